Background: an optimization exercise with open tools, aiming at small area and few clock cycles per item. Do not read the settings as production practice. Where RTL was checked, it was by simulation tests only, not by an equivalence proof against the original. Runs are listed by start time; runs that overlapped did not see each other's results, and the first one shown may already differ from the original design. Not every run is shown, and edits may drop behaviour that the tests do not exercise. No functional check of the RTL was part of runs 1 to 3. In runs 12 to 14 the design's own scripts or RTL, not TritonCTS, make the clock network. The clock port is modelled as an ideal driver, which makes a skipped or thinned clock tree look cheaper than it is; a real chip needs a root buffer or a tree. No activity file was given, so power comes from the tool's default toggle rates.

==> flow/run.sh <==
#!/bin/bash
# synth_recipe.tcl (not shown) runs the flow's synth.tcl, then flattens the netlist and writes it again
# the make line also repeats each setting of config.mk as NAME=value (left out here)
make -C /OpenROAD-flow-scripts/flow DESIGN_CONFIG=/design/flow/config.mk WORK_HOME=/design/flow/orfs CLKGATE_MAP_FILE= SYNTH_SCRIPT=/design/flow/synth_recipe.tcl finish
==> flow/config.mk <==
export PLATFORM = sky130hd
export DESIGN_NAME = system
export DESIGN_NICKNAME = system
export VERILOG_FILES = /design/flow/design.v
export SDC_FILE = /design/flow/constraint.sdc
export NUM_CORES = 4
export LEC_CHECK = 0
export CAP_MARGIN = 20
export CORE_MARGIN = 2
export CORE_UTILIZATION = 40
export SLEW_MARGIN = 20
==> flow/constraint.sdc <==
create_clock -name core_clock -period 4.0 [get_ports {aclk}]
set_input_delay 0.8000 -clock core_clock [delete_from_list [all_inputs] [get_ports {aclk}]]
set_output_delay 0.8000 -clock core_clock [all_outputs]
set_load 0.01 [all_outputs]
==> flow/design.v <==
`timescale 1ns / 1ps
module scrambler
 #(parameter WIDTH = 32,
   parameter SEED = 7'b1111111)
  (input aclk,
   input aresetn,
   input [WIDTH-1:0] s_axis_tdata,
   input [3:0] s_axis_tuser,
   input s_axis_tvalid,
   output s_axis_tready,
   input s_axis_tlast,
   output reg [WIDTH-1:0] m_axis_tdata,
   output reg [3:0] m_axis_tuser,
   output reg m_axis_tvalid,
   input m_axis_tready,
   output reg m_axis_tlast);
  localparam TAIL_MASK = {{7{1'b0}}, {(WIDTH-7){1'b1}}};
  wire axis_tready_int = m_axis_tready;
  assign s_axis_tready = axis_tready_int;
  wire m_handshake = m_axis_tvalid && axis_tready_int;
  wire s_handshake = s_axis_tvalid && axis_tready_int;
  reg [6:0] lfsr;
  wire [WIDTH-1:0] fb;
  genvar i;
  generate
    for (i = 0; i < WIDTH; i = i + 1) begin : gen_feedback
      if (i < 4)
        assign fb[i] = lfsr[i+3] ^ lfsr[i];
      else if (i < 7)
        assign fb[i] = lfsr[i] ^ fb[i-4];
      else
        assign fb[i] = fb[i-7] ^ fb[i-4];
    end
  endgenerate
  always @(posedge aclk)
    if (~aresetn) begin
      m_axis_tdata <= {WIDTH{1'b0}};
      m_axis_tuser <= 4'h0;
      m_axis_tlast <= 1'b0;
      m_axis_tvalid <= 1'b0;
    end
    else if (s_handshake) begin
      if (s_axis_tlast)
        m_axis_tdata <= (s_axis_tdata ^ fb) & TAIL_MASK;
      else
        m_axis_tdata <= s_axis_tdata ^ fb;
      m_axis_tuser <= s_axis_tuser;
      m_axis_tlast <= s_axis_tlast;
      m_axis_tvalid <= 1'b1;
    end
    else if (m_handshake)
      m_axis_tvalid <= 1'b0;
  always @(posedge aclk)
    if (~aresetn)
      lfsr <= SEED;
    else if (s_handshake)
      lfsr <= fb[WIDTH-1:WIDTH-7];
endmodule
`timescale 1ns / 1ps
module encoder
 #(parameter WIDTH = 24)
  (input aclk,
   input aresetn,
   input [WIDTH-1:0] s_axis_tdata,
   input [3:0] s_axis_tuser,
   input s_axis_tvalid,
   output s_axis_tready,
   input s_axis_tlast,
   output reg [2*WIDTH-1:0] m_axis_tdata,
   output reg [3:0] m_axis_tuser,
   output reg m_axis_tvalid,
   input m_axis_tready,
   output reg m_axis_tlast);
  localparam HISTSIZE = 6;
  wire axis_tready_int = m_axis_tready;
  assign s_axis_tready = axis_tready_int;
  wire m_handshake = m_axis_tvalid && axis_tready_int;
  wire s_handshake = s_axis_tvalid && axis_tready_int;
  reg [2*WIDTH-1:0] m_axis_tdata_int;
  wire [WIDTH-1:0] g0;
  wire [WIDTH-1:0] g1;
  wire [2*WIDTH-1:0] hr;
  wire [2*WIDTH-1:0] tfr;
  wire [2*WIDTH-1:0] ttr;
  reg [HISTSIZE-1:0] history;
  wire [WIDTH+HISTSIZE-1:0] operand = {s_axis_tdata, history};
  genvar i;
  generate
    for (i = 0; i < WIDTH; i = i + 1) begin : gen_poly
      assign g0[i] = operand[i+6] ^ operand[i+4] ^ operand[i+3] ^ operand[i+1] ^ operand[i];
      assign g1[i] = g0[i] ^ operand[i+5] ^ operand[i+1];
    end
    for (i = 0; i < 2*WIDTH-1; i = i + 2) begin : gen_half_rate
      assign hr[i]   = g0[i/2];
      assign hr[i+1] = g1[i/2];
    end
    for (i = 0; i < 3*WIDTH/2-2; i = i + 3) begin : gen_two_thirds
      assign ttr[i]   = g0[2*(i/3)];
      assign ttr[i+1] = g1[2*(i/3)];
      assign ttr[i+2] = g0[2*(i/3)+1];
    end
    for (i = 0; i < 4*WIDTH/3-3; i = i + 4) begin : gen_three_fourths
      assign tfr[i]   = g0[i-i/4];
      assign tfr[i+1] = g1[i-i/4];
      assign tfr[i+2] = g0[i-i/4+1];
      assign tfr[i+3] = g1[i-i/4+2];
    end
  endgenerate
  assign ttr[2*WIDTH-1:3*WIDTH/2] = 0;
  assign tfr[2*WIDTH-1:4*WIDTH/3] = 0;
  always @*
    case (s_axis_tuser)
      4'b1111, 4'b0111, 4'b1011, 4'b0011:
        m_axis_tdata_int = tfr;
      4'b0001:
        m_axis_tdata_int = ttr;
      default:
        m_axis_tdata_int = hr;
    endcase
  always @(posedge aclk)
    if (~aresetn) begin
      m_axis_tdata <= {2*WIDTH{1'b0}};
      m_axis_tuser <= 4'h0;
      m_axis_tlast <= 1'b0;
      m_axis_tvalid <= 1'b0;
    end
    else if (s_handshake) begin
      m_axis_tdata <= m_axis_tdata_int;
      m_axis_tuser <= s_axis_tuser;
      m_axis_tlast <= s_axis_tlast;
      m_axis_tvalid <= 1'b1;
    end
    else if (m_handshake)
      m_axis_tvalid <= 1'b0;
  always @(posedge aclk)
    if (~aresetn)
      history <= {HISTSIZE{1'b0}};
    else if (s_handshake)
      history <= s_axis_tdata[WIDTH-1:WIDTH-HISTSIZE];
endmodule
`timescale 1ns / 1ps
module system
  #(parameter WIDTH = 24)
   (input aclk,
    input aresetn,
    input [WIDTH-1:0] s_axis_tdata,
    input s_axis_tvalid,
    output s_axis_tready,
    input s_axis_tlast,
    input [3:0] s_axis_tuser,
    output [2*WIDTH-1:0] m_axis_tdata,
    output m_axis_tvalid,
    input m_axis_tready,
    output m_axis_tlast,
    output [3:0] m_axis_tuser);
    localparam SEED = 7'b1011101;
    wire [WIDTH-1:0] s2e_tdata;
    wire s2e_tvalid;
    wire s2e_tready;
    wire s2e_tlast;
    wire [3:0] s2e_tuser;
    scrambler #(.WIDTH(WIDTH), .SEED(SEED)) scrambler_i(
        .aclk(aclk),
        .aresetn(aresetn),
        .s_axis_tdata(s_axis_tdata),
        .s_axis_tvalid(s_axis_tvalid),
        .s_axis_tready(s_axis_tready),
        .s_axis_tuser(s_axis_tuser),
        .s_axis_tlast(s_axis_tlast),
        .m_axis_tdata(s2e_tdata),
        .m_axis_tvalid(s2e_tvalid),
        .m_axis_tready(s2e_tready),
        .m_axis_tuser(s2e_tuser),
        .m_axis_tlast(s2e_tlast)
    );
    encoder #(.WIDTH(WIDTH)) encoder_i(
        .aclk(aclk),
        .aresetn(aresetn),
        .s_axis_tdata(s2e_tdata),
        .s_axis_tvalid(s2e_tvalid),
        .s_axis_tready(s2e_tready),
        .s_axis_tuser(s2e_tuser),
        .s_axis_tlast(s2e_tlast),
        .m_axis_tdata(m_axis_tdata),
        .m_axis_tvalid(m_axis_tvalid),
        .m_axis_tready(m_axis_tready),
        .m_axis_tuser(m_axis_tuser),
        .m_axis_tlast(m_axis_tlast)
    );
endmodule
==> results_dict.tcl, run 1 <==
set metrics [dict create \
    synth_ff_type "dfxtp_1" \
    cp-end-kind "primary output" \
    synth_area_leaders "dfxtp_1, xnor3_1, xnor2_1" \
    grt_usage_pct 20.5 \
    drt_iter0_drc 384 \
    slew_viol_final 0 \
    synth_seq_cells 97 \
    die-area_sq_um 16200 \
    rsz0062_at_grt "false" \
    r2r_cells 4 \
    min_to "encoder_i.m_axis_tdata[0]" \
    die_h_microns 127 \
    cts_resized 0 \
    drc 0 \
    fp.coreArea_sq_um 14600 \
    synth_edf_count 0 \
    dpl_cell_area_sq_um 6920 \
    hold_depth 2 \
    min_from "encoder_i.m_axis_tdata[0]" \
    synth-warning-count 2 \
    reg2reg_setup_slack_ns 1.89 \
    use_met3_pct 3.06 \
    outcome "no timing/DRC/antenna violations" \
    p_leak_nw 2.84 \
    hold_buffers 0 \
    clk_pin_slew_worst_paths_ns 0.07 \
    fin_area_sq_um 7210 \
    cpMostUsedCell "clkdlybuf4s50_1" \
    cp_num_buf_inv 2 \
    syn_inst 613 \
    grt_util_met2_pct 31.3 \
    critPathMaxFanout 8 \
    slowest_stage "clkdlybuf4s50_1" \
    hold_violations 0 \
    diodes 0 \
    drive_gt1_share_pct 6.26 \
    max_freq_mhz 361 \
    synth_nets 646 \
    grt_pass1_wl_microns 25800 \
    ios 88 \
    ys_types 50 \
    relSlewSlack_pct 39.9 \
    setup_tns_ns 0 \
    hp-class "reg2reg" \
    critPathKind "in2out" \
    gp_congestion 0.841 \
    synth_largest_area_cell "dfxtp_1" \
    io_buffer_count 87 \
    rr_startpoint "scrambler_i.m_axis_tuser[1]" \
    maxCapViolations 0 \
    final_cell_mix "dfxtp_1, clkdlybuf4s50_1, nand2_1, a21oi_1, xnor2_1" \
    htree_levels 3 \
    drt_first_pass_iters 5 \
    drt-total-wl_microns 16300 \
    grt-ovfl-total 0 \
    top_usage_layer "met2" \
    seq_area_frac_synth_pct 32.0 \
    cts.sinks 97 \
    insertion_delay_ns 0.35 \
    grt_max_degree 63 \
    r2r_end "encoder_i.m_axis_tdata[29]" \
    final_antenna_net_count 0 \
    ir_drop_v 0.000236 \
    nets 683 \
    finalSetupViolations 0 \
    start_util_pct 41.4 \
    power_mw 3.00 \
    skew_ns 0.00886 \
    postCtsSetupBuffers 0 \
    viasPerCell 5.64 \
    layoutNonFillerInstCount 839 \
    place_hpwl_microns 11600 \
    period_share_pct 69.2 \
    critPathArrivalTime_ns 1.97 \
    layout.cells.most_common "dfxtp_1" \
    dieWidth_microns 127 \
    worstPathRequired_ns 3.20 \
    via_count 4732 \
    cp-start-kind "input port" \
    max_stage_delay_ns 0.59 \
    powerDensity_nw_per_um2 416 \
    finalCriticalPeriod_ns 2.77 \
    wire_per_inst_microns 19.4 \
    cts_buffers 9 \
    grt_use_met1_pct 29.6 \
    tightest_slew_ns 0.902 \
    clk_root_buffer_cell "clkbuf_16" \
    placed_cells 823 \
    antenna_found_initial 0 \
    synth.avg_cell_area_sq_um 9.89 \
    timing.hold.ws_ns 0.457 \
    async_flop_share_pct 0 \
    grt_pass1_vias 4683 \
    synth_top_area_share_pct 32.0 \
    rows 44 \
    cpLargestDelayFamily "buffers and inverters" \
    clk_path_buf_depth 2 \
    cts_tree "built" \
    crit_path_cell_trace "clkdlybuf4s50_1 > clkdlybuf4s50_1" \
    synth_area_sq_um 6060 \
    area_delta_synth_final_pct 19.0 \
]
==> cell families after synthesis <==
group           Yosys count  synth area share, %
compound gates          167                 17.8
simple gates            139                 10.2
flops                    97                 32.0
xor+xnor                138                 34.3
mux                       1                0.165
buf+inv                  71                 5.53
==> layer usage <==
| metal | vias to the layer above | wire length, microns |
|---|---|---|
| li1 | 2240 | - |
| met1 | 2284 | 7790 |
| met2 | 190 | 7270 |
| met3 | 18 | 952 |
| met4 | 0 | 257 |
| met5 | - | 0 |
==> sequential cells by signal (all words and copies together), names as in the netlist <==
register and flops:
scrambler_i.m_axis_tdata 24, encoder_i.m_axis_tlast 1, scrambler_i.m_axis_tuser 4, scrambler_i.m_axis_tvalid 1, encoder_i.m_axis_tuser 4, scrambler_i.m_axis_tlast 1
encoder_i.m_axis_tdata 48, scrambler_i.lfsr 7, encoder_i.history 6, encoder_i.m_axis_tvalid 1
==> per-stage QoR <==
step,utilization (%),worst slack [ns]
after floorplan,-,2.15
after global placement,47.2,1.23
after detailed placement,47.2,1.20
after CTS,49.3,1.22
after global routing,49.3,1.18
final,49.3,1.23
==> tightest hold or removal path: cells and delay by family, from the launching register on <==
kind	cells	cell delay [ns]
AO/OA/AOI/OAI	1	0.05
flip-flops	1	0.31
AND/OR/NAND/NOR	1	0.05
==> synth_stat cells (4+ instances only) <==
cell type   n
a222oi_1    8
or3_1       9
xnor2_2     6
a32oi_1     8
a21oi_1    56
dfxtp_1    97
buf_2      21
buf_4       8
xor3_1     11
xnor2_1    48
xor2_1     25
o22ai_1     6
nor2_1     23
nand3_1    11
and2_1      8
a22oi_1    25
nand2_1    76
o21ai_0    31
a2bb2oi_1   4
clkbuf_1   36
a211oi_1   10
xnor3_1    41
==> how the worst max path moves through the flow <==
stage,cells after the start,to,slack (ns),start
floorplan,4,scrambler_i.m_axis_tdata[13],2.15,aresetn
global route,2,s_axis_tready,1.18,m_axis_tready
CTS,2,s_axis_tready,1.22,m_axis_tready
detailed placement,4,scrambler_i.m_axis_tdata[13],1.20,m_axis_tready
global placement,2,s_axis_tready,1.23,m_axis_tready
finish,2,s_axis_tready,1.23,m_axis_tready
==> power by group <==
part           switching, mW  internal [mW]
clock                  0.380          0.500
combinational          0.477          0.529
sequential            0.0985           1.02
==> final cells by class <==
class / count / area [sq um]
well taps: 184 / 230
fillers: 1362 / 7430
inverters: 1 / 3.75
clock inverters: 5 / 55.1
clock buffers: 11 / 243
flip-flops and latches: 97 / 1940
multi-input cells: 445 / 3790
repair buffers: 96 / 951
==> run 2: changes to the inputs <==
==> flow/design.v (replaced) <==
`timescale 1ns / 1ps
module scrambler
 #(parameter WIDTH = 24)
  (input  [6:0]       lfsr,
   output [WIDTH-1:0] fb);
  genvar i;
  generate
    for (i = 0; i < WIDTH; i = i + 1) begin : gen_feedback
      if (i < 4)
        assign fb[i] = lfsr[i+3] ^ lfsr[i];
      else if (i < 7)
        assign fb[i] = lfsr[i] ^ fb[i-4];
      else
        assign fb[i] = fb[i-7] ^ fb[i-4];
    end
  endgenerate
endmodule
`timescale 1ns / 1ps
module encoder
 #(parameter WIDTH = 24)
  (input  [WIDTH-1:0]   data,
   input  [5:0]         history,
   input  [3:0]         tuser,
   output reg [2*WIDTH-1:0] coded);
  wire [WIDTH-1:0] g0;
  wire [WIDTH-1:0] g1;
  wire [2*WIDTH-1:0] hr;
  wire [2*WIDTH-1:0] tfr;
  wire [2*WIDTH-1:0] ttr;
  wire [WIDTH+5:0] operand = {data, history};
  genvar i;
  generate
    for (i = 0; i < WIDTH; i = i + 1) begin : gen_poly
      assign g0[i] = operand[i+6] ^ operand[i+4] ^ operand[i+3] ^ operand[i+1] ^ operand[i];
      assign g1[i] = g0[i] ^ operand[i+5] ^ operand[i+1];
    end
    for (i = 0; i < 2*WIDTH-1; i = i + 2) begin : gen_half_rate
      assign hr[i]   = g0[i/2];
      assign hr[i+1] = g1[i/2];
    end
    for (i = 0; i < 3*WIDTH/2-2; i = i + 3) begin : gen_two_thirds
      assign ttr[i]   = g0[2*(i/3)];
      assign ttr[i+1] = g1[2*(i/3)];
      assign ttr[i+2] = g0[2*(i/3)+1];
    end
    for (i = 0; i < 4*WIDTH/3-3; i = i + 4) begin : gen_three_fourths
      assign tfr[i]   = g0[i-i/4];
      assign tfr[i+1] = g1[i-i/4];
      assign tfr[i+2] = g0[i-i/4+1];
      assign tfr[i+3] = g1[i-i/4+2];
    end
  endgenerate
  assign ttr[2*WIDTH-1:3*WIDTH/2] = 0;
  assign tfr[2*WIDTH-1:4*WIDTH/3] = 0;
  always @*
    case (tuser)
      4'b1111, 4'b0111, 4'b1011, 4'b0011:
        coded = tfr;
      4'b0001:
        coded = ttr;
      default:
        coded = hr;
    endcase
endmodule
`timescale 1ns / 1ps
module system
  #(parameter WIDTH = 24)
   (input aclk,
    input aresetn,
    input [WIDTH-1:0] s_axis_tdata,
    input s_axis_tvalid,
    output s_axis_tready,
    input s_axis_tlast,
    input [3:0] s_axis_tuser,
    output [2*WIDTH-1:0] m_axis_tdata,
    output m_axis_tvalid,
    input m_axis_tready,
    output m_axis_tlast,
    output [3:0] m_axis_tuser);
    localparam SEED = 7'b1011101;
    reg [6:0]       lfsr;      
    reg [WIDTH-1:0] sdata;     
    reg [3:0]       tuser;
    reg             tlast;
    reg             tvalid;
    reg [5:0]       history;   
    wire [WIDTH-1:0] fb;
    scrambler #(.WIDTH(WIDTH)) scrambler_i(.lfsr(lfsr), .fb(fb));
    wire [WIDTH-1:0] smask = {sdata[WIDTH-1:WIDTH-7] & {7{~tlast}}, sdata[WIDTH-8:0]};
    assign s_axis_tready = ~tvalid | m_axis_tready;
    wire accept = s_axis_tvalid & s_axis_tready;
    always @(posedge aclk)
      if (~aresetn) begin
        lfsr   <= SEED;
        tlast  <= 1'b1;
        tvalid <= 1'b0;
      end
      else begin
        if (accept) begin
          lfsr  <= fb[WIDTH-1:WIDTH-7];
          tlast <= s_axis_tlast;
        end
        tvalid <= accept | (tvalid & ~m_axis_tready);
      end
    always @(posedge aclk)
      if (accept) begin
        sdata   <= s_axis_tdata ^ fb;
        tuser   <= s_axis_tuser;
        history <= smask[WIDTH-1:WIDTH-6];
      end
    encoder #(.WIDTH(WIDTH)) encoder_i(
        .data(smask),
        .history(history),
        .tuser(tuser),
        .coded(m_axis_tdata)
    );
    assign m_axis_tvalid = tvalid;
    assign m_axis_tlast  = tlast;
    assign m_axis_tuser  = tuser;
endmodule
==> run 2 against run 1 <==
Still clean on timing, DRC and antenna. Non-clock buffer count fell by 4. Register-to-register slack improved by 0.10 ns. Sequential share of layout area fell by 1.8 points. Via count fell by 40%. Area after synthesis fell by 38%. Cell area fell by 34%. Critical path depth rose by 4.
==> results_dict.tcl, run 2 <==
set metrics [dict create \
    cts_tree "built" \
    fin_area_sq_um 4780 \
    slew_viol_final 0 \
    skew_ns 0.00754 \
    grt_pass1_wl_microns 14700 \
    synth_largest_area_cell "xnor2_1" \
    synth_area_leaders "xnor2_1, edfxtp_1, xor2_1" \
    synth.avg_cell_area_sq_um 9.80 \
    cp-start-kind "register" \
    synth_nets 419 \
    start_util_pct 41.1 \
    hold_buffers 0 \
    die-area_sq_um 10300 \
    hold_violations 0 \
    dieWidth_microns 101 \
    cts_buffers 5 \
    synth_seq_cells 43 \
    synth_ff_type "edfxtp_1" \
    dpl_cell_area_sq_um 4690 \
    io_buffer_count 87 \
    cts.sinks 43 \
    cpMostUsedCell "xnor2_1" \
    largest_reg_flops 24 \
    clk_pin_slew_worst_paths_ns 0.09 \
    grt_max_degree 24 \
    grt_usage_pct 18.4 \
    antenna_found_initial 0 \
    drt_first_pass_iters 5 \
    worstPathRequired_ns 3.20 \
    rsz0062_at_grt "false" \
    postCtsSetupBuffers 0 \
    grt_pass1_vias 2804 \
    regMostFlops "sdata" \
    relSlewSlack_pct 47.7 \
    synth_area_sq_um 3780 \
    max_stage_delay_ns 0.58 \
    finalSetupViolations 0 \
    drt_iter0_drc 145 \
    fp.coreArea_sq_um 9200 \
    rows 35 \
    seq_area_frac_synth_pct 31.7 \
    crit_path_cell_trace "xnor2_1 > xor3_1 > xnor2_1 > or2_0 > o221ai_1 > clkdlybuf4s50_1" \
    cts_resized 0 \
    ys_types 43 \
    layout.cells.most_common "xnor2_1" \
    async_flop_share_pct 0 \
    period_share_pct 87.9 \
    clk_root_buffer_cell "clkbuf_8" \
    maxCapViolations 0 \
    drt-total-wl_microns 9180 \
    critPathMaxFanout 6 \
    ios 88 \
    nets 485 \
    syn_inst 386 \
    outcome "no timing/DRC/antenna violations" \
    setup_tns_ns 0 \
    yosysMostFrequentCell "xnor2_1" \
    die_h_microns 101 \
    clk_path_buf_depth 2 \
    drc 0 \
    drive_gt1_share_pct 5.96 \
    htree_levels 2 \
    reg_top3 "sdata: 24 flops, lfsr: 7 flops, history: 6 flops" \
    wire_per_inst_microns 16.3 \
    area_delta_synth_final_pct 26.4 \
    timing.hold.ws_ns 0.551 \
    tightest_slew_ns 0.785 \
    critPathKind "reg2out" \
    finalCriticalPeriod_ns 3.52 \
    slowest_stage "clkdlybuf4s50_1" \
    hp-class "reg2reg" \
    final_cell_mix "xnor2_1, clkdlybuf4s50_1, xor2_1, edfxtp_1, nand2_1" \
    gp_congestion 0.833 \
    synth_top_area_share_pct 28.7 \
    max_freq_mhz 284 \
    cp-end-kind "primary output" \
    place_hpwl_microns 7510 \
    viasPerCell 5.01 \
    via_count 2826 \
    synth-warning-count 2 \
    final_antenna_net_count 0 \
    yosys-top-cells-count "xnor2_1, xor2_1, edfxtp_1, nand2_1, nor2_1" \
    critPathArrivalTime_ns 2.72 \
    diodes 0 \
    grt-ovfl-total 0 \
    synth_edf_count 34 \
    insertion_delay_ns 0.30 \
]
[run 2: worst paths after layout]
check	slack, ns	end	depth (start not counted)	startpoint
setup / recovery	0.48	m_axis_tdata[31]	6	sdata[15]
hold reg to reg	0.55	tvalid	2	tvalid
setup reg to reg	1.99	sdata[19]	4	lfsr[3]
hold / removal	0.55	tvalid	2	tvalid
[run 2: cell type report]
| cell class | count | area (sq um) |
|---|---|---|
| Timing Repair Buffer | 92 | 908 |
| Sequential cell | 43 | 1200 |
| Fill cell | 879 | 4410 |
| Clock inverter | 3 | 26.3 |
| Clock buffer | 5 | 68.8 |
| Tap cell | 111 | 139 |
| Inverter | 9 | 33.8 |
| Multi-Input combinational cell | 301 | 2400 |
[run 2: kinds of logic after synthesis]
kind of cell           after synthesis  share of synthesized area [%]
AO/OA/AOI/OAI                       50                           10.1
XOR/XNOR                           174                           44.3
buffers and inverters               42                           4.86
flip-flops                          43                           31.7
AND/OR/NAND/NOR                     77                           9.06
[run 2: worst max-delay path, delay by kind of cell (launching register included)]
kind,cells,cell delay (ns)
xor gates and xnor gates,3,1.03
DFF,1,0.53
AOI/OAI and AO/OA,1,0.07
and+or+nand+nor,1,0.20
buffers and inverters,1,0.58
[run 2: metrics by stage]
stage	std cells	worst slack [ns]	utilization, %
2_1_floorplan	386	1.36	-
3_3_place_gp	556	0.818	51.0
3_5_place_dp	556	0.808	51.0
4_1_cts	564	0.463	52.0
5_1_grt	564	0.287	52.0
6_report	564	0.482	52.0
[run 2: per-layer routing]
layer  global-route usage, %  wire length, microns  vias up
met2                    32.0                  4470       94
met3                    2.48                   565        7
met1                    24.5                  4060     1323
li1                        -                     -     1402
met5                       0                     0        -
met4                    3.95                    85        0
Power of run 2 is left out: the tool's default activity adds up to more than one toggle a clock period on the data nets, which glitch-free logic cannot reach.
==> run 3: changes to the inputs <==
--- a/flow/design.v
+++ b/flow/design.v
@@ -28,11 +28,21 @@
   wire [2*WIDTH-1:0] tfr;
   wire [2*WIDTH-1:0] ttr;
   wire [WIDTH+5:0] operand = {data, history};
+  wire [WIDTH+5:0] a;
+  wire [WIDTH+5:0] b;
   genvar i;
   generate
+    for (i = 3; i < WIDTH + 6; i = i + 1) begin : gen_a
+      assign a[i] = operand[i] ^ operand[i-2];
+    end
+    assign a[2:0] = 3'b000;
+    for (i = 6; i < WIDTH + 6; i = i + 1) begin : gen_b
+      assign b[i] = a[i] ^ operand[i-6];
+    end
+    assign b[5:0] = 6'b000000;
     for (i = 0; i < WIDTH; i = i + 1) begin : gen_poly
-      assign g0[i] = operand[i+6] ^ operand[i+4] ^ operand[i+3] ^ operand[i+1] ^ operand[i];
-      assign g1[i] = g0[i] ^ operand[i+5] ^ operand[i+1];
+      assign g0[i] = b[i+6] ^ a[i+3];
+      assign g1[i] = b[i+6] ^ a[i+5];
     end
     for (i = 0; i < 2*WIDTH-1; i = i + 2) begin : gen_half_rate
       assign hr[i]   = g0[i/2];
==> run 3 against run 2 <==
Sequential share of layout area shrank 0.14 points. Setup slack improved by 0.16 ns. Critical path depth stayed put. Clock skew shrank 0.0025 ns. Fmax rose by 4.9%. Hold slack got worse by 0.0058 ns. Synthesized cell count increased by 2.1%. Global-route usage decreased by 1.1 points. Non-clock buffer count down 1. Cell count rose by 2.0%. Area after synthesis is 0.17% lower. Critical path type unchanged.
==> results_dict.tcl, run 3 <==
set metrics [dict create \
    outcome "no timing/DRC/antenna violations" \
    seq_area_frac_synth_pct 31.8 \
    seq_area_sq_um 1200 \
    yosysMostFrequentCell "xnor2_1" \
    cts.sinks 43 \
    clk_root_buffer_cell "clkbuf_8" \
    via_count 2818 \
    synth_top_area_share_pct 30.6 \
    grt_usage_pct 17.3 \
    cts_resized 0 \
    layoutNonFillerInstCount 575 \
    synth-warning-count 2 \
    drt-total-wl_microns 8660 \
    clk_path_buf_depth 2 \
    cts_buffers 5 \
    dieWidth_microns 101 \
    nets 496 \
    hold_buffers 0 \
    grt-ovfl-total 0 \
    finalCriticalPeriod_ns 3.35 \
    final_antenna_net_count 0 \
    finalSetupViolations 0 \
    start_util_pct 41.1 \
    final_cell_mix "xnor2_1, clkdlybuf4s50_1, xor2_1, edfxtp_1, nand2_1" \
    wire_per_inst_microns 15.1 \
    worstPathRequired_ns 3.20 \
    cts_tree "built" \
    skew_ns 0.00504 \
    postCtsSetupBuffers 0 \
    crit_path_start "sdata[14]" \
    critPathKind "reg2out" \
    hold_violations 0 \
    tightest_slew_ns 0.679 \
    fillers 882 \
    grt_pass1_wl_microns 14000 \
    drt_iter0_drc 152 \
    synth_largest_area_cell "xnor2_1" \
    grt_pass1_vias 2771 \
    yosys-top-cells-count "xnor2_1, xor2_1, edfxtp_1, nand2_1, nor2_1" \
    synth.avg_cell_area_sq_um 9.59 \
    drive_gt1_share_pct 4.31 \
    viasPerCell 4.90 \
    setup_tns_ns 0 \
    async_flop_share_pct 0 \
    insertion_delay_ns 0.29 \
    rr_startpoint "lfsr[2]" \
    cp-end-kind "primary output" \
    synth_ff_type "edfxtp_1" \
    grt_max_degree 32 \
    timing.hold.ws_ns 0.545 \
    die_h_microns 101 \
    drc 0 \
    cp-start-kind "register" \
    critPathMaxFanout 7 \
    clk_pin_slew_worst_paths_ns 0.08 \
    io_buffer_count 87 \
    min_from "tvalid" \
    period_share_pct 83.9 \
    multi_input_area_sq_um 2410 \
    synth_area_sq_um 3780 \
    synth_area_leaders "xnor2_1, edfxtp_1, xor2_1" \
    regMostFlops "sdata" \
    rows 35 \
    relSlewSlack_pct 54.7 \
    largest_reg_flops 24 \
    reg_top3 "sdata: 24 flops, lfsr: 7 flops, history: 6 flops" \
    maxCapViolations 0 \
    synth_edf_count 34 \
    syn_inst 394 \
    synth_seq_cells 43 \
    htree_levels 2 \
    fp.coreArea_sq_um 9200 \
    gp_congestion 0.889 \
    slew_viol_final 0 \
    die-area_sq_um 10200 \
    max_freq_mhz 298 \
    ios 88 \
    diodes 0 \
    area_delta_synth_final_pct 27.3 \
    critPathArrivalTime_ns 2.55 \
    ys_types 38 \
    antenna_found_initial 0 \
    synth_nets 427 \
    drt_first_pass_iters 7 \
    placed_cells 567 \
    rsz0062_at_grt "false" \
    layout.cells.most_common "xnor2_1" \
    place_hpwl_microns 7240 \
    hp-class "reg2reg" \
]
-- run 3: cell families (layout without fill, tap and decap cells) --
family                    Yosys count  in the layout  share of synthesized area, %
xor gates and xnor gates          183            183                          43.8
and+or+nand+nor                    76             76                          9.31
AOI/OAI and AO/OA                  49             49                          9.87
DFF                                43             43                          31.8
buffers and inverters              41            111                          4.67
muxes                               2              2                         0.530
-- run 3: worst paths after layout --
kind	end	slack, ns	depth (start not counted)
setup / recovery	m_axis_tdata[19]	0.65	6
hold / removal	tvalid	0.54	2
setup reg to reg	sdata[17]	2.36	4
hold reg to reg	tvalid	0.54	2
-- run 3: layer usage --
metal	vias to the layer above	global-route usage (%)	wire, microns
li1	1443	-	-
met1	1276	24.5	4170
met2	90	28.6	4020
met3	9	2.48	386
met4	0	3.12	82
met5	-	0	0
-- run 3: stage by stage --
step / worst slack (ns) / instance area (sq um) / util (%)
global route: 0.441 / 4810 / 52.3
finish: 0.646 / 4810 / 52.3
detailed placement: 0.973 / 4700 / 51.1
global placement: 0.962 / 4700 / 51.1
CTS: 0.634 / 4810 / 52.3
floorplan: 1.36 / 3780 / -
-- run 3: critical path: stages, from the launching register on --
cell and delay [ns]:
edfxtp_1 0.56, xnor2_1 0.36, xor2_1 0.27, xor2_1 0.15
a222oi_1 0.38, inv_1 0.07, clkdlybuf4s50_1 0.48
-- run 3: final cells by class --
class	instances	share of cell area (%)
Clock buffer	5	1.43
Timing Repair Buffer	91	18.7
Inverter	12	0.937
Sequential cell	43	25.0
Clock inverter	3	0.884
Tap cell	111	2.89
Multi-Input combinational cell	310	50.2
Power of run 3 is left out for the same reason.
==> run 4: changes to the inputs <==
--- a/flow/design.v
+++ b/flow/design.v
@@ -7,11 +7,11 @@
   generate
     for (i = 0; i < WIDTH; i = i + 1) begin : gen_feedback
       if (i < 4)
-        assign fb[i] = lfsr[i+3] ^ lfsr[i];
+        xor2 u_fb(.a(lfsr[i+3]), .b(lfsr[i]), .y(fb[i]));
       else if (i < 7)
-        assign fb[i] = lfsr[i] ^ fb[i-4];
+        xor2 u_fb(.a(lfsr[i]), .b(fb[i-4]), .y(fb[i]));
       else
-        assign fb[i] = fb[i-7] ^ fb[i-4];
+        xor2 u_fb(.a(fb[i-7]), .b(fb[i-4]), .y(fb[i]));
     end
   endgenerate
 endmodule
@@ -33,16 +33,16 @@
   genvar i;
   generate
     for (i = 3; i < WIDTH + 6; i = i + 1) begin : gen_a
-      assign a[i] = operand[i] ^ operand[i-2];
+      xor2 u_a(.a(operand[i]), .b(operand[i-2]), .y(a[i]));
     end
     assign a[2:0] = 3'b000;
     for (i = 6; i < WIDTH + 6; i = i + 1) begin : gen_b
-      assign b[i] = a[i] ^ operand[i-6];
+      xor2 u_b(.a(a[i]), .b(operand[i-6]), .y(b[i]));
     end
     assign b[5:0] = 6'b000000;
     for (i = 0; i < WIDTH; i = i + 1) begin : gen_poly
-      assign g0[i] = b[i+6] ^ a[i+3];
-      assign g1[i] = b[i+6] ^ a[i+5];
+      xor2 u_g0(.a(b[i+6]), .b(a[i+3]), .y(g0[i]));
+      xor2 u_g1(.a(b[i+6]), .b(a[i+5]), .y(g1[i]));
     end
     for (i = 0; i < 2*WIDTH-1; i = i + 2) begin : gen_half_rate
       assign hr[i]   = g0[i/2];
@@ -71,6 +71,12 @@
       default:
         coded = hr;
     endcase
+endmodule
+module xor2
+  (input a,
+   input b,
+   output y);
+  assign y = a ^ b;
 endmodule
 `timescale 1ns / 1ps
 module system
--- a/flow/config.mk
+++ b/flow/config.mk
@@ -9,3 +9,5 @@
 export CORE_MARGIN = 2
 export CORE_UTILIZATION = 40
 export SLEW_MARGIN = 20
+export SYNTH_HIERARCHICAL = 1
+export SYNTH_MINIMUM_KEEP_SIZE = 0
==> run 4 against run 3 <==
Die area down 7.7%. Cell count down 12%. Area after synthesis down 8.0%. Critical path type unchanged. Critical endpoint is now m_axis_tdata[27].
==> results_dict.tcl, run 4 <==
set metrics [dict create \
    die_h_microns 97.2 \
    grt_pass1_vias 2580 \
    dieWidth_microns 97.2 \
    finalCriticalPeriod_ns 3.65 \
    hold_depth 2 \
    cpMostUsedCell "xor2_1" \
    syn_inst 321 \
    relSlewSlack_pct 42.3 \
    drt-total-wl_microns 7940 \
    ys_types 25 \
    final_antenna_net_count 0 \
    nets 431 \
    grt_usage_pct 16.8 \
    synth_largest_area_cell "xor2_1" \
    outcome "no timing/DRC/antenna violations" \
    period_share_pct 91.3 \
    async_flop_share_pct 0 \
    place_hpwl_microns 6470 \
    synth_nets 354 \
    drt_iter0_drc 74 \
    hp-class "reg2reg" \
    gp_congestion 0.835 \
    maxCapViolations 0 \
    grt_pass1_wl_microns 12900 \
    min_from "lfsr[1]" \
    clk_pin_slew_worst_paths_ns 0.09 \
    start_util_pct 40.6 \
    min_to "lfsr[1]" \
    antenna_found_initial 0 \
    rows 34 \
    clk_path_buf_depth 2 \
    reg2reg_setup_slack_ns 0.92 \
    synth_seq_cells 43 \
    yosysMostFrequentCell "xor2_1" \
    crit_path_cell_trace "nor2b_1 > xor2_1 > xor2_1 > xor2_1 > and3_1 > a221o_1 > clkdlybuf4s50_1" \
    synth_edf_count 34 \
    fp.coreArea_sq_um 8550 \
    viasPerCell 5.03 \
    rr_startpoint "lfsr[3]" \
    cts_buffers 5 \
    synth_area_sq_um 3470 \
    synth_top_area_share_pct 37.1 \
    drt_first_pass_iters 4 \
    cp-start-kind "register" \
    final_cell_mix "xor2_1, clkdlybuf4s50_1, edfxtp_1, and3_1, a221o_1" \
    max_freq_mhz 274 \
    skew_ns 0.0126 \
    synth.avg_cell_area_sq_um 10.8 \
    area_delta_synth_final_pct 27.7 \
    grt_max_degree 46 \
    drc 0 \
    via_count 2552 \
    io_buffer_count 87 \
    setup_tns_ns 0 \
    diodes 0 \
    htree_levels 2 \
    cp-end-kind "primary output" \
    r2r_cells 7 \
    yosys-top-cells-count "xor2_1, edfxtp_1, a221o_1, and3_1, and2_1" \
    cts_tree "built" \
    synth_area_leaders "xor2_1, edfxtp_1, a221o_1" \
    cts.sinks 43 \
    die-area_sq_um 9450 \
    r2r_end "sdata[20]" \
    drive_gt1_share_pct 3.76 \
    largest_reg_flops 24 \
    rsz0062_at_grt "false" \
    crit_path_start "tlast" \
    layout.cells.most_common "xor2_1" \
    seq_area_frac_synth_pct 34.6 \
    reg_top3 "sdata: 24 flops, lfsr: 7 flops, history: 6 flops" \
    max_stage_delay_ns 0.54 \
    cts_resized 0 \
    slew_viol_final 0 \
    ios 88 \
    regMostFlops "sdata" \
    worstPathRequired_ns 3.20 \
    grt-ovfl-total 0 \
    hold_buffers 0 \
    slowest_stage "clkdlybuf4s50_1" \
    synth-warning-count 8 \
    critPathArrivalTime_ns 2.85 \
    tightest_slew_ns 0.866 \
    wire_per_inst_microns 15.7 \
    clk_root_buffer_cell "clkbuf_8" \
    hold_violations 0 \
    insertion_delay_ns 0.29 \
    postCtsSetupBuffers 0 \
    synth_ff_type "edfxtp_1" \
    critPathKind "reg2out" \
    critPathMaxFanout 9 \
    finalSetupViolations 0 \
]
## run 4: area by class of cell
class / count / area (sq um)
fillers: 781 / 4110
clock buffers: 6 / 82.6
flip-flops and latches: 43 / 1200
repair buffers: 90 / 893
inverters: 7 / 26.3
multi-input cells: 251 / 2080
clock inverters: 2 / 13.8
well taps: 108 / 135
## run 4: worst max-delay path: cells and delay by family, from the launching register on
family	cells	cell delay, ns
XOR/XNOR	3	0.96
AND/OR/NAND/NOR	2	0.55
AO/OA/AOI/OAI	1	0.11
buffers and inverters	1	0.54
flip-flops	1	0.40
## run 4: worst max-delay path by stage
stage,end,slack [ns]
3_3_place_gp,m_axis_tdata[30],0.70
6_report,m_axis_tdata[27],0.35
5_1_grt,m_axis_tdata[30],0.18
2_1_floorplan,m_axis_tdata[26],1.38
3_5_place_dp,m_axis_tdata[30],0.68
4_1_cts,m_axis_tdata[30],0.33
## run 4: cells by family after synthesis
group	share of synthesized area [%]
DFF	34.6
muxes	0.900
and+or+nand+nor	11.2
AOI/OAI and AO/OA	10.8
buffers and inverters	5.44
xor gates and xnor gates	37.1
## run 4: through the flow
stage	util [%]	area [sq um]	std cells	worst slack (ns)	hold slack (ns)
2_1_floorplan	-	3470	321	1.38	0.446
3_3_place_gp	50.8	4340	499	0.705	0.461
3_5_place_dp	50.8	4340	499	0.681	0.468
4_1_cts	51.9	4440	507	0.335	0.480
5_1_grt	51.9	4440	507	0.177	0.523
6_report	51.9	4440	507	0.350	0.474
## run 4: Yosys stat by module, one instance, submodules excluded, a selection
| module | flip-flops and latches | area (sq um) | copies in the design |
|---|---|---|---|
| xor2 | 0 | 8.76 | 123 |
| system | 43 | 1650 | 1 |
## run 4: per-layer routing
layer,global-route usage (%),vias to the layer above,part of all wire (%)
met2,29.2,86,49
met4,4.55,0,1.2
met5,0,-,0
met1,21.4,1189,45
li1,-,1271,-
met3,2.95,6,5.6
Testbench counts for the RTL of run 4, summed over its fixed seeds: cycles 12,472, items 12,464.
Power of run 4 is left out for the same reason.
==> run 5: changes to the inputs <==
==> flow/design.v (replaced) <==
`timescale 1ns / 1ps
module scrambler
 #(parameter WIDTH = 24)
  (input  [6:0]       lfsr,
   output [WIDTH-1:0] fb);
  genvar i;
  generate
    for (i = 0; i < WIDTH; i = i + 1) begin : gen_feedback
      if (i < 4)
        xor2 u_fb(.a(lfsr[i+3]), .b(lfsr[i]), .y(fb[i]));
      else if (i < 7)
        xor2 u_fb(.a(lfsr[i]), .b(fb[i-4]), .y(fb[i]));
      else
        xor2 u_fb(.a(fb[i-7]), .b(fb[i-4]), .y(fb[i]));
    end
  endgenerate
endmodule
`timescale 1ns / 1ps
module encoder
  (input  [23:0] data,
   input  [5:0]  history,
   input         sh,
   input         st,
   input         sf,
   input         shn,
   input         stn,
   output [47:0] coded);
  wire [29:0] op = {data, history};
  wire [29:0] a;
  wire [29:0] b;
  wire [23:0] g0;
  wire [23:0] g1;
  xor2 u_a3 (.a(op[3]), .b(op[1]), .y(a[3]));
  xor2 u_a4 (.a(op[4]), .b(op[2]), .y(a[4]));
  xor2 u_a5 (.a(op[5]), .b(op[3]), .y(a[5]));
  xor2 u_a6 (.a(op[6]), .b(op[4]), .y(a[6]));
  xor2 u_a7 (.a(op[7]), .b(op[5]), .y(a[7]));
  xor2 u_a8 (.a(op[8]), .b(op[6]), .y(a[8]));
  xor2 u_a9 (.a(op[9]), .b(op[7]), .y(a[9]));
  xor2 u_a10 (.a(op[10]), .b(op[8]), .y(a[10]));
  xor2 u_a11 (.a(op[11]), .b(op[9]), .y(a[11]));
  xor2 u_a12 (.a(op[12]), .b(op[10]), .y(a[12]));
  xor2 u_a13 (.a(op[13]), .b(op[11]), .y(a[13]));
  xor2 u_a14 (.a(op[14]), .b(op[12]), .y(a[14]));
  xor2 u_a15 (.a(op[15]), .b(op[13]), .y(a[15]));
  xor2 u_a16 (.a(op[16]), .b(op[14]), .y(a[16]));
  xor2 u_a17 (.a(op[17]), .b(op[15]), .y(a[17]));
  xor2 u_a18 (.a(op[18]), .b(op[16]), .y(a[18]));
  xor2 u_a19 (.a(op[19]), .b(op[17]), .y(a[19]));
  xor2 u_a20 (.a(op[20]), .b(op[18]), .y(a[20]));
  xor2 u_a21 (.a(op[21]), .b(op[19]), .y(a[21]));
  xor2 u_a22 (.a(op[22]), .b(op[20]), .y(a[22]));
  xor2 u_a23 (.a(op[23]), .b(op[21]), .y(a[23]));
  xor2 u_a24 (.a(op[24]), .b(op[22]), .y(a[24]));
  xor2 u_a25 (.a(op[25]), .b(op[23]), .y(a[25]));
  xor2 u_a26 (.a(op[26]), .b(op[24]), .y(a[26]));
  xor2 u_a27 (.a(op[27]), .b(op[25]), .y(a[27]));
  xor2 u_a28 (.a(op[28]), .b(op[26]), .y(a[28]));
  xor2 u_a29 (.a(op[29]), .b(op[27]), .y(a[29]));
  assign a[2:0] = 3'b000;
  xor2 u_b6 (.a(a[6]), .b(op[0]), .y(b[6]));
  xor2 u_b7 (.a(a[7]), .b(op[1]), .y(b[7]));
  xor2 u_b8 (.a(a[8]), .b(op[2]), .y(b[8]));
  xor2 u_b9 (.a(a[9]), .b(op[3]), .y(b[9]));
  xor2 u_b10 (.a(a[10]), .b(op[4]), .y(b[10]));
  xor2 u_b11 (.a(a[11]), .b(op[5]), .y(b[11]));
  xor2 u_b12 (.a(a[12]), .b(op[6]), .y(b[12]));
  xor2 u_b13 (.a(a[13]), .b(op[7]), .y(b[13]));
  xor2 u_b14 (.a(a[14]), .b(op[8]), .y(b[14]));
  xor2 u_b15 (.a(a[15]), .b(op[9]), .y(b[15]));
  xor2 u_b16 (.a(a[16]), .b(op[10]), .y(b[16]));
  xor2 u_b17 (.a(a[17]), .b(op[11]), .y(b[17]));
  xor2 u_b18 (.a(a[18]), .b(op[12]), .y(b[18]));
  xor2 u_b19 (.a(a[19]), .b(op[13]), .y(b[19]));
  xor2 u_b20 (.a(a[20]), .b(op[14]), .y(b[20]));
  xor2 u_b21 (.a(a[21]), .b(op[15]), .y(b[21]));
  xor2 u_b22 (.a(a[22]), .b(op[16]), .y(b[22]));
  xor2 u_b23 (.a(a[23]), .b(op[17]), .y(b[23]));
  xor2 u_b24 (.a(a[24]), .b(op[18]), .y(b[24]));
  xor2 u_b25 (.a(a[25]), .b(op[19]), .y(b[25]));
  xor2 u_b26 (.a(a[26]), .b(op[20]), .y(b[26]));
  xor2 u_b27 (.a(a[27]), .b(op[21]), .y(b[27]));
  xor2 u_b28 (.a(a[28]), .b(op[22]), .y(b[28]));
  xor2 u_b29 (.a(a[29]), .b(op[23]), .y(b[29]));
  assign b[5:0] = 6'b000000;
  xor2 u_g0_0 (.a(b[6]), .b(a[3]), .y(g0[0]));
  xor2 u_g1_0 (.a(b[6]), .b(a[5]), .y(g1[0]));
  xor2 u_g0_1 (.a(b[7]), .b(a[4]), .y(g0[1]));
  xnor2 u_g1_1 (.a(b[7]), .b(a[6]), .y(g1[1]));
  xnor2 u_g0_2 (.a(b[8]), .b(a[5]), .y(g0[2]));
  xnor2 u_g1_2 (.a(b[8]), .b(a[7]), .y(g1[2]));
  xnor2 u_g0_3 (.a(b[9]), .b(a[6]), .y(g0[3]));
  xnor2 u_g1_3 (.a(b[9]), .b(a[8]), .y(g1[3]));
  xnor2 u_g0_4 (.a(b[10]), .b(a[7]), .y(g0[4]));
  xnor2 u_g1_4 (.a(b[10]), .b(a[9]), .y(g1[4]));
  xnor2 u_g0_5 (.a(b[11]), .b(a[8]), .y(g0[5]));
  xnor2 u_g1_5 (.a(b[11]), .b(a[10]), .y(g1[5]));
  xnor2 u_g0_6 (.a(b[12]), .b(a[9]), .y(g0[6]));
  xnor2 u_g1_6 (.a(b[12]), .b(a[11]), .y(g1[6]));
  xnor2 u_g0_7 (.a(b[13]), .b(a[10]), .y(g0[7]));
  xnor2 u_g1_7 (.a(b[13]), .b(a[12]), .y(g1[7]));
  xnor2 u_g0_8 (.a(b[14]), .b(a[11]), .y(g0[8]));
  xnor2 u_g1_8 (.a(b[14]), .b(a[13]), .y(g1[8]));
  xnor2 u_g0_9 (.a(b[15]), .b(a[12]), .y(g0[9]));
  xnor2 u_g1_9 (.a(b[15]), .b(a[14]), .y(g1[9]));
  xnor2 u_g0_10 (.a(b[16]), .b(a[13]), .y(g0[10]));
  xnor2 u_g1_10 (.a(b[16]), .b(a[15]), .y(g1[10]));
  xnor2 u_g0_11 (.a(b[17]), .b(a[14]), .y(g0[11]));
  xnor2 u_g1_11 (.a(b[17]), .b(a[16]), .y(g1[11]));
  xnor2 u_g0_12 (.a(b[18]), .b(a[15]), .y(g0[12]));
  xnor2 u_g1_12 (.a(b[18]), .b(a[17]), .y(g1[12]));
  xnor2 u_g0_13 (.a(b[19]), .b(a[16]), .y(g0[13]));
  xnor2 u_g1_13 (.a(b[19]), .b(a[18]), .y(g1[13]));
  xnor2 u_g0_14 (.a(b[20]), .b(a[17]), .y(g0[14]));
  xnor2 u_g1_14 (.a(b[20]), .b(a[19]), .y(g1[14]));
  xnor2 u_g0_15 (.a(b[21]), .b(a[18]), .y(g0[15]));
  xnor2 u_g1_15 (.a(b[21]), .b(a[20]), .y(g1[15]));
  xnor2 u_g0_16 (.a(b[22]), .b(a[19]), .y(g0[16]));
  xnor2 u_g1_16 (.a(b[22]), .b(a[21]), .y(g1[16]));
  xnor2 u_g0_17 (.a(b[23]), .b(a[20]), .y(g0[17]));
  xnor2 u_g1_17 (.a(b[23]), .b(a[22]), .y(g1[17]));
  xnor2 u_g0_18 (.a(b[24]), .b(a[21]), .y(g0[18]));
  xnor2 u_g1_18 (.a(b[24]), .b(a[23]), .y(g1[18]));
  xnor2 u_g0_19 (.a(b[25]), .b(a[22]), .y(g0[19]));
  xnor2 u_g1_19 (.a(b[25]), .b(a[24]), .y(g1[19]));
  xnor2 u_g0_20 (.a(b[26]), .b(a[23]), .y(g0[20]));
  xnor2 u_g1_20 (.a(b[26]), .b(a[25]), .y(g1[20]));
  xnor2 u_g0_21 (.a(b[27]), .b(a[24]), .y(g0[21]));
  xnor2 u_g1_21 (.a(b[27]), .b(a[26]), .y(g1[21]));
  xnor2 u_g0_22 (.a(b[28]), .b(a[25]), .y(g0[22]));
  xnor2 u_g1_22 (.a(b[28]), .b(a[27]), .y(g1[22]));
  xnor2 u_g0_23 (.a(b[29]), .b(a[26]), .y(g0[23]));
  xnor2 u_g1_23 (.a(b[29]), .b(a[28]), .y(g1[23]));
  assign coded[0] = g0[0];
  assign coded[1] = g1[0];
  assign coded[2] = g0[1];
  aoi222 u_o3 (.a0(g1[1]), .b0(sh), .a1(g0[2]), .b1(st), .a2(g1[2]), .b2(sf), .y(coded[3]));
  aoi222 u_o4 (.a0(g0[2]), .b0(sh), .a1(g1[2]), .b1(st), .a2(g0[3]), .b2(sf), .y(coded[4]));
  aoi222 u_o5 (.a0(g1[2]), .b0(sh), .a1(g0[3]), .b1(st), .a2(g1[3]), .b2(sf), .y(coded[5]));
  mux2i u_o6 (.a0(g0[4]), .a1(g0[3]), .s(sh), .y(coded[6]));
  aoi222 u_o7 (.a0(g1[3]), .b0(sh), .a1(g1[4]), .b1(st), .a2(g1[5]), .b2(sf), .y(coded[7]));
  aoi222 u_o8 (.a0(g0[4]), .b0(sh), .a1(g0[5]), .b1(st), .a2(g0[6]), .b2(sf), .y(coded[8]));
  aoi222 u_o9 (.a0(g1[4]), .b0(sh), .a1(g0[6]), .b1(st), .a2(g1[6]), .b2(sf), .y(coded[9]));
  aoi222 u_o10 (.a0(g0[5]), .b0(sh), .a1(g1[6]), .b1(st), .a2(g0[7]), .b2(sf), .y(coded[10]));
  aoi222 u_o11 (.a0(g1[5]), .b0(sh), .a1(g0[7]), .b1(st), .a2(g1[8]), .b2(sf), .y(coded[11]));
  aoi222 u_o12 (.a0(g0[6]), .b0(sh), .a1(g0[8]), .b1(st), .a2(g0[9]), .b2(sf), .y(coded[12]));
  aoi222 u_o13 (.a0(g1[6]), .b0(sh), .a1(g1[8]), .b1(st), .a2(g1[9]), .b2(sf), .y(coded[13]));
  aoi222 u_o14 (.a0(g0[7]), .b0(sh), .a1(g0[9]), .b1(st), .a2(g0[10]), .b2(sf), .y(coded[14]));
  aoi222 u_o15 (.a0(g1[7]), .b0(sh), .a1(g0[10]), .b1(st), .a2(g1[11]), .b2(sf), .y(coded[15]));
  aoi222 u_o16 (.a0(g0[8]), .b0(sh), .a1(g1[10]), .b1(st), .a2(g0[12]), .b2(sf), .y(coded[16]));
  aoi222 u_o17 (.a0(g1[8]), .b0(sh), .a1(g0[11]), .b1(st), .a2(g1[12]), .b2(sf), .y(coded[17]));
  aoi222 u_o18 (.a0(g0[9]), .b0(sh), .a1(g0[12]), .b1(st), .a2(g0[13]), .b2(sf), .y(coded[18]));
  aoi222 u_o19 (.a0(g1[9]), .b0(sh), .a1(g1[12]), .b1(st), .a2(g1[14]), .b2(sf), .y(coded[19]));
  aoi222 u_o20 (.a0(g0[10]), .b0(sh), .a1(g0[13]), .b1(st), .a2(g0[15]), .b2(sf), .y(coded[20]));
  aoi222 u_o21 (.a0(g1[10]), .b0(sh), .a1(g0[14]), .b1(st), .a2(g1[15]), .b2(sf), .y(coded[21]));
  aoi222 u_o22 (.a0(g0[11]), .b0(sh), .a1(g1[14]), .b1(st), .a2(g0[16]), .b2(sf), .y(coded[22]));
  aoi222 u_o23 (.a0(g1[11]), .b0(sh), .a1(g0[15]), .b1(st), .a2(g1[17]), .b2(sf), .y(coded[23]));
  aoi222 u_o24 (.a0(g0[12]), .b0(sh), .a1(g0[16]), .b1(st), .a2(g0[18]), .b2(sf), .y(coded[24]));
  aoi222 u_o25 (.a0(g1[12]), .b0(sh), .a1(g1[16]), .b1(st), .a2(g1[18]), .b2(sf), .y(coded[25]));
  aoi222 u_o26 (.a0(g0[13]), .b0(sh), .a1(g0[17]), .b1(st), .a2(g0[19]), .b2(sf), .y(coded[26]));
  aoi222 u_o27 (.a0(g1[13]), .b0(sh), .a1(g0[18]), .b1(st), .a2(g1[20]), .b2(sf), .y(coded[27]));
  aoi222 u_o28 (.a0(g0[14]), .b0(sh), .a1(g1[18]), .b1(st), .a2(g0[21]), .b2(sf), .y(coded[28]));
  aoi222 u_o29 (.a0(g1[14]), .b0(sh), .a1(g0[19]), .b1(st), .a2(g1[21]), .b2(sf), .y(coded[29]));
  aoi222 u_o30 (.a0(g0[15]), .b0(sh), .a1(g0[20]), .b1(st), .a2(g0[22]), .b2(sf), .y(coded[30]));
  aoi222 u_o31 (.a0(g1[15]), .b0(sh), .a1(g1[20]), .b1(st), .a2(g1[23]), .b2(sf), .y(coded[31]));
  oai22 u_o32 (.a0(g0[16]), .b0(shn), .a1(g0[21]), .b1(stn), .y(coded[32]));
  oai22 u_o33 (.a0(g1[16]), .b0(shn), .a1(g0[22]), .b1(stn), .y(coded[33]));
  oai22 u_o34 (.a0(g0[17]), .b0(shn), .a1(g1[22]), .b1(stn), .y(coded[34]));
  oai22 u_o35 (.a0(g1[17]), .b0(shn), .a1(g0[23]), .b1(stn), .y(coded[35]));
  nor2 u_o36 (.a(g0[18]), .b(shn), .y(coded[36]));
  nor2 u_o37 (.a(g1[18]), .b(shn), .y(coded[37]));
  nor2 u_o38 (.a(g0[19]), .b(shn), .y(coded[38]));
  nor2 u_o39 (.a(g1[19]), .b(shn), .y(coded[39]));
  nor2 u_o40 (.a(g0[20]), .b(shn), .y(coded[40]));
  nor2 u_o41 (.a(g1[20]), .b(shn), .y(coded[41]));
  nor2 u_o42 (.a(g0[21]), .b(shn), .y(coded[42]));
  nor2 u_o43 (.a(g1[21]), .b(shn), .y(coded[43]));
  nor2 u_o44 (.a(g0[22]), .b(shn), .y(coded[44]));
  nor2 u_o45 (.a(g1[22]), .b(shn), .y(coded[45]));
  nor2 u_o46 (.a(g0[23]), .b(shn), .y(coded[46]));
  nor2 u_o47 (.a(g1[23]), .b(shn), .y(coded[47]));
endmodule
module xor2 (input a, input b, output y);
  assign y = a ^ b;
endmodule
module xnor2 (input a, input b, output y);
  assign y = ~(a ^ b);
endmodule
module nor2 (input a, input b, output y);
  assign y = ~(a | b);
endmodule
module oai22 (input a0, input b0, input a1, input b1, output y);
  assign y = ~((a0 | b0) & (a1 | b1));
endmodule
module aoi222 (input a0, input b0, input a1, input b1, input a2, input b2, output y);
  assign y = ~((a0 & b0) | (a1 & b1) | (a2 & b2));
endmodule
module mux2i (input a0, input a1, input s, output y);
  assign y = ~(s ? a1 : a0);
endmodule
`timescale 1ns / 1ps
module system
  #(parameter WIDTH = 24)
   (input aclk,
    input aresetn,
    input [WIDTH-1:0] s_axis_tdata,
    input s_axis_tvalid,
    output s_axis_tready,
    input s_axis_tlast,
    input [3:0] s_axis_tuser,
    output [2*WIDTH-1:0] m_axis_tdata,
    output m_axis_tvalid,
    input m_axis_tready,
    output m_axis_tlast,
    output [3:0] m_axis_tuser);
    localparam SEED = 7'b1011101;
    localparam [WIDTH-1:0] INV = {{7{1'b1}}, {(WIDTH-7){1'b0}}};
    reg [6:0]       lfsr;      
    reg [WIDTH-1:0] sdata;     
    reg [3:0]       tuser;
    reg             tlast;
    reg             tvalid;
    reg [5:0]       history;   
    wire [WIDTH-1:0] fb;
    scrambler #(.WIDTH(WIDTH)) scrambler_i(.lfsr(lfsr), .fb(fb));
    wire [WIDTH-1:0] smask;
    assign smask[WIDTH-8:0] = sdata[WIDTH-8:0];
    genvar i;
    generate
      for (i = WIDTH-7; i < WIDTH; i = i + 1) begin : gen_mask
        nor2 u_mask(.a(sdata[i]), .b(tlast), .y(smask[i]));
      end
    endgenerate
    assign s_axis_tready = ~tvalid | m_axis_tready;
    wire accept = s_axis_tvalid & s_axis_tready;
    always @(posedge aclk)
      if (~aresetn) begin
        lfsr   <= SEED;
        tlast  <= 1'b1;
        tvalid <= 1'b0;
      end
      else begin
        if (accept) begin
          lfsr  <= fb[WIDTH-1:WIDTH-7];
          tlast <= s_axis_tlast;
        end
        tvalid <= accept | (tvalid & ~m_axis_tready);
      end
    always @(posedge aclk)
      if (accept) begin
        sdata   <= s_axis_tdata ^ fb ^ INV;
        tuser   <= s_axis_tuser;
        history <= smask[WIDTH-1:WIDTH-6];
      end
    reg r34, r23;
    always @*
      case (tuser)
        4'b1111, 4'b0111, 4'b1011, 4'b0011: {r34, r23} = 2'b10;
        4'b0001:                                 {r34, r23} = 2'b01;
        default:                                   {r34, r23} = 2'b00;
      endcase
    wire r12 = ~(r34 | r23);
    encoder encoder_i(
        .data(smask),
        .history(history),
        .sh(r12),
        .st(r23),
        .sf(r34),
        .shn(~r12),
        .stn(~r23),
        .coded(m_axis_tdata)
    );
    assign m_axis_tvalid = tvalid;
    assign m_axis_tlast  = tlast;
    assign m_axis_tuser  = tuser;
endmodule
==> flow/flow/run.sh (new file) <==
#!/bin/bash
# The standard layout, except that the port buffers buffer_ports inserts are
# the smallest buffer, sky130_fd_sc_hd__buf_1, instead of the cell it picks
# by default. Everything else (synthesis, floorplan, power grid, tap cells,
# CTS, routing) is standard.sh unchanged.
set -euo pipefail
export BUFFER_PORTS_ARGS="-buffer_cell sky130_fd_sc_hd__buf_1"
bash standard.sh > standard.log 2>&1
==> flow/standard.sh (new file) <==
#!/bin/bash
# synth_recipe.tcl (not shown) runs the flow's synth.tcl, then flattens the netlist and writes it again
# the make line also repeats each setting of config.mk as NAME=value (left out here)
make -C /OpenROAD-flow-scripts/flow DESIGN_CONFIG=/design/flow/config.mk WORK_HOME=/design/flow/orfs CLKGATE_MAP_FILE= SYNTH_SCRIPT=/design/flow/synth_recipe.tcl "${@:-finish}"
removed: flow/run.sh
==> run 5 against run 4 <==
Cell area decreased by 17%. Area after synthesis is 10% lower. Largest cell class unchanged. Still clean on timing, DRC and antenna. Die area fell by 9.6%. Sequential cell count is the same. Hold slack better by 0.0022 ns. First-iteration DRC count increased to 2.7 times the previous value. Sequential share of layout area increased by 5.6 points. Critical endpoint unchanged. Clock skew decreased by 0.0062 ns. Via count decreased by 3.5%. Global-route usage up 0.87 points.
==> results_dict.tcl, run 5 <==
set metrics [dict create \
    dieWidth_microns 92.4 \
    final_antenna_net_count 0 \
    finalSetupViolations 0 \
    synth_nets 316 \
    seq_area_frac_synth_pct 38.4 \
    start_util_pct 40.9 \
    clk_path_buf_depth 2 \
    dp_slack_ns 0.984 \
    slew_viol_final 0 \
    ys_types 22 \
    grt_usage_pct 17.7 \
    hold_violations 0 \
    synth_seq_cells 43 \
    place_hpwl_microns 6100 \
    maxCapViolations 0 \
    relSlewSlack_pct 36.5 \
    synth_area_leaders "edfxtp_1, xor2_1, xnor2_1" \
    cts_buffers 5 \
    setup_tns_ns 0 \
    cp-start-kind "register" \
    diodes 0 \
    worstPathRequired_ns 3.20 \
    clk_root_buffer_cell "clkbuf_8" \
    die-area_sq_um 8540 \
    largest_reg_flops 24 \
    timing.hold.ws_ns 0.476 \
    max_stage_delay_ns 0.48 \
    synth_ff_type "edfxtp_1" \
    synth.avg_cell_area_sq_um 11.0 \
    clk_pin_slew_worst_paths_ns 0.08 \
    yosys-top-cells-count "xor2_1, xnor2_1, edfxtp_1, a222oi_1, nor2_1" \
    drc 0 \
    layout.cells.most_common "xor2_1" \
    synth_largest_area_cell "edfxtp_1" \
    synth-warning-count 7 \
    io_buffer_count 87 \
    async_flop_share_pct 0 \
    synth_area_sq_um 3130 \
    gp_congestion 0.856 \
    synth_top_area_share_pct 32.7 \
    htree_levels 2 \
    grt_pass1_wl_microns 11700 \
    hold_buffers 0 \
    die_h_microns 92.4 \
    drt_first_pass_iters 14 \
    syn_inst 283 \
    reg_top3 "sdata: 24 flops, lfsr: 7 flops, history: 6 flops" \
    grt_max_degree 43 \
    synth_edf_count 34 \
    drt-total-wl_microns 7620 \
    worst_slack_ns 0.713 \
    antenna_found_initial 0 \
    fp.coreArea_sq_um 7650 \
    cts_tree "built" \
    insertion_delay_ns 0.30 \
    postCtsSetupBuffers 0 \
    max_freq_mhz 304 \
    finalCriticalPeriod_ns 3.29 \
    final_util_pct 48.0 \
    area_delta_synth_final_pct 17.5 \
    via_count 2463 \
    regMostFlops "sdata" \
    cpMostUsedCell "xor2_1" \
    rsz0062_at_grt "false" \
    critPathMaxFanout 9 \
    nets 404 \
    cp-end-kind "primary output" \
    ios 88 \
    drive_gt1_share_pct 3.23 \
    outcome "no timing/DRC/antenna violations" \
    critPathArrivalTime_ns 2.49 \
    cp_num_buf_inv 1 \
    viasPerCell 5.20 \
    cpLargestDelayFamily "XOR/XNOR gates" \
    crit_path_cell_trace "nor2_1 > xor2_1 > xor2_1 > xnor2_1 > a222oi_1 > buf_1" \
    hp-class "reg2reg" \
    cts.sinks 43 \
    cts_resized 0 \
    slowest_stage "a222oi_1" \
    tightest_slew_ns 0.953 \
    rows 32 \
    wire_per_inst_microns 16.1 \
    final_cell_mix "xor2_1, buf_1, xnor2_1, edfxtp_1, a222oi_1" \
    critPathKind "reg2out" \
    period_share_pct 82.2 \
    skew_ns 0.00641 \
    grt-ovfl-total 0 \
    drt_iter0_drc 199 \
    grt_pass1_vias 2330 \
    yosysMostFrequentCell "xor2_1" \
]
-- run 5: cell count changes in the layout (fill, tap and decap cells not counted), moves of 7 or more --
cell and delta:
nor2b_1 -7, a221o_1 -28, and2_1 -11, buf_1 +87
a222oi_1 +28, clkdlybuf4s50_1 -87, xnor2_1 +52, nor2_1 +19
xor2_1 -52, and3_1 -28
-- run 5: final timing paths --
path           start          endpoint  slack, ns  cells after the start
max reg2reg  lfsr[4]         sdata[21]       0.97                      7
min reg2reg  lfsr[1]           lfsr[1]       0.48                      2
min          lfsr[1]           lfsr[1]       0.48                      2
max            tlast  m_axis_tdata[27]       0.71                      6
-- run 5: area by class of cell --
type	count	area, sq um
Multi-Input combinational cell	224	1840
Fill cell	768	3970
Inverter	9	33.8
Tap cell	102	128
Timing Repair Buffer	88	334
Sequential cell	43	1200
Clock buffer	5	68.8
Clock inverter	3	67.6
-- run 5: layer usage --
layer	vias to the layer above	wire [microns]	GRT usage (%)
met4	0	68	4.85
met5	-	0	0
met3	5	589	3.25
met1	1154	3270	23.1
li1	1194	-	-
met2	110	3690	29.9
-- run 5: worst reg2reg max path, cell delays in order (launching register included) --
cell and delay [ns]:
dfxtp_1 0.41, xor2_1 0.35, xor2_1 0.44, xor2_1 0.44
xor2_1 0.36, xor2_1 0.35, xor2_1 0.32, xnor2_1 0.11
-- run 5: per-module statistics from Yosys (local to each module, per instance), excerpt --
module,cells inside,cell area [sq um],copies in the design,flip-flops and latches
xor2,1,8.76,78,0
nor2,1,3.75,19,0
system,105,1640,1,43
aoi222,1,10.0,28,0
mux2i,1,10.0,1,0
oai22,1,6.26,4,0
xnor2,1,8.76,45,0
-- run 5: cells by family after synthesis --
group,synth area share [%]
xor gates and xnor gates,41.2
DFF,38.4
AOI/OAI and AO/OA,11.6
and+or+nand+nor,5.00
buffers and inverters,2.80
muxes,0.961
-- run 5: per-stage QoR --
| stage | cells | cell area, sq um |
|---|---|---|
| finish | 474 | 3670 |
| global route | 474 | 3670 |
| CTS | 474 | 3670 |
| detailed placement | 466 | 3540 |
| global placement | 466 | 3540 |
| floorplan | 283 | 3130 |
Testbench counts for the RTL of run 5, summed over its fixed seeds: cycles 12,472, items 12,464.
Power of run 5 is left out for the same reason.
==> run 6: changes to the inputs <==
==> flow/run.sh (new file) <==
#!/bin/bash
# synth_recipe.tcl (not shown) runs the flow's synth.tcl, then flattens the netlist and writes it again
# the make line also repeats each setting of config.mk as NAME=value (left out here)
make -C /OpenROAD-flow-scripts/flow DESIGN_CONFIG=/design/flow/config.mk WORK_HOME=/design/flow/orfs CLKGATE_MAP_FILE= SYNTH_SCRIPT=/design/flow/synth_recipe.tcl finish
removed: flow/flow/run.sh
removed: flow/standard.sh
==> run 6 against run 5 <==
Sequential cell count did not move. Non-clock buffer count rose by 1. Clock skew fell by 0.0029 ns. Fmax fell by 8.5%. Setup slack got worse by 0.31 ns. Critical path type unchanged. Register-to-register slack got worse by 0.02 ns. Die area did not move. Global-route usage rose by 0.66 points. Cell count rose by 0.21%. First-iteration DRC count fell by 27%. Highest routed layer unchanged.
==> results_dict.tcl, run 6 <==
set metrics [dict create \
    outcome "no timing/DRC/antenna violations" \
    tightest_slew_ns 0.961 \
    drc 0 \
    via_count 2435 \
    clk_root_buffer_cell "clkbuf_8" \
    synth.avg_cell_area_sq_um 11.0 \
    final_antenna_net_count 0 \
    htree_levels 2 \
    wire_per_inst_microns 16.3 \
    cts_tree "built" \
    grt_max_degree 43 \
    reg2reg_setup_slack_ns 0.95 \
    hold_buffers 0 \
    drive_gt1_share_pct 2.95 \
    drt_first_pass_iters 10 \
    async_flop_share_pct 0 \
    synth_ff_type "edfxtp_1" \
    grt_pass1_vias 2414 \
    layout.cells.most_common "xor2_1" \
    cp-end-kind "primary output" \
    cts_resized 0 \
    rsz0062_at_grt "false" \
    worstPathRequired_ns 3.20 \
    finalCriticalPeriod_ns 3.59 \
    yosysMostFrequentCell "xor2_1" \
    fp.coreArea_sq_um 7650 \
    rows 32 \
    skew_ns 0.00347 \
    antenna_found_initial 0 \
    synth_top_area_share_pct 32.7 \
    start_util_pct 40.9 \
    area_delta_synth_final_pct 34.2 \
    synth_seq_cells 43 \
    synth_largest_area_cell "edfxtp_1" \
    critPathArrivalTime_ns 2.79 \
    cts_buffers 5 \
    gp_congestion 0.889 \
    critPathKind "reg2out" \
    cts.sinks 43 \
    critPathMaxFanout 9 \
    ys_types 22 \
    ios 88 \
    synth_area_sq_um 3130 \
    reg_top3 "sdata: 24 flops, lfsr: 7 flops, history: 6 flops" \
    clk_path_buf_depth 2 \
    finalSetupViolations 0 \
    period_share_pct 89.8 \
    die_h_microns 92.4 \
    maxCapViolations 0 \
    place_hpwl_microns 6390 \
    seq_area_frac_synth_pct 38.4 \
    hp-class "reg2reg" \
    hold_violations 0 \
    synth_nets 316 \
    final_cell_mix "xor2_1, clkdlybuf4s50_1, xnor2_1, edfxtp_1, a222oi_1" \
    synth-warning-count 7 \
    grt_usage_pct 18.3 \
    io_buffer_count 87 \
    setup_tns_ns 0 \
    fillers 681 \
    viasPerCell 5.13 \
    max_freq_mhz 278 \
    insertion_delay_ns 0.29 \
    largest_reg_flops 24 \
    cp-start-kind "register" \
    postCtsSetupBuffers 0 \
    nets 405 \
    grt-ovfl-total 0 \
    diodes 0 \
    regMostFlops "sdata" \
    relSlewSlack_pct 35.9 \
    grt_pass1_wl_microns 12200 \
    syn_inst 283 \
    slew_viol_final 0 \
    drt-total-wl_microns 7740 \
    synth_area_leaders "edfxtp_1, xor2_1, xnor2_1" \
    clk_pin_slew_worst_paths_ns 0.08 \
    yosys-top-cells-count "xor2_1, xnor2_1, edfxtp_1, a222oi_1, nor2_1" \
    drt_iter0_drc 145 \
    die-area_sq_um 8540 \
    dieWidth_microns 92.4 \
    synth_edf_count 34 \
]
run 6: changes by cell type in the layout (fill, tap and decap cells not counted), sizes merged:
cell,change
buf,-86
clkinvlp,-1
clkbuf,+2
bufinv,-1
clkdlybuf4s50,+87
run 6: kinds of logic (layout without fill, tap and decap cells):
kind of cell              count (synthesis)  in the layout  synth area share (%)
AOI/OAI and AO/OA                        40             40                  11.6
muxes                                     3              3                 0.961
and+or+nand+nor                          34             34                  5.00
xor gates and xnor gates                147            147                  41.2
DFF                                      43             43                  38.4
buffers and inverters                    16            106                  2.80
run 6: worst paths after layout:
check | startpoint | to | depth (start not counted)
worst min register to register | lfsr[1] | lfsr[1] | 2
worst max-delay path | tlast | m_axis_tdata[26] | 6
worst max register to register | lfsr[3] | sdata[23] | 7
worst min-delay path | lfsr[1] | lfsr[1] | 2
run 6: per-module statistics from Yosys, one instance, submodules excluded, a selection:
module,times used,flops+latches
nor2,19,0
mux2i,1,0
aoi222,28,0
oai22,4,0
system,1,43
encoder,1,0
xnor2,45,0
xor2,78,0
run 6: critical path, stage by stage (launching register included):
cell and delay [ns]:
dfxtp_1 0.39, nor2_1 0.30, xor2_1 0.36, xor2_1 0.29, xnor2_1 0.14, a222oi_1 0.42, clkdlybuf4s50_1 0.61
run 6: per-layer routing:
metal / vias up / global-route usage [%] / part of all wire (%)
li1: 1198 / - / -
met1: 1132 / 22.2 / 42
met2: 95 / 33.2 / 50
met3: 10 / 2.85 / 5.5
met4: 0 / 5.85 / 2.1
met5: - / 0 / 0
run 6: metrics by stage:
stage          std cells  setup WS, ns  util [%]  cell area, sq um  hold WS [ns]
2_1_floorplan        283         0.203         -              3130         0.446
3_3_place_gp         467         0.778      53.5              4090         0.460
3_5_place_dp         467         0.718      53.5              4090         0.469
4_1_cts              475         0.365      54.9              4200         0.480
5_1_grt              475         0.168      54.9              4200         0.490
6_report             475         0.407      54.9              4200         0.480
run 6: area by class of cell:
| type | instances | area [sq um] | area share, % |
|---|---|---|---|
| Sequential cell | 43 | 1200 | 28.6 |
| Inverter | 9 | 33.8 | 0.805 |
| Timing Repair Buffer | 89 | 886 | 21.1 |
| Tap cell | 102 | 128 | 3.04 |
| Clock inverter | 1 | 30.0 | 0.716 |
| Clock buffer | 7 | 76.3 | 1.82 |
| Multi-Input combinational cell | 224 | 1840 | 43.9 |
Power of run 6 is left out for the same reason.
==> run 7: changes to the inputs <==
--- a/flow/design.v
+++ b/flow/design.v
@@ -231,7 +231,7 @@
         nor2 u_mask(.a(sdata[i]), .b(tlast), .y(smask[i]));
       end
     endgenerate
-    assign s_axis_tready = ~tvalid | m_axis_tready;
+    assign s_axis_tready = m_axis_tready;
     wire accept = s_axis_tvalid & s_axis_tready;
     always @(posedge aclk)
       if (~aresetn) begin
==> flow/flow/run.sh (new file) <==
#!/bin/bash
# The standard layout (standard.sh, unchanged) with two settings:
# - the port buffers that buffer_ports inserts are the smallest buffer,
#   sky130_fd_sc_hd__buf_1, instead of the cell it picks by default;
# - clock tree synthesis uses sky130_fd_sc_hd__clkbuf_8 and inserts no dummy
#   loads. The tree is otherwise TritonCTS's own (H-tree, balanced).
set -euo pipefail
export BUFFER_PORTS_ARGS="-buffer_cell sky130_fd_sc_hd__buf_1"
export CTS_ARGS="-sink_clustering_enable -repair_clock_nets -dont_use_dummy_load -buf_list sky130_fd_sc_hd__clkbuf_8"
bash standard.sh > standard.log 2>&1
==> flow/standard.sh (new file) <==
#!/bin/bash
# synth_recipe.tcl (not shown) runs the flow's synth.tcl, then flattens the netlist and writes it again
# the make line also repeats each setting of config.mk as NAME=value (left out here)
make -C /OpenROAD-flow-scripts/flow DESIGN_CONFIG=/design/flow/config.mk WORK_HOME=/design/flow/orfs CLKGATE_MAP_FILE= SYNTH_SCRIPT=/design/flow/synth_recipe.tcl "${@:-finish}"
removed: flow/run.sh
==> run 7 against run 6 <==
Area after synthesis shrank 0.12%. Register-to-register slack better by 0.13 ns. Clock-buffer cell count shrank 2. Synthesized cell count is the same. Sequential cell count stayed put. Cell area is 14% lower. Clock skew rose by 0.022 ns. Fmax increased by 9.8%. Critical path depth stayed put. Non-clock buffer count did not move. Via count rose by 0.16%. Cell count fell by 0.84%.
==> results_dict.tcl, run 7 <==
set metrics [dict create \
    drt_iter0_drc 261 \
    drc 0 \
    final_antenna_net_count 0 \
    seq_area_frac_synth_pct 38.5 \
    setup_tns_ns 0 \
    slowest_stage "dfxtp_1" \
    relSlewSlack_pct 38.9 \
    diodes 0 \
    place_hpwl_microns 6040 \
    critPathKind "reg2out" \
    fin_area_sq_um 3610 \
    fp.coreArea_sq_um 7650 \
    layoutNonFillerInstCount 471 \
    grt_max_degree 44 \
    synth_ff_type "edfxtp_1" \
    drt-total-wl_microns 7430 \
    die_h_microns 92.3 \
    finalCriticalPeriod_ns 3.27 \
    ios 88 \
    r2r_end "sdata[22]" \
    final_cell_mix "xor2_1, buf_1, xnor2_1, edfxtp_1, a222oi_1" \
    cts_buffers 5 \
    outcome "no timing/DRC/antenna violations" \
    worstPathRequired_ns 3.20 \
    synth_top_area_share_pct 32.7 \
    nets 404 \
    synth_edf_count 34 \
    clk_root_buffer_cell "clkbuf_8" \
    viasPerCell 5.18 \
    cp_num_buf_inv 1 \
    cp-start-kind "register" \
    ys_types 24 \
    reg_top3 "sdata: 24 flops, lfsr: 7 flops, history: 6 flops" \
    min_from "lfsr[1]" \
    slew_viol_final 0 \
    min_to "lfsr[1]" \
    grt-ovfl-total 0 \
    drt_first_pass_iters 8 \
    synth_seq_cells 43 \
    synth_nets 316 \
    max_stage_delay_ns 0.40 \
    antenna_found_initial 0 \
    critPathArrivalTime_ns 2.47 \
    synth_area_sq_um 3120 \
    clk_path_buf_depth 2 \
    max_freq_mhz 306 \
    insertion_delay_ns 0.30 \
    wire_per_inst_microns 15.8 \
    cpLargestDelayFamily "XOR/XNOR gates" \
    layout.cells.most_common "xor2_1" \
    htree_levels 2 \
    crit_path_cell_trace "nor2_1 > xor2_1 > xor2_1 > xnor2_1 > a222oi_1 > buf_1" \
    yosys-top-cells-count "xor2_1, xnor2_1, edfxtp_1, a222oi_1, nor2_1" \
    synth_largest_area_cell "edfxtp_1" \
    die-area_sq_um 8530 \
    area_delta_synth_final_pct 15.8 \
    grt_pass1_wl_microns 11600 \
    dieWidth_microns 92.3 \
    yosysMostFrequentCell "xor2_1" \
    syn_inst 283 \
    cts_resized 0 \
    largest_reg_flops 24 \
    rr_startpoint "lfsr[5]" \
    hold_buffers 0 \
    grt_usage_pct 17.3 \
    grt_pass1_vias 2338 \
    hold_violations 0 \
    cts_tree "built" \
    rows 32 \
    rsz0062_at_grt "false" \
    critPathMaxFanout 9 \
    skew_ns 0.0259 \
    hold_depth 2 \
    finalSetupViolations 0 \
    synth-warning-count 7 \
    start_util_pct 40.8 \
    regMostFlops "sdata" \
    drive_gt1_share_pct 2.44 \
    period_share_pct 81.8 \
    via_count 2439 \
    maxCapViolations 0 \
    dpl_cell_area_sq_um 3540 \
    placed_cells 466 \
    r2r_cells 7 \
    tightest_slew_ns 0.917 \
    hp-class "reg2reg" \
    cts.sinks 43 \
    cp-end-kind "primary output" \
    gp_congestion 0.853 \
    synth_area_leaders "edfxtp_1, xor2_1, xnor2_1" \
    synth.avg_cell_area_sq_um 11.0 \
    reg2reg_setup_slack_ns 1.08 \
    postCtsSetupBuffers 0 \
    clk_pin_slew_worst_paths_ns 0.08 \
    io_buffer_count 87 \
    cpMostUsedCell "xor2_1" \
    async_flop_share_pct 0 \
]
==> run 7: cell types whose count changed in the layout (fill, tap and decap cells not counted), sizes merged, moves of 2 or more <==
cell,previous run,this run
o21ai,1,3
inv,9,7
nand4,0,2
nand2,4,2
o21a,0,2
clkdlybuf4s50,87,0
buf,2,89
mux2i,3,1
clkbuf,7,5
==> run 7: cell families (layout without fill, tap and decap cells) <==
logic type	Yosys count	after routing	share of synthesized area (%)
buf+inv	15	101	2.81
compound gates	43	43	12.2
mux	1	1	0.321
flops	43	43	38.5
xor+xnor	147	147	41.2
simple gates	34	34	4.97
==> run 7: layout make-up <==
type,instances,area [sq um]
well taps,102,128
repair buffers,89,342
fillers,765,4030
inverters,7,26.3
multi-input cells,225,1850
clock buffers,5,68.8
flip-flops and latches,43,1200
==> run 7: metal layers <==
metal	up-vias	track usage, %	routed length, microns
li1	1196	-	-
met1	1147	23.2	3420
met2	89	28.8	3540
met3	7	2.36	368
met4	0	6.09	105
met5	-	0	0
==> run 7: Yosys stat by module (local to each module, per instance), a selection <==
module / cell area, sq um / flip-flops and latches
encoder: 22.5 / 0
xnor2: 8.76 / 0
system: 1640 / 43
xor2: 8.76 / 0
oai22: 6.26 / 0
mux2i: 10.0 / 0
aoi222: 10.0 / 0
nor2: 3.75 / 0
==> run 7: tightest hold or removal path: cells and delay by family (launching register included) <==
kind | cells | cell delay, ns
AO/OA/AOI/OAI | 1 | 0.05
flip-flops | 1 | 0.32
AND/OR/NAND/NOR | 1 | 0.06
==> run 7: metrics by stage <==
stage / util [%] / worst slack [ns] / hold slack, ns
floorplan: - / 0.777 / 0.440
global placement: 46.4 / 1.01 / 0.458
detailed placement: 46.4 / 1.05 / 0.465
CTS: 47.3 / 0.704 / 0.476
global route: 47.3 / 0.561 / 0.510
finish: 47.3 / 0.729 / 0.469
==> run 7: worst max path at each step <==
| stage | startpoint | end | depth (start not counted) |
|---|---|---|---|
| final | tlast | m_axis_tdata[27] | 6 |
| after detailed placement | tlast | m_axis_tdata[27] | 6 |
| after global placement | lfsr[5] | sdata[22] | 7 |
| after floorplan | tuser[1] | m_axis_tdata[10] | 2 |
| after CTS | tlast | m_axis_tdata[27] | 6 |
| after global routing | tlast | m_axis_tdata[27] | 6 |
Testbench counts for the RTL of run 7, summed over its fixed seeds: cycles 12,472, items 12,464.
Power of run 7 is left out for the same reason.
==> run 8: changes to the inputs <==
--- a/flow/design.v
+++ b/flow/design.v
@@ -189,6 +189,18 @@
 module nor2 (input a, input b, output y);
   assign y = ~(a | b);
 endmodule
+module inv (input a, output y);
+  assign y = ~a;
+endmodule
+module and2 (input a, input b, output y);
+  assign y = a & b;
+endmodule
+module one_of_four (input a, input b, input c, input d, output y);
+  assign y = a & ~b & ~c & ~d;
+endmodule
+module nand2 (input a, input b, output y);
+  assign y = ~(a & b);
+endmodule
 module oai22 (input a0, input b0, input a1, input b1, output y);
   assign y = ~((a0 | b0) & (a1 | b1));
 endmodule
@@ -233,41 +245,47 @@
     endgenerate
     assign s_axis_tready = m_axis_tready;
     wire accept = s_axis_tvalid & s_axis_tready;
-    always @(posedge aclk)
-      if (~aresetn) begin
-        lfsr   <= SEED;
-        tlast  <= 1'b1;
-        tvalid <= 1'b0;
+    wire rst = ~aresetn;
+    wire [6:0] lfsr_m, lfsr_d;
+    wire tlast_m, tlast_d, tvalid_m, tvalid_d;
+    generate
+      for (i = 0; i < 7; i = i + 1) begin : gen_lfsr
+        mux2i u_m(.a0(lfsr[i]), .a1(fb[WIDTH-7+i]), .s(accept), .y(lfsr_m[i]));
+        if (SEED[i])
+          nand2 u_r(.a(lfsr_m[i]), .b(aresetn), .y(lfsr_d[i]));
+        else
+          nor2 u_r(.a(lfsr_m[i]), .b(rst), .y(lfsr_d[i]));
       end
-      else begin
-        if (accept) begin
-          lfsr  <= fb[WIDTH-1:WIDTH-7];
-          tlast <= s_axis_tlast;
-        end
-        tvalid <= accept | (tvalid & ~m_axis_tready);
-      end
+    endgenerate
+    mux2i u_tlast_m(.a0(tlast), .a1(s_axis_tlast), .s(accept), .y(tlast_m));
+    nand2 u_tlast_r(.a(tlast_m), .b(aresetn), .y(tlast_d));
+    mux2i u_tvalid_m(.a0(tvalid), .a1(s_axis_tvalid), .s(m_axis_tready), .y(tvalid_m));
+    nor2 u_tvalid_r(.a(tvalid_m), .b(rst), .y(tvalid_d));
+    always @(posedge aclk) begin
+      lfsr   <= lfsr_d;
+      tlast  <= tlast_d;
+      tvalid <= tvalid_d;
+    end
     always @(posedge aclk)
       if (accept) begin
         sdata   <= s_axis_tdata ^ fb ^ INV;
         tuser   <= s_axis_tuser;
         history <= smask[WIDTH-1:WIDTH-6];
       end
-    reg r34, r23;
-    always @*
-      case (tuser)
-        4'b1111, 4'b0111, 4'b1011, 4'b0011: {r34, r23} = 2'b10;
-        4'b0001:                                 {r34, r23} = 2'b01;
-        default:                                   {r34, r23} = 2'b00;
-      endcase
-    wire r12 = ~(r34 | r23);
+    wire r34, r23, r12, r23n, r12n;
+    and2        u_r34 (.a(tuser[0]), .b(tuser[1]), .y(r34));
+    one_of_four u_r23 (.a(tuser[0]), .b(tuser[1]), .c(tuser[2]), .d(tuser[3]), .y(r23));
+    inv         u_r23n(.a(r23), .y(r23n));
+    nor2        u_r12 (.a(r34), .b(r23), .y(r12));
+    inv         u_r12n(.a(r12), .y(r12n));
     encoder encoder_i(
         .data(smask),
         .history(history),
         .sh(r12),
         .st(r23),
         .sf(r34),
-        .shn(~r12),
-        .stn(~r23),
+        .shn(r12n),
+        .stn(r23n),
         .coded(m_axis_tdata)
     );
     assign m_axis_tvalid = tvalid;
==> run 8 against run 7 <==
Utilization rose by 1.8 points. Global-route usage shrank 0.46 points. Hold slack improved by 0.037 ns. Via count shrank 3.5%. Clock skew is 0.0021 ns higher. Critical path type unchanged.
==> results_dict.tcl, run 8 <==
set metrics [dict create \
    outcome "no timing/DRC/antenna violations" \
    synth_largest_area_cell "edfxtp_1" \
    synth-warning-count 7 \
    wire_per_inst_microns 15.3 \
    reg_top3 "sdata: 24 flops, lfsr: 7 flops, history: 6 flops" \
    via_count 2353 \
    largest_reg_flops 24 \
    regMostFlops "sdata" \
    ios 88 \
    synth_edf_count 34 \
    hp-class "reg2reg" \
    multi_input_area_sq_um 1840 \
    period_share_pct 84.5 \
    relSlewSlack_pct 32.6 \
    hold_violations 0 \
    setup_tns_ns 0 \
    io_buffer_count 87 \
    final_antenna_net_count 0 \
    cts_resized 0 \
    grt-ovfl-total 0 \
    syn_inst 271 \
    finalSetupViolations 0 \
    place_hpwl_microns 5720 \
    max_freq_mhz 296 \
    drc 0 \
    fp.coreArea_sq_um 7330 \
    synth_seq_cells 43 \
    insertion_delay_ns 0.29 \
    skew_ns 0.0280 \
    synth_nets 304 \
    drt_iter0_drc 163 \
    timing.hold.ws_ns 0.506 \
    drt_first_pass_iters 8 \
    slew_viol_final 0 \
    synth_area_sq_um 3070 \
    synth.avg_cell_area_sq_um 11.3 \
    async_flop_share_pct 0 \
    r2r_end "sdata[23]" \
    crit_path_cell_trace "and2_1 > buf_4 > nor2_1 > inv_1 > o22ai_1 > buf_1" \
    r2r_cells 7 \
    rsz0062_at_grt "false" \
    htree_levels 2 \
    finalCriticalPeriod_ns 3.38 \
    rr_startpoint "lfsr[6]" \
    slowest_stage "nor2_1" \
    synth_ff_type "edfxtp_1" \
    critPathMaxFanout 29 \
    area_delta_synth_final_pct 17.0 \
    max_stage_delay_ns 0.59 \
    drive_gt1_share_pct 2.76 \
    grt_pass1_vias 2268 \
    seq_area_sq_um 1200 \
    clk_pin_slew_worst_paths_ns 0.08 \
    grt_pass1_wl_microns 11400 \
    tightest_slew_ns 1.01 \
    synth_top_area_share_pct 33.2 \
    min_from "lfsr[0]" \
    worstPathRequired_ns 3.20 \
    grt_max_degree 43 \
    yosysMostFrequentCell "xor2_1" \
    drt-total-wl_microns 7050 \
    fillers 708 \
    critPathArrivalTime_ns 2.58 \
    clk_path_buf_depth 2 \
    maxCapViolations 0 \
    min_to "lfsr[0]" \
    clk_root_buffer_cell "clkbuf_8" \
    die_h_microns 91.6 \
    cts_tree "built" \
    final_util_pct 49.0 \
    reg2reg_setup_slack_ns 1.10 \
    grt_usage_pct 16.9 \
    critPathKind "reg2out" \
    viasPerCell 5.10 \
    cp-end-kind "primary output" \
    nets 397 \
    hold_buffers 0 \
    gp_congestion 0.870 \
    yosys-top-cells-count "xor2_1, xnor2_1, edfxtp_1, a222oi_1, nor2_1" \
    seq_area_frac_synth_pct 39.1 \
    hold_depth 2 \
    final_cell_mix "xor2_1, buf_1, xnor2_1, edfxtp_1, a222oi_1" \
    cts_buffers 5 \
    diodes 0 \
    postCtsSetupBuffers 0 \
    cts.sinks 43 \
    ys_types 13 \
    rows 31 \
    antenna_found_initial 0 \
    synth_area_leaders "edfxtp_1, xor2_1, xnor2_1" \
    cp-start-kind "register" \
    start_util_pct 41.9 \
    dieWidth_microns 91.6 \
    layout.cells.most_common "xor2_1" \
    die-area_sq_um 8400 \
]
==> run 8: changes by cell type after synthesis, moves of 3 or more <==
cell,before,now
inv_1,7,3
mux2i_1,1,10
nand2_1,2,6
nand3_1,6,0
nor2_1,20,23
o211ai_1,6,0
==> run 8: cell families (layout without fill, tap and decap cells) <==
kind of cell | after synthesis | after routing | share of synthesized area (%)
flip-flops | 43 | 43 | 39.1
buffers and inverters | 7 | 98 | 1.34
multiplexers | 10 | 10 | 3.26
AND/OR/NAND/NOR | 32 | 32 | 4.44
AO/OA/AOI/OAI | 32 | 32 | 9.94
XOR/XNOR | 147 | 147 | 41.9
==> run 8: area by class of cell <==
cell class              instances  share of cell area, %
multi-input cells             221                   51.2
clock buffers                   5                   1.92
repair buffers                 90                   9.71
well taps                      99                   3.45
flip-flops and latches         43                   33.4
inverters                       3                  0.313
==> run 8: Yosys stat by module (local to each module, per instance), excerpt <==
module,cells inside,times used,flip-flops and latches,cell area [sq um]
nor2,1,23,0,3.75
aoi222,1,28,0,10.0
mux2i,1,10,0,10.0
one_of_four,1,1,0,15.0
xnor2,1,45,0,8.76
oai22,1,4,0,6.26
encoder,3,1,0,22.5
nand2,1,6,0,3.75
xor2,1,78,0,8.76
inv,1,2,0,3.75
and2,1,1,0,6.26
system,70,1,43,1430
==> run 8: per-stage QoR <==
step / instances / instance area, sq um / setup WS, ns
3_5_place_dp: 456 / 3520 / 1.03
4_1_cts: 461 / 3590 / 0.687
6_report: 461 / 3590 / 0.618
3_3_place_gp: 456 / 3520 / 1.03
2_1_floorplan: 271 / 3070 / 0.0160
5_1_grt: 461 / 3590 / 0.490
==> run 8: critical path, delay by kind of cell (launching register included) <==
kind / cells / cell delay, ns
AO/OA/AOI/OAI: 1 / 0.27
buffers and inverters: 3 / 0.80
flip-flops: 1 / 0.45
AND/OR/NAND/NOR: 2 / 0.76
==> run 8: per-layer routing <==
layer | vias to the layer above | routed length, microns | GRT usage (%)
li1 | 1158 | - | -
met5 | - | 0 | 0
met4 | 0 | 83 | 4.29
met2 | 92 | 3380 | 28.8
met1 | 1093 | 3200 | 22.3
met3 | 10 | 387 | 2.55
==> run 8: worst max path at each step <==
stage             start               end  depth (start not counted)
3_5_place_dp   tuser[1]  m_axis_tdata[32]                          6
3_3_place_gp   tuser[1]  m_axis_tdata[32]                          6
6_report       tuser[1]  m_axis_tdata[34]                          6
2_1_floorplan  tuser[1]  m_axis_tdata[32]                          4
5_1_grt        tuser[1]  m_axis_tdata[34]                          6
4_1_cts        tuser[1]  m_axis_tdata[32]                          6
Testbench counts for the RTL of run 8, summed over its fixed seeds: cycles 12,472, items 12,464.
Power of run 8 is left out for the same reason.
==> run 9: changes to the inputs <==
--- a/flow/design.v
+++ b/flow/design.v
@@ -195,8 +195,8 @@
 module and2 (input a, input b, output y);
   assign y = a & b;
 endmodule
-module one_of_four (input a, input b, input c, input d, output y);
-  assign y = a & ~b & ~c & ~d;
+module nor3 (input a, input b, input c, output y);
+  assign y = ~(a | b | c);
 endmodule
 module nand2 (input a, input b, output y);
   assign y = ~(a & b);
@@ -274,7 +274,9 @@
       end
     wire r34, r23, r12, r23n, r12n;
     and2        u_r34 (.a(tuser[0]), .b(tuser[1]), .y(r34));
-    one_of_four u_r23 (.a(tuser[0]), .b(tuser[1]), .c(tuser[2]), .d(tuser[3]), .y(r23));
+    wire        hi_zero;
+    nor3        u_hiz (.a(tuser[1]), .b(tuser[2]), .c(tuser[3]), .y(hi_zero));
+    and2        u_r23 (.a(tuser[0]), .b(hi_zero), .y(r23));
     inv         u_r23n(.a(r23), .y(r23n));
     nor2        u_r12 (.a(r34), .b(r23), .y(r12));
     inv         u_r12n(.a(r12), .y(r12n));
==> flow/flow/run.sh (replaced) <==
#!/bin/bash
# The standard layout (standard.sh, unchanged) with these settings:
# - the port buffers that buffer_ports inserts are the smallest buffer,
#   sky130_fd_sc_hd__buf_1, instead of the cell it picks by default;
# - clock tree synthesis uses sky130_fd_sc_hd__clkbuf_8 and inserts no dummy
#   loads;
# - flow/post_cts.tcl, run at the end of the CTS step, removes the H-tree's
#   root buffer so the clock port drives the (four) leaf clock buffers
#   directly. Every register still gets its clock through one leaf buffer.
# ORFS's own logs are in orfs/logs/; make's output is in standard.log.
set -euo pipefail
export BUFFER_PORTS_ARGS="-buffer_cell sky130_fd_sc_hd__buf_1"
export CTS_ARGS="-sink_clustering_enable -repair_clock_nets -dont_use_dummy_load -buf_list sky130_fd_sc_hd__clkbuf_8"
export POST_CTS_TCL="$PWD/flow/post_cts.tcl"
bash standard.sh > standard.log 2>&1
==> flow/flow/post_cts.tcl (new file) <==
set block [ord::get_db_block]
set clk_net [$block findNet aclk]
set roots {}
foreach it [$clk_net getITerms] {
  set inst [$it getInst]
  if {[string match "sky130_fd_sc_hd__clkbuf_*" [[$inst getMaster] getName]]} {
    lappend roots $inst
  }
}
puts "post_cts: clock port drives [llength [$clk_net getITerms]] pins"
if {[llength $roots] == 1 && [llength [$clk_net getITerms]] == 1} {
  set root [lindex $roots 0]
  set out_net [[$root findITerm X] getNet]
  set leaves {}
  foreach it [$out_net getITerms] {
    if {[$it getInst] ne $root && [$it isInputSignal]} { lappend leaves $it }
  }
  set leaf_buffers 1
  foreach it $leaves {
    if {![string match "sky130_fd_sc_hd__clkbuf_*" [[[$it getInst] getMaster] getName]]} {
      set leaf_buffers 0
    }
  }
  if {[llength $leaves] <= 4 && $leaf_buffers} {
    puts "post_cts: removing root buffer [$root getName], port now drives [llength $leaves] leaf buffers"
    foreach it $leaves {
      $it disconnect
      $it connect $clk_net
    }
    odb::dbInst_destroy $root
    odb::dbNet_destroy $out_net
  } else {
    puts "post_cts: root buffer kept"
  }
}

proc clk_slew_max {} {
  set mx 0
  foreach p [get_pins -hierarchical */CLK] {
    set s [get_property $p slew_max]
    if {$s > $mx} { set mx $s }
  }
  return $mx
}

detailed_placement
check_placement -verbose
estimate_parasitics -placement
puts "post_cts: final clock-pin slew [clk_slew_max]"
report_worst_slack -max
report_worst_slack -min
==> run 9 against run 8 <==
Utilization down 0.29 points. Area after synthesis about the same. Setup slack better by 0.26 ns. Synthesized cell count up 0.37%. First-iteration DRC count down 2.5%. Fmax up 8.2%. Still clean on timing, DRC and antenna. Via count up 1.6%. Clock skew down 0.0065 ns. Wire length up 2.8%. Cell count unchanged. Critical endpoint is now m_axis_tdata[26]. Cell area down 0.59%.
==> results_dict.tcl, run 9 <==
set metrics [dict create \
    hold_violations 0 \
    start_util_pct 41.9 \
    fp.coreArea_sq_um 7330 \
    synth.avg_cell_area_sq_um 11.3 \
    drive_gt1_share_pct 2.49 \
    final_antenna_net_count 0 \
    max_freq_mhz 320 \
    ios 88 \
    final_cell_mix "xor2_1, buf_1, xnor2_1, edfxtp_1, a222oi_1" \
    cpMostUsedCell "xor2_1" \
    die-area_sq_um 8400 \
    slowest_stage "xor2_1" \
    gp_congestion 0.864 \
    tightest_slew_ns 0.974 \
    synth_ff_type "edfxtp_1" \
    drt-total-wl_microns 7250 \
    seq_area_frac_synth_pct 39.1 \
    grt_pass1_vias 2340 \
    yosysMostFrequentCell "xor2_1" \
    critPathKind "reg2out" \
    ys_types 13 \
    cpLargestDelayFamily "XOR/XNOR gates" \
    synth_top_area_share_pct 33.2 \
    synth_edf_count 34 \
    drt_first_pass_iters 10 \
    wire_per_inst_microns 15.7 \
    dp_slack_ns 0.917 \
    worst_slack_ns 0.874 \
    finalSetupViolations 0 \
    insertion_delay_ns 0.14 \
    period_share_pct 78.1 \
    rows 31 \
    synth_largest_area_cell "edfxtp_1" \
    area_delta_synth_final_pct 16.2 \
    reg2reg_setup_slack_ns 0.91 \
    cp_num_buf_inv 1 \
    synth_seq_cells 43 \
    drc 0 \
    synth_area_leaders "edfxtp_1, xor2_1, xnor2_1" \
    io_buffer_count 87 \
    critPathArrivalTime_ns 2.33 \
    place_hpwl_microns 5910 \
    cp-start-kind "register" \
    layout.cells.most_common "xor2_1" \
    grt_usage_pct 17.2 \
    grt_pass1_wl_microns 11600 \
    cp-end-kind "primary output" \
    relSlewSlack_pct 35.1 \
    outcome "no timing/DRC/antenna violations" \
    critPathMaxFanout 9 \
    largest_reg_flops 24 \
    drt_iter0_drc 159 \
    worstPathRequired_ns 3.20 \
    synth_nets 305 \
    finalCriticalPeriod_ns 3.13 \
    grt-ovfl-total 0 \
    fillers 733 \
    cts.sinks 43 \
    maxCapViolations 0 \
    grt_max_degree 43 \
    crit_path_cell_trace "nor2_1 > xor2_1 > xor2_1 > xnor2_1 > a222oi_1 > buf_1" \
    max_stage_delay_ns 0.43 \
    syn_inst 272 \
    regMostFlops "sdata" \
    hp-class "reg2reg" \
    setup_tns_ns 0 \
    synth_area_sq_um 3070 \
    rsz0062_at_grt "false" \
    dieWidth_microns 91.7 \
    synth-warning-count 7 \
    viasPerCell 5.18 \
    clk_pin_slew_worst_paths_ns 0.08 \
    slew_viol_final 0 \
    nets 397 \
    diodes 0 \
    async_flop_share_pct 0 \
    die_h_microns 91.7 \
    antenna_found_initial 0 \
    via_count 2390 \
    skew_ns 0.0215 \
    reg_top3 "sdata: 24 flops, lfsr: 7 flops, history: 6 flops" \
    yosys-top-cells-count "xor2_1, xnor2_1, edfxtp_1, a222oi_1, nor2_1" \
]
==> run 9: cell count changes after synthesis, sizes merged <==
cell,previous run,this run
and2,2,3
nor3,0,1
nor4b,1,0
==> run 9: path summary, 6_finish.rpt <==
path	start	to	depth (start not counted)
hold / removal	tvalid	tvalid	2
setup / recovery	tlast	m_axis_tdata[26]	6
hold reg to reg	tvalid	tvalid	2
setup reg to reg	lfsr[3]	sdata[20]	7
==> run 9: logic make-up after synthesis <==
family / share of synthesized area (%)
flops: 39.1
buf+inv: 1.34
simple gates: 4.48
mux: 3.26
compound gates: 9.93
xor+xnor: 41.9
==> run 9: area by class of cell <==
class | count | area, sq um | area share, %
clock buffer | 4 | 55.1 | 1.54
inverter | 3 | 11.3 | 0.315
multi-input combinational | 222 | 1830 | 51.3
sequential | 43 | 1200 | 33.6
tap | 99 | 124 | 3.47
timing repair buffer | 90 | 349 | 9.77
==> run 9: metal layers <==
layer / GRT usage [%] / part of all wire [%] / up-vias
li1: - / - / 1164
met4: 3.79 / 0.99 / 0
met3: 2.71 / 5.8 / 6
met5: 0 / 0 / -
met1: 22.7 / 44 / 1118
met2: 29.8 / 49 / 102
==> run 9: through the flow <==
| stage | hold slack (ns) | util (%) | cells | cell area (sq um) |
|---|---|---|---|---|
| 5_1_grt | 0.554 | 48.7 | 461 | 3570 |
| 3_3_place_gp | 0.476 | 48.0 | 457 | 3520 |
| 6_report | 0.509 | 48.7 | 461 | 3570 |
| 3_5_place_dp | 0.495 | 48.0 | 457 | 3520 |
| 2_1_floorplan | 0.462 | - | 272 | 3070 |
==> run 9: worst min-delay path, cell delays in order, from the launching register on <==
cell and delay [ns]:
dfxtp_1 0.33, mux2i_1 0.07, nor2_1 0.08
==> run 9: modules after synthesis (local to each module, per instance), excerpt <==
module   cell area [sq um]  copies in the design  cells inside
and2                  6.26                     2             1
xor2                  8.76                    78             1
nor2                  3.75                    23             1
mux2i                 10.0                    10             1
encoder               22.5                     1             3
oai22                 6.26                     4             1
xnor2                 8.76                    45             1
inv                   3.75                     2             1
nor3                  10.0                     1             1
nand2                 3.75                     6             1
aoi222                10.0                    28             1
system                1430                     1            70
Testbench counts for the RTL of run 9, summed over its fixed seeds: cycles 12,472, items 12,464.
Power of run 9 is left out for the same reason.
==> run 10: changes to the inputs <==
--- a/flow/config.mk
+++ b/flow/config.mk
@@ -5,9 +5,9 @@
 export SDC_FILE = /design/flow/constraint.sdc
 export NUM_CORES = 4
 export LEC_CHECK = 0
-export CAP_MARGIN = 20
+export CAP_MARGIN = 5
 export CORE_MARGIN = 2
 export CORE_UTILIZATION = 40
-export SLEW_MARGIN = 20
+export SLEW_MARGIN = 5
 export SYNTH_HIERARCHICAL = 1
 export SYNTH_MINIMUM_KEEP_SIZE = 0
==> run 10 against run 9 <==
Cell count did not move. Non-clock buffer count unchanged. Clock-buffer cell count is the same. Die area did not move. Area after synthesis unchanged. Utilization stayed put. First-iteration DRC count is the same. Register-to-register slack is essentially flat. Clock skew unchanged. Sequential share of layout area did not move.
==> results_dict.tcl, run 10 <==
set metrics [dict create \
    drt_iter0_drc 159 \
    diodes 0 \
    yosys-top-cells-count "xor2_1, xnor2_1, edfxtp_1, a222oi_1, nor2_1" \
    fp.coreArea_sq_um 7330 \
    viasPerCell 5.18 \
    syn_inst 272 \
    die_h_microns 91.7 \
    wire_per_inst_microns 15.7 \
    ys_types 13 \
    hold_violations 0 \
    final_antenna_net_count 0 \
    drt-total-wl_microns 7250 \
    grt_max_degree 43 \
    finalCriticalPeriod_ns 3.13 \
    synth_largest_area_cell "edfxtp_1" \
    grt_usage_pct 17.2 \
    antenna_found_initial 0 \
    synth_area_sq_um 3070 \
    ios 88 \
    grt_pass1_wl_microns 11600 \
    critPathArrivalTime_ns 2.33 \
    place_hpwl_microns 5910 \
    synth_seq_cells 43 \
    regMostFlops "sdata" \
    worstPathRequired_ns 3.20 \
    cts.sinks 43 \
    max_freq_mhz 320 \
    max_stage_delay_ns 0.43 \
    relSlewSlack_pct 35.1 \
    hp-class "reg2reg" \
    cp-end-kind "primary output" \
    rsz0062_at_grt "false" \
    cpLargestDelayFamily "XOR/XNOR gates" \
    drt_first_pass_iters 10 \
    synth.avg_cell_area_sq_um 11.3 \
    setup_tns_ns 0 \
    clk_pin_slew_worst_paths_ns 0.08 \
    nets 397 \
    period_share_pct 78.1 \
    skew_ns 0.0215 \
    finalSetupViolations 0 \
    synth_nets 305 \
    slew_viol_final 0 \
    grt_pass1_vias 2340 \
    synth_top_area_share_pct 33.2 \
    fillers 733 \
    cp-start-kind "register" \
    outcome "no timing/DRC/antenna violations" \
    cpMostUsedCell "xor2_1" \
    critPathKind "reg2out" \
    multi_input_area_sq_um 1830 \
    reg2reg_setup_slack_ns 0.91 \
    synth_ff_type "edfxtp_1" \
    slowest_stage "xor2_1" \
    largest_reg_flops 24 \
    final_cell_mix "xor2_1, buf_1, xnor2_1, edfxtp_1, a222oi_1" \
    async_flop_share_pct 0 \
    die-area_sq_um 8400 \
    grt-ovfl-total 0 \
    rows 31 \
    synth-warning-count 7 \
    yosysMostFrequentCell "xor2_1" \
    reg_top3 "sdata: 24 flops, lfsr: 7 flops, history: 6 flops" \
    via_count 2390 \
    cp_num_buf_inv 1 \
    seq_area_frac_synth_pct 39.1 \
    tightest_slew_ns 0.974 \
    drive_gt1_share_pct 2.49 \
    critPathMaxFanout 9 \
    layout.cells.most_common "xor2_1" \
    synth_area_leaders "edfxtp_1, xor2_1, xnor2_1" \
    drc 0 \
    io_buffer_count 87 \
    dieWidth_microns 91.7 \
    gp_congestion 0.864 \
    crit_path_cell_trace "nor2_1 > xor2_1 > xor2_1 > xnor2_1 > a222oi_1 > buf_1" \
    insertion_delay_ns 0.14 \
    area_delta_synth_final_pct 16.2 \
    start_util_pct 41.9 \
    synth_edf_count 34 \
    maxCapViolations 0 \
    seq_area_sq_um 1200 \
]
[run 10: cell counts in the layout (fill, tap and decap cells not counted)]
No cell type changed its count.
[run 10: per-stage QoR]
stage	util, %	worst slack (ns)	area [sq um]	hold slack (ns)	cells
global placement	48.0	0.915	3520	0.476	457
global route	48.7	0.719	3570	0.554	461
finish	48.7	0.874	3570	0.509	461
detailed placement	48.0	0.917	3520	0.495	457
floorplan	-	0.559	3070	0.462	272
[run 10: metal layers]
layer	global-route usage [%]	wire length [microns]	vias to the layer above
met1	22.7	3190	1118
met5	0	0	-
met4	3.79	72	0
li1	-	-	1164
met2	29.8	3570	102
met3	2.71	418	6
[run 10: cells by family after synthesis]
group	count (synthesis)	synth area share, %
multiplexers	10	3.26
AO/OA/AOI/OAI	32	9.93
AND/OR/NAND/NOR	33	4.48
XOR/XNOR	147	41.9
flip-flops	43	39.1
buffers and inverters	7	1.34
[run 10: modules after synthesis (local to each module, per instance), a selection]
module   area (sq um)  flops+latches
oai22            6.26              0
nand2            3.75              0
mux2i            10.0              0
encoder          22.5              0
and2             6.26              0
xor2             8.76              0
inv              3.75              0
aoi222           10.0              0
nor3             10.0              0
system           1430             43
xnor2            8.76              0
nor2             3.75              0
[run 10: cell type report]
cell class,instances,share of cell area [%]
well taps,99,3.47
inverters,3,0.315
flip-flops and latches,43,33.6
clock buffers,4,1.54
repair buffers,90,9.77
multi-input cells,222,51.3
[run 10: final timing paths]
check,startpoint,endpoint,cells past startpoint
setup / recovery,tlast,m_axis_tdata[26],6
hold / removal,tvalid,tvalid,2
setup reg to reg,lfsr[3],sdata[20],7
hold reg to reg,tvalid,tvalid,2
[run 10: tightest hold or removal path, cell delays in order, from the launching register on]
cell and delay (ns):
dfxtp_1 0.33, mux2i_1 0.07, nor2_1 0.08
Power of run 10 is left out for the same reason.
==> run 11: changes to the inputs <==
==> flow/config.mk (replaced) <==
export PLATFORM = sky130hd
export DESIGN_NAME = system
export DESIGN_NICKNAME = system
export VERILOG_FILES = /design/flow/design.v
export SDC_FILE = /design/flow/constraint.sdc
export NUM_CORES = 4
export LEC_CHECK = 0
export CAP_MARGIN = 20
export CORE_MARGIN = 2
export CORE_UTILIZATION = 60
export SLEW_MARGIN = 20
export SYNTH_HIERARCHICAL = 1
export SYNTH_MINIMUM_KEEP_SIZE = 0
==> run 11 against run 10 <==
Still clean. Fmax increased by 2.9%. First-iteration DRC count is 54% higher. Setup slack better by 0.087 ns. Clock-buffer cell count stayed put. Highest routed layer unchanged.
==> results_dict.tcl, run 11 <==
set metrics [dict create \
    die_h_microns 75.6 \
    synth.avg_cell_area_sq_um 11.3 \
    synth_top_area_share_pct 33.2 \
    hp-class "reg2reg" \
    skew_ns 0.0117 \
    min_from "tvalid" \
    top_usage_layer "met2" \
    final_cell_mix "xor2_1, buf_1, xnor2_1, edfxtp_1, a222oi_1" \
    synth_top_family_by_area "XOR/XNOR gates" \
    diodes 0 \
    area_delta_synth_final_pct 15.1 \
    viasPerCell 5.43 \
    cts.sinks 43 \
    place_hpwl_microns 5360 \
    synth_largest_area_cell "edfxtp_1" \
    start_util_pct 61.3 \
    grt_util_met2_pct 41.6 \
    fillers 444 \
    finalCriticalPeriod_ns 3.04 \
    synth_edf_count 34 \
    worstPathRequired_ns 3.20 \
    tightest_slew_ns 0.973 \
    synth_mux_area_share_pct 3.26 \
    min_to "tvalid" \
    synth-warning-count 7 \
    hold_violations 0 \
    hold_depth 2 \
    wire_per_inst_microns 15.4 \
    critPathArrivalTime_ns 2.24 \
    synth_seq_cells 43 \
    async_flop_share_pct 0 \
    grt_pass1_wl_microns 9850 \
    rsz0062_at_grt "false" \
    reg_top3 "sdata: 24 flops, lfsr: 7 flops, history: 6 flops" \
    use_met3_pct 3.17 \
    finalSetupViolations 0 \
    slew_viol_final 0 \
    largest_reg_flops 24 \
    relSlewSlack_pct 35.1 \
    grt_pass1_vias 1971 \
    final_antenna_net_count 0 \
    drc 0 \
    seq_area_sq_um 1200 \
    grt-ovfl-total 0 \
    period_share_pct 76.0 \
    cp-start-kind "register" \
    layout.cells.most_common "xor2_1" \
    ys_types 13 \
    via_count 2346 \
    fp.coreArea_sq_um 5010 \
    grt_usage_pct 23.4 \
    drt_iter0_drc 245 \
    r2r_end "sdata[22]" \
    synth_xor_area_share_pct 41.9 \
    synth-simple-area-share_pct 4.48 \
    io_buffer_count 87 \
    reg2reg_setup_slack_ns 1.09 \
    die-area_sq_um 5710 \
    syn_inst 272 \
    synthAdderAreaFrac_pct 0 \
    r2r_cells 7 \
    synth_nets 305 \
    setup_tns_ns 0 \
    antenna_found_initial 0 \
    gp_congestion 0.866 \
    synth_ff_type "edfxtp_1" \
    seq_area_frac_synth_pct 39.1 \
    critPathKind "reg2out" \
    ios 88 \
    maxCapViolations 0 \
    drt-total-wl_microns 6660 \
    yosysMostFrequentCell "xor2_1" \
    grt_max_degree 43 \
    insertion_delay_ns 0.14 \
    dieWidth_microns 75.6 \
    max_freq_mhz 329 \
    clk_pin_slew_worst_paths_ns 0.07 \
    nets 397 \
    rr_startpoint "lfsr[5]" \
    outcome "no timing/DRC/antenna violations" \
    drive_gt1_share_pct 2.49 \
    regMostFlops "sdata" \
    final_util_pct 70.6 \
    rows 26 \
    synth_area_sq_um 3070 \
    timing.hold.ws_ns 0.496 \
    critPathMaxFanout 9 \
    drt_first_pass_iters 8 \
    synth_area_leaders "edfxtp_1, xor2_1, xnor2_1" \
    synth_compound_area_share_pct 9.93 \
    multi_input_area_sq_um 1830 \
    cp-end-kind "primary output" \
    yosys-top-cells-count "xor2_1, xnor2_1, edfxtp_1, a222oi_1, nor2_1" \
    grt_use_met1_pct 30.6 \
]
-- run 11: how the worst max path moves through the flow --
stage	startpoint	end	slack (ns)	cells after the start
finish	tlast	m_axis_tdata[23]	0.96	6
global route	tlast	m_axis_tdata[26]	0.78	6
detailed placement	lfsr[3]	sdata[20]	1.09	7
global placement	lfsr[4]	sdata[21]	1.06	7
floorplan	tuser[0]	m_axis_tdata[32]	0.56	4
-- run 11: routing by layer --
layer / share of wire, % / vias to the layer above
li1: - / 1164
met1: 42 / 1075
met2: 51 / 104
met3: 5.8 / 3
met4: 0.83 / 0
met5: 0 / -
-- run 11: metrics by stage --
| stage | setup WS, ns | std cells | instance area, sq um |
|---|---|---|---|
| 3_3_place_gp | 1.06 | 428 | 3480 |
| 6_report | 0.962 | 432 | 3540 |
| 3_5_place_dp | 1.09 | 428 | 3480 |
| 2_1_floorplan | 0.559 | 272 | 3070 |
| 5_1_grt | 0.779 | 432 | 3540 |
-- run 11: cell type report --
class	count	share of cell area [%]
multi-input cells	222	51.8
flip-flops and latches	43	34.0
repair buffers	90	9.87
well taps	70	2.48
clock buffers	4	1.56
inverters	3	0.318
-- run 11: critical path, cell delays in order, from the launching register on --
cell,delay (ns)
dfxtp_1,0.39
nor2_1,0.32
xor2_1,0.41
xor2_1,0.28
xnor2_1,0.13
a222oi_1,0.37
buf_1,0.20
-- run 11: modules after synthesis, one instance, submodules excluded, a selection --
module	cell area (sq um)	cells inside	flip-flops and latches	copies in the design
encoder	22.5	3	0	1
aoi222	10.0	1	0	28
mux2i	10.0	1	0	10
xnor2	8.76	1	0	45
nand2	3.75	1	0	6
nor2	3.75	1	0	23
-- run 11: cell families (layout without fill, tap and decap cells) --
group | Yosys count | after routing
compound gates | 32 | 32
xor+xnor | 147 | 147
flops | 43 | 43
buf+inv | 7 | 97
mux | 10 | 10
simple gates | 33 | 33
Power of run 11 is not shown: the default activity estimate is doubtful for this run.
==> run 12: changes to the inputs <==
==> flow/flow/run.sh (replaced) <==
#!/bin/bash
# The standard layout (standard.sh, unchanged) with these settings:
# - the port buffers that buffer_ports inserts are the smallest buffer,
#   sky130_fd_sc_hd__buf_1, instead of the cell it picks by default;
# - clock tree synthesis uses sky130_fd_sc_hd__clkbuf_8 and inserts no dummy
#   loads;
# - flow/post_cts.tcl, run at the end of the CTS step, replaces the H-tree
#   with a one-level tree: three clkbuf_8, driven by the clock port, each
#   clocking one group of nearby registers.
# ORFS's own logs are in orfs/logs/; make's output is in standard.log.
set -euo pipefail
export BUFFER_PORTS_ARGS="-buffer_cell sky130_fd_sc_hd__buf_1"
export CTS_ARGS="-sink_clustering_enable -repair_clock_nets -dont_use_dummy_load -buf_list sky130_fd_sc_hd__clkbuf_8"
export CLOCK_BUFFER=sky130_fd_sc_hd__clkbuf_8
export CLOCK_GROUPS=3
export POST_CTS_TCL="$PWD/flow/post_cts.tcl"
bash standard.sh > standard.log 2>&1
==> flow/flow/post_cts.tcl (replaced) <==
# Sourced by ORFS's CTS step (POST_CTS_TCL) after clock tree synthesis,
# timing repair and detailed placement, before 4_1_cts.odb is written.
#
# The design has few registers, so TritonCTS's H-tree (a root buffer and
# four leaf buffers) is more than it needs. Replace it with a one-level tree:
# CLOCK_GROUPS buffers of type CLOCK_BUFFER, all driven by the clock port,
# each driving the clock pins of one group of nearby registers. Every
# register gets its clock through exactly one buffer of the same type.
set block [ord::get_db_block]
set clk_net [$block findNet aclk]
set master [[ord::get_db] findMaster $::env(CLOCK_BUFFER)]

# Walk the tree from the port: collect clock buffers, their nets, and sinks.
set bufs {}
set nets {}
set sinks {}
set todo [list $clk_net]
while {[llength $todo]} {
  set net [lindex $todo 0]
  set todo [lrange $todo 1 end]
  foreach it [$net getITerms] {
    if {![$it isInputSignal] && [$it getIoType] ne "INPUT"} { continue }
    set inst [$it getInst]
    set m [[$inst getMaster] getName]
    if {[string match "sky130_fd_sc_hd__clkbuf_*" $m]} {
      lappend bufs $inst
      set out [[$inst findITerm X] getNet]
      lappend nets $out
      lappend todo $out
    } else {
      lappend sinks $it
    }
  }
}
puts "post_cts: tree has [llength $bufs] buffers and [llength $sinks] sinks"

# Split the registers into CLOCK_GROUPS groups by position (k-means on the
# clock-pin locations, started from an even split along x) and give each
# group one buffer at its centre.
set k $::env(CLOCK_GROUPS)
set pts {}
foreach it $sinks {
  set bb [[$it getInst] getBBox]
  lappend pts [list [expr {([$bb xMin] + [$bb xMax]) / 2}] [expr {([$bb yMin] + [$bb yMax]) / 2}] $it]
}
set pts [lsort -integer -index 0 $pts]
set n [llength $pts]
set cent {}
for {set g 0} {$g < $k} {incr g} {
  set p [lindex $pts [expr {int(($g + 0.5) * $n / $k)}]]
  lappend cent [list [lindex $p 0] [lindex $p 1]]
}
for {set iter 0} {$iter < 20} {incr iter} {
  set assign {}
  foreach p $pts {
    set best 0
    set bd 1e30
    for {set g 0} {$g < $k} {incr g} {
      set c [lindex $cent $g]
      set d [expr {abs([lindex $p 0] - [lindex $c 0]) + abs([lindex $p 1] - [lindex $c 1])}]
      if {$d < $bd} { set bd $d; set best $g }
    }
    lappend assign $best
  }
  set newc {}
  for {set g 0} {$g < $k} {incr g} {
    set sx 0; set sy 0; set m 0
    foreach p $pts a $assign {
      if {$a == $g} { set sx [expr {$sx + [lindex $p 0]}]; set sy [expr {$sy + [lindex $p 1]}]; incr m }
    }
    if {$m} { lappend newc [list [expr {$sx / $m}] [expr {$sy / $m}]] } else { lappend newc [lindex $cent $g] }
  }
  set cent $newc
}

foreach it $sinks { $it disconnect }
foreach inst $bufs { odb::dbInst_destroy $inst }
foreach net $nets { odb::dbNet_destroy $net }

for {set g 0} {$g < $k} {incr g} {
  set buf [odb::dbInst_create $block $master clkbuf_${g}_aclk]
  set leaf [odb::dbNet_create $block clknet_${g}_aclk]
  $leaf setSigType CLOCK
  [$buf findITerm A] connect $clk_net
  [$buf findITerm X] connect $leaf
  set m 0
  foreach p $pts a $assign {
    if {$a == $g} { [lindex $p 2] connect $leaf; incr m }
  }
  set c [lindex $cent $g]
  $buf setLocation [lindex $c 0] [lindex $c 1]
  $buf setPlacementStatus PLACED
  puts "post_cts: [$buf getName] drives $m registers"
}

detailed_placement
check_placement -verbose

proc clk_slew_max {} {
  set mx 0
  foreach p [get_pins -hierarchical */CLK] {
    set s [get_property $p slew_max]
    if {$s > $mx} { set mx $s }
  }
  return $mx
}
estimate_parasitics -placement
puts "post_cts: clock port drives [llength [$clk_net getITerms]] pins"
puts "post_cts: final clock-pin slew [clk_slew_max]"
report_worst_slack -max
report_worst_slack -min
--- a/flow/config.mk
+++ b/flow/config.mk
@@ -7,7 +7,7 @@
 export LEC_CHECK = 0
 export CAP_MARGIN = 20
 export CORE_MARGIN = 2
-export CORE_UTILIZATION = 60
+export CORE_UTILIZATION = 40
 export SLEW_MARGIN = 20
 export SYNTH_HIERARCHICAL = 1
 export SYNTH_MINIMUM_KEEP_SIZE = 0
==> run 12 against run 11 <==
Cell area grew 0.64%. First-iteration DRC count shrank 25%. Wire length grew 9.0%. Area after synthesis is the same. Cell count grew 6.5%. Via count grew 0.72%. Sequential share of layout area shrank 0.21 points. Global-route usage shrank 6.2 points. Synthesized cell count is the same. Register-to-register slack lost 0.19 ns. Hold slack gained 0.018 ns. Critical endpoint is now m_axis_tdata[26].
==> results_dict.tcl, run 12 <==
set metrics [dict create \
    place_hpwl_microns 5910 \
    clk_pin_slew_worst_paths_ns 0.11 \
    max_freq_mhz 316 \
    synth_ff_type "edfxtp_1" \
    reg2reg_setup_slack_ns 0.90 \
    tightest_slew_ns 0.960 \
    synth_largest_area_cell "edfxtp_1" \
    largest_reg_flops 24 \
    fp.coreArea_sq_um 7330 \
    grt-ovfl-total 0 \
    yosysMostFrequentCell "xor2_1" \
    regMostFlops "sdata" \
    r2r_end "sdata[20]" \
    slew_viol_final 0 \
    yosys-top-cells-count "xor2_1, xnor2_1, edfxtp_1, a222oi_1, nor2_1" \
    synth_seq_cells 43 \
    drc 0 \
    skew_ns 0.0318 \
    drt_iter0_drc 183 \
    async_flop_share_pct 0 \
    dp_slack_ns 0.917 \
    syn_inst 272 \
    r2r_cells 7 \
    drt_first_pass_iters 8 \
    maxCapViolations 0 \
    reg_top3 "sdata: 24 flops, lfsr: 7 flops, history: 6 flops" \
    die-area_sq_um 8400 \
    area_delta_synth_final_pct 15.8 \
    diodes 0 \
    nets 396 \
    synth_nets 305 \
    cp-start-kind "register" \
    hold_violations 0 \
    critPathMaxFanout 9 \
    gp_congestion 0.864 \
    die_h_microns 91.7 \
    wire_per_inst_microns 15.8 \
    setup_tns_ns 0 \
    io_buffer_count 87 \
    dieWidth_microns 91.7 \
    synth_area_leaders "edfxtp_1, xor2_1, xnor2_1" \
    final_antenna_net_count 0 \
    grt_usage_pct 17.2 \
    synth.avg_cell_area_sq_um 11.3 \
    via_count 2363 \
    rr_startpoint "lfsr[3]" \
    final_cell_mix "xor2_1, buf_1, xnor2_1, edfxtp_1, a222oi_1" \
    grt_pass1_vias 2336 \
    min_from "tvalid" \
    drive_gt1_share_pct 2.22 \
    start_util_pct 41.9 \
    worst_slack_ns 0.840 \
    synth-warning-count 7 \
    synth_edf_count 34 \
    rsz0062_at_grt "false" \
    min_to "tvalid" \
    timing.hold.ws_ns 0.514 \
    insertion_delay_ns 0.17 \
    finalSetupViolations 0 \
    viasPerCell 5.14 \
    hp-class "reg2reg" \
    critPathKind "reg2out" \
    antenna_found_initial 0 \
    rows 31 \
    drt-total-wl_microns 7260 \
    cp-end-kind "primary output" \
    grt_pass1_wl_microns 11600 \
    ios 88 \
    seq_area_frac_synth_pct 39.1 \
    outcome "no timing/DRC/antenna violations" \
    ys_types 13 \
    finalCriticalPeriod_ns 3.16 \
    period_share_pct 79.0 \
    cts.sinks 43 \
    hold_depth 2 \
    fillers 731 \
    critPathArrivalTime_ns 2.36 \
    layout.cells.most_common "xor2_1" \
    relSlewSlack_pct 36.0 \
    grt_max_degree 43 \
    synth_area_sq_um 3070 \
    worstPathRequired_ns 3.20 \
    synth_top_area_share_pct 33.2 \
]
run 12: cell count changes in the layout (fill, tap and decap cells not counted), sizes merged:
cell and change:
clkbuf -1
run 12: cell type report:
| cell class | count | area (sq um) | share of cell area (%) |
|---|---|---|---|
| Timing Repair Buffer | 90 | 349 | 9.81 |
| Multi-Input combinational cell | 222 | 1830 | 51.5 |
| Sequential cell | 43 | 1200 | 33.8 |
| Inverter | 3 | 11.3 | 0.316 |
| Tap cell | 99 | 124 | 3.48 |
| Buffer | 3 | 41.3 | 1.16 |
run 12: Yosys stat by module (local to each module, per instance), a selection:
module	area [sq um]	flops+latches
nor3	10.0	0
inv	3.75	0
xor2	8.76	0
oai22	6.26	0
xnor2	8.76	0
aoi222	10.0	0
and2	6.26	0
encoder	22.5	0
nand2	3.75	0
nor2	3.75	0
mux2i	10.0	0
run 12: stage by stage:
| step | utilization [%] | instances | cell area (sq um) |
|---|---|---|---|
| final | 48.5 | 460 | 3560 |
| after detailed placement | 48.0 | 457 | 3520 |
| after floorplan | - | 272 | 3070 |
| after global placement | 48.0 | 457 | 3520 |
| after global routing | 48.5 | 460 | 3560 |
run 12: routing by layer:
layer | wire (microns) | GRT usage [%] | part of all wire (%)
met4 | 69 | 3.79 | 0.95
met3 | 457 | 2.71 | 6.3
met1 | 3170 | 22.7 | 44
met5 | 0 | 0 | 0
met2 | 3560 | 29.7 | 49
run 12: kinds of logic (layout without fill, tap and decap cells):
group / after synthesis / after routing / share of synthesized area, %
buffers and inverters: 7 / 96 / 1.34
XOR/XNOR: 147 / 147 / 41.9
flip-flops: 43 / 43 / 39.1
AO/OA/AOI/OAI: 32 / 32 / 9.93
AND/OR/NAND/NOR: 33 / 33 / 4.48
multiplexers: 10 / 10 / 3.26
run 12: worst max path at each step:
stage             start               end  slack (ns)  depth (start not counted)
2_1_floorplan  tuser[0]  m_axis_tdata[32]        0.56                          4
3_3_place_gp    lfsr[3]         sdata[20]        0.91                          7
3_5_place_dp    lfsr[3]         sdata[20]        0.92                          7
5_1_grt           tlast  m_axis_tdata[25]        0.68                          6
6_report          tlast  m_axis_tdata[26]        0.84                          6
run 12: critical path: stages (launching register included):
cell and delay, ns:
dfxtp_1 0.42, nor2_1 0.36, xor2_1 0.42, xor2_1 0.29, xnor2_1 0.17, a222oi_1 0.33
buf_1 0.20
Power of run 12 is left out: the tool's default activity adds up to more than one toggle a clock period on the data nets, which glitch-free logic cannot reach.
==> run 13: changes to the inputs <==
--- a/flow/config.mk
+++ b/flow/config.mk
@@ -8,6 +8,7 @@
 export CAP_MARGIN = 20
 export CORE_MARGIN = 2
 export CORE_UTILIZATION = 40
+export GPL_TIMING_DRIVEN = 0
 export SLEW_MARGIN = 20
 export SYNTH_HIERARCHICAL = 1
 export SYNTH_MINIMUM_KEEP_SIZE = 0
==> run 13 against run 12 <==
Still clean. Setup slack worse by 0.24 ns. Wire length is 5.3% lower. First-iteration DRC count is 13% lower. Critical endpoint is now m_axis_tdata[32]. Cell count is 0.65% higher.
==> results_dict.tcl, run 13 <==
set metrics [dict create \
    io_buffer_count 87 \
    synth.avg_cell_area_sq_um 11.3 \
    outcome "no timing/DRC/antenna violations" \
    place_hpwl_microns 5680 \
    die-area_sq_um 8400 \
    finalSetupViolations 0 \
    setup_tns_ns 0 \
    hold_depth 2 \
    dieWidth_microns 91.7 \
    grt_usage_pct 16.5 \
    multi_input_area_sq_um 1830 \
    crit_path_cell_trace "nor3_2 > and2_1 > nor2_2 > buf_6 > inv_1 > o22ai_1 > buf_1" \
    skew_ns 0.0239 \
    reg2reg_setup_slack_ns 1.04 \
    finalCriticalPeriod_ns 3.40 \
    rows 31 \
    largest_reg_flops 24 \
    via_count 2353 \
    drive_gt1_share_pct 3.30 \
    synth_nets 305 \
    nets 399 \
    r2r_cells 7 \
    min_to "lfsr[2]" \
    drt_iter0_drc 159 \
    rr_startpoint "lfsr[3]" \
    clk_pin_slew_worst_paths_ns 0.09 \
    critPathArrivalTime_ns 2.60 \
    reg_top3 "sdata: 24 flops, lfsr: 7 flops, history: 6 flops" \
    layout.cells.most_common "xor2_1" \
    cp-end-kind "primary output" \
    synth-warning-count 7 \
    r2r_end "sdata[23]" \
    hold_violations 0 \
    period_share_pct 85.0 \
    yosys-top-cells-count "xor2_1, xnor2_1, edfxtp_1, a222oi_1, nor2_1" \
    placed_cells 460 \
    max_stage_delay_ns 0.79 \
    slew_viol_final 0 \
    fp.coreArea_sq_um 7330 \
    die_h_microns 91.7 \
    worstPathRequired_ns 3.20 \
    wire_per_inst_microns 14.8 \
    maxCapViolations 0 \
    cp-start-kind "register" \
    tightest_slew_ns 0.982 \
    seq_area_sq_um 1200 \
    gp_congestion 0.814 \
    synth_ff_type "edfxtp_1" \
    hp-class "reg2reg" \
    syn_inst 272 \
    synth_top_area_share_pct 33.2 \
    ios 88 \
    regMostFlops "sdata" \
    area_delta_synth_final_pct 17.4 \
    grt_max_degree 31 \
    drt_first_pass_iters 9 \
    grt_pass1_wl_microns 11100 \
    critPathMaxFanout 30 \
    diodes 0 \
    yosysMostFrequentCell "xor2_1" \
    slowest_stage "and2_1" \
    start_util_pct 41.9 \
    critPathKind "reg2out" \
    async_flop_share_pct 0 \
    final_cell_mix "xor2_1, buf_1, xnor2_1, edfxtp_1, a222oi_1" \
    synth_largest_area_cell "edfxtp_1" \
    synth_area_leaders "edfxtp_1, xor2_1, xnor2_1" \
    final_util_pct 49.2 \
    viasPerCell 5.08 \
    grt_pass1_vias 2308 \
    grt-ovfl-total 0 \
    min_from "lfsr[2]" \
    drc 0 \
    seq_area_frac_synth_pct 39.1 \
    fillers 723 \
    drt-total-wl_microns 6870 \
    antenna_found_initial 0 \
    rsz0062_at_grt "false" \
    cts.sinks 43 \
    ys_types 13 \
    layoutNonFillerInstCount 463 \
    synth_seq_cells 43 \
    synth_edf_count 34 \
    final_antenna_net_count 0 \
    synth_area_sq_um 3070 \
    max_freq_mhz 294 \
    insertion_delay_ns 0.15 \
    relSlewSlack_pct 34.6 \
]
-- run 13: cell counts after synthesis --
Identical to the previous run, type by type.
-- run 13: per-layer routing --
metal | track usage (%) | routed length [microns] | vias to the layer above
met3 | 2.88 | 412 | 8
met5 | 0 | 0 | -
met1 | 21.1 | 3020 | 1094
li1 | - | - | 1165
met2 | 28.3 | 3320 | 86
met4 | 5.18 | 122 | 0
-- run 13: final cells by class --
| class | count | area share [%] |
|---|---|---|
| tap | 99 | 3.43 |
| timing repair buffer | 89 | 10.1 |
| buffer | 7 | 1.98 |
| sequential | 43 | 33.3 |
| multi-input combinational | 222 | 50.8 |
| inverter | 3 | 0.312 |
-- run 13: cells by family after synthesis --
group	Yosys count	synth area share (%)
compound gates	32	9.93
xor+xnor	147	41.9
buf+inv	7	1.34
flops	43	39.1
mux	10	3.26
simple gates	33	4.48
-- run 13: worst max-delay path by stage --
stage	cells after the start	from	to	slack (ns)
2_1_floorplan	4	tuser[0]	m_axis_tdata[32]	0.56
3_3_place_gp	6	tuser[1]	m_axis_tdata[34]	0.05
3_5_place_dp	7	tuser[2]	m_axis_tdata[32]	0.80
5_1_grt	7	tuser[2]	m_axis_tdata[33]	0.34
6_report	7	tuser[1]	m_axis_tdata[32]	0.60
-- run 13: modules after synthesis, one instance, submodules excluded, excerpt --
module	cells inside	times used
system	70	1
encoder	3	1
aoi222	1	28
mux2i	1	10
nor3	1	1
xnor2	1	45
xor2	1	78
and2	1	2
oai22	1	4
inv	1	2
nand2	1	6
nor2	1	23
-- run 13: stage by stage --
step | worst slack, ns | cell area, sq um | hold WS [ns]
3_5_place_dp | 0.801 | 3570 | 0.487
2_1_floorplan | 0.559 | 3070 | 0.462
5_1_grt | 0.344 | 3610 | 0.522
6_report | 0.600 | 3610 | 0.501
3_3_place_gp | 0.0480 | 3520 | 0.477
-- run 13: worst max-delay path, delay by kind of cell (launching register included) --
kind | cells | cell delay, ns
AO/OA/AOI/OAI | 1 | 0.16
AND/OR/NAND/NOR | 3 | 1.14
flip-flops | 1 | 0.43
buffers and inverters | 3 | 0.71
Power of run 13 is not shown: the default activity estimate is doubtful for this run.
==> run 14: changes to the inputs <==
--- a/flow/design.v
+++ b/flow/design.v
@@ -19,9 +19,9 @@
 module encoder
   (input  [23:0] data,
    input  [5:0]  history,
-   input         sh,
-   input         st,
-   input         sf,
+   input  [1:0]  sh,
+   input  [1:0]  st,
+   input  [1:0]  sf,
    input         shn,
    input         stn,
    output [47:0] coded);
@@ -134,35 +134,35 @@
   assign coded[0] = g0[0];
   assign coded[1] = g1[0];
   assign coded[2] = g0[1];
-  aoi222 u_o3 (.a0(g1[1]), .b0(sh), .a1(g0[2]), .b1(st), .a2(g1[2]), .b2(sf), .y(coded[3]));
-  aoi222 u_o4 (.a0(g0[2]), .b0(sh), .a1(g1[2]), .b1(st), .a2(g0[3]), .b2(sf), .y(coded[4]));
-  aoi222 u_o5 (.a0(g1[2]), .b0(sh), .a1(g0[3]), .b1(st), .a2(g1[3]), .b2(sf), .y(coded[5]));
-  mux2i u_o6 (.a0(g0[4]), .a1(g0[3]), .s(sh), .y(coded[6]));
-  aoi222 u_o7 (.a0(g1[3]), .b0(sh), .a1(g1[4]), .b1(st), .a2(g1[5]), .b2(sf), .y(coded[7]));
-  aoi222 u_o8 (.a0(g0[4]), .b0(sh), .a1(g0[5]), .b1(st), .a2(g0[6]), .b2(sf), .y(coded[8]));
-  aoi222 u_o9 (.a0(g1[4]), .b0(sh), .a1(g0[6]), .b1(st), .a2(g1[6]), .b2(sf), .y(coded[9]));
-  aoi222 u_o10 (.a0(g0[5]), .b0(sh), .a1(g1[6]), .b1(st), .a2(g0[7]), .b2(sf), .y(coded[10]));
-  aoi222 u_o11 (.a0(g1[5]), .b0(sh), .a1(g0[7]), .b1(st), .a2(g1[8]), .b2(sf), .y(coded[11]));
-  aoi222 u_o12 (.a0(g0[6]), .b0(sh), .a1(g0[8]), .b1(st), .a2(g0[9]), .b2(sf), .y(coded[12]));
-  aoi222 u_o13 (.a0(g1[6]), .b0(sh), .a1(g1[8]), .b1(st), .a2(g1[9]), .b2(sf), .y(coded[13]));
-  aoi222 u_o14 (.a0(g0[7]), .b0(sh), .a1(g0[9]), .b1(st), .a2(g0[10]), .b2(sf), .y(coded[14]));
-  aoi222 u_o15 (.a0(g1[7]), .b0(sh), .a1(g0[10]), .b1(st), .a2(g1[11]), .b2(sf), .y(coded[15]));
-  aoi222 u_o16 (.a0(g0[8]), .b0(sh), .a1(g1[10]), .b1(st), .a2(g0[12]), .b2(sf), .y(coded[16]));
-  aoi222 u_o17 (.a0(g1[8]), .b0(sh), .a1(g0[11]), .b1(st), .a2(g1[12]), .b2(sf), .y(coded[17]));
-  aoi222 u_o18 (.a0(g0[9]), .b0(sh), .a1(g0[12]), .b1(st), .a2(g0[13]), .b2(sf), .y(coded[18]));
-  aoi222 u_o19 (.a0(g1[9]), .b0(sh), .a1(g1[12]), .b1(st), .a2(g1[14]), .b2(sf), .y(coded[19]));
-  aoi222 u_o20 (.a0(g0[10]), .b0(sh), .a1(g0[13]), .b1(st), .a2(g0[15]), .b2(sf), .y(coded[20]));
-  aoi222 u_o21 (.a0(g1[10]), .b0(sh), .a1(g0[14]), .b1(st), .a2(g1[15]), .b2(sf), .y(coded[21]));
-  aoi222 u_o22 (.a0(g0[11]), .b0(sh), .a1(g1[14]), .b1(st), .a2(g0[16]), .b2(sf), .y(coded[22]));
-  aoi222 u_o23 (.a0(g1[11]), .b0(sh), .a1(g0[15]), .b1(st), .a2(g1[17]), .b2(sf), .y(coded[23]));
-  aoi222 u_o24 (.a0(g0[12]), .b0(sh), .a1(g0[16]), .b1(st), .a2(g0[18]), .b2(sf), .y(coded[24]));
-  aoi222 u_o25 (.a0(g1[12]), .b0(sh), .a1(g1[16]), .b1(st), .a2(g1[18]), .b2(sf), .y(coded[25]));
-  aoi222 u_o26 (.a0(g0[13]), .b0(sh), .a1(g0[17]), .b1(st), .a2(g0[19]), .b2(sf), .y(coded[26]));
-  aoi222 u_o27 (.a0(g1[13]), .b0(sh), .a1(g0[18]), .b1(st), .a2(g1[20]), .b2(sf), .y(coded[27]));
-  aoi222 u_o28 (.a0(g0[14]), .b0(sh), .a1(g1[18]), .b1(st), .a2(g0[21]), .b2(sf), .y(coded[28]));
-  aoi222 u_o29 (.a0(g1[14]), .b0(sh), .a1(g0[19]), .b1(st), .a2(g1[21]), .b2(sf), .y(coded[29]));
-  aoi222 u_o30 (.a0(g0[15]), .b0(sh), .a1(g0[20]), .b1(st), .a2(g0[22]), .b2(sf), .y(coded[30]));
-  aoi222 u_o31 (.a0(g1[15]), .b0(sh), .a1(g1[20]), .b1(st), .a2(g1[23]), .b2(sf), .y(coded[31]));
+  aoi222 u_o3 (.a0(g1[1]), .b0(sh[0]), .a1(g0[2]), .b1(st[0]), .a2(g1[2]), .b2(sf[0]), .y(coded[3]));
+  aoi222 u_o4 (.a0(g0[2]), .b0(sh[0]), .a1(g1[2]), .b1(st[0]), .a2(g0[3]), .b2(sf[0]), .y(coded[4]));
+  aoi222 u_o5 (.a0(g1[2]), .b0(sh[0]), .a1(g0[3]), .b1(st[0]), .a2(g1[3]), .b2(sf[0]), .y(coded[5]));
+  mux2i u_o6 (.a0(g0[4]), .a1(g0[3]), .s(sh[0]), .y(coded[6]));
+  aoi222 u_o7 (.a0(g1[3]), .b0(sh[0]), .a1(g1[4]), .b1(st[0]), .a2(g1[5]), .b2(sf[0]), .y(coded[7]));
+  aoi222 u_o8 (.a0(g0[4]), .b0(sh[0]), .a1(g0[5]), .b1(st[0]), .a2(g0[6]), .b2(sf[0]), .y(coded[8]));
+  aoi222 u_o9 (.a0(g1[4]), .b0(sh[0]), .a1(g0[6]), .b1(st[0]), .a2(g1[6]), .b2(sf[0]), .y(coded[9]));
+  aoi222 u_o10 (.a0(g0[5]), .b0(sh[0]), .a1(g1[6]), .b1(st[0]), .a2(g0[7]), .b2(sf[0]), .y(coded[10]));
+  aoi222 u_o11 (.a0(g1[5]), .b0(sh[0]), .a1(g0[7]), .b1(st[0]), .a2(g1[8]), .b2(sf[0]), .y(coded[11]));
+  aoi222 u_o12 (.a0(g0[6]), .b0(sh[0]), .a1(g0[8]), .b1(st[0]), .a2(g0[9]), .b2(sf[0]), .y(coded[12]));
+  aoi222 u_o13 (.a0(g1[6]), .b0(sh[0]), .a1(g1[8]), .b1(st[0]), .a2(g1[9]), .b2(sf[0]), .y(coded[13]));
+  aoi222 u_o14 (.a0(g0[7]), .b0(sh[0]), .a1(g0[9]), .b1(st[0]), .a2(g0[10]), .b2(sf[0]), .y(coded[14]));
+  aoi222 u_o15 (.a0(g1[7]), .b0(sh[0]), .a1(g0[10]), .b1(st[0]), .a2(g1[11]), .b2(sf[0]), .y(coded[15]));
+  aoi222 u_o16 (.a0(g0[8]), .b0(sh[0]), .a1(g1[10]), .b1(st[0]), .a2(g0[12]), .b2(sf[0]), .y(coded[16]));
+  aoi222 u_o17 (.a0(g1[8]), .b0(sh[1]), .a1(g0[11]), .b1(st[1]), .a2(g1[12]), .b2(sf[1]), .y(coded[17]));
+  aoi222 u_o18 (.a0(g0[9]), .b0(sh[1]), .a1(g0[12]), .b1(st[1]), .a2(g0[13]), .b2(sf[1]), .y(coded[18]));
+  aoi222 u_o19 (.a0(g1[9]), .b0(sh[1]), .a1(g1[12]), .b1(st[1]), .a2(g1[14]), .b2(sf[1]), .y(coded[19]));
+  aoi222 u_o20 (.a0(g0[10]), .b0(sh[1]), .a1(g0[13]), .b1(st[1]), .a2(g0[15]), .b2(sf[1]), .y(coded[20]));
+  aoi222 u_o21 (.a0(g1[10]), .b0(sh[1]), .a1(g0[14]), .b1(st[1]), .a2(g1[15]), .b2(sf[1]), .y(coded[21]));
+  aoi222 u_o22 (.a0(g0[11]), .b0(sh[1]), .a1(g1[14]), .b1(st[1]), .a2(g0[16]), .b2(sf[1]), .y(coded[22]));
+  aoi222 u_o23 (.a0(g1[11]), .b0(sh[1]), .a1(g0[15]), .b1(st[1]), .a2(g1[17]), .b2(sf[1]), .y(coded[23]));
+  aoi222 u_o24 (.a0(g0[12]), .b0(sh[1]), .a1(g0[16]), .b1(st[1]), .a2(g0[18]), .b2(sf[1]), .y(coded[24]));
+  aoi222 u_o25 (.a0(g1[12]), .b0(sh[1]), .a1(g1[16]), .b1(st[1]), .a2(g1[18]), .b2(sf[1]), .y(coded[25]));
+  aoi222 u_o26 (.a0(g0[13]), .b0(sh[1]), .a1(g0[17]), .b1(st[1]), .a2(g0[19]), .b2(sf[1]), .y(coded[26]));
+  aoi222 u_o27 (.a0(g1[13]), .b0(sh[1]), .a1(g0[18]), .b1(st[1]), .a2(g1[20]), .b2(sf[1]), .y(coded[27]));
+  aoi222 u_o28 (.a0(g0[14]), .b0(sh[1]), .a1(g1[18]), .b1(st[1]), .a2(g0[21]), .b2(sf[1]), .y(coded[28]));
+  aoi222 u_o29 (.a0(g1[14]), .b0(sh[1]), .a1(g0[19]), .b1(st[1]), .a2(g1[21]), .b2(sf[1]), .y(coded[29]));
+  aoi222 u_o30 (.a0(g0[15]), .b0(sh[1]), .a1(g0[20]), .b1(st[1]), .a2(g0[22]), .b2(sf[1]), .y(coded[30]));
+  aoi222 u_o31 (.a0(g1[15]), .b0(sh[1]), .a1(g1[20]), .b1(st[1]), .a2(g1[23]), .b2(sf[1]), .y(coded[31]));
   oai22 u_o32 (.a0(g0[16]), .b0(shn), .a1(g0[21]), .b1(stn), .y(coded[32]));
   oai22 u_o33 (.a0(g1[16]), .b0(shn), .a1(g0[22]), .b1(stn), .y(coded[33]));
   oai22 u_o34 (.a0(g0[17]), .b0(shn), .a1(g1[22]), .b1(stn), .y(coded[34]));
@@ -272,14 +272,19 @@
         tuser   <= s_axis_tuser;
         history <= smask[WIDTH-1:WIDTH-6];
       end
-    wire r34, r23, r12, r23n, r12n;
-    and2        u_r34 (.a(tuser[0]), .b(tuser[1]), .y(r34));
-    wire        hi_zero;
+    wire [1:0] r34, r23, r12;
+    wire       r23n, r12n;
+    wire       hi_zero;
     nor3        u_hiz (.a(tuser[1]), .b(tuser[2]), .c(tuser[3]), .y(hi_zero));
-    and2        u_r23 (.a(tuser[0]), .b(hi_zero), .y(r23));
-    inv         u_r23n(.a(r23), .y(r23n));
-    nor2        u_r12 (.a(r34), .b(r23), .y(r12));
-    inv         u_r12n(.a(r12), .y(r12n));
+    generate
+      for (i = 0; i < 2; i = i + 1) begin : gen_sel
+        and2 u_r34 (.a(tuser[0]), .b(tuser[1]), .y(r34[i]));
+        and2 u_r23 (.a(tuser[0]), .b(hi_zero), .y(r23[i]));
+        nor2 u_r12 (.a(r34[i]), .b(r23[i]), .y(r12[i]));
+      end
+    endgenerate
+    inv         u_r23n(.a(r23[0]), .y(r23n));
+    inv         u_r12n(.a(r12[0]), .y(r12n));
     encoder encoder_i(
         .data(smask),
         .history(history),
--- a/flow/config.mk
+++ b/flow/config.mk
@@ -8,7 +8,6 @@
 export CAP_MARGIN = 20
 export CORE_MARGIN = 2
 export CORE_UTILIZATION = 40
-export GPL_TIMING_DRIVEN = 0
 export SLEW_MARGIN = 20
 export SYNTH_HIERARCHICAL = 1
 export SYNTH_MINIMUM_KEEP_SIZE = 0
==> run 14 against run 13 <==
Cell count is the same. Setup slack gained 0.030 ns. Synthesized cell count grew 1.1%. Sequential share of layout area rose by 0.48 points. Clock skew shrank 0.021 ns. Global-route usage grew 0.36 points. Critical path depth decreased by 2. Hold slack improved by 0.0031 ns. Wire length is 1.5% higher.
==> results_dict.tcl, run 14 <==
set metrics [dict create \
    critPathArrivalTime_ns 2.57 \
    grt-ovfl-total 0 \
    largest_reg_flops 24 \
    rr_startpoint "lfsr[4]" \
    drc 0 \
    critPathKind "reg2out" \
    skew_ns 0.00313 \
    io_buffer_count 87 \
    r2r_end "sdata[21]" \
    hold_violations 0 \
    period_share_pct 84.3 \
    synth_ff_type "edfxtp_1" \
    die_h_microns 91.9 \
    die-area_sq_um 8440 \
    drt_iter0_drc 212 \
    grt_pass1_wl_microns 11300 \
    synth.avg_cell_area_sq_um 11.2 \
    synth-warning-count 7 \
    gp_congestion 0.852 \
    dpl_cell_area_sq_um 3510 \
    slew_viol_final 0 \
    hold_depth 2 \
    rsz0062_at_grt "false" \
    place_hpwl_microns 5740 \
    final_antenna_net_count 0 \
    finalSetupViolations 0 \
    synth_top_area_share_pct 33.0 \
    synth_nets 308 \
    yosys-top-cells-count "xor2_1, xnor2_1, edfxtp_1, a222oi_1, nor2_1" \
    fp.coreArea_sq_um 7610 \
    syn_inst 275 \
    start_util_pct 40.6 \
    tightest_slew_ns 1.02 \
    cp-end-kind "primary output" \
    ys_types 13 \
    drive_gt1_share_pct 1.39 \
    worstPathRequired_ns 3.20 \
    cp-start-kind "register" \
    finalCriticalPeriod_ns 3.37 \
    diodes 0 \
    async_flop_share_pct 0 \
    layout.cells.most_common "xor2_1" \
    viasPerCell 5.07 \
    drt-total-wl_microns 6970 \
    setup_tns_ns 0 \
    grt_pass1_vias 2315 \
    fillers 781 \
    timing.hold.ws_ns 0.504 \
    outcome "no timing/DRC/antenna violations" \
    yosysMostFrequentCell "xor2_1" \
    maxCapViolations 0 \
    nets 396 \
    seq_area_sq_um 1200 \
    wire_per_inst_microns 15.1 \
    seq_area_frac_synth_pct 38.9 \
    multi_input_area_sq_um 1850 \
    via_count 2348 \
    min_to "lfsr[2]" \
    antenna_found_initial 0 \
    final_cell_mix "xor2_1, buf_1, xnor2_1, edfxtp_1, a222oi_1" \
    clk_pin_slew_worst_paths_ns 0.09 \
    dp_slack_ns 0.882 \
    reg_top3 "sdata: 24 flops, lfsr: 7 flops, history: 6 flops" \
    cts.sinks 43 \
    area_delta_synth_final_pct 15.1 \
    insertion_delay_ns 0.15 \
    regMostFlops "sdata" \
    dieWidth_microns 91.9 \
    ios 88 \
    hp-class "reg2reg" \
    synth_edf_count 34 \
    fin_area_sq_um 3560 \
    synth_seq_cells 43 \
    critPathMaxFanout 16 \
    min_from "lfsr[2]" \
    max_freq_mhz 297 \
    synth_largest_area_cell "edfxtp_1" \
    reg2reg_setup_slack_ns 0.98 \
    relSlewSlack_pct 32.2 \
    drt_first_pass_iters 9 \
    worst_slack_ns 0.630 \
    rows 32 \
    r2r_cells 7 \
    grt_max_degree 43 \
    synth_area_leaders "edfxtp_1, xor2_1, xnor2_1" \
    synth_area_sq_um 3090 \
    grt_usage_pct 16.8 \
]
[run 14: cell count changes after synthesis, sizes merged]
cell,previous run,this run
and2,3,5
nor2,23,24
[run 14: final cells by class]
class | count | share of cell area [%]
inverters | 3 | 0.317
flip-flops and latches | 43 | 33.8
well taps | 102 | 3.59
plain buffers | 3 | 1.16
repair buffers | 87 | 9.18
multi-input cells | 225 | 52.0
[run 14: critical path, stage by stage (launching register included)]
cell      delay [ns]
edfxtp_1        0.43
and2_1          0.34
nor2_1          0.77
inv_1           0.44
o22ai_1         0.28
buf_1           0.17
[run 14: Yosys stat by module, one instance, submodules excluded, a selection]
module | flops+latches | copies in the design
nor2 | 0 | 24
xor2 | 0 | 78
and2 | 0 | 4
system | 43 | 1
nor3 | 0 | 1
nand2 | 0 | 6
xnor2 | 0 | 45
encoder | 0 | 1
oai22 | 0 | 4
aoi222 | 0 | 28
inv | 0 | 2
mux2i | 0 | 10
[run 14: kinds of logic (layout without fill, tap and decap cells)]
family / after synthesis / in the layout / share of synthesized area, %
xor+xnor: 147 / 147 / 41.7
flops: 43 / 43 / 38.9
simple gates: 36 / 36 / 4.98
compound gates: 32 / 32 / 9.88
mux: 10 / 10 / 3.24
buf+inv: 7 / 93 / 1.34
[run 14: how the worst max path moves through the flow]
stage                  start  slack [ns]          endpoint  depth (start not counted)
floorplan           tuser[0]        1.24  m_axis_tdata[32]                          4
global placement     lfsr[4]        0.98         sdata[21]                          7
detailed placement  tuser[1]        0.88  m_axis_tdata[34]                          6
global route        tuser[0]        0.34  m_axis_tdata[33]                          5
finish              tuser[0]        0.63  m_axis_tdata[34]                          5
[run 14: stage by stage]
| stage | instances | util, % |
|---|---|---|
| 2_1_floorplan | 275 | - |
| 3_3_place_gp | 460 | 46.2 |
| 3_5_place_dp | 460 | 46.2 |
| 5_1_grt | 463 | 46.7 |
| 6_report | 463 | 46.7 |
[run 14: metal layers]
metal	track usage [%]	vias to the layer above	part of all wire [%]
met5	0	-	0
met4	5.22	0	1.7
met3	2.30	12	6.1
met2	28.6	101	48
met1	22.3	1072	44
li1	-	1163	-
Testbench counts for the RTL of run 14, summed over its fixed seeds: cycles 12,472, items 12,464.
Power of run 14 is not shown: default switching activity piles up to over one toggle a cycle in this logic, so the estimate is an artifact.

[port drivers added, routing unchanged]
In the flow no input, the clock included, has a driving cell. The finished layouts below were timed again as built, in two steps.
Step 1 assumes that a clkbuf_16 drives the clock port and a buf_2 every other input.
Step 2 times the ports against the registers' clock, not the clock port: input delays grow and output delays shrink by t, the midpoint of the rising clock arrivals with the driver on.
a / b / c = ideal ports / drivers / drivers and shift; a / b = the first two.
| run | t, ns | setup slack, ns | worst register clock-pin slew, ns | worst data-port slew with drivers (ns) |
|---|---|---|---|---|
| run 1 | 0.386 | 1.230 / 1.205 / 1.201 | 0.07 / 0.07 | 0.04 |
| run 2 | 0.324 | 0.482 / 0.455 / 0.778 | 0.09 / 0.09 | 0.04 |
| run 3 | 0.315 | 0.646 / 0.621 / 0.935 | 0.08 / 0.08 | 0.04 |
| run 4 | 0.315 | 0.350 / 0.322 / 0.637 | 0.09 / 0.09 | 0.05 |
| run 5 | 0.326 | 0.713 / 0.684 / 0.967 | 0.09 / 0.09 | 0.04 |
| run 6 | 0.313 | 0.407 / 0.380 / 0.693 | 0.08 / 0.08 | 0.04 |
| run 7 | 0.316 | 0.729 / 0.700 / 1.016 | 0.09 / 0.09 | 0.04 |
| run 8 | 0.304 | 0.618 / 0.594 / 0.898 | 0.08 / 0.08 | 0.03 |
| run 9 | 0.178 | 0.874 / 0.826 / 0.913 | 0.08 / 0.08 | 0.04 |
| run 10 | 0.178 | 0.874 / 0.826 / 0.913 | 0.08 / 0.08 | 0.04 |
| run 11 | 0.186 | 0.962 / 0.907 / 1.091 | 0.08 / 0.08 | 0.04 |
| run 12 | 0.194 | 0.840 / 0.797 / 0.901 | 0.11 / 0.11 | 0.04 |
| run 13 | 0.192 | 0.600 / 0.550 / 0.742 | 0.10 / 0.10 | 0.04 |
| run 14 | 0.197 | 0.630 / 0.580 / 0.777 | 0.09 / 0.09 | 0.04 |
After both steps setup and hold are still met in every run listed. For run 1, which loses most, drivers alone change the setup slack by -0.025 ns; drivers and shift together by -0.029 ns.
